Context: an optimization exercise on an open-source flow, tuned for small area. The choices shown serve that exercise and are no tape-out recipe.
At most, simulation tests tie the RTL to the original design; equivalence was not proved.
Runs are listed by start time; runs that overlapped did not see each other's results, and the first one shown may already differ from the original design.
The series may have gaps, and a smaller design here may also do less where the tests do not look.
No functional check of the RTL was part of run 1.

`design.v`:
```
`timescale 1ns/100ps
module rst_synch(clk, erst, rst, ena);
    parameter RSTSIZE = 4;
    parameter ENASIZE = 2;
    input clk;
    input erst;
    output rst;
    output ena;
    reg [RSTSIZE+ENASIZE-1:0] buff;
    assign rst = buff[RSTSIZE-1];
    assign ena = ~buff[RSTSIZE+ENASIZE-1];
    always @ (posedge clk or negedge erst) begin
        if (!erst)
            buff <= {(RSTSIZE+ENASIZE){1'd0}};
        else begin
            buff[RSTSIZE+ENASIZE-1:1] <= buff[RSTSIZE+ENASIZE-2:0];
            buff[0] <= 1'd1;
        end
    end
endmodule
`timescale 1ns/100ps
module counter(clk, rst, ena, dout);
    parameter NDATA = 128;
    localparam NDATA_LOG = $clog2(NDATA);
    input clk;
    input rst;
    input ena;
    output reg [NDATA_LOG-1:0] dout;
    wire [NDATA_LOG-1:0] dout_next;
    assign dout_next = dout + {{(NDATA_LOG-1){1'd0}}, 1'd1};
    always @ (posedge clk or negedge rst) begin
        if (!rst)
            dout <= {NDATA_LOG{1'd0}};
        else
            if (!ena)
                dout <= dout_next;
    end
endmodule
`timescale 1ns/100ps
module shift_reg(din, clk, rst, ena, dout);
    parameter NDATA = 128;
    localparam NDATA_LOG = $clog2(NDATA);
    input din;
    input clk;
    input rst;
    input ena;
    output [NDATA-1:0] dout;
    reg [NDATA-1:0] dout;
    always @ (posedge clk or negedge rst) begin
        if (!rst)
            dout <= {NDATA{1'd0}};
        else begin
            if (!ena) begin
                dout[NDATA-1:1] <= dout[NDATA-2:0];
                dout[0] <= din;
            end
        end
    end
endmodule
`timescale 1ns/100ps
module serial_buff(din, cntin, clk, rst, ena, dout);
    parameter MOVIN = 1'd0;
    parameter NDATA = 128;
    localparam NDATA_LOG = $clog2(NDATA);
    input din;
    input [NDATA_LOG-1:0] cntin;
    input clk;
    input rst;
    input ena;
    output reg [NDATA-1:0] dout;
    wire [NDATA-1:0] buffer;
    shift_reg #(NDATA) shiftRegInst (
        .din (din),
        .clk (clk),
        .rst (rst),
        .ena (ena),
        .dout (buffer)
    );
    always @ (posedge clk or negedge rst) begin
        if (!rst)
            dout <= {NDATA{1'd0}};
        else begin
            if (!ena) begin
                if (cntin == {(NDATA_LOG){1'd0}})
                    dout <= buffer;
                else if (!MOVIN && cntin[1:0] == 2'd0) begin
                    dout[NDATA-1:4] <= dout[NDATA-5:0];
                    dout[3:0] <= dout[NDATA-1:NDATA-4];
                end
                else
                    dout <= dout;
            end
        end
    end
endmodule
`timescale 1ns/100ps
module input_buff(  din, cntin, clk, rst, ena,
                    doutRef, doutSigA, doutSigB, doutSigC);
    parameter NDATA = 128;
    localparam NDATA_LOG = $clog2(NDATA);
    input [3:0] din;
    input [NDATA_LOG-1:0] cntin;
    input clk;
    input rst;
    input ena;
    output [NDATA-1:0] doutRef;
    output [NDATA-1:0] doutSigA;
    output [NDATA-1:0] doutSigB;
    output [NDATA-1:0] doutSigC;
    reg [7:0] dinBuff;
    serial_buff #(1'd1, NDATA) serialBuffInstA (
        .din (dinBuff[4]),
        .cntin (cntin),
        .clk (clk),
        .rst (rst),
        .ena (ena),
        .dout (doutRef)
    );
    serial_buff #(1'd0, NDATA) serialBuffInstB (
        .din (dinBuff[5]),
        .cntin (cntin),
        .clk (clk),
        .rst (rst),
        .ena (ena),
        .dout (doutSigA)
    );
    serial_buff #(1'd0, NDATA) serialBuffInstC (
        .din (dinBuff[6]),
        .cntin (cntin),
        .clk (clk),
        .rst (rst),
        .ena (ena),
        .dout (doutSigB)
    );
    serial_buff #(1'd0, NDATA) serialBuffInstD (
        .din (dinBuff[7]),
        .cntin (cntin),
        .clk (clk),
        .rst (rst),
        .ena (ena),
        .dout (doutSigC)
    );
    always @ (posedge clk or negedge rst) begin
        if (!rst) begin
            dinBuff <= 8'd0;
        end
        else
            if (!ena) begin
                dinBuff[7:4] <= dinBuff[3:0];
                dinBuff[3:0] <= din;
            end
    end
endmodule
`timescale 1ns/100ps
module bintree(din, dout);
    parameter NDATA = 128;
    localparam NDATA_LOG = $clog2(NDATA);
    input [NDATA-1:0] din;
    output [NDATA_LOG:0] dout;
    genvar i,x;
    generate
        for(i=1; i<NDATA_LOG;i = i+1) begin: bAdd
            localparam j = (NDATA >> i);
            wire [i:0] data [0:j-1];
            for(x=0; x<j; x = x + 1) begin: bAdder
                localparam nx = x*2;
                if (i == 1)
                    assign bAdd[i].data[x] = din[nx:nx] + din[nx+1:nx+1];
                else
                    assign bAdd[i].data[x] = bAdd[i-1].data[nx] + bAdd[i-1].data[nx+1];
            end
        end
        assign dout = bAdd[NDATA_LOG-1].data[0] + bAdd[NDATA_LOG-1].data[1];
    endgenerate
endmodule
`timescale 1ns/100ps
module xcorr_proc(dinA, dinB, dout);
    parameter NDATA = 128;
    localparam NDATA_LOG = $clog2(NDATA);
    input [NDATA-1:0]           dinA;
    input [NDATA-1:0]           dinB;
    output [NDATA_LOG:0]        dout;
    wire [NDATA-1:0]            dproc;
    assign dproc = ~(dinA ^ dinB);
    bintree #(NDATA) bintreeInst (
        .din                    (dproc),
        .dout                   (dout)
    );
endmodule
`timescale 1ns/100ps
module proc_comp(dinA, dinB, dinC, dinD, dout, doutVal);
    parameter NDATA = 128;
    parameter NDATA_LOG = $clog2(NDATA);
    input [NDATA_LOG:0] dinA;
    input [NDATA_LOG:0] dinB;
    input [NDATA_LOG:0] dinC;
    input [NDATA_LOG:0] dinD;
    output [1:0] dout;
    output reg [NDATA_LOG:0] doutVal;
    wire dgtA, dgtB, dgtAll;
    assign dgtA = (dinB > dinA);
    assign dgtB = (dinD > dinC);
    assign dgtAll = ((dgtB ? dinD : dinC) > (dgtA ? dinB : dinA));
    assign dout = {dgtAll, (dgtAll ? dgtB : dgtA)};
    always @ (*) begin
        case (dout)
            2'd0: doutVal = dinA;
            2'd1: doutVal = dinB;
            2'd2: doutVal = dinC;
            2'd3: doutVal = dinD;
        endcase
    end
endmodule
`timescale 1ns/100ps
module proc_array(dinRef, dinSig, clk, rst, ena, cntin, dout);
    parameter NDATA = 128;
    parameter NDATA_LOG = $clog2(NDATA);
    input [NDATA-1:0] dinRef;
    input [NDATA-1:0] dinSig;
    input clk;
    input rst;
    input ena;
    input [NDATA_LOG-1:0] cntin;
    output reg [NDATA_LOG-1:0] dout;
    reg [NDATA_LOG-1:0] doutId;
    reg [NDATA_LOG:0] doutVal;
    reg [NDATA_LOG-1:0] cntstore;
    wire [1:0] doutLocal;
    wire [NDATA_LOG:0] doutLocalVal;
    wire isReplace;
    wire [NDATA_LOG:0] doutA;
    wire [NDATA_LOG:0] doutB;
    wire [NDATA_LOG:0] doutC;
    wire [NDATA_LOG:0] doutD;
    wire [NDATA-1:0] dinSigA;
    wire [NDATA-1:0] dinSigB;
    wire [NDATA-1:0] dinSigC;
    wire [NDATA-1:0] dinSigD;
    assign dinSigA = dinSig;
    assign dinSigB = {dinSig[NDATA-2:0], dinSig[NDATA-1]};
    assign dinSigC = {dinSig[NDATA-3:0], dinSig[NDATA-1:NDATA-2]};
    assign dinSigD = {dinSig[NDATA-4:0], dinSig[NDATA-1:NDATA-3]};
    xcorr_proc #(NDATA) xcorrProcInstA (
        .dinA (dinRef),
        .dinB (dinSigA),
        .dout (doutA)
    );
    xcorr_proc #(NDATA) xcorrProcInstB (
        .dinA (dinRef),
        .dinB (dinSigB),
        .dout (doutB)
    );
    xcorr_proc #(NDATA) xcorrProcInstC (
        .dinA (dinRef),
        .dinB (dinSigC),
        .dout (doutC)
    );
    xcorr_proc #(NDATA) xcorrProcInstD (
        .dinA (dinRef),
        .dinB (dinSigD),
        .dout (doutD)
    );
    proc_comp #(NDATA) procCompInst (
        .dinA (doutA),
        .dinB (doutB),
        .dinC (doutC),
        .dinD (doutD),
        .dout (doutLocal),
        .doutVal (doutLocalVal)
    );
    assign isReplace = (doutLocalVal > doutVal);
    always @ (posedge clk or negedge rst) begin
        if (!rst) begin
            dout <= {NDATA_LOG{1'd0}};
            doutId <= {NDATA_LOG{1'd0}};
            doutVal <= {(NDATA_LOG+1){1'd0}};
        end
        else begin
            if (!ena) begin
                if (cntin == {(NDATA_LOG){1'd0}}) begin
                    cntstore <= {(NDATA_LOG-2){1'd0}};
                    dout <= doutId;
                    doutId <= {NDATA_LOG{1'd0}};
                    doutVal <= {(NDATA_LOG+1){1'd0}};
                end
                else if (cntin[1:0] == 2'd0) begin
                    if (isReplace) begin
                        doutId <= {cntstore[NDATA_LOG-1:2], doutLocal};
                        doutVal <= doutLocalVal;
                    end
                    cntstore <= cntin;
                end
            end
        end
    end
endmodule
module output_lut(din, clk, rst, ena, dout);
    parameter NDATA = 128;
    parameter NDATA_LOG = $clog2(NDATA);
    input [NDATA_LOG-1:0] din;
    input clk;
    input rst;
    input ena;
    output reg [8:0] dout;
    always @ (posedge clk or negedge rst) begin
        if (!rst)
            dout <= 9'd0;
        else
            if (!ena)
                case (din)
                    0: dout <= 9'd90;
                    1: dout <= 9'd89;
                    2: dout <= 9'd88;
                    3: dout <= 9'd87;
                    4: dout <= 9'd86;
                    5: dout <= 9'd85;
                    6: dout <= 9'd85;
                    7: dout <= 9'd84;
                    8: dout <= 9'd83;
                    9: dout <= 9'd82;
                    10: dout <= 9'd81;
                    11: dout <= 9'd80;
                    12: dout <= 9'd79;
                    13: dout <= 9'd78;
                    14: dout <= 9'd77;
                    15: dout <= 9'd76;
                    16: dout <= 9'd75;
                    17: dout <= 9'd74;
                    18: dout <= 9'd73;
                    19: dout <= 9'd72;
                    20: dout <= 9'd71;
                    21: dout <= 9'd71;
                    22: dout <= 9'd70;
                    23: dout <= 9'd69;
                    24: dout <= 9'd68;
                    25: dout <= 9'd67;
                    26: dout <= 9'd66;
                    27: dout <= 9'd65;
                    28: dout <= 9'd64;
                    29: dout <= 9'd63;
                    30: dout <= 9'd62;
                    31: dout <= 9'd61;
                    32: dout <= 9'd59;
                    33: dout <= 9'd58;
                    34: dout <= 9'd57;
                    35: dout <= 9'd56;
                    36: dout <= 9'd55;
                    37: dout <= 9'd54;
                    38: dout <= 9'd53;
                    39: dout <= 9'd52;
                    40: dout <= 9'd51;
                    41: dout <= 9'd49;
                    42: dout <= 9'd48;
                    43: dout <= 9'd47;
                    44: dout <= 9'd46;
                    45: dout <= 9'd44;
                    46: dout <= 9'd43;
                    47: dout <= 9'd42;
                    48: dout <= 9'd40;
                    49: dout <= 9'd39;
                    50: dout <= 9'd37;
                    51: dout <= 9'd36;
                    52: dout <= 9'd34;
                    53: dout <= 9'd33;
                    54: dout <= 9'd31;
                    55: dout <= 9'd29;
                    56: dout <= 9'd27;
                    57: dout <= 9'd25;
                    58: dout <= 9'd23;
                    59: dout <= 9'd21;
                    60: dout <= 9'd18;
                    61: dout <= 9'd14;
                    62: dout <= 9'd10;
                    63: dout <= 9'd0;
                    64: dout <= 9'd0;
                    65: dout <= 9'd180;
                    66: dout <= 9'd170;
                    67: dout <= 9'd166;
                    68: dout <= 9'd162;
                    69: dout <= 9'd159;
                    70: dout <= 9'd157;
                    71: dout <= 9'd155;
                    72: dout <= 9'd153;
                    73: dout <= 9'd151;
                    74: dout <= 9'd149;
                    75: dout <= 9'd147;
                    76: dout <= 9'd146;
                    77: dout <= 9'd144;
                    78: dout <= 9'd143;
                    79: dout <= 9'd141;
                    80: dout <= 9'd140;
                    81: dout <= 9'd138;
                    82: dout <= 9'd137;
                    83: dout <= 9'd136;
                    84: dout <= 9'd134;
                    85: dout <= 9'd133;
                    86: dout <= 9'd132;
                    87: dout <= 9'd131;
                    88: dout <= 9'd129;
                    89: dout <= 9'd128;
                    90: dout <= 9'd127;
                    91: dout <= 9'd126;
                    92: dout <= 9'd125;
                    93: dout <= 9'd124;
                    94: dout <= 9'd123;
                    95: dout <= 9'd122;
                    96: dout <= 9'd121;
                    97: dout <= 9'd119;
                    98: dout <= 9'd118;
                    99: dout <= 9'd117;
                    100: dout <= 9'd116;
                    101: dout <= 9'd115;
                    102: dout <= 9'd114;
                    103: dout <= 9'd113;
                    104: dout <= 9'd112;
                    105: dout <= 9'd111;
                    106: dout <= 9'd110;
                    107: dout <= 9'd109;
                    108: dout <= 9'd109;
                    109: dout <= 9'd108;
                    110: dout <= 9'd107;
                    111: dout <= 9'd106;
                    112: dout <= 9'd105;
                    113: dout <= 9'd104;
                    114: dout <= 9'd103;
                    115: dout <= 9'd102;
                    116: dout <= 9'd101;
                    117: dout <= 9'd100;
                    118: dout <= 9'd99;
                    119: dout <= 9'd98;
                    120: dout <= 9'd97;
                    121: dout <= 9'd96;
                    122: dout <= 9'd95;
                    123: dout <= 9'd95;
                    124: dout <= 9'd94;
                    125: dout <= 9'd93;
                    126: dout <= 9'd92;
                    127: dout <= 9'd91;
                endcase
    end
endmodule
`timescale 1ns/100ps
module addthree(din, dout);
    input [3:0] din;
    output reg [3:0] dout;
    always @ (*) begin
        case (din)
            4'd0: dout = 4'd0;
            4'd1: dout = 4'd1;
            4'd2: dout = 4'd2;
            4'd3: dout = 4'd3;
            4'd4: dout = 4'd4;
            4'd5: dout = 4'd8;
            4'd6: dout = 4'd9;
            4'd7: dout = 4'd10;
            4'd8: dout = 4'd11;
            4'd9: dout = 4'd12;
            default: dout = 4'd0;
        endcase
    end
endmodule
`timescale 1ns/100ps
module bcd(din, dout);
    input [8:0] din;
    output [11:0] dout;
    wire [3:0] dat [0:8];
    addthree at0 ({1'd0, din[8:6]}, dat[0]);
    addthree at1 ({dat[0][2:0], din[5]}, dat[1]);
    addthree at2 ({dat[1][2:0], din[4]}, dat[2]);
    addthree at3 ({dat[2][2:0], din[3]}, dat[3]);
    addthree at4 ({dat[3][2:0], din[2]}, dat[4]);
    addthree at5 ({dat[4][2:0], din[1]}, dat[5]);
    addthree at6 ({1'd0, dat[0][3], dat[1][3], dat[2][3]}, dat[6]);
    addthree at7 ({dat[6][2:0], dat[3][3]}, dat[7]);
    addthree at8 ({dat[7][2:0], dat[4][3]}, dat[8]);
    assign dout = {1'd0, dat[6][3], dat[7][3], dat[8], dat[5], din[0]};
endmodule
`timescale 1ns/100ps
module sevenseg(din, dout);
    input [3:0] din;
    output reg [6:0] dout;
    always @ (*) begin
        case (din)
            0: dout = 7'b1000000;
            1: dout = 7'b1111001;
            2: dout = 7'b0100100;
            3: dout = 7'b0110000;
            4: dout = 7'b0011001;
            5: dout = 7'b0010010;
            6: dout = 7'b0000010;
            7: dout = 7'b1111000;
            8: dout = 7'b0000000;
            9: dout = 7'b0010000;
            default: dout = 7'b1111111;
        endcase
    end
endmodule
`timescale 1ns/100ps
module output_proc(din, clk, rst, ena, cntin, dout);
    parameter NDATA = 128;
    parameter NDATA_LOG = $clog2(NDATA);
    input [NDATA_LOG-1:0] din;
    input clk;
    input rst;
    input ena;
    input [NDATA_LOG-1:0] cntin;
    output reg [20:0] dout;
    wire [8:0] lutout;
    wire [11:0] bcdout;
    wire [20:0] dout_next;
    output_lut #(NDATA) outputLutInst(din, clk, rst, ena, lutout);
    bcd bcdInst(lutout, bcdout);
    sevenseg sevensegInstA(bcdout[3:0], dout_next[6:0]);
    sevenseg sevensegInstB(bcdout[7:4], dout_next[13:7]);
    sevenseg sevensegInstC(bcdout[11:8], dout_next[20:14]);
    always @ (posedge clk or negedge rst) begin
        if (!rst)
            dout <= 21'd1;
        else
            if (!ena)
                if (cntin == {{(NDATA_LOG-3){1'd0}}, 3'd4})
                    dout <= dout_next;
    end
endmodule
`timescale 1ns/100ps
module ssl(clk, erst, din, dIdA, dIdB, dIdC, dSsA);
    parameter RSTSIZE = 4;
    parameter ENASIZE = 2;
    parameter NDATA = 128;
    parameter NDATA_LOG = $clog2(NDATA);
    input clk;
    input erst;
    input [3:0] din;
    output [NDATA_LOG-1:0] dIdA;
    output [NDATA_LOG-1:0] dIdB;
    output [NDATA_LOG-1:0] dIdC;
    output [20:0] dSsA;
    wire rst;
    wire ena;
    wire [NDATA_LOG-1:0] cntin;
    wire [NDATA-1:0] dinRef;
    wire [NDATA-1:0] dinSigA;
    wire [NDATA-1:0] dinSigB;
    wire [NDATA-1:0] dinSigC;
    rst_synch #(RSTSIZE, ENASIZE) rstSynchInst (
        .clk (clk),
        .erst (erst),
        .rst (rst),
        .ena (ena)
    );
    counter #(NDATA) counterInst (
        .clk (clk),
        .rst (rst),
        .ena (ena),
        .dout (cntin)
    );
    input_buff #(NDATA) inputBuffInst (
        .din (din),
        .cntin (cntin),
        .clk (clk),
        .rst (rst),
        .ena (ena),
        .doutRef (dinRef),
        .doutSigA (dinSigA),
        .doutSigB (dinSigB),
        .doutSigC (dinSigC)
    );
    proc_array #(NDATA) procArrayA (
        .dinRef (dinRef),
        .dinSig (dinSigA),
        .clk (clk),
        .rst (rst),
        .ena (ena),
        .cntin (cntin),
        .dout (dIdA)
    );
    proc_array #(NDATA) procArrayB (
        .dinRef (dinRef),
        .dinSig (dinSigB),
        .clk (clk),
        .rst (rst),
        .ena (ena),
        .cntin (cntin),
        .dout (dIdB)
    );
    proc_array #(NDATA) procArrayC (
        .dinRef (dinRef),
        .dinSig (dinSigC),
        .clk (clk),
        .rst (rst),
        .ena (ena),
        .cntin (cntin),
        .dout (dIdC)
    );
    output_proc #(NDATA) outputProcA (
        .din (dIdA),
        .clk (clk),
        .rst (rst),
        .ena (ena),
        .cntin (cntin),
        .dout (dSsA)
    );
endmodule
```
`run.sh`:
```
#!/bin/bash
# synth_recipe.tcl (not shown) runs the flow's synth.tcl, then flattens the netlist and writes it again
# the make line also repeats each setting of config.mk as NAME=value (left out here)
make -C /OpenROAD-flow-scripts/flow DESIGN_CONFIG=/design/flow/config.mk WORK_HOME=/design/flow/orfs CLKGATE_MAP_FILE= SYNTH_SCRIPT=/design/flow/synth_recipe.tcl finish
```
`config.mk`:
```
export PLATFORM = sky130hd
export DESIGN_NAME = ssl
export DESIGN_NICKNAME = ssl
export VERILOG_FILES = /design/flow/design.v
export SDC_FILE = /design/flow/constraint.sdc
export NUM_CORES = 4
export LEC_CHECK = 0
export CAP_MARGIN = 20
export CORE_MARGIN = 2
export CORE_UTILIZATION = 40
export SLEW_MARGIN = 20
```
`constraint.sdc`:
```
create_clock -name core_clock -period 15.0 [get_ports {clk}]
set_input_delay 3.0000 -clock core_clock [delete_from_list [all_inputs] [get_ports {clk}]]
set_output_delay 3.0000 -clock core_clock [all_outputs]
set_load 0.01 [all_outputs]
```
==> flow_metrics.env, run 1 <==
export IMPL_max_cap_violations=0
export IMPL_nets=11193
export IMPL_yosys_warnings=14
export IMPL_syn_inst=9799
export IMPL_synthSimpleGateAreaFrac_pct=6.029
export IMPL_antenna_found_initial=3
export IMPL_dp_cells=12637
export IMPL_grt_max_degree=162
export IMPL_worst_endpoint_required_ns=15.69
export IMPL_period_share_pct=94.44
export IMPL_rsz0062_at_grt="no"
export IMPL_core_region_area_sq_um=257200
export IMPL_netlist_area_sq_um=103600
export IMPL_worstSetupStartpointType="flop"
export IMPL_cts_hold_fix_buffers=0
export IMPL_cp_top_family="adder cells"
export IMPL_crit_slowest_cell="dfrtp_1"
export IMPL_synth_xor_area_share_pct=13.50
export IMPL_cpPeakStageDelay_ns=0.79
export IMPL_synth_compound_area_share_pct=5.891
export IMPL_synth_edff_count=5
export IMPL_outcome="timing/DRC/antenna clean"
export IMPL_critPathCaptureType="flop"
export IMPL_gr_total_overflow=0
export IMPL_wl_per_cell_um=26.49
export IMPL_nFillCells=24118
export IMPL_drc=0
export IMPL_grt_usage_pct=26.11
export IMPL_cts_buffer_depth=3
export IMPL_path_buf_inv=9
export IMPL_clk_pin_slew_ns=0.07
export IMPL_drt_initial_drc_count=5865
export IMPL_cp_max_fo=16
export IMPL_fin_skew_ns=0.05817
export IMPL_place_area_sq_um=107100
export IMPL_clk_latency_ns=0.85
export IMPL_tightest_slew_ns=1.069
export IMPL_finalWeightedCongestion=0.9786
export IMPL_dieArea_sq_um=263200
export IMPL_fp_row_count=186
export IMPL_die_width_um=513
export IMPL_slew_violations=0
export IMPL_numCtsBuffers=136
export IMPL_h_tree_depth=4
export IMPL_synth_top_family_by_area="adder cells"
export IMPL_cts_sinks=1143
export IMPL_synth_area_per_cell_sq_um=10.58
export IMPL_grt_pass1_wl_um=498600
export IMPL_synth_async_reset_ratio_pct=99.56
export IMPL_grt_pass1_vias=70253
export IMPL_ys_flop_type="dfrtp_1"
export IMPL_yosysSeqAreaShare_pct=27.63
export IMPL_die_h_um=513
export IMPL_num_vias=67559
export IMPL_slew_headroom_pct=28.72
export IMPL_critical_path_class="reg2reg"
export IMPL_synth_fa_ha_area_share_pct=31.68
export IMPL_synth_mux_area_share_pct=7.664
export IMPL_fin_util_pct=43.45
export IMPL_ios=48
export IMPL_final_cell_area_sq_um=111700
export IMPL_cts_root_buffer="clkbuf_16"
export IMPL_ys_seq_elements=1143
export IMPL_area_growth_pct=7.818
export IMPL_fin_tns_setup_ns=0
export IMPL_antenna_left=0
export IMPL_hold_path_class="reg2async"
export IMPL_cts_resized_gates=0
export IMPL_cts_setup_buffers=0
export IMPL_dp_hpwl_um=278300
export IMPL_worstReg2RegStart="inputBuffInst.serialBuffInstA.dout[61]$_DFFE_PN0P_"
export IMPL_setup_viol=0
export IMPL_instances_no_fill=12882
export IMPL_fin_crit_ns=14.17
export IMPL_cts_tree="done"
export IMPL_max_freq_mhz=70.59
export IMPL_finalHoldViolations=0
export IMPL_arrival_ns=14.86
export IMPL_drive_above_1_share_pct=12.45
export IMPL_drt_first_pass_iters=6
export IMPL_startpoint="inputBuffInst.serialBuffInstA.dout[61]$_DFFE_PN0P_"
export IMPL_viasPerCell=5.244
export IMPL_portBuffers=46
export IMPL_totalWireLength_um=341200
export IMPL_yosysUniqueCellTypes=95
export IMPL_start_util_pct=40.30
export IMPL_path_common_cell="fa_1"
[worst reg2reg max path: cells and delay by family, from the launching register on]
kind	cells	cell delay, ns
adder cells (fa/ha/maj)	15	6.74
AO/OA/AOI/OAI	16	3.62
buffers and inverters	9	1.08
AND/OR/NAND/NOR	6	0.90
flip-flops	1	0.79
XOR/XNOR	2	0.46
multiplexers	1	0.40
[cells in the final DEF (no fill, tap or decap), types with 28 or more instances in the layout]
| cell type | netlist | final |
|---|---|---|
| a21oi_1 | 99 | 99 |
| o21a_1 | 37 | 37 |
| o21ai_0 | 122 | 122 |
| buf_4 | 2 | 224 |
| xor2_1 | 733 | 733 |
| clkbuf_1 | 483 | 30 |
| nand2_1 | 895 | 894 |
| dfrtp_1 | 1137 | 1131 |
| mux2_2 | 678 | 678 |
| a21o_1 | 52 | 52 |
| nor2b_1 | 28 | 28 |
| clkdlybuf4s50_1 | 0 | 46 |
| xnor2_1 | 863 | 863 |
| a31oi_1 | 395 | 395 |
| inv_1 | 1270 | 1270 |
| nor2_1 | 478 | 478 |
| fa_1 | 1380 | 1380 |
| clkbuf_16 | 0 | 136 |
| a211oi_1 | 32 | 32 |
| ha_1 | 416 | 416 |
[synth_stat cells, drive strengths merged, types with 17 or more instances]
| cell | instances | area, sq um |
|---|---|---|
| fa | 1380 | 27630 |
| inv | 1270 | 4767 |
| dfrtp | 1137 | 28450 |
| nand2 | 895 | 3359 |
| xnor2 | 864 | 7575 |
| xor2 | 733 | 6420 |
| mux2 | 678 | 7635 |
| clkbuf | 483 | 1813 |
| nor2 | 480 | 1807 |
| ha | 416 | 5205 |
| a31oi | 395 | 2471 |
| buf | 340 | 1291 |
| o21ai | 129 | 660.6 |
| a21oi | 102 | 521.8 |
| a21o | 55 | 416.7 |
| o21a | 37 | 277.8 |
| a211oi | 35 | 277.8 |
| nor2b | 28 | 175.2 |
| mux2i | 24 | 240.2 |
| nor3 | 23 | 120.1 |
| o211ai | 23 | 182.7 |
| nand3 | 22 | 110.1 |
| nand2b | 17 | 106.4 |
| o31ai | 17 | 127.6 |
[layer usage]
layer / track usage [%] / wire length, um
met2: 41.12 / 155800
met5: 0 / 0
met4: 8.333 / 11550
met3: 3.341 / 19250
met1: 37.30 / 154700
[kinds of logic (layout without fill, tap and decap cells)]
logic type / after synthesis / count (layout)
buffers and inverters: 2094 / 1791
adders and majority gates: 1796 / 1796
xor gates and xnor gates: 1597 / 1597
and+or+nand+nor: 1545 / 1545
DFF: 1143 / 1143
AOI/OAI and AO/OA: 917 / 917
muxes: 705 / 705
other: 2 / 4
[sequential cells by signal (all words and copies together), names as in the netlist]
name,count
counterInst.dout,7
inputBuffInst.dinBuff,8
outputProcA.dout,19
inputBuffInst.serialBuffInstC.dout,128
procArrayB.doutId,7
procArrayB.dout,7
procArrayA.dout,7
inputBuffInst.serialBuffInstC.shiftRegInst.dout,128
procArrayC.cntstore,5
procArrayA.doutVal,8
procArrayA.doutId,7
procArrayC.doutId,7
outputProcA.outputLutInst.dout,8
inputBuffInst.serialBuffInstA.shiftRegInst.dout,128
inputBuffInst.serialBuffInstD.shiftRegInst.dout,128
procArrayC.doutVal,8
procArrayC.dout,7
procArrayB.doutVal,8
inputBuffInst.serialBuffInstB.dout,128
inputBuffInst.serialBuffInstA.dout,128
rstSynchInst.buff,6
inputBuffInst.serialBuffInstD.dout,128
inputBuffInst.serialBuffInstB.shiftRegInst.dout,128
[metrics by stage]
stage,setup WS [ns],hold WS (ns)
after detailed placement,0.9228,0.3355
after floorplan,2.473,0.3312
after global placement,1.136,0.3316
after CTS,0.8266,0.3484
final,0.8346,0.3175
after global routing,0.1318,0.3522
[final timing paths]
kind | end | slack, ns | depth (start not counted)
hold / removal | inputBuffInst.dinBuff[7]$_DFFE_PN0P_ | 0.32 | 0
max in group asynchronous | inputBuffInst.serialBuffInstA.dout[80]$_DFFE_PN0P_ | 10.81 | 4
setup reg to reg | procArrayC.doutVal[4]$_DFFE_PN0P_ | 0.83 | 49
min in group core_clock | rstSynchInst.buff[1]$_DFF_PN0_ | 0.35 | 0
hold reg to reg | inputBuffInst.dinBuff[7]$_DFFE_PN0P_ | 0.32 | 0
setup / recovery | procArrayC.doutVal[4]$_DFFE_PN0P_ | 0.83 | 49
[layout make-up]
type	count	area (sq um)	share of cell area [%]
Antenna cell	2	5.005	0.004479
Clock buffer	190	3846	3.442
Clock inverter	53	804.5	0.7200
Inverter	1271	4771	4.270
Multi-Input combinational cell	6562	67150	60.10
Sequential cell	1143	28640	25.63
Tap cell	3384	4234	3.789
Timing Repair Buffer	277	2282	2.043
Power of run 1 is not shown: default switching activity piles up to over one toggle a cycle in this logic, so the estimate is an artifact.
==> inputs of run 2 (changes only) <==
==> design.v (replaced) <==
`timescale 1ns/100ps
module rst_synch(clk, erst, rst, ena);
    parameter RSTSIZE = 4;
    parameter ENASIZE = 2;
    input clk;
    input erst;
    output rst;
    output ena;
    reg [RSTSIZE+ENASIZE-1:0] buff;
    assign rst = buff[RSTSIZE-1];
    assign ena = ~buff[RSTSIZE+ENASIZE-1];
    always @ (posedge clk or negedge erst) begin
        if (!erst)
            buff <= {(RSTSIZE+ENASIZE){1'd0}};
        else begin
            buff[RSTSIZE+ENASIZE-1:1] <= buff[RSTSIZE+ENASIZE-2:0];
            buff[0] <= 1'd1;
        end
    end
endmodule
`timescale 1ns/100ps
module counter(clk, rst, ena, dout);
    parameter NDATA = 128;
    localparam NDATA_LOG = $clog2(NDATA);
    input clk;
    input rst;
    input ena;
    output reg [NDATA_LOG-1:0] dout;
    wire [NDATA_LOG-1:0] dout_next;
    assign dout_next = dout + {{(NDATA_LOG-1){1'd0}}, 1'd1};
    always @ (posedge clk or negedge rst) begin
        if (!rst)
            dout <= {NDATA_LOG{1'd0}};
        else
            if (!ena)
                dout <= dout_next;
    end
endmodule
`timescale 1ns/100ps
module shift_reg(din, clk, load, dout);
    input din;
    input clk;
    input load;
    output reg [127:0] dout;
    reg [127:0] hist;
    always @ (posedge clk) begin
        hist <= {hist[126:0], din};
        if (load)
            dout <= {hist[126:0], hist[127]};
    end
endmodule
`timescale 1ns/100ps
module serial_buff(din, clk, ph, doutA, doutB);
    input din;
    input clk;
    input ph;
    output reg [127:0] doutA;
    output reg [127:0] doutB;
    always @ (posedge clk) begin
        doutA <= {doutA[126:0], ph ? doutA[127] : din};
        doutB <= {doutB[126:0], ph ? din : doutB[127]};
    end
endmodule
`timescale 1ns/100ps
module input_buff(din, clk, rst, ena, dout);
    input [3:0] din;
    input clk;
    input rst;
    input ena;
    output [3:0] dout;
    reg [7:0] dinBuff;
    assign dout = dinBuff[7:4];
    always @ (posedge clk or negedge rst) begin
        if (!rst)
            dinBuff <= 8'd0;
        else if (!ena) begin
            dinBuff[7:4] <= dinBuff[3:0];
            dinBuff[3:0] <= din;
        end
    end
endmodule
`timescale 1ns/100ps
module bintree(din, dout);
    input [127:0] din;
    output [7:0] dout;
    wire n0;
    wire n1;
    wire n2;
    wire n3;
    wire n4;
    wire n5;
    wire n6;
    wire n7;
    wire n8;
    wire n9;
    wire n10;
    wire n11;
    wire n12;
    wire n13;
    wire n14;
    wire n15;
    wire n16;
    wire n17;
    wire n18;
    wire n19;
    wire n20;
    wire n21;
    wire n22;
    wire n23;
    wire n24;
    wire n25;
    wire n26;
    wire n27;
    wire n28;
    wire n29;
    wire n30;
    wire n31;
    wire n32;
    wire n33;
    wire n34;
    wire n35;
    wire n36;
    wire n37;
    wire n38;
    wire n39;
    wire n40;
    wire n41;
    wire n42;
    wire n43;
    wire n44;
    wire n45;
    wire n46;
    wire n47;
    wire n48;
    wire n49;
    wire n50;
    wire n51;
    wire n52;
    wire n53;
    wire n54;
    wire n55;
    wire n56;
    wire n57;
    wire n58;
    wire n59;
    wire n60;
    wire n61;
    wire n62;
    wire n63;
    wire n64;
    wire n65;
    wire n66;
    wire n67;
    wire n68;
    wire n69;
    wire n70;
    wire n71;
    wire n72;
    wire n73;
    wire n74;
    wire n75;
    wire n76;
    wire n77;
    wire n78;
    wire n79;
    wire n80;
    wire n81;
    wire n82;
    wire n83;
    wire n84;
    wire n85;
    wire n86;
    wire n87;
    wire n88;
    wire n89;
    wire n90;
    wire n91;
    wire n92;
    wire n93;
    wire n94;
    wire n95;
    wire n96;
    wire n97;
    wire n98;
    wire n99;
    wire n100;
    wire n101;
    wire n102;
    wire n103;
    wire n104;
    wire n105;
    wire n106;
    wire n107;
    wire n108;
    wire n109;
    wire n110;
    wire n111;
    wire n112;
    wire n113;
    wire n114;
    wire n115;
    wire n116;
    wire n117;
    wire n118;
    wire n119;
    wire n120;
    wire n121;
    wire n122;
    wire n123;
    wire n124;
    wire n125;
    wire n126;
    wire n127;
    wire n128;
    wire n129;
    wire n130;
    wire n131;
    wire n132;
    wire n133;
    wire n134;
    wire n135;
    wire n136;
    wire n137;
    wire n138;
    wire n139;
    wire n140;
    wire n141;
    wire n142;
    wire n143;
    wire n144;
    wire n145;
    wire n146;
    wire n147;
    wire n148;
    wire n149;
    wire n150;
    wire n151;
    wire n152;
    wire n153;
    wire n154;
    wire n155;
    wire n156;
    wire n157;
    wire n158;
    wire n159;
    wire n160;
    wire n161;
    wire n162;
    wire n163;
    wire n164;
    wire n165;
    wire n166;
    wire n167;
    wire n168;
    wire n169;
    wire n170;
    wire n171;
    wire n172;
    wire n173;
    wire n174;
    wire n175;
    wire n176;
    wire n177;
    wire n178;
    wire n179;
    wire n180;
    wire n181;
    wire n182;
    wire n183;
    wire n184;
    wire n185;
    wire n186;
    wire n187;
    wire n188;
    wire n189;
    wire n190;
    wire n191;
    wire n192;
    wire n193;
    wire n194;
    wire n195;
    wire n196;
    wire n197;
    wire n198;
    wire n199;
    wire n200;
    wire n201;
    wire n202;
    wire n203;
    wire n204;
    wire n205;
    wire n206;
    wire n207;
    wire n208;
    wire n209;
    wire n210;
    wire n211;
    wire n212;
    wire n213;
    wire n214;
    wire n215;
    wire n216;
    wire n217;
    wire n218;
    wire n219;
    wire n220;
    wire n221;
    wire n222;
    wire n223;
    wire n224;
    wire n225;
    wire n226;
    wire n227;
    wire n228;
    wire n229;
    wire n230;
    wire n231;
    wire n232;
    wire n233;
    wire n234;
    wire n235;
    wire n236;
    wire n237;
    wire n238;
    wire n239;
    wire n240;
    wire n241;
    wire n242;
    wire n243;
    wire n244;
    wire n245;
    wire n246;
    wire n247;
    wire n248;
    wire n249;
    wire n250;
    wire n251;
    wire n252;
    wire n253;
    fadd fa2 (.a(din[0]), .b(din[1]), .c(din[2]), .s(n0), .co(n1));
    fadd fa4 (.a(din[3]), .b(din[4]), .c(din[5]), .s(n2), .co(n3));
    fadd fa6 (.a(din[6]), .b(din[7]), .c(din[8]), .s(n4), .co(n5));
    fadd fa8 (.a(din[9]), .b(din[10]), .c(din[11]), .s(n6), .co(n7));
    fadd fa10 (.a(din[12]), .b(din[13]), .c(din[14]), .s(n8), .co(n9));
    fadd fa12 (.a(din[15]), .b(din[16]), .c(din[17]), .s(n10), .co(n11));
    fadd fa14 (.a(din[18]), .b(din[19]), .c(din[20]), .s(n12), .co(n13));
    fadd fa16 (.a(din[21]), .b(din[22]), .c(din[23]), .s(n14), .co(n15));
    fadd fa18 (.a(din[24]), .b(din[25]), .c(din[26]), .s(n16), .co(n17));
    fadd fa20 (.a(din[27]), .b(din[28]), .c(din[29]), .s(n18), .co(n19));
    fadd fa22 (.a(din[30]), .b(din[31]), .c(din[32]), .s(n20), .co(n21));
    fadd fa24 (.a(din[33]), .b(din[34]), .c(din[35]), .s(n22), .co(n23));
    fadd fa26 (.a(din[36]), .b(din[37]), .c(din[38]), .s(n24), .co(n25));
    fadd fa28 (.a(din[39]), .b(din[40]), .c(din[41]), .s(n26), .co(n27));
    fadd fa30 (.a(din[42]), .b(din[43]), .c(din[44]), .s(n28), .co(n29));
    fadd fa32 (.a(din[45]), .b(din[46]), .c(din[47]), .s(n30), .co(n31));
    fadd fa34 (.a(din[48]), .b(din[49]), .c(din[50]), .s(n32), .co(n33));
    fadd fa36 (.a(din[51]), .b(din[52]), .c(din[53]), .s(n34), .co(n35));
    fadd fa38 (.a(din[54]), .b(din[55]), .c(din[56]), .s(n36), .co(n37));
    fadd fa40 (.a(din[57]), .b(din[58]), .c(din[59]), .s(n38), .co(n39));
    fadd fa42 (.a(din[60]), .b(din[61]), .c(din[62]), .s(n40), .co(n41));
    fadd fa44 (.a(din[63]), .b(din[64]), .c(din[65]), .s(n42), .co(n43));
    fadd fa46 (.a(din[66]), .b(din[67]), .c(din[68]), .s(n44), .co(n45));
    fadd fa48 (.a(din[69]), .b(din[70]), .c(din[71]), .s(n46), .co(n47));
    fadd fa50 (.a(din[72]), .b(din[73]), .c(din[74]), .s(n48), .co(n49));
    fadd fa52 (.a(din[75]), .b(din[76]), .c(din[77]), .s(n50), .co(n51));
    fadd fa54 (.a(din[78]), .b(din[79]), .c(din[80]), .s(n52), .co(n53));
    fadd fa56 (.a(din[81]), .b(din[82]), .c(din[83]), .s(n54), .co(n55));
    fadd fa58 (.a(din[84]), .b(din[85]), .c(din[86]), .s(n56), .co(n57));
    fadd fa60 (.a(din[87]), .b(din[88]), .c(din[89]), .s(n58), .co(n59));
    fadd fa62 (.a(din[90]), .b(din[91]), .c(din[92]), .s(n60), .co(n61));
    fadd fa64 (.a(din[93]), .b(din[94]), .c(din[95]), .s(n62), .co(n63));
    fadd fa66 (.a(din[96]), .b(din[97]), .c(din[98]), .s(n64), .co(n65));
    fadd fa68 (.a(din[99]), .b(din[100]), .c(din[101]), .s(n66), .co(n67));
    fadd fa70 (.a(din[102]), .b(din[103]), .c(din[104]), .s(n68), .co(n69));
    fadd fa72 (.a(din[105]), .b(din[106]), .c(din[107]), .s(n70), .co(n71));
    fadd fa74 (.a(din[108]), .b(din[109]), .c(din[110]), .s(n72), .co(n73));
    fadd fa76 (.a(din[111]), .b(din[112]), .c(din[113]), .s(n74), .co(n75));
    fadd fa78 (.a(din[114]), .b(din[115]), .c(din[116]), .s(n76), .co(n77));
    fadd fa80 (.a(din[117]), .b(din[118]), .c(din[119]), .s(n78), .co(n79));
    fadd fa82 (.a(din[120]), .b(din[121]), .c(din[122]), .s(n80), .co(n81));
    fadd fa84 (.a(din[123]), .b(din[124]), .c(din[125]), .s(n82), .co(n83));
    fadd fa86 (.a(n0), .b(n2), .c(n4), .s(n84), .co(n85));
    fadd fa88 (.a(n6), .b(n8), .c(n10), .s(n86), .co(n87));
    fadd fa90 (.a(n12), .b(n14), .c(n16), .s(n88), .co(n89));
    fadd fa92 (.a(n18), .b(n20), .c(n22), .s(n90), .co(n91));
    fadd fa94 (.a(n24), .b(n26), .c(n28), .s(n92), .co(n93));
    fadd fa96 (.a(n30), .b(n32), .c(n34), .s(n94), .co(n95));
    fadd fa98 (.a(n36), .b(n38), .c(n40), .s(n96), .co(n97));
    fadd fa100 (.a(n42), .b(n44), .c(n46), .s(n98), .co(n99));
    fadd fa102 (.a(n48), .b(n50), .c(n52), .s(n100), .co(n101));
    fadd fa104 (.a(n54), .b(n56), .c(n58), .s(n102), .co(n103));
    fadd fa106 (.a(n60), .b(n62), .c(n64), .s(n104), .co(n105));
    fadd fa108 (.a(n66), .b(n68), .c(n70), .s(n106), .co(n107));
    fadd fa110 (.a(n72), .b(n74), .c(n76), .s(n108), .co(n109));
    fadd fa112 (.a(n78), .b(n80), .c(n82), .s(n110), .co(n111));
    fadd fa114 (.a(n1), .b(n3), .c(n5), .s(n112), .co(n113));
    fadd fa116 (.a(n7), .b(n9), .c(n11), .s(n114), .co(n115));
    fadd fa118 (.a(n13), .b(n15), .c(n17), .s(n116), .co(n117));
    fadd fa120 (.a(n19), .b(n21), .c(n23), .s(n118), .co(n119));
    fadd fa122 (.a(n25), .b(n27), .c(n29), .s(n120), .co(n121));
    fadd fa124 (.a(n31), .b(n33), .c(n35), .s(n122), .co(n123));
    fadd fa126 (.a(n37), .b(n39), .c(n41), .s(n124), .co(n125));
    fadd fa128 (.a(n43), .b(n45), .c(n47), .s(n126), .co(n127));
    fadd fa130 (.a(n49), .b(n51), .c(n53), .s(n128), .co(n129));
    fadd fa132 (.a(n55), .b(n57), .c(n59), .s(n130), .co(n131));
    fadd fa134 (.a(n61), .b(n63), .c(n65), .s(n132), .co(n133));
    fadd fa136 (.a(n67), .b(n69), .c(n71), .s(n134), .co(n135));
    fadd fa138 (.a(n73), .b(n75), .c(n77), .s(n136), .co(n137));
    fadd fa140 (.a(n79), .b(n81), .c(n83), .s(n138), .co(n139));
    fadd fa142 (.a(n84), .b(n86), .c(n88), .s(n140), .co(n141));
    fadd fa144 (.a(n90), .b(n92), .c(n94), .s(n142), .co(n143));
    fadd fa146 (.a(n96), .b(n98), .c(n100), .s(n144), .co(n145));
    fadd fa148 (.a(n102), .b(n104), .c(n106), .s(n146), .co(n147));
    fadd fa150 (.a(n108), .b(n110), .c(din[126]), .s(n148), .co(n149));
    fadd fa152 (.a(n85), .b(n87), .c(n89), .s(n150), .co(n151));
    fadd fa154 (.a(n91), .b(n93), .c(n95), .s(n152), .co(n153));
    fadd fa156 (.a(n97), .b(n99), .c(n101), .s(n154), .co(n155));
    fadd fa158 (.a(n103), .b(n105), .c(n107), .s(n156), .co(n157));
    fadd fa160 (.a(n109), .b(n111), .c(n112), .s(n158), .co(n159));
    fadd fa162 (.a(n114), .b(n116), .c(n118), .s(n160), .co(n161));
    fadd fa164 (.a(n120), .b(n122), .c(n124), .s(n162), .co(n163));
    fadd fa166 (.a(n126), .b(n128), .c(n130), .s(n164), .co(n165));
    fadd fa168 (.a(n132), .b(n134), .c(n136), .s(n166), .co(n167));
    fadd fa170 (.a(n113), .b(n115), .c(n117), .s(n168), .co(n169));
    fadd fa172 (.a(n119), .b(n121), .c(n123), .s(n170), .co(n171));
    fadd fa174 (.a(n125), .b(n127), .c(n129), .s(n172), .co(n173));
    fadd fa176 (.a(n131), .b(n133), .c(n135), .s(n174), .co(n175));
    fadd fa178 (.a(n140), .b(n142), .c(n144), .s(n176), .co(n177));
    fadd fa180 (.a(n146), .b(n148), .c(din[127]), .s(n178), .co(n179));
    fadd fa182 (.a(n141), .b(n143), .c(n145), .s(n180), .co(n181));
    fadd fa184 (.a(n147), .b(n149), .c(n150), .s(n182), .co(n183));
    fadd fa186 (.a(n152), .b(n154), .c(n156), .s(n184), .co(n185));
    fadd fa188 (.a(n158), .b(n160), .c(n162), .s(n186), .co(n187));
    fadd fa190 (.a(n164), .b(n166), .c(n138), .s(n188), .co(n189));
    fadd fa192 (.a(n151), .b(n153), .c(n155), .s(n190), .co(n191));
    fadd fa194 (.a(n157), .b(n159), .c(n161), .s(n192), .co(n193));
    fadd fa196 (.a(n163), .b(n165), .c(n167), .s(n194), .co(n195));
    fadd fa198 (.a(n168), .b(n170), .c(n172), .s(n196), .co(n197));
    fadd fa200 (.a(n174), .b(n137), .c(n139), .s(n198), .co(n199));
    fadd fa202 (.a(n169), .b(n171), .c(n173), .s(n200), .co(n201));
    fadd fa204 (.a(n177), .b(n179), .c(n180), .s(n202), .co(n203));
    fadd fa206 (.a(n182), .b(n184), .c(n186), .s(n204), .co(n205));
    fadd fa208 (.a(n181), .b(n183), .c(n185), .s(n206), .co(n207));
    fadd fa210 (.a(n187), .b(n189), .c(n190), .s(n208), .co(n209));
    fadd fa212 (.a(n192), .b(n194), .c(n196), .s(n210), .co(n211));
    fadd fa214 (.a(n191), .b(n193), .c(n195), .s(n212), .co(n213));
    fadd fa216 (.a(n197), .b(n199), .c(n200), .s(n214), .co(n215));
    fadd fa218 (.a(n202), .b(n204), .c(n188), .s(n216), .co(n217));
    fadd fa220 (.a(n203), .b(n205), .c(n206), .s(n218), .co(n219));
    fadd fa222 (.a(n208), .b(n210), .c(n198), .s(n220), .co(n221));
    fadd fa224 (.a(n207), .b(n209), .c(n211), .s(n222), .co(n223));
    fadd fa226 (.a(n212), .b(n214), .c(n175), .s(n224), .co(n225));
    fadd fa228 (.a(n213), .b(n215), .c(n201), .s(n226), .co(n227));
    fadd fa230 (.a(n217), .b(n218), .c(n220), .s(n228), .co(n229));
    fadd fa232 (.a(n219), .b(n221), .c(n222), .s(n230), .co(n231));
    fadd fa234 (.a(n223), .b(n225), .c(n226), .s(n232), .co(n233));
    fadd fa236 (.a(n229), .b(n230), .c(n224), .s(n234), .co(n235));
    fadd fa238 (.a(n235), .b(n231), .c(n232), .s(n236), .co(n237));
    fadd fa240 (.a(n237), .b(n233), .c(n227), .s(n238), .co(n239));
    hadd ha242 (.a(n176), .b(n178), .s(n240), .co(n241));
    hadd ha244 (.a(n216), .b(n241), .s(n242), .co(n243));
    hadd ha246 (.a(n228), .b(n243), .s(n244), .co(n245));
    hadd ha248 (.a(n234), .b(n245), .s(n246), .co(n247));
    hadd ha250 (.a(n236), .b(n247), .s(n248), .co(n249));
    hadd ha252 (.a(n238), .b(n249), .s(n250), .co(n251));
    hadd ha254 (.a(n239), .b(n251), .s(n252), .co(n253));
    assign dout = {n253, n252, n250, n248, n246, n244, n242, n240};
endmodule
module fadd(a, b, c, s, co);
    input a, b, c;
    output s, co;
    assign s = a ^ b ^ c;
    assign co = (a & b) | (a & c) | (b & c);
endmodule
module hadd(a, b, s, co);
    input a, b;
    output s, co;
    assign s = a ^ b;
    assign co = a & b;
endmodule
`timescale 1ns/100ps
module xcorr_proc(dinA, dinB0, dinB1, sel, seln, dout);
    input [127:0] dinA;
    input [127:0] dinB0;
    input [127:0] dinB1;
    input sel;
    input seln;
    output [7:0] dout;
    wire [127:0] nprod;
    genvar i;
    generate
        for (i = 0; i < 128; i = i + 1) begin: gbit
            xcorr_bit xcorrBitInst (
                .a (dinA[i]),
                .b0 (dinB0[i]),
                .b1 (dinB1[i]),
                .s (sel),
                .sn (seln),
                .y (nprod[i])
            );
        end
    endgenerate
    bintree bintreeInst (
        .din (nprod),
        .dout (dout)
    );
endmodule
module xcorr_bit(a, b0, b1, s, sn, y);
    input a, b0, b1, s, sn;
    output y;
    assign y = ~(a & (b1 | sn) & (b0 | s));
endmodule
`timescale 1ns/100ps
module proc_comp(clk, cntin, din, dout);
    input clk;
    input [6:0] cntin;
    input [7:0] din;
    output reg [6:0] dout;
    reg [7:0] best;
    wire first = (cntin == 7'd1);
    wire inwin = (cntin != 7'd0) && (cntin < 7'd125);
    wire upd = first | (inwin & (din < best));
    always @ (posedge clk) begin
        if (upd) begin
            best <= din;
            dout <= cntin - 7'd1;
        end
    end
endmodule
`timescale 1ns/100ps
module proc_array(dinRef, din, clk, rst, ph, phn, valid, cntin, dout);
    input [127:0] dinRef;
    input din;
    input clk;
    input rst;
    input ph;
    input phn;
    input valid;
    input [6:0] cntin;
    output reg [6:0] dout;
    wire [127:0] dinSigA;
    wire [127:0] dinSigB;
    wire [7:0] score;
    wire [6:0] bestId;
    serial_buff serialBuffInst (
        .din (din),
        .clk (clk),
        .ph (ph),
        .doutA (dinSigA),
        .doutB (dinSigB)
    );
    xcorr_proc xcorrProcInst (
        .dinA (dinRef),
        .dinB0 (dinSigB),
        .dinB1 (dinSigA),
        .sel (ph),
        .seln (phn),
        .dout (score)
    );
    proc_comp procCompInst (
        .clk (clk),
        .cntin (cntin),
        .din (score),
        .dout (bestId)
    );
    always @ (posedge clk or negedge rst) begin
        if (!rst)
            dout <= 7'd0;
        else if (cntin == 7'd0)
            dout <= valid ? bestId : 7'd0;
    end
endmodule
module output_lut(din, dout);
    input [6:0] din;
    output reg [8:0] dout;
    always @ (*)
                case (din)
                    0: dout = 9'd90;
                    1: dout = 9'd89;
                    2: dout = 9'd88;
                    3: dout = 9'd87;
                    4: dout = 9'd86;
                    5: dout = 9'd85;
                    6: dout = 9'd85;
                    7: dout = 9'd84;
                    8: dout = 9'd83;
                    9: dout = 9'd82;
                    10: dout = 9'd81;
                    11: dout = 9'd80;
                    12: dout = 9'd79;
                    13: dout = 9'd78;
                    14: dout = 9'd77;
                    15: dout = 9'd76;
                    16: dout = 9'd75;
                    17: dout = 9'd74;
                    18: dout = 9'd73;
                    19: dout = 9'd72;
                    20: dout = 9'd71;
                    21: dout = 9'd71;
                    22: dout = 9'd70;
                    23: dout = 9'd69;
                    24: dout = 9'd68;
                    25: dout = 9'd67;
                    26: dout = 9'd66;
                    27: dout = 9'd65;
                    28: dout = 9'd64;
                    29: dout = 9'd63;
                    30: dout = 9'd62;
                    31: dout = 9'd61;
                    32: dout = 9'd59;
                    33: dout = 9'd58;
                    34: dout = 9'd57;
                    35: dout = 9'd56;
                    36: dout = 9'd55;
                    37: dout = 9'd54;
                    38: dout = 9'd53;
                    39: dout = 9'd52;
                    40: dout = 9'd51;
                    41: dout = 9'd49;
                    42: dout = 9'd48;
                    43: dout = 9'd47;
                    44: dout = 9'd46;
                    45: dout = 9'd44;
                    46: dout = 9'd43;
                    47: dout = 9'd42;
                    48: dout = 9'd40;
                    49: dout = 9'd39;
                    50: dout = 9'd37;
                    51: dout = 9'd36;
                    52: dout = 9'd34;
                    53: dout = 9'd33;
                    54: dout = 9'd31;
                    55: dout = 9'd29;
                    56: dout = 9'd27;
                    57: dout = 9'd25;
                    58: dout = 9'd23;
                    59: dout = 9'd21;
                    60: dout = 9'd18;
                    61: dout = 9'd14;
                    62: dout = 9'd10;
                    63: dout = 9'd0;
                    64: dout = 9'd0;
                    65: dout = 9'd180;
                    66: dout = 9'd170;
                    67: dout = 9'd166;
                    68: dout = 9'd162;
                    69: dout = 9'd159;
                    70: dout = 9'd157;
                    71: dout = 9'd155;
                    72: dout = 9'd153;
                    73: dout = 9'd151;
                    74: dout = 9'd149;
                    75: dout = 9'd147;
                    76: dout = 9'd146;
                    77: dout = 9'd144;
                    78: dout = 9'd143;
                    79: dout = 9'd141;
                    80: dout = 9'd140;
                    81: dout = 9'd138;
                    82: dout = 9'd137;
                    83: dout = 9'd136;
                    84: dout = 9'd134;
                    85: dout = 9'd133;
                    86: dout = 9'd132;
                    87: dout = 9'd131;
                    88: dout = 9'd129;
                    89: dout = 9'd128;
                    90: dout = 9'd127;
                    91: dout = 9'd126;
                    92: dout = 9'd125;
                    93: dout = 9'd124;
                    94: dout = 9'd123;
                    95: dout = 9'd122;
                    96: dout = 9'd121;
                    97: dout = 9'd119;
                    98: dout = 9'd118;
                    99: dout = 9'd117;
                    100: dout = 9'd116;
                    101: dout = 9'd115;
                    102: dout = 9'd114;
                    103: dout = 9'd113;
                    104: dout = 9'd112;
                    105: dout = 9'd111;
                    106: dout = 9'd110;
                    107: dout = 9'd109;
                    108: dout = 9'd109;
                    109: dout = 9'd108;
                    110: dout = 9'd107;
                    111: dout = 9'd106;
                    112: dout = 9'd105;
                    113: dout = 9'd104;
                    114: dout = 9'd103;
                    115: dout = 9'd102;
                    116: dout = 9'd101;
                    117: dout = 9'd100;
                    118: dout = 9'd99;
                    119: dout = 9'd98;
                    120: dout = 9'd97;
                    121: dout = 9'd96;
                    122: dout = 9'd95;
                    123: dout = 9'd95;
                    124: dout = 9'd94;
                    125: dout = 9'd93;
                    126: dout = 9'd92;
                    127: dout = 9'd91;
                endcase
endmodule
`timescale 1ns/100ps
module addthree(din, dout);
    input [3:0] din;
    output reg [3:0] dout;
    always @ (*) begin
        case (din)
            4'd0: dout = 4'd0;
            4'd1: dout = 4'd1;
            4'd2: dout = 4'd2;
            4'd3: dout = 4'd3;
            4'd4: dout = 4'd4;
            4'd5: dout = 4'd8;
            4'd6: dout = 4'd9;
            4'd7: dout = 4'd10;
            4'd8: dout = 4'd11;
            4'd9: dout = 4'd12;
            default: dout = 4'd0;
        endcase
    end
endmodule
`timescale 1ns/100ps
module bcd(din, dout);
    input [8:0] din;
    output [11:0] dout;
    wire [3:0] dat [0:8];
    addthree at0 ({1'd0, din[8:6]}, dat[0]);
    addthree at1 ({dat[0][2:0], din[5]}, dat[1]);
    addthree at2 ({dat[1][2:0], din[4]}, dat[2]);
    addthree at3 ({dat[2][2:0], din[3]}, dat[3]);
    addthree at4 ({dat[3][2:0], din[2]}, dat[4]);
    addthree at5 ({dat[4][2:0], din[1]}, dat[5]);
    addthree at6 ({1'd0, dat[0][3], dat[1][3], dat[2][3]}, dat[6]);
    addthree at7 ({dat[6][2:0], dat[3][3]}, dat[7]);
    addthree at8 ({dat[7][2:0], dat[4][3]}, dat[8]);
    assign dout = {1'd0, dat[6][3], dat[7][3], dat[8], dat[5], din[0]};
endmodule
`timescale 1ns/100ps
module sevenseg(din, dout);
    input [3:0] din;
    output reg [6:0] dout;
    always @ (*) begin
        case (din)
            0: dout = 7'b1000000;
            1: dout = 7'b1111001;
            2: dout = 7'b0100100;
            3: dout = 7'b0110000;
            4: dout = 7'b0011001;
            5: dout = 7'b0010010;
            6: dout = 7'b0000010;
            7: dout = 7'b1111000;
            8: dout = 7'b0000000;
            9: dout = 7'b0010000;
            default: dout = 7'b1111111;
        endcase
    end
endmodule
`timescale 1ns/100ps
module output_proc(din, clk, rst, cntin, dout);
    input [6:0] din;
    input clk;
    input rst;
    input [6:0] cntin;
    output reg [20:0] dout;
    wire [8:0] lutout;
    wire [11:0] bcdout;
    wire [20:0] dout_next;
    output_lut outputLutInst(din, lutout);
    bcd bcdInst(lutout, bcdout);
    sevenseg sevensegInstA(bcdout[3:0], dout_next[6:0]);
    sevenseg sevensegInstB(bcdout[7:4], dout_next[13:7]);
    sevenseg sevensegInstC(bcdout[11:8], dout_next[20:14]);
    always @ (posedge clk or negedge rst) begin
        if (!rst)
            dout <= 21'd1;
        else if (cntin == 7'd4)
            dout <= dout_next;
    end
endmodule
`timescale 1ns/100ps
module ssl(clk, erst, din, dIdA, dIdB, dIdC, dSsA);
    input clk;
    input erst;
    input [3:0] din;
    output [6:0] dIdA;
    output [6:0] dIdB;
    output [6:0] dIdC;
    output [20:0] dSsA;
    wire rst;
    wire ena;
    wire [6:0] cntin;
    wire [3:0] dline;
    wire [127:0] dinRef;
    reg ph;
    reg valid0, valid1;
    rst_synch #(4, 2) rstSynchInst (
        .clk (clk),
        .erst (erst),
        .rst (rst),
        .ena (ena)
    );
    counter #(128) counterInst (
        .clk (clk),
        .rst (rst),
        .ena (ena),
        .dout (cntin)
    );
    input_buff inputBuffInst (
        .din (din),
        .clk (clk),
        .rst (rst),
        .ena (ena),
        .dout (dline)
    );
    always @ (posedge clk or negedge rst) begin
        if (!rst) begin
            ph <= 1'b0;
            valid0 <= 1'b0;
            valid1 <= 1'b0;
        end
        else if (cntin == 7'd127) begin
            ph <= ~ph;
            valid0 <= 1'b1;
            valid1 <= valid0;
        end
    end
    shift_reg refInst (
        .din (dline[0]),
        .clk (clk),
        .load (cntin == 7'd0),
        .dout (dinRef)
    );
    proc_array procArrayA (
        .dinRef (dinRef), .din (dline[1]), .clk (clk), .rst (rst),
        .ph (ph), .phn (~ph), .valid (valid1), .cntin (cntin), .dout (dIdA)
    );
    proc_array procArrayB (
        .dinRef (dinRef), .din (dline[2]), .clk (clk), .rst (rst),
        .ph (ph), .phn (~ph), .valid (valid1), .cntin (cntin), .dout (dIdB)
    );
    proc_array procArrayC (
        .dinRef (dinRef), .din (dline[3]), .clk (clk), .rst (rst),
        .ph (ph), .phn (~ph), .valid (valid1), .cntin (cntin), .dout (dIdC)
    );
    output_proc outputProcA (
        .din (dIdA),
        .clk (clk),
        .rst (rst),
        .cntin (cntin),
        .dout (dSsA)
    );
endmodule
--- a/config.mk
+++ b/config.mk
@@ -9,3 +9,5 @@
 export CORE_MARGIN = 2
 export CORE_UTILIZATION = 40
 export SLEW_MARGIN = 20
+export SYNTH_HIERARCHICAL = 1
+export SYNTH_MINIMUM_KEEP_SIZE = 0
==> flow_metrics.env, run 2 <==
export IMPL_dieArea_sq_um=110700
export IMPL_cts_buffer_depth=3
export IMPL_max_freq_mhz=97.19
export IMPL_cts_root_buffer="clkbuf_16"
export IMPL_die_width_um=332.6
export IMPL_viasPerCell=5.134
export IMPL_yosys_top_cells_count="896 x dfxtp_1, 384 x o221ai_2, 360 x fa_1"
export IMPL_clk_pin_slew_ns=0.06
export IMPL_ios=48
export IMPL_area_growth_pct=14.83
export IMPL_synth_area_per_cell_sq_um=16.54
export IMPL_r2r_end="procArrayC.procCompInst.dout[2]$_DFFE_PP_"
export IMPL_synth_area_leaders="dfxtp_1 42%, fa_1 17%, o221ai_2 13%, edfxtp_1 12%, dfrtp_1 3.8%"
export IMPL_cts_tree="done"
export IMPL_die_h_um=332.6
export IMPL_finalWorstSetupSlack_ns=4.711
export IMPL_critical_path_class="reg2reg"
export IMPL_nets=3189
export IMPL_cts_setup_buffers=0
export IMPL_synth_async_reset_ratio_pct=5.815
export IMPL_syn_inst=2612
export IMPL_drive_above_1_share_pct=28.31
export IMPL_fin_skew_ns=0.04953
export IMPL_grt_usage_pct=16.56
export IMPL_cts_sinks=1135
export IMPL_worstSetupStartpointType="flop"
export IMPL_rr_worst_depth=21
export IMPL_antenna_cells=0
export IMPL_cts_hold_fix_buffers=0
export IMPL_num_vias=21782
export IMPL_gr_total_overflow=0
export IMPL_final_common_cell="dfxtp_1"
export IMPL_fin_tns_setup_ns=0
export IMPL_critPathCaptureType="flop"
export IMPL_instances_no_fill=4243
export IMPL_totalWireLength_um=90520
export IMPL_rsz0062_at_grt="no"
export IMPL_dp_hpwl_um=65580
export IMPL_yosysSeqAreaShare_pct=57.37
export IMPL_setup_viol=0
export IMPL_grt_pass1_wl_um=142200
export IMPL_wl_per_cell_um=21.33
export IMPL_rrSetupSlack_ns=4.71
export IMPL_fp_row_count=120
export IMPL_ys_flop_type="dfxtp_1"
export IMPL_synth_edff_count=173
export IMPL_dp_cells=4032
export IMPL_finalWeightedCongestion=0.8517
export IMPL_outcome="timing/DRC/antenna clean"
export IMPL_slew_violations=0
export IMPL_drc=0
export IMPL_antenna_left=0
export IMPL_drt_initial_drc_count=1202
export IMPL_portBuffers=47
export IMPL_startpoint="ph$_DFFE_PN0N_"
export IMPL_max_cap_violations=0
export IMPL_grt_pass1_vias=23967
export IMPL_cp_max_fo=64
export IMPL_fin_util_pct=46.34
export IMPL_synth_top_cell_by_area="dfxtp_1"
export IMPL_numCtsBuffers=112
export IMPL_grt_max_degree=140
export IMPL_pre_cts_slack_ns=4.432
export IMPL_yosys_warnings=19
export IMPL_ys_seq_elements=1135
export IMPL_worstReg2RegStart="ph$_DFFE_PN0N_"
export IMPL_clk_latency_ns=0.69
export IMPL_start_util_pct=40.36
export IMPL_mostFrequentLayoutCells="896 x dfxtp_1, 384 x o221ai_2, 267 x fa_1"
export IMPL_synth_top_area_share_pct=41.52
export IMPL_netlist_area_sq_um=43200
export IMPL_yosysUniqueCellTypes=74
export IMPL_slew_headroom_pct=16.69
export IMPL_period_share_pct=68.60
export IMPL_antenna_found_initial=0
export IMPL_core_region_area_sq_um=107100
export IMPL_synth_most_common_cell="dfxtp_1"
export IMPL_drt_first_pass_iters=5
export IMPL_worst_endpoint_required_ns=15.33
export IMPL_arrival_ns=10.62
export IMPL_tightest_slew_ns=1.250
export IMPL_finalHoldViolations=0
export IMPL_fin_crit_ns=10.29
export IMPL_h_tree_depth=3
export IMPL_hold_path_class="reg2async"
export IMPL_cts_resized_gates=0
## run 2: cell count changes after synthesis, moves of 850 or more
| cell | change |
|---|---|
| fa_1 | -1020 |
| dfrtp_1 | -1072 |
| nand2_1 | -850 |
| xnor2_1 | -854 |
| inv_1 | -1195 |
| dfxtp_1 | +896 |
## run 2: worst max-delay path: stages, from the launching register on
cell and delay [ns]:
dfrtp_4 0.84, buf_4 0.69, buf_6 0.70, buf_4 0.85
o221ai_2 0.25, fa_1 0.52, fa_1 0.54, fa_1 0.58
fa_1 0.49, fa_1 0.55, fa_1 0.45, fa_2 0.42
fa_2 0.40, fa_2 0.35, fa_1 0.57, ha_2 0.23
ha_4 0.21, ha_4 0.21, o21ai_1 0.15, nor2_1 0.07
a211oi_1 0.21, a22o_2 0.42
## run 2: final cells by class
| cell class | instances | area, sq um |
|---|---|---|
| tap | 1403 | 1755 |
| clock buffer | 152 | 3208 |
| fill | 9030 | 57450 |
| clock inverter | 59 | 600.6 |
| sequential | 1135 | 24790 |
| timing repair buffer | 65 | 646.9 |
| multi-input combinational | 1354 | 18320 |
| inverter | 75 | 289.0 |
## run 2: how the worst max path moves through the flow
stage	slack, ns	end	depth (start not counted)
after floorplan	-22.21	procArrayA.procCompInst.best[0]$_DFFE_PP_	20
after global placement	4.59	procArrayC.procCompInst.dout[3]$_DFFE_PP_	21
after detailed placement	4.43	procArrayC.procCompInst.dout[1]$_DFFE_PP_	21
after CTS	4.41	procArrayC.procCompInst.dout[2]$_DFFE_PP_	21
after global routing	4.31	procArrayA.procCompInst.dout[3]$_DFFE_PP_	21
final	4.71	procArrayC.procCompInst.dout[2]$_DFFE_PP_	21
## run 2: metal layers
layer	vias up	GRT usage (%)	wire length [um]
li1	10068	-	-
met1	11205	21.77	40280
met2	370	27.75	44290
met3	139	3.049	3477
met4	0	5.106	2474
met5	-	0	0
## run 2: Yosys stat by module, one instance, submodules excluded, a selection
module       times used  cells inside
output_lut            1           185
output_proc           1            47
proc_comp             3            62
input_buff            1            21
proc_array            3            31
sevenseg              3            33
ssl                   1            12
addthree              9            13
bintree               3             8
bcd                   1             3
xcorr_bit           384             1
## run 2: per-stage QoR
| stage | hold WS (ns) | area [sq um] |
|---|---|---|
| floorplan | 0.3265 | 43910 |
| global route | 0.1295 | 49610 |
| CTS | 0.1208 | 49600 |
| detailed placement | 0.1140 | 45790 |
| finish | 0.1093 | 49610 |
| global placement | 0.1121 | 45790 |
## run 2: cells by family (layout without fill, tap and decap cells)
kind of cell | count (synthesis) | in the layout | share of synthesized area (%)
AOI/OAI and AO/OA | 551 | 551 | 15.93
xor gates and xnor gates | 24 | 24 | 0.4866
adders and majority gates | 440 | 440 | 19.00
buffers and inverters | 137 | 351 | 1.680
DFF | 1135 | 1135 | 57.37
muxes | 62 | 62 | 1.787
other | 3 | 17 | 0.02606
and+or+nand+nor | 260 | 260 | 3.722
Power of run 2 is not shown: the default activity estimate is doubtful for this run.
==> inputs of run 3 (changes only) <==
--- a/design.v
+++ b/design.v
@@ -511,37 +511,25 @@
     assign y = ~(a & (b1 | sn) & (b0 | s));
 endmodule
 `timescale 1ns/100ps
-module proc_comp(clk, cntin, din, dout);
-    input clk;
-    input [6:0] cntin;
-    input [7:0] din;
-    output reg [6:0] dout;
-    reg [7:0] best;
-    wire first = (cntin == 7'd1);
-    wire inwin = (cntin != 7'd0) && (cntin < 7'd125);
-    wire upd = first | (inwin & (din < best));
-    always @ (posedge clk) begin
-        if (upd) begin
-            best <= din;
-            dout <= cntin - 7'd1;
-        end
-    end
-endmodule
-`timescale 1ns/100ps
-module proc_array(dinRef, din, clk, rst, ph, phn, valid, cntin, dout);
+module proc_array(dinRef, din, clk, rst, ph, phn, first, inwin, lag, cnt0,
+                  valid, dout);
     input [127:0] dinRef;
     input din;
     input clk;
     input rst;
     input ph;
     input phn;
-    input valid;
-    input [6:0] cntin;
+    input first;         
+    input inwin;         
+    input [6:0] lag;     
+    input cnt0;          
+    input valid;         
     output reg [6:0] dout;
     wire [127:0] dinSigA;
     wire [127:0] dinSigB;
     wire [7:0] score;
-    wire [6:0] bestId;
+    reg [7:0] best;
+    reg [6:0] bestId;
     serial_buff serialBuffInst (
         .din (din),
         .clk (clk),
@@ -557,230 +545,181 @@
         .seln (phn),
         .dout (score)
     );
-    proc_comp procCompInst (
-        .clk (clk),
-        .cntin (cntin),
-        .din (score),
-        .dout (bestId)
-    );
+    always @ (posedge clk) begin
+        if (first | (inwin & (score < best))) begin
+            best <= score;
+            bestId <= lag;
+        end
+    end
     always @ (posedge clk or negedge rst) begin
         if (!rst)
             dout <= 7'd0;
-        else if (cntin == 7'd0)
+        else if (cnt0)
             dout <= valid ? bestId : 7'd0;
     end
 endmodule
+`timescale 1ns/100ps
 module output_lut(din, dout);
     input [6:0] din;
-    output reg [8:0] dout;
-    always @ (*)
-                case (din)
-                    0: dout = 9'd90;
-                    1: dout = 9'd89;
-                    2: dout = 9'd88;
-                    3: dout = 9'd87;
-                    4: dout = 9'd86;
-                    5: dout = 9'd85;
-                    6: dout = 9'd85;
-                    7: dout = 9'd84;
-                    8: dout = 9'd83;
-                    9: dout = 9'd82;
-                    10: dout = 9'd81;
-                    11: dout = 9'd80;
-                    12: dout = 9'd79;
-                    13: dout = 9'd78;
-                    14: dout = 9'd77;
-                    15: dout = 9'd76;
-                    16: dout = 9'd75;
-                    17: dout = 9'd74;
-                    18: dout = 9'd73;
-                    19: dout = 9'd72;
-                    20: dout = 9'd71;
-                    21: dout = 9'd71;
-                    22: dout = 9'd70;
-                    23: dout = 9'd69;
-                    24: dout = 9'd68;
-                    25: dout = 9'd67;
-                    26: dout = 9'd66;
-                    27: dout = 9'd65;
-                    28: dout = 9'd64;
-                    29: dout = 9'd63;
-                    30: dout = 9'd62;
-                    31: dout = 9'd61;
-                    32: dout = 9'd59;
-                    33: dout = 9'd58;
-                    34: dout = 9'd57;
-                    35: dout = 9'd56;
-                    36: dout = 9'd55;
-                    37: dout = 9'd54;
-                    38: dout = 9'd53;
-                    39: dout = 9'd52;
-                    40: dout = 9'd51;
-                    41: dout = 9'd49;
-                    42: dout = 9'd48;
-                    43: dout = 9'd47;
-                    44: dout = 9'd46;
-                    45: dout = 9'd44;
-                    46: dout = 9'd43;
-                    47: dout = 9'd42;
-                    48: dout = 9'd40;
-                    49: dout = 9'd39;
-                    50: dout = 9'd37;
-                    51: dout = 9'd36;
-                    52: dout = 9'd34;
-                    53: dout = 9'd33;
-                    54: dout = 9'd31;
-                    55: dout = 9'd29;
-                    56: dout = 9'd27;
-                    57: dout = 9'd25;
-                    58: dout = 9'd23;
-                    59: dout = 9'd21;
-                    60: dout = 9'd18;
-                    61: dout = 9'd14;
-                    62: dout = 9'd10;
-                    63: dout = 9'd0;
-                    64: dout = 9'd0;
-                    65: dout = 9'd180;
-                    66: dout = 9'd170;
-                    67: dout = 9'd166;
-                    68: dout = 9'd162;
-                    69: dout = 9'd159;
-                    70: dout = 9'd157;
-                    71: dout = 9'd155;
-                    72: dout = 9'd153;
-                    73: dout = 9'd151;
-                    74: dout = 9'd149;
-                    75: dout = 9'd147;
-                    76: dout = 9'd146;
-                    77: dout = 9'd144;
-                    78: dout = 9'd143;
-                    79: dout = 9'd141;
-                    80: dout = 9'd140;
-                    81: dout = 9'd138;
-                    82: dout = 9'd137;
-                    83: dout = 9'd136;
-                    84: dout = 9'd134;
-                    85: dout = 9'd133;
-                    86: dout = 9'd132;
-                    87: dout = 9'd131;
-                    88: dout = 9'd129;
-                    89: dout = 9'd128;
-                    90: dout = 9'd127;
-                    91: dout = 9'd126;
-                    92: dout = 9'd125;
-                    93: dout = 9'd124;
-                    94: dout = 9'd123;
-                    95: dout = 9'd122;
-                    96: dout = 9'd121;
-                    97: dout = 9'd119;
-                    98: dout = 9'd118;
-                    99: dout = 9'd117;
-                    100: dout = 9'd116;
-                    101: dout = 9'd115;
-                    102: dout = 9'd114;
-                    103: dout = 9'd113;
-                    104: dout = 9'd112;
-                    105: dout = 9'd111;
-                    106: dout = 9'd110;
-                    107: dout = 9'd109;
-                    108: dout = 9'd109;
-                    109: dout = 9'd108;
-                    110: dout = 9'd107;
-                    111: dout = 9'd106;
-                    112: dout = 9'd105;
-                    113: dout = 9'd104;
-                    114: dout = 9'd103;
-                    115: dout = 9'd102;
-                    116: dout = 9'd101;
-                    117: dout = 9'd100;
-                    118: dout = 9'd99;
-                    119: dout = 9'd98;
-                    120: dout = 9'd97;
-                    121: dout = 9'd96;
-                    122: dout = 9'd95;
-                    123: dout = 9'd95;
-                    124: dout = 9'd94;
-                    125: dout = 9'd93;
-                    126: dout = 9'd92;
-                    127: dout = 9'd91;
-                endcase
-endmodule
-`timescale 1ns/100ps
-module addthree(din, dout);
-    input [3:0] din;
-    output reg [3:0] dout;
-    always @ (*) begin
-        case (din)
-            4'd0: dout = 4'd0;
-            4'd1: dout = 4'd1;
-            4'd2: dout = 4'd2;
-            4'd3: dout = 4'd3;
-            4'd4: dout = 4'd4;
-            4'd5: dout = 4'd8;
-            4'd6: dout = 4'd9;
-            4'd7: dout = 4'd10;
-            4'd8: dout = 4'd11;
-            4'd9: dout = 4'd12;
-            default: dout = 4'd0;
-        endcase
-    end
-endmodule
-`timescale 1ns/100ps
-module bcd(din, dout);
-    input [8:0] din;
-    output [11:0] dout;
-    wire [3:0] dat [0:8];
-    addthree at0 ({1'd0, din[8:6]}, dat[0]);
-    addthree at1 ({dat[0][2:0], din[5]}, dat[1]);
-    addthree at2 ({dat[1][2:0], din[4]}, dat[2]);
-    addthree at3 ({dat[2][2:0], din[3]}, dat[3]);
-    addthree at4 ({dat[3][2:0], din[2]}, dat[4]);
-    addthree at5 ({dat[4][2:0], din[1]}, dat[5]);
-    addthree at6 ({1'd0, dat[0][3], dat[1][3], dat[2][3]}, dat[6]);
-    addthree at7 ({dat[6][2:0], dat[3][3]}, dat[7]);
-    addthree at8 ({dat[7][2:0], dat[4][3]}, dat[8]);
-    assign dout = {1'd0, dat[6][3], dat[7][3], dat[8], dat[5], din[0]};
-endmodule
-`timescale 1ns/100ps
-module sevenseg(din, dout);
-    input [3:0] din;
-    output reg [6:0] dout;
+    output reg [20:0] dout;
     always @ (*) begin
         case (din)
-            0: dout = 7'b1000000;
-            1: dout = 7'b1111001;
-            2: dout = 7'b0100100;
-            3: dout = 7'b0110000;
-            4: dout = 7'b0011001;
-            5: dout = 7'b0010010;
-            6: dout = 7'b0000010;
-            7: dout = 7'b1111000;
-            8: dout = 7'b0000000;
-            9: dout = 7'b0010000;
-            default: dout = 7'b1111111;
+            7'd0: dout = 21'b100000000100001000000;
+            7'd1: dout = 21'b100000000000000010000;
+            7'd2: dout = 21'b100000000000000000000;
+            7'd3: dout = 21'b100000000000001111000;
+            7'd4: dout = 21'b100000000000000000010;
+            7'd5: dout = 21'b100000000000000010010;
+            7'd6: dout = 21'b100000000000000010010;
+            7'd7: dout = 21'b100000000000000011001;
+            7'd8: dout = 21'b100000000000000110000;
+            7'd9: dout = 21'b100000000000000100100;
+            7'd10: dout = 21'b100000000000001111001;
+            7'd11: dout = 21'b100000000000001000000;
+            7'd12: dout = 21'b100000011110000010000;
+            7'd13: dout = 21'b100000011110000000000;
+            7'd14: dout = 21'b100000011110001111000;
+            7'd15: dout = 21'b100000011110000000010;
+            7'd16: dout = 21'b100000011110000010010;
+            7'd17: dout = 21'b100000011110000011001;
+            7'd18: dout = 21'b100000011110000110000;
+            7'd19: dout = 21'b100000011110000100100;
+            7'd20: dout = 21'b100000011110001111001;
+            7'd21: dout = 21'b100000011110001111001;
+            7'd22: dout = 21'b100000011110001000000;
+            7'd23: dout = 21'b100000000000100010000;
+            7'd24: dout = 21'b100000000000100000000;
+            7'd25: dout = 21'b100000000000101111000;
+            7'd26: dout = 21'b100000000000100000010;
+            7'd27: dout = 21'b100000000000100010010;
+            7'd28: dout = 21'b100000000000100011001;
+            7'd29: dout = 21'b100000000000100110000;
+            7'd30: dout = 21'b100000000000100100100;
+            7'd31: dout = 21'b100000000000101111001;
+            7'd32: dout = 21'b100000000100100010000;
+            7'd33: dout = 21'b100000000100100000000;
+            7'd34: dout = 21'b100000000100101111000;
+            7'd35: dout = 21'b100000000100100000010;
+            7'd36: dout = 21'b100000000100100010010;
+            7'd37: dout = 21'b100000000100100011001;
+            7'd38: dout = 21'b100000000100100110000;
+            7'd39: dout = 21'b100000000100100100100;
+            7'd40: dout = 21'b100000000100101111001;
+            7'd41: dout = 21'b100000000110010010000;
+            7'd42: dout = 21'b100000000110010000000;
+            7'd43: dout = 21'b100000000110011111000;
+            7'd44: dout = 21'b100000000110010000010;
+            7'd45: dout = 21'b100000000110010011001;
+            7'd46: dout = 21'b100000000110010110000;
+            7'd47: dout = 21'b100000000110010100100;
+            7'd48: dout = 21'b100000000110011000000;
+            7'd49: dout = 21'b100000001100000010000;
+            7'd50: dout = 21'b100000001100001111000;
+            7'd51: dout = 21'b100000001100000000010;
+            7'd52: dout = 21'b100000001100000011001;
+            7'd53: dout = 21'b100000001100000110000;
+            7'd54: dout = 21'b100000001100001111001;
+            7'd55: dout = 21'b100000001001000010000;
+            7'd56: dout = 21'b100000001001001111000;
+            7'd57: dout = 21'b100000001001000010010;
+            7'd58: dout = 21'b100000001001000110000;
+            7'd59: dout = 21'b100000001001001111001;
+            7'd60: dout = 21'b100000011110010000000;
+            7'd61: dout = 21'b100000011110010011001;
+            7'd62: dout = 21'b100000011110011000000;
+            7'd63: dout = 21'b100000010000001000000;
+            7'd64: dout = 21'b100000010000001000000;
+            7'd65: dout = 21'b111100100000001000000;
+            7'd66: dout = 21'b111100111110001000000;
+            7'd67: dout = 21'b111100100000100000010;
+            7'd68: dout = 21'b111100100000100100100;
+            7'd69: dout = 21'b111100100100100010000;
+            7'd70: dout = 21'b111100100100101111000;
+            7'd71: dout = 21'b111100100100100010010;
+            7'd72: dout = 21'b111100100100100110000;
+            7'd73: dout = 21'b111100100100101111001;
+            7'd74: dout = 21'b111100100110010010000;
+            7'd75: dout = 21'b111100100110011111000;
+            7'd76: dout = 21'b111100100110010000010;
+            7'd77: dout = 21'b111100100110010011001;
+            7'd78: dout = 21'b111100100110010110000;
+            7'd79: dout = 21'b111100100110011111001;
+            7'd80: dout = 21'b111100100110011000000;
+            7'd81: dout = 21'b111100101100000000000;
+            7'd82: dout = 21'b111100101100001111000;
+            7'd83: dout = 21'b111100101100000000010;
+            7'd84: dout = 21'b111100101100000011001;
+            7'd85: dout = 21'b111100101100000110000;
+            7'd86: dout = 21'b111100101100000100100;
+            7'd87: dout = 21'b111100101100001111001;
+            7'd88: dout = 21'b111100101001000010000;
+            7'd89: dout = 21'b111100101001000000000;
+            7'd90: dout = 21'b111100101001001111000;
+            7'd91: dout = 21'b111100101001000000010;
+            7'd92: dout = 21'b111100101001000010010;
+            7'd93: dout = 21'b111100101001000011001;
+            7'd94: dout = 21'b111100101001000110000;
+            7'd95: dout = 21'b111100101001000100100;
+            7'd96: dout = 21'b111100101001001111001;
+            7'd97: dout = 21'b111100111110010010000;
+            7'd98: dout = 21'b111100111110010000000;
+            7'd99: dout = 21'b111100111110011111000;
+            7'd100: dout = 21'b111100111110010000010;
+            7'd101: dout = 21'b111100111110010010010;
+            7'd102: dout = 21'b111100111110010011001;
+            7'd103: dout = 21'b111100111110010110000;
+            7'd104: dout = 21'b111100111110010100100;
+            7'd105: dout = 21'b111100111110011111001;
+            7'd106: dout = 21'b111100111110011000000;
+            7'd107: dout = 21'b111100110000000010000;
+            7'd108: dout = 21'b111100110000000010000;
+            7'd109: dout = 21'b111100110000000000000;
+            7'd110: dout = 21'b111100110000001111000;
+            7'd111: dout = 21'b111100110000000000010;
+            7'd112: dout = 21'b111100110000000010010;
+            7'd113: dout = 21'b111100110000000011001;
+            7'd114: dout = 21'b111100110000000110000;
+            7'd115: dout = 21'b111100110000000100100;
+            7'd116: dout = 21'b111100110000001111001;
+            7'd117: dout = 21'b111100110000001000000;
+            7'd118: dout = 21'b100000000100000010000;
+            7'd119: dout = 21'b100000000100000000000;
+            7'd120: dout = 21'b100000000100001111000;
+            7'd121: dout = 21'b100000000100000000010;
+            7'd122: dout = 21'b100000000100000010010;
+            7'd123: dout = 21'b100000000100000010010;
+            7'd124: dout = 21'b100000000100000011001;
+            7'd125: dout = 21'b100000000100000110000;
+            7'd126: dout = 21'b100000000100000100100;
+            7'd127: dout = 21'b100000000100001111001;
+            default: dout = 21'd0;
         endcase
     end
 endmodule
 `timescale 1ns/100ps
-module output_proc(din, clk, rst, cntin, dout);
+module output_proc(din, clk, rst, load, dout);
     input [6:0] din;
     input clk;
     input rst;
-    input [6:0] cntin;
-    output reg [20:0] dout;
-    wire [8:0] lutout;
-    wire [11:0] bcdout;
-    wire [20:0] dout_next;
-    output_lut outputLutInst(din, lutout);
-    bcd bcdInst(lutout, bcdout);
-    sevenseg sevensegInstA(bcdout[3:0], dout_next[6:0]);
-    sevenseg sevensegInstB(bcdout[7:4], dout_next[13:7]);
-    sevenseg sevensegInstC(bcdout[11:8], dout_next[20:14]);
+    input load;
+    output [20:0] dout;
+    reg [6:0] idx;
+    reg loaded;
+    wire [20:0] seg;
+    output_lut outputLutInst (
+        .din (idx),
+        .dout (seg)
+    );
+    assign dout = loaded ? seg : 21'd1;
     always @ (posedge clk or negedge rst) begin
         if (!rst)
-            dout <= 21'd1;
-        else if (cntin == 7'd4)
-            dout <= dout_next;
+            loaded <= 1'b0;
+        else if (load)
+            loaded <= 1'b1;
+    end
+    always @ (posedge clk) begin
+        if (load)
+            idx <= din;
     end
 endmodule
 `timescale 1ns/100ps
@@ -830,29 +769,36 @@
             valid1 <= valid0;
         end
     end
+    wire cnt0 = (cntin == 7'd0);
+    wire first = (cntin == 7'd1);
+    wire inwin = (cntin != 7'd0) && (cntin < 7'd125);
+    wire [6:0] lag = cntin - 7'd1;
     shift_reg refInst (
         .din (dline[0]),
         .clk (clk),
-        .load (cntin == 7'd0),
+        .load (cnt0),
         .dout (dinRef)
     );
     proc_array procArrayA (
         .dinRef (dinRef), .din (dline[1]), .clk (clk), .rst (rst),
-        .ph (ph), .phn (~ph), .valid (valid1), .cntin (cntin), .dout (dIdA)
+        .ph (ph), .phn (~ph), .first (first), .inwin (inwin), .lag (lag),
+        .cnt0 (cnt0), .valid (valid1), .dout (dIdA)
     );
     proc_array procArrayB (
         .dinRef (dinRef), .din (dline[2]), .clk (clk), .rst (rst),
-        .ph (ph), .phn (~ph), .valid (valid1), .cntin (cntin), .dout (dIdB)
+        .ph (ph), .phn (~ph), .first (first), .inwin (inwin), .lag (lag),
+        .cnt0 (cnt0), .valid (valid1), .dout (dIdB)
     );
     proc_array procArrayC (
         .dinRef (dinRef), .din (dline[3]), .clk (clk), .rst (rst),
-        .ph (ph), .phn (~ph), .valid (valid1), .cntin (cntin), .dout (dIdC)
+        .ph (ph), .phn (~ph), .first (first), .inwin (inwin), .lag (lag),
+        .cnt0 (cnt0), .valid (valid1), .dout (dIdC)
     );
     output_proc outputProcA (
         .din (dIdA),
         .clk (clk),
         .rst (rst),
-        .cntin (cntin),
+        .load (cntin == 7'd4),
         .dout (dSsA)
     );
 endmodule
==> flow/run.sh (new file) <==
#!/bin/bash
# Own layout flow: the standard synthesis, then the standard ORFS layout
# with three changes:
#  * combinational cells in the synthesized netlist start at their smallest
#    drive strength (downsize.py); repair_design and repair_timing size up
#    whatever needs it;
#  * floorplan removes synthesis buffers instead of sizing on wire-load
#    estimates (REMOVE_ABC_BUFFERS);
#  * CTS uses small clock buffers and no dummy loads.
set -euo pipefail
R=orfs/results/${FLOW_PLATFORM}/ssl/base

bash standard.sh synth > synth.log 2>&1
cp $R/1_2_yosys.v synth_netlist.v
python3 flow/downsize.py $R/1_2_yosys.v > downsize.log 2>&1

CTS="-sink_clustering_enable -repair_clock_nets -dont_use_dummy_load"
CTS="$CTS -buf_list ${CTS_BUF:-sky130_fd_sc_hd__clkbuf_4}"
bash standard.sh REMOVE_ABC_BUFFERS=1 "CTS_ARGS=$CTS" finish > layout.log 2>&1
==> flow/downsize.py (new file) <==
#!/usr/bin/env python3
"""Rewrite a sky130hd gate-level netlist so that every combinational cell is
the smallest drive strength of its function (same cell family, same pins).
Flip-flops, tie cells and clock cells are left alone."""
import re
import sys

LIB = '/OpenROAD-flow-scripts/flow/platforms/sky130hd/lib/sky130_fd_sc_hd__tt_025C_1v80.lib'
DONT = ('probe', 'lpflow', 'df', 'sdf', 'edf', 'dl', 'conb', 'clk', 'tap',
        'fill', 'decap', 'diode', 'mux4')


def areas():
    t = open(LIB).read()
    res = {}
    for m in re.finditer(r'\n\s*cell\s*\(\s*"?(\w+)"?\s*\)', t):
        a = re.search(r'area\s*:\s*([\d.]+)', t[m.end():m.end() + 5000])
        if a:
            res[m.group(1)] = float(a.group(1))
    return res


def main(path):
    area = areas()
    fam = {}
    for c in area:
        m = re.match(r'(sky130_fd_sc_hd__\w+?)_(\d+)$', c)
        if m:
            fam.setdefault(m.group(1), []).append(c)
    best = {}
    for base, cells in fam.items():
        if any(k in base[len('sky130_fd_sc_hd__'):] for k in DONT):
            continue
        small = min(cells, key=lambda c: (area[c], int(c.rsplit('_', 1)[1])))
        for c in cells:
            if c != small and area[c] > area[small]:
                best[c] = small
    text = open(path).read()
    count = {}

    def sub(m):
        c = m.group(1)
        if c in best:
            count[c] = count.get(c, 0) + 1
            return best[c] + m.group(2)
        return m.group(0)

    text = re.sub(r'\b(sky130_fd_sc_hd__\w+)(\s+\S+\s*\()', sub, text)
    open(path, 'w').write(text)
    for c, n in sorted(count.items()):
        print('%5d %s -> %s' % (n, c, best[c]))


if __name__ == '__main__':
    main(sys.argv[1])
==> standard.sh (new file) <==
#!/bin/bash
# synth_recipe.tcl (not shown) runs the flow's synth.tcl, then flattens the netlist and writes it again
# the make line also repeats each setting of config.mk as NAME=value (left out here)
make -C /OpenROAD-flow-scripts/flow DESIGN_CONFIG=/design/flow/config.mk WORK_HOME=/design/flow/orfs CLKGATE_MAP_FILE= SYNTH_SCRIPT=/design/flow/synth_recipe.tcl "${@:-finish}"
--- a/config.mk
+++ b/config.mk
@@ -7,7 +7,7 @@
 export LEC_CHECK = 0
 export CAP_MARGIN = 20
 export CORE_MARGIN = 2
-export CORE_UTILIZATION = 40
+export CORE_UTILIZATION = 50
 export SLEW_MARGIN = 20
 export SYNTH_HIERARCHICAL = 1
 export SYNTH_MINIMUM_KEEP_SIZE = 0
removed: run.sh
==> flow_metrics.env, run 3 <==
export IMPL_dieArea_sq_um=79610
export IMPL_grt_max_degree=211
export IMPL_totalWireLength_um=83270
export IMPL_fp_row_count=101
export IMPL_hold_path_class="reg2reg"
export IMPL_startpoint="ph$_DFFE_PN0N_"
export IMPL_grt_pass1_wl_um=131800
export IMPL_die_width_um=282.2
export IMPL_worst_endpoint_required_ns=15.73
export IMPL_period_share_pct=71.09
export IMPL_yosys_warnings=15
export IMPL_viasPerCell=5.634
export IMPL_final_common_cell="dfxtp_1"
export IMPL_dp_hpwl_um=58280
export IMPL_ios=48
export IMPL_fin_skew_ns=0.08969
export IMPL_grt_pass1_vias=23425
export IMPL_antenna_found_initial=2
export IMPL_cts_root_buffer="clkbuf_4"
export IMPL_drc=0
export IMPL_rr_worst_depth=20
export IMPL_fin_tns_setup_ns=0
export IMPL_wl_per_cell_um=22.19
export IMPL_finalWeightedCongestion=0.8783
export IMPL_mostFrequentLayoutCells="896 x dfxtp_1, 386 x o221ai_1, 360 x fa_1"
export IMPL_die_h_um=282.2
export IMPL_r2r_end="procArrayB.bestId[0]$_DFFE_PP_"
export IMPL_seq_area_sq_um=24500
export IMPL_h_tree_depth=5
export IMPL_fin_util_pct=55.75
export IMPL_crit_end="procArrayB.bestId[0]$_DFFE_PP_"
export IMPL_gr_total_overflow=0
export IMPL_synth_area_per_cell_sq_um=15.89
export IMPL_syn_inst=2434
export IMPL_cts_tree="done"
export IMPL_rrSetupSlack_ns=4.34
export IMPL_worstSetupStartpointType="flop"
export IMPL_outcome="timing/DRC/antenna clean"
export IMPL_drt_first_pass_iters=5
export IMPL_cts_buffer_depth=4
export IMPL_setup_viol=0
export IMPL_max_cap_violations=0
export IMPL_slew_headroom_pct=28.60
export IMPL_portBuffers=45
export IMPL_max_freq_mhz=93.77
export IMPL_min_from="procArrayC.serialBuffInst.doutA[37]$_DFF_P_"
export IMPL_rsz0062_at_grt="no"
export IMPL_worstReg2RegStart="ph$_DFFE_PN0N_"
export IMPL_tightest_slew_ns=1.071
export IMPL_core_region_area_sq_um=76330
export IMPL_cts_resized_gates=0
export IMPL_start_util_pct=50.68
export IMPL_cp_max_fo=99
export IMPL_drive_above_1_share_pct=12.07
export IMPL_finalHoldViolations=0
export IMPL_numCtsBuffers=296
export IMPL_antenna_left=0
export IMPL_drt_initial_drc_count=1320
export IMPL_nFillCells=6245
export IMPL_arrival_ns=11.40
export IMPL_area_growth_pct=9.994
export IMPL_clk_latency_ns=1.07
export IMPL_num_vias=21143
export IMPL_critical_path_class="reg2reg"
export IMPL_cts_hold_fix_buffers=0
export IMPL_netlist_area_sq_um=38690
export IMPL_clk_pin_slew_ns=0.06
export IMPL_critPathCaptureType="flop"
export IMPL_nets=3145
export IMPL_grt_usage_pct=21.84
export IMPL_cts_sinks=1122
export IMPL_cts_setup_buffers=0
export IMPL_multi_input_area_sq_um=13710
export IMPL_slew_violations=0
export IMPL_fin_crit_ns=10.66
[run 3: layout make-up]
| type | instances | area share [%] |
|---|---|---|
| Sequential cell | 1122 | 57.57 |
| Multi-Input combinational cell | 1183 | 32.22 |
| Clock buffer | 296 | 5.222 |
| Tap cell | 1030 | 3.029 |
| Timing Repair Buffer | 59 | 1.400 |
| Inverter | 58 | 0.5293 |
| Antenna cell | 5 | 0.02940 |
[run 3: worst min-delay path by stage]
stage / endpoint / slack [ns] / cells past startpoint
CTS: procArrayC.serialBuffInst.doutA[38]$_DFF_P_ / 0.25 / 0
finish: procArrayC.serialBuffInst.doutA[38]$_DFF_P_ / 0.27 / 0
floorplan: refInst.hist[100]$_DFF_P_ / 0.33 / 0
detailed placement: refInst.hist[24]$_DFF_P_ / 0.33 / 0
global placement: refInst.hist[78]$_DFF_P_ / 0.33 / 0
global route: procArrayC.serialBuffInst.doutA[38]$_DFF_P_ / 0.27 / 0
[run 3: worst max-delay path, cell delays in order (launching register included)]
cell       delay (ns)
dfrtp_4          1.01
buf_6            0.66
buf_4            0.87
o221ai_1         0.36
fa_1             0.63
fa_1             0.46
fa_1             0.56
fa_1             0.49
fa_1             0.52
fa_1             0.47
fa_1             0.46
fa_1             0.49
fa_1             0.47
fa_1             0.49
ha_1             0.21
ha_1             0.29
ha_1             0.33
a21o_1           0.17
a211oi_1         0.28
a2bb2oi_1        0.71
buf_4            0.33
[run 3: routing by layer]
layer / part of all wire [%] / global-route usage, % / vias up
li1: - / - / 9639
met1: 45 / 28.96 / 10854
met4: 3.0 / 9.795 / 0
met2: 48 / 34.42 / 497
met3: 4.2 / 5.129 / 153
met5: 0 / 0 / -
[run 3: stage by stage]
| step | worst slack, ns | hold WS (ns) | area (sq um) | instances |
|---|---|---|---|---|
| 3_5_place_dp | 3.885 | 0.3327 | 40280 | 3451 |
| 2_1_floorplan | -9.961 | 0.3265 | 38420 | 2363 |
| 4_1_cts | 3.874 | 0.2498 | 42500 | 3747 |
| 5_1_grt | 3.801 | 0.2720 | 42550 | 3753 |
| 3_3_place_gp | 4.074 | 0.3291 | 40280 | 3451 |
| 6_report | 4.336 | 0.2705 | 42550 | 3753 |
Power of run 3 is not shown: the default activity estimate is doubtful for this run.
==> inputs of run 4 (changes only) <==
==> flow/run.sh (replaced) <==
#!/bin/bash
# Own layout flow: the standard synthesis, then the standard ORFS layout
# with these changes (settings in flow/knobs.sh):
#  * combinational cells in the synthesized netlist start at their smallest
#    drive strength (downsize.py); repair_design and repair_timing size up
#    whatever needs it;
#  * floorplan removes synthesis buffers instead of sizing on wire-load
#    estimates (REMOVE_ABC_BUFFERS);
#  * the port buffers are the smallest buffer cell;
#  * CTS uses the clock buffer and clustering in knobs.sh and no dummy loads.
set -euo pipefail
R=orfs/results/${FLOW_PLATFORM}/ssl/base
source flow/knobs.sh

bash standard.sh synth > synth.log 2>&1
cp $R/1_2_yosys.v synth_netlist.v
python3 flow/downsize.py $R/1_2_yosys.v > downsize.log 2>&1

CTS="-sink_clustering_enable -repair_clock_nets -dont_use_dummy_load"
CTS="$CTS -buf_list $CTS_BUF $CTS_EXTRA"
bash standard.sh REMOVE_ABC_BUFFERS=1 "CTS_ARGS=$CTS" \
    "BUFFER_PORTS_ARGS=-buffer_cell sky130_fd_sc_hd__buf_1" \
    $EXTRA_VARS finish > layout.log 2>&1
==> flow/knobs.sh (new file) <==
CTS_BUF=sky130_fd_sc_hd__clkbuf_8
CTS_EXTRA="-sink_clustering_size 18 -sink_clustering_max_diameter 50"
EXTRA_VARS=""
==> flow_metrics.env, run 4 <==
export IMPL_outcome="timing/DRC/antenna clean"
export IMPL_cts_setup_buffers=0
export IMPL_slew_violations=0
export IMPL_synth_area_per_cell_sq_um=15.89
export IMPL_start_util_pct=50.68
export IMPL_hold_slack_ns=0.2843
export IMPL_arrival_ns=10.81
export IMPL_worstSetupStartpointType="flop"
export IMPL_setup_viol=0
export IMPL_mostFrequentLayoutCells="896 x dfxtp_1, 386 x o221ai_1, 360 x fa_1"
export IMPL_critical_path_class="reg2reg"
export IMPL_drt_initial_drc_count=1637
export IMPL_dieArea_sq_um=79610
export IMPL_ios=48
export IMPL_die_width_um=282.2
export IMPL_wl_per_cell_um=23.19
export IMPL_antenna_left=0
export IMPL_rsz0062_at_grt="no"
export IMPL_drive_above_1_share_pct=5.159
export IMPL_viasPerCell=5.724
export IMPL_totalWireLength_um=82350
export IMPL_cts_buffer_depth=3
export IMPL_multi_input_area_sq_um=13710
export IMPL_h_tree_depth=3
export IMPL_numCtsBuffers=96
export IMPL_finalHoldViolations=0
export IMPL_die_h_um=282.2
export IMPL_max_cap_violations=0
export IMPL_syn_inst=2434
export IMPL_max_freq_mhz=95.81
export IMPL_clk_pin_slew_ns=0.10
export IMPL_antenna_found_initial=1
export IMPL_hold_path_class="reg2reg"
export IMPL_finalWeightedCongestion=0.8869
export IMPL_fin_tns_setup_ns=0
export IMPL_grt_pass1_wl_um=128600
export IMPL_slew_headroom_pct=30.10
export IMPL_grt_max_degree=152
export IMPL_final_common_cell="dfxtp_1"
export IMPL_period_share_pct=69.58
export IMPL_grt_usage_pct=21.25
export IMPL_drt_first_pass_iters=7
export IMPL_critPathCaptureType="flop"
export IMPL_seq_area_sq_um=24500
export IMPL_cp_max_fo=103
export IMPL_worst_endpoint_required_ns=15.37
export IMPL_yosys_warnings=15
export IMPL_cts_tree="done"
export IMPL_tightest_slew_ns=1.049
export IMPL_gr_total_overflow=0
export IMPL_fin_crit_ns=10.44
export IMPL_num_vias=20326
export IMPL_grt_pass1_vias=21644
export IMPL_cts_resized_gates=0
export IMPL_dp_hpwl_um=59570
export IMPL_cts_sinks=1122
export IMPL_fin_util_pct=54.16
export IMPL_cts_hold_fix_buffers=0
export IMPL_fin_skew_ns=0.08709
export IMPL_cts_root_buffer="clkbuf_8"
export IMPL_fp_row_count=101
export IMPL_clk_latency_ns=0.72
export IMPL_drc=0
export IMPL_area_growth_pct=6.857
export IMPL_nets=2947
export IMPL_core_region_area_sq_um=76330
export IMPL_nFillCells=6295
export IMPL_netlist_area_sq_um=38690
export IMPL_portBuffers=45
==> run 4: final timing paths <==
kind | start | slack, ns | depth (start not counted) | end
worst min-delay path | refInst.hist[56]$_DFF_P_ | 0.28 | 0 | refInst.hist[57]$_DFF_P_
worst min register to register | refInst.hist[56]$_DFF_P_ | 0.28 | 0 | refInst.hist[57]$_DFF_P_
min in group asynchronous | rstSynchInst.buff[3]$_DFF_PN0_ | 0.40 | 0 | inputBuffInst.dinBuff[4]$_DFFE_PN0N_
worst max-delay path | ph$_DFFE_PN0N_ | 4.56 | 20 | procArrayC.bestId[2]$_DFFE_PP_
worst max register to register | ph$_DFFE_PN0N_ | 4.56 | 20 | procArrayC.bestId[2]$_DFFE_PP_
max in group asynchronous | erst | 12.58 | 1 | rstSynchInst.buff[3]$_DFF_PN0_
==> run 4: metrics by stage <==
stage | area, sq um | setup WS (ns) | instances
floorplan | 38420 | -9.961 | 2363
global placement | 40010 | 4.650 | 3454
detailed placement | 40010 | 4.580 | 3454
CTS | 41330 | 4.488 | 3550
global route | 41340 | 4.009 | 3551
finish | 41340 | 4.563 | 3551
==> run 4: area by class of cell <==
cell class / count / area share, %
Antenna cell: 1 / 0.006053
Inverter: 58 / 0.5448
Timing Repair Buffer: 61 / 0.7083
Multi-Input combinational cell: 1183 / 33.16
Clock buffer: 96 / 3.196
Sequential cell: 1122 / 59.26
Tap cell: 1030 / 3.118
==> run 4: worst max-delay path: stages (launching register included) <==
cell,delay [ns]
dfrtp_4,0.80
buf_4,0.68
buf_4,0.91
o221ai_1,0.32
fa_1,0.56
fa_1,0.57
fa_1,0.54
fa_1,0.51
fa_1,0.51
fa_1,0.46
fa_1,0.46
fa_1,0.46
fa_1,0.46
fa_1,0.61
ha_1,0.25
ha_1,0.29
ha_1,0.33
a21o_1,0.17
a211oi_1,0.23
a2bb2oi_1,0.55
buf_4,0.30
==> run 4: layer usage <==
| layer | global-route usage [%] | part of all wire (%) | routed length (um) | vias up |
|---|---|---|---|---|
| li1 | - | - | - | 9163 |
| met1 | 30.03 | 46 | 37540 | 10652 |
| met2 | 35.12 | 49 | 40090 | 401 |
| met3 | 3.097 | 3.8 | 3122 | 110 |
| met4 | 4.640 | 1.9 | 1602 | 0 |
| met5 | 0 | 0 | 0 | - |
Power of run 4 is not shown: the default activity estimate is doubtful for this run.
==> inputs of run 5 (changes only) <==
==> flow/knobs.sh (replaced) <==
CTS_BUF=sky130_fd_sc_hd__clkbuf_4
CTS_EXTRA="-sink_clustering_size 9 -sink_clustering_max_diameter 40"
EXTRA_VARS=""
==> flow_metrics.env, run 5 <==
export IMPL_setup_viol=0
export IMPL_cts_sinks=1122
export IMPL_cpPeakStageDelay_ns=0.90
export IMPL_outcome="timing/DRC/antenna clean"
export IMPL_cts_resized_gates=0
export IMPL_whs_path_depth=0
export IMPL_start_util_pct=50.68
export IMPL_num_vias=20657
export IMPL_dp_hpwl_um=59570
export IMPL_fp_row_count=101
export IMPL_cts_setup_buffers=0
export IMPL_min_from="procArrayB.serialBuffInst.doutA[89]$_DFF_P_"
export IMPL_cp_cell_sequence="buf_4, buf_4, o221ai_1, fa_1, fa_1, fa_1, fa_1, fa_1, fa_1, fa_1, fa_1, fa_1, fa_1, ha_1, ha_1, ha_1, a21o_1, a211oi_1, a2bb2oi_1, buf_4"
export IMPL_crit_slowest_cell="buf_4"
export IMPL_max_cap_violations=0
export IMPL_drive_above_1_share_pct=7.364
export IMPL_cp_max_fo=103
export IMPL_drt_first_pass_iters=5
export IMPL_rsz0062_at_grt="no"
export IMPL_period_share_pct=69.32
export IMPL_ios=48
export IMPL_clk_latency_ns=1.05
export IMPL_cts_hold_fix_buffers=0
export IMPL_netlist_area_sq_um=38690
export IMPL_antenna_left=0
export IMPL_worst_endpoint_required_ns=15.68
export IMPL_yosys_warnings=15
export IMPL_cts_root_buffer="clkbuf_4"
export IMPL_grt_max_degree=152
export IMPL_totalWireLength_um=82940
export IMPL_antenna_found_initial=3
export IMPL_wl_per_cell_um=22.94
export IMPL_tightest_slew_ns=1.062
export IMPL_r2r_end="procArrayA.bestId[4]$_DFFE_PP_"
export IMPL_rr_worst_depth=20
export IMPL_die_h_um=282.2
export IMPL_gr_total_overflow=0
export IMPL_hold_end="procArrayB.serialBuffInst.doutA[90]$_DFF_P_"
export IMPL_clk_pin_slew_ns=0.09
export IMPL_die_width_um=282.2
export IMPL_finalHoldViolations=0
export IMPL_viasPerCell=5.714
export IMPL_core_region_area_sq_um=76330
export IMPL_fin_tns_setup_ns=0
export IMPL_final_common_cell="dfxtp_1"
export IMPL_h_tree_depth=4
export IMPL_cts_buffer_depth=3
export IMPL_worstSetupStartpointType="flop"
export IMPL_mostFrequentLayoutCells="896 x dfxtp_1, 386 x o221ai_1, 360 x fa_1"
export IMPL_path_common_cell="fa_1"
export IMPL_final_cell_area_sq_um=41200
export IMPL_fin_crit_ns=10.40
export IMPL_arrival_ns=11.08
export IMPL_finalWeightedCongestion=0.8869
export IMPL_nets=3007
export IMPL_slew_headroom_pct=29.22
export IMPL_max_freq_mhz=96.18
export IMPL_area_growth_pct=6.494
export IMPL_place_area_sq_um=40010
export IMPL_drt_initial_drc_count=1637
export IMPL_portBuffers=45
export IMPL_synth_area_per_cell_sq_um=15.89
export IMPL_cts_tree="done"
export IMPL_path_buf_inv=3
export IMPL_cp_top_family="adder cells"
export IMPL_worstReg2RegStart="ph$_DFFE_PN0N_"
export IMPL_grt_pass1_wl_um=129600
export IMPL_critical_path_class="reg2reg"
export IMPL_numCtsBuffers=156
export IMPL_fin_skew_ns=0.1370
export IMPL_dieArea_sq_um=79610
export IMPL_hold_path_class="reg2reg"
export IMPL_slew_violations=0
export IMPL_grt_pass1_vias=22218
export IMPL_drc=0
export IMPL_syn_inst=2434
export IMPL_critPathCaptureType="flop"
export IMPL_grt_usage_pct=21.67
export IMPL_rrSetupSlack_ns=4.60
run 5: worst max path at each step:
stage / slack (ns) / startpoint / depth (start not counted) / to
after detailed placement: 4.58 / ph$_DFFE_PN0N_ / 20 / procArrayB.bestId[4]$_DFFE_PP_
after global placement: 4.65 / ph$_DFFE_PN0N_ / 20 / procArrayB.bestId[0]$_DFFE_PP_
after global routing: 4.07 / ph$_DFFE_PN0N_ / 20 / procArrayB.best[7]$_DFFE_PP_
after floorplan: -9.96 / ph$_DFFE_PN0N_ / 18 / procArrayA.bestId[0]$_DFFE_PP_
final: 4.60 / ph$_DFFE_PN0N_ / 20 / procArrayA.bestId[4]$_DFFE_PP_
after CTS: 4.52 / ph$_DFFE_PN0N_ / 20 / procArrayB.best[7]$_DFFE_PP_
run 5: area by class of cell:
class | instances | area (sq um)
fillers | 6360 | 35130
flip-flops and latches | 1122 | 24500
diodes | 5 | 12.51
clock buffers | 156 | 1171
multi-input cells | 1183 | 13710
repair buffers | 61 | 292.8
inverters | 58 | 225.2
well taps | 1030 | 1289
run 5: per-stage QoR:
stage	setup slack (ns)	util (%)	cells	hold WS, ns
after floorplan	-9.961	-	2363	0.3265
after global placement	4.650	52.42	3454	0.3289
after detailed placement	4.580	52.42	3454	0.3338
after CTS	4.521	53.95	3610	0.2297
after global routing	4.072	53.97	3614	0.2367
final	4.602	53.98	3615	0.2500
run 5: worst reg2reg max path, cell delays in order (launching register included):
cell and delay [ns]:
dfrtp_4 0.80, buf_4 0.73, buf_4 0.90, o221ai_1 0.40, fa_1 0.57, fa_1 0.50
fa_1 0.57, fa_1 0.55, fa_1 0.60, fa_1 0.45, fa_1 0.41, fa_1 0.47
fa_1 0.47, fa_1 0.54, ha_1 0.23, ha_1 0.30, ha_1 0.34, a21o_1 0.17
a211oi_1 0.30, a2bb2oi_1 0.47, buf_4 0.31
run 5: per-layer routing:
layer	vias to the layer above	part of all wire, %	global-route usage, %
li1	9350	-	-
met1	10611	43	28.93
met2	528	48	34.11
met3	166	5.8	5.402
met4	2	3.2	8.845
met5	-	0.011	0
Power of run 5 is not shown: the default activity estimate is doubtful for this run.
==> inputs of run 6 (changes only) <==
==> flow/knobs.sh (replaced) <==
CTS_BUF=sky130_fd_sc_hd__clkbuf_4
CTS_EXTRA="-sink_clustering_size 11 -sink_clustering_max_diameter 40"
EXTRA_VARS=""
==> flow_metrics.env, run 6 <==
export IMPL_rsz0062_at_grt="no"
export IMPL_drive_above_1_share_pct=6.823
export IMPL_dieArea_sq_um=79610
export IMPL_max_cap_violations=0
export IMPL_arrival_ns=11.13
export IMPL_drt_initial_drc_count=1628
export IMPL_finalHoldViolations=0
export IMPL_max_freq_mhz=95.70
export IMPL_cp_cell_sequence="buf_4, buf_4, o221ai_1, fa_1, fa_1, fa_1, fa_1, fa_1, fa_1, fa_1, fa_1, fa_1, fa_1, ha_1, ha_1, ha_1, a21o_1, a211oi_1, a2bb2oi_1, buf_4"
export IMPL_die_h_um=282.2
export IMPL_synth_area_per_cell_sq_um=15.89
export IMPL_hold_path_class="reg2reg"
export IMPL_cts_buffer_depth=3
export IMPL_cpPeakStageDelay_ns=0.91
export IMPL_min_from="procArrayB.serialBuffInst.doutB[10]$_DFF_P_"
export IMPL_worstSetupStartpointType="flop"
export IMPL_viasPerCell=5.722
export IMPL_drt_first_pass_iters=5
export IMPL_totalWireLength_um=82610
export IMPL_ios=48
export IMPL_worstReg2RegStart="ph$_DFFE_PN0N_"
export IMPL_yosys_warnings=15
export IMPL_startpoint="ph$_DFFE_PN0N_"
export IMPL_slew_headroom_pct=29.00
export IMPL_fp_row_count=101
export IMPL_cts_hold_fix_buffers=0
export IMPL_critPathCaptureType="flop"
export IMPL_fin_util_pct=53.83
export IMPL_dr_max_layer_used="met4"
export IMPL_crit_slowest_cell="buf_4"
export IMPL_slew_violations=0
export IMPL_outcome="timing/DRC/antenna clean"
export IMPL_gr_total_overflow=0
export IMPL_hold_slack_ns=0.2529
export IMPL_antenna_found_initial=2
export IMPL_critical_path_class="reg2reg"
export IMPL_start_util_pct=50.68
export IMPL_cp_max_fo=103
export IMPL_h_tree_depth=4
export IMPL_numCtsBuffers=141
export IMPL_cts_resized_gates=0
export IMPL_antenna_left=0
export IMPL_cts_setup_buffers=0
export IMPL_area_growth_pct=6.203
export IMPL_cts_root_buffer="clkbuf_4"
export IMPL_grt_pass1_vias=21910
export IMPL_fin_crit_ns=10.45
export IMPL_tightest_slew_ns=1.065
export IMPL_clk_latency_ns=1.02
export IMPL_finalWorstSetupSlack_ns=4.550
export IMPL_rrSetupSlack_ns=4.55
export IMPL_dp_hpwl_um=59570
export IMPL_mostFrequentLayoutCells="896 x dfxtp_1, 386 x o221ai_1, 360 x fa_1"
export IMPL_dr_wl_met2_um=40060
export IMPL_fin_skew_ns=0.1052
export IMPL_syn_inst=2434
export IMPL_num_vias=20600
export IMPL_cts_tree="done"
export IMPL_worst_endpoint_required_ns=15.68
export IMPL_cts_sinks=1122
export IMPL_drc=0
export IMPL_die_width_um=282.2
export IMPL_core_region_area_sq_um=76330
export IMPL_wl_per_cell_um=22.95
export IMPL_grt_usage_pct=21.62
export IMPL_grt_max_degree=152
export IMPL_wl_met1_um=36860
export IMPL_pre_cts_slack_ns=4.580
export IMPL_final_common_cell="dfxtp_1"
export IMPL_setup_viol=0
export IMPL_finalWeightedCongestion=0.8869
export IMPL_period_share_pct=69.67
export IMPL_clk_pin_slew_ns=0.11
export IMPL_nets=2992
export IMPL_portBuffers=45
export IMPL_grt_pass1_wl_um=129900
export IMPL_netlist_area_sq_um=38690
export IMPL_path_common_cell="fa_1"
export IMPL_wl_met3_um=4111
run 6: changes by cell type in the layout (fill, tap and decap cells not counted):
cell / before / now
clkbuf_4: 156 / 141
run 6: cell type report:
cell class,instances,area (sq um)
fillers,6353,35240
flip-flops and latches,1122,24500
multi-input cells,1183,13710
well taps,1030,1289
clock buffers,141,1059
repair buffers,61,292.8
inverters,58,225.2
diodes,5,12.51
run 6: layer usage:
| metal | track usage, % | up-vias |
|---|---|---|
| li1 | - | 9303 |
| met1 | 29.99 | 10686 |
| met2 | 34.88 | 489 |
| met3 | 3.915 | 122 |
| met4 | 6.621 | 0 |
| met5 | 0 | - |
run 6: worst paths after layout:
| check | cells after the start | endpoint |
|---|---|---|
| setup / recovery | 20 | procArrayB.best[7]$_DFFE_PP_ |
| hold / removal | 0 | procArrayB.serialBuffInst.doutB[11]$_DFF_P_ |
| setup reg to reg | 20 | procArrayB.best[7]$_DFFE_PP_ |
| hold reg to reg | 0 | procArrayB.serialBuffInst.doutB[11]$_DFF_P_ |
| max in group asynchronous | 1 | rstSynchInst.buff[3]$_DFF_PN0_ |
| min in group asynchronous | 0 | procArrayA.dout[3]$_DFFE_PN0P_ |
run 6: worst max-delay path, delay by kind of cell (launching register included):
kind                     cells  cell delay (ns)
adder cells (fa/ha/maj)     13             5.95
buffers and inverters        3             1.89
AO/OA/AOI/OAI                4             1.38
flip-flops                   1             0.80
run 6: stage by stage:
| step | cell area [sq um] | std cells | TNS, ns |
|---|---|---|---|
| floorplan | 38420 | 2363 | -624.09 |
| finish | 41090 | 3600 | 0 |
| global placement | 40010 | 3454 | 0 |
| CTS | 41070 | 3595 | 0 |
| detailed placement | 40010 | 3454 | 0 |
| global route | 41080 | 3598 | 0 |
Power of run 6 is not shown: the default activity estimate is doubtful for this run.
==> inputs of run 7 (changes only) <==
--- a/config.mk
+++ b/config.mk
@@ -7,7 +7,7 @@
 export LEC_CHECK = 0
 export CAP_MARGIN = 20
 export CORE_MARGIN = 2
-export CORE_UTILIZATION = 50
+export CORE_UTILIZATION = 65
 export SLEW_MARGIN = 20
 export SYNTH_HIERARCHICAL = 1
 export SYNTH_MINIMUM_KEEP_SIZE = 0
==> flow_metrics.env, run 7 <==
export IMPL_outcome="timing/DRC/antenna clean"
export IMPL_fp_row_count=89
export IMPL_dp_hpwl_um=56790
export IMPL_core_region_area_sq_um=58910
export IMPL_crit_slowest_cell="inv_8"
export IMPL_finalWeightedCongestion=0.8839
export IMPL_hold_path_class="reg2reg"
export IMPL_clk_pin_slew_ns=0.10
export IMPL_die_width_um=248.0
export IMPL_totalWireLength_um=79140
export IMPL_period_share_pct=71.36
export IMPL_finalWorstSetupSlack_ns=4.296
export IMPL_slew_violations=0
export IMPL_drive_above_1_share_pct=6.497
export IMPL_grt_pass1_vias=21513
export IMPL_critical_path_class="reg2reg"
export IMPL_tightest_slew_ns=1.135
export IMPL_synth_area_per_cell_sq_um=15.89
export IMPL_syn_inst=2434
export IMPL_clk_latency_ns=1.01
export IMPL_dieArea_sq_um=61480
export IMPL_cpPeakStageDelay_ns=0.82
export IMPL_gr_total_overflow=0
export IMPL_path_common_cell="fa_1"
export IMPL_place_area_sq_um=39700
export IMPL_cts_tree="done"
export IMPL_h_tree_depth=4
export IMPL_nFillCells=4106
export IMPL_instances_no_fill=3335
export IMPL_antenna_found_initial=2
export IMPL_mostFrequentLayoutCells="896 x dfxtp_1, 386 x o221ai_1, 360 x fa_1"
export IMPL_cts_hold_fix_buffers=0
export IMPL_max_freq_mhz=93.42
export IMPL_rsz0062_at_grt="no"
export IMPL_nets=2982
export IMPL_wl_per_cell_um=23.73
export IMPL_start_util_pct=65.67
export IMPL_viasPerCell=6.149
export IMPL_netlist_area_sq_um=38690
export IMPL_antenna_left=0
export IMPL_grt_max_degree=209
export IMPL_final_common_cell="dfxtp_1"
export IMPL_die_h_um=248.0
export IMPL_dp_cells=3194
export IMPL_slew_headroom_pct=24.33
export IMPL_cts_root_buffer="clkbuf_4"
export IMPL_worst_endpoint_required_ns=15.70
export IMPL_setup_viol=0
export IMPL_grt_usage_pct=26.96
export IMPL_arrival_ns=11.41
export IMPL_worstSetupStartpointType="flop"
export IMPL_cts_buffer_depth=3
export IMPL_finalHoldViolations=0
export IMPL_fin_skew_ns=0.1186
export IMPL_cts_resized_gates=0
export IMPL_portBuffers=45
export IMPL_drt_first_pass_iters=5
export IMPL_cts_setup_buffers=0
export IMPL_grt_pass1_wl_um=124100
export IMPL_numCtsBuffers=134
export IMPL_cp_cell_sequence="buf_12, inv_8, buf_12, o221ai_1, fa_1, fa_1, fa_1, fa_1, fa_1, fa_1, fa_1, fa_1, fa_1, fa_1, ha_1, ha_1, ha_1, a21o_1, a211oi_1, a2bb2oi_2, buf_4"
export IMPL_drt_initial_drc_count=1294
export IMPL_drc=0
export IMPL_fin_crit_ns=10.70
export IMPL_ios=48
export IMPL_final_cell_area_sq_um=40720
export IMPL_pre_cts_slack_ns=4.512
export IMPL_num_vias=20506
export IMPL_critPathCaptureType="flop"
export IMPL_cp_max_fo=208
export IMPL_area_growth_pct=5.262
export IMPL_yosys_warnings=15
export IMPL_cts_sinks=1122
export IMPL_max_cap_violations=0
[run 7: area by class of cell]
cell class / count / area (sq um) / area share (%)
Clock buffer: 134 / 1006 / 2.470
Tap cell: 773 / 967.2 / 2.375
Antenna cell: 7 / 17.52 / 0.04302
Timing Repair Buffer: 58 / 291.5 / 0.7159
Inverter: 58 / 225.2 / 0.5531
Sequential cell: 1122 / 24500 / 60.16
Multi-Input combinational cell: 1183 / 13720 / 33.68
[run 7: worst max-delay path, delay by kind of cell, from the launching register on]
family | cells | cell delay, ns
compound gates | 4 | 1.45
fa+ha+maj | 13 | 5.88
buf+inv | 4 | 2.03
flops | 1 | 0.49
[run 7: through the flow]
stage                     hold WS [ns]  util, %  setup TNS (ns)
after CTS                       0.2349    69.10               0
after detailed placement        0.3323    67.39               0
after global routing            0.2323    69.11               0
after global placement          0.3273    67.38               0
after floorplan                 0.3265        -         -624.09
final                           0.2510    69.13               0
[run 7: worst paths after layout]
check | startpoint | end | slack (ns) | cells past startpoint
min reg2reg | refInst.hist[119]$_DFF_P_ | refInst.hist[120]$_DFF_P_ | 0.25 | 0
min in group asynchronous | rstSynchInst.buff[3]$_DFF_PN0_ | inputBuffInst.dinBuff[2]$_DFFE_PN0N_ | 0.41 | 0
max in group asynchronous | erst | rstSynchInst.buff[2]$_DFF_PN0_ | 12.92 | 1
min | refInst.hist[119]$_DFF_P_ | refInst.hist[120]$_DFF_P_ | 0.25 | 0
max | ph$_DFFE_PN0N_ | procArrayB.bestId[5]$_DFFE_PP_ | 4.30 | 21
max reg2reg | ph$_DFFE_PN0N_ | procArrayB.bestId[5]$_DFFE_PP_ | 4.30 | 21
[run 7: metal layers]
metal | up-vias | wire length, um | global-route usage, %
met5 | - | 0 | 0
met4 | 0 | 2505 | 10.07
met3 | 150 | 3431 | 4.736
met2 | 468 | 37690 | 42.31
met1 | 10609 | 35510 | 38.16
li1 | 9279 | - | -
Power of run 7 is not shown: the default activity estimate is doubtful for this run.
==> inputs of run 8 (changes only) <==
--- a/design.v
+++ b/design.v
@@ -561,140 +561,553 @@
 `timescale 1ns/100ps
 module output_lut(din, dout);
     input [6:0] din;
-    output reg [20:0] dout;
-    always @ (*) begin
-        case (din)
-            7'd0: dout = 21'b100000000100001000000;
-            7'd1: dout = 21'b100000000000000010000;
-            7'd2: dout = 21'b100000000000000000000;
-            7'd3: dout = 21'b100000000000001111000;
-            7'd4: dout = 21'b100000000000000000010;
-            7'd5: dout = 21'b100000000000000010010;
-            7'd6: dout = 21'b100000000000000010010;
-            7'd7: dout = 21'b100000000000000011001;
-            7'd8: dout = 21'b100000000000000110000;
-            7'd9: dout = 21'b100000000000000100100;
-            7'd10: dout = 21'b100000000000001111001;
-            7'd11: dout = 21'b100000000000001000000;
-            7'd12: dout = 21'b100000011110000010000;
-            7'd13: dout = 21'b100000011110000000000;
-            7'd14: dout = 21'b100000011110001111000;
-            7'd15: dout = 21'b100000011110000000010;
-            7'd16: dout = 21'b100000011110000010010;
-            7'd17: dout = 21'b100000011110000011001;
-            7'd18: dout = 21'b100000011110000110000;
-            7'd19: dout = 21'b100000011110000100100;
-            7'd20: dout = 21'b100000011110001111001;
-            7'd21: dout = 21'b100000011110001111001;
-            7'd22: dout = 21'b100000011110001000000;
-            7'd23: dout = 21'b100000000000100010000;
-            7'd24: dout = 21'b100000000000100000000;
-            7'd25: dout = 21'b100000000000101111000;
-            7'd26: dout = 21'b100000000000100000010;
-            7'd27: dout = 21'b100000000000100010010;
-            7'd28: dout = 21'b100000000000100011001;
-            7'd29: dout = 21'b100000000000100110000;
-            7'd30: dout = 21'b100000000000100100100;
-            7'd31: dout = 21'b100000000000101111001;
-            7'd32: dout = 21'b100000000100100010000;
-            7'd33: dout = 21'b100000000100100000000;
-            7'd34: dout = 21'b100000000100101111000;
-            7'd35: dout = 21'b100000000100100000010;
-            7'd36: dout = 21'b100000000100100010010;
-            7'd37: dout = 21'b100000000100100011001;
-            7'd38: dout = 21'b100000000100100110000;
-            7'd39: dout = 21'b100000000100100100100;
-            7'd40: dout = 21'b100000000100101111001;
-            7'd41: dout = 21'b100000000110010010000;
-            7'd42: dout = 21'b100000000110010000000;
-            7'd43: dout = 21'b100000000110011111000;
-            7'd44: dout = 21'b100000000110010000010;
-            7'd45: dout = 21'b100000000110010011001;
-            7'd46: dout = 21'b100000000110010110000;
-            7'd47: dout = 21'b100000000110010100100;
-            7'd48: dout = 21'b100000000110011000000;
-            7'd49: dout = 21'b100000001100000010000;
-            7'd50: dout = 21'b100000001100001111000;
-            7'd51: dout = 21'b100000001100000000010;
-            7'd52: dout = 21'b100000001100000011001;
-            7'd53: dout = 21'b100000001100000110000;
-            7'd54: dout = 21'b100000001100001111001;
-            7'd55: dout = 21'b100000001001000010000;
-            7'd56: dout = 21'b100000001001001111000;
-            7'd57: dout = 21'b100000001001000010010;
-            7'd58: dout = 21'b100000001001000110000;
-            7'd59: dout = 21'b100000001001001111001;
-            7'd60: dout = 21'b100000011110010000000;
-            7'd61: dout = 21'b100000011110010011001;
-            7'd62: dout = 21'b100000011110011000000;
-            7'd63: dout = 21'b100000010000001000000;
-            7'd64: dout = 21'b100000010000001000000;
-            7'd65: dout = 21'b111100100000001000000;
-            7'd66: dout = 21'b111100111110001000000;
-            7'd67: dout = 21'b111100100000100000010;
-            7'd68: dout = 21'b111100100000100100100;
-            7'd69: dout = 21'b111100100100100010000;
-            7'd70: dout = 21'b111100100100101111000;
-            7'd71: dout = 21'b111100100100100010010;
-            7'd72: dout = 21'b111100100100100110000;
-            7'd73: dout = 21'b111100100100101111001;
-            7'd74: dout = 21'b111100100110010010000;
-            7'd75: dout = 21'b111100100110011111000;
-            7'd76: dout = 21'b111100100110010000010;
-            7'd77: dout = 21'b111100100110010011001;
-            7'd78: dout = 21'b111100100110010110000;
-            7'd79: dout = 21'b111100100110011111001;
-            7'd80: dout = 21'b111100100110011000000;
-            7'd81: dout = 21'b111100101100000000000;
-            7'd82: dout = 21'b111100101100001111000;
-            7'd83: dout = 21'b111100101100000000010;
-            7'd84: dout = 21'b111100101100000011001;
-            7'd85: dout = 21'b111100101100000110000;
-            7'd86: dout = 21'b111100101100000100100;
-            7'd87: dout = 21'b111100101100001111001;
-            7'd88: dout = 21'b111100101001000010000;
-            7'd89: dout = 21'b111100101001000000000;
-            7'd90: dout = 21'b111100101001001111000;
-            7'd91: dout = 21'b111100101001000000010;
-            7'd92: dout = 21'b111100101001000010010;
-            7'd93: dout = 21'b111100101001000011001;
-            7'd94: dout = 21'b111100101001000110000;
-            7'd95: dout = 21'b111100101001000100100;
-            7'd96: dout = 21'b111100101001001111001;
-            7'd97: dout = 21'b111100111110010010000;
-            7'd98: dout = 21'b111100111110010000000;
-            7'd99: dout = 21'b111100111110011111000;
-            7'd100: dout = 21'b111100111110010000010;
-            7'd101: dout = 21'b111100111110010010010;
-            7'd102: dout = 21'b111100111110010011001;
-            7'd103: dout = 21'b111100111110010110000;
-            7'd104: dout = 21'b111100111110010100100;
-            7'd105: dout = 21'b111100111110011111001;
-            7'd106: dout = 21'b111100111110011000000;
-            7'd107: dout = 21'b111100110000000010000;
-            7'd108: dout = 21'b111100110000000010000;
-            7'd109: dout = 21'b111100110000000000000;
-            7'd110: dout = 21'b111100110000001111000;
-            7'd111: dout = 21'b111100110000000000010;
-            7'd112: dout = 21'b111100110000000010010;
-            7'd113: dout = 21'b111100110000000011001;
-            7'd114: dout = 21'b111100110000000110000;
-            7'd115: dout = 21'b111100110000000100100;
-            7'd116: dout = 21'b111100110000001111001;
-            7'd117: dout = 21'b111100110000001000000;
-            7'd118: dout = 21'b100000000100000010000;
-            7'd119: dout = 21'b100000000100000000000;
-            7'd120: dout = 21'b100000000100001111000;
-            7'd121: dout = 21'b100000000100000000010;
-            7'd122: dout = 21'b100000000100000010010;
-            7'd123: dout = 21'b100000000100000010010;
-            7'd124: dout = 21'b100000000100000011001;
-            7'd125: dout = 21'b100000000100000110000;
-            7'd126: dout = 21'b100000000100000100100;
-            7'd127: dout = 21'b100000000100001111001;
-            default: dout = 21'd0;
-        endcase
-    end
+    output [20:0] dout;
+    wire _000_;
+    wire _001_;
+    wire _002_;
+    wire _003_;
+    wire _004_;
+    wire _005_;
+    wire _006_;
+    wire _007_;
+    wire _008_;
+    wire _009_;
+    wire _010_;
+    wire _011_;
+    wire _012_;
+    wire _013_;
+    wire _014_;
+    wire _015_;
+    wire _016_;
+    wire _017_;
+    wire _018_;
+    wire _019_;
+    wire _020_;
+    wire _021_;
+    wire _022_;
+    wire _023_;
+    wire _024_;
+    wire _025_;
+    wire _026_;
+    wire _027_;
+    wire _028_;
+    wire _029_;
+    wire _030_;
+    wire _031_;
+    wire _032_;
+    wire _033_;
+    wire _034_;
+    wire _035_;
+    wire _036_;
+    wire _037_;
+    wire _038_;
+    wire _039_;
+    wire _040_;
+    wire _041_;
+    wire _042_;
+    wire _043_;
+    wire _044_;
+    wire _045_;
+    wire _046_;
+    wire _047_;
+    wire _048_;
+    wire _049_;
+    wire _050_;
+    wire _051_;
+    wire _052_;
+    wire _053_;
+    wire _054_;
+    wire _055_;
+    wire _056_;
+    wire _057_;
+    wire _058_;
+    wire _059_;
+    wire _060_;
+    wire _061_;
+    wire _062_;
+    wire _063_;
+    wire _064_;
+    wire _065_;
+    wire _066_;
+    wire _067_;
+    wire _068_;
+    wire _069_;
+    wire _070_;
+    wire _071_;
+    wire _072_;
+    wire _073_;
+    wire _074_;
+    wire _075_;
+    wire _076_;
+    wire _077_;
+    wire _078_;
+    wire _079_;
+    wire _080_;
+    wire _081_;
+    wire _082_;
+    wire _083_;
+    wire _084_;
+    wire _085_;
+    wire _086_;
+    wire _087_;
+    wire _088_;
+    wire _089_;
+    wire _090_;
+    wire _091_;
+    wire _092_;
+    wire _093_;
+    wire _094_;
+    wire _095_;
+    wire _096_;
+    wire _097_;
+    wire _098_;
+    wire _099_;
+    wire _100_;
+    wire _101_;
+    wire _102_;
+    wire _103_;
+    wire _104_;
+    wire _105_;
+    wire _106_;
+    wire _107_;
+    wire _108_;
+    wire _109_;
+    wire _110_;
+    wire _111_;
+    wire _112_;
+    wire _113_;
+    wire _114_;
+    wire _115_;
+    wire _116_;
+    wire _117_;
+    wire _118_;
+    wire _119_;
+    wire _120_;
+    wire _121_;
+    wire _122_;
+    wire _123_;
+    wire _124_;
+    wire _125_;
+    wire _126_;
+    wire _127_;
+    wire _128_;
+    wire _129_;
+    wire _130_;
+    wire _131_;
+    wire _132_;
+    wire _133_;
+    wire _134_;
+    wire _135_;
+    wire _136_;
+    wire _137_;
+    wire _138_;
+    wire _139_;
+    wire _140_;
+    wire _141_;
+    wire _142_;
+    wire _143_;
+    wire _144_;
+    wire _145_;
+    wire _146_;
+    wire _147_;
+    wire _148_;
+    wire _149_;
+    wire _150_;
+    wire _151_;
+    wire _152_;
+    wire _153_;
+    wire _154_;
+    wire _155_;
+    wire _156_;
+    wire _157_;
+    wire _158_;
+    wire _159_;
+    wire _160_;
+    wire _161_;
+    wire _162_;
+    wire _163_;
+    wire _164_;
+    wire _165_;
+    wire _166_;
+    wire [17:0] _167_;
+    wire [17:0] _168_;
+    wire [17:0] _169_;
+    wire [17:0] _170_;
+    wire [17:0] _171_;
+    wire [17:0] _172_;
+    wire [17:0] _173_;
+    wire [17:0] _174_;
+    wire [17:0] _175_;
+    wire [17:0] _176_;
+    wire [17:0] _177_;
+    wire [17:0] _178_;
+    wire [17:0] _179_;
+    wire [17:0] _180_;
+    wire [17:0] _181_;
+    wire [17:0] _182_;
+    wire [17:0] _183_;
+    wire [17:0] _184_;
+    wire [17:0] _185_;
+    wire [17:0] _186_;
+    wire [17:0] _187_;
+    wire [17:0] _188_;
+    wire [17:0] _189_;
+    wire [17:0] _190_;
+    wire [17:0] _191_;
+    wire [17:0] _192_;
+    wire [17:0] _193_;
+    wire [17:0] _194_;
+    wire [17:0] _195_;
+    wire [17:0] _196_;
+    wire [17:0] _197_;
+    wire [17:0] _198_;
+    wire [17:0] _199_;
+    wire [17:0] _200_;
+    wire [17:0] _201_;
+    wire [17:0] _202_;
+    wire [17:0] _203_;
+    wire [17:0] _204_;
+    assign { _203_[17:5], _203_[3:0] } = { _201_[1], _201_[1], _201_[1], _201_[1], _201_[1], 1'h0, din[1], 4'h0, _201_[1], _196_[11], _196_[11], 2'h0, _196_[11] };
+    assign _200_[17:1] = { 12'hf48, din[1], _197_[1], _200_[0], _196_[3], _196_[11] };
+    assign { _198_[17:7], _198_[5:4], _198_[2:0] } = { 5'h1e, _197_[4], 1'h1, _196_[11], 2'h0, _196_[11], _198_[3], _198_[3], 1'h0, _196_[3], 1'h0 };
+    assign { _199_[17:5], _199_[3:0] } = { 11'h7b0, _196_[3], _197_[4], _196_[6], _198_[3], 1'h0, _196_[6] };
+    assign { _201_[17:2], _201_[0] } = { 12'hff2, _196_[3], _197_[4], _198_[3], 1'h0, _198_[3] };
+    assign { _204_[17:5], _204_[3:0] } = { 11'h010, _196_[11], _196_[11], _196_[11], 1'h0, _197_[4], 1'h0 };
+    assign { _197_[17:5], _197_[3:2], _197_[0] } = { 13'h0000, _196_[3], 1'h0, _196_[3] };
+    assign { _196_[17:12], _196_[10:7], _196_[5:4], _196_[2:0] } = { 10'h000, _196_[3], din[0], 3'h0 };
+    assign { _195_[17:7], _195_[2], _195_[0] } = { 11'h010, _184_[2], _184_[0] };
+    assign { _194_[17:14], _194_[12], _194_[10:6], _194_[3:1] } = { _194_[13], _194_[13], _194_[13], _194_[13], 5'h00, _192_[1], _194_[0], _181_[5], _181_[11] };
+    assign { _193_[17:8], _193_[2:0] } = { 5'h1f, _193_[7], _193_[7], _193_[7], 2'h0, _181_[11], _181_[0], _182_[2] };
+    assign { _192_[17:6], _192_[2] } = { 4'hf, _186_[7], 1'h1, _186_[7], _186_[7], _181_[11], 1'h0, _186_[7], _181_[6], 1'h0 };
+    assign { _202_[17:7], _202_[5:0] } = { 5'h1f, _197_[1], _197_[1], _197_[1], 2'h0, _197_[1], _201_[1], din[0], _200_[0], _196_[11], 1'h0, _200_[0] };
+    assign { _191_[17:7], _191_[5], _191_[2:0] } = { 5'h1e, _186_[7], 1'h1, _181_[11], 2'h0, _181_[11], _189_[11], _184_[2], _181_[5], _184_[0] };
+    assign { _190_[17:9], _190_[3:1] } = { 7'h79, _190_[7], 1'h0, din[0], 1'h0, _186_[1] };
+    assign { _189_[17:14], _189_[12], _189_[10:9], _189_[7:6], _189_[3:0] } = { _186_[7], _186_[7], _186_[7], _186_[7], _182_[0], _182_[0], 2'h0, _182_[5], _184_[2], _186_[1], _181_[3], 1'h0 };
+    assign { _188_[17:10], _188_[8:6], _188_[3:1] } = { 4'h0, din[2], _183_[10], _181_[1], _181_[1], 1'h0, _181_[1], _186_[5], _186_[3], 1'h0, _182_[2] };
+    assign { _187_[17:7], _187_[2:1] } = { 5'h00, _186_[7], _183_[10], _181_[11], _181_[0], 1'h0, _181_[11], 1'h0, _181_[5] };
+    assign { _186_[17:8], _186_[6], _186_[2] } = { 7'h01, _186_[7], 1'h0, _181_[11], _181_[6], _181_[0] };
+    assign { _185_[17:6], _185_[2] } = { 11'h012, _182_[0], _181_[0] };
+    assign _184_[17:7] = 11'h002;
+    assign { _183_[17:11], _183_[9:6], _183_[3:1] } = { 4'h0, _183_[10], _183_[10], _183_[10], 1'h0, _181_[0], 1'h0, _181_[1], _183_[0], _181_[5], _181_[11] };
+    assign { _182_[17:7], _182_[1] } = { 4'h0, din[2], din[2], din[2], din[2], 3'h0, _181_[0] };
+    assign { _181_[17:12], _181_[10:7], _181_[2] } = 11'h000;
+    assign { _180_[17:14], _180_[12], _180_[10:7], _180_[2] } = { _180_[13], _180_[13], _180_[13], _180_[13], 5'h00, _174_[2] };
+    assign { _179_[17:13], _179_[11:8] } = { 4'hf, _177_[14], _179_[7], _179_[7], _178_[7], 1'h0 };
+    assign { _178_[17:12], _178_[10:8] } = { 5'h1e, _177_[14], _178_[7], din[3], 1'h0 };
+    assign { _177_[17:15], _177_[9] } = { _177_[14], _177_[14], _177_[14], 1'h0 };
+    assign { _176_[17:13], _176_[10], _176_[8], _176_[2] } = { 4'h0, _173_[10], _176_[7], 2'h0 };
+    assign _175_[17:9] = { 7'h01, _175_[7], 1'h0 };
+    assign { _174_[17:11], _174_[9], _174_[7] } = { 4'h0, _174_[10], _174_[10], _174_[10], 2'h0 };
+    assign { _173_[17:12], _173_[9:7] } = { 4'h0, _173_[10], _173_[10], 3'h0 };
+    assign { _172_[17:15], _172_[10], _172_[8] } = { _172_[14], _172_[14], _172_[14], _172_[7], 1'h0 };
+    assign _171_[17:15] = { _171_[14], _171_[14], _171_[14] };
+    assign { _170_[17:14], _170_[10] } = { 4'h0, _170_[7] };
+    assign { _169_[17:12], _169_[9], _169_[7] } = { 4'h0, _169_[10], _169_[10], 2'h0 };
+    assign _168_[17:15] = { _168_[14], _168_[14], _168_[14] };
+    assign _167_[17:14] = 4'h0;
+    assign dout[20:15] = { 1'h1, dout[14], dout[14], dout[14], 2'h0 };
+    assign _002_ = din[2];
+    assign _001_ = din[1];
+    assign _000_ = din[0];
+    assign _003_ = din[3];
+    assign _004_ = din[4];
+    assign _005_ = din[5];
+    assign _006_ = din[6];
+    assign dout[13] = _011_;
+    assign dout[12] = _010_;
+    assign dout[11] = _009_;
+    assign dout[10] = _008_;
+    assign dout[9] = _021_;
+    assign dout[8] = _020_;
+    assign dout[7] = _019_;
+    assign dout[6] = _018_;
+    assign dout[5] = _017_;
+    assign dout[4] = _016_;
+    assign dout[3] = _015_;
+    assign dout[2] = _014_;
+    assign dout[1] = _013_;
+    assign dout[0] = _007_;
+    assign dout[14] = _012_;
+    lut_a31oi g0 (.A1(_052_), .A2(_001_), .A3(_004_), .B1(_068_), .Y(_069_));
+    lut_o21ai g1 (.A1(_164_), .A2(_160_), .B1(_102_), .Y(_070_));
+    lut_clkinv g2 (.A(_133_), .Y(_071_));
+    lut_a211oi g3 (.A1(_157_), .A2(_071_), .B1(_067_), .C1(_046_), .Y(_072_));
+    lut_o311ai g4 (.A1(_006_), .A2(_115_), .A3(_061_), .B1(_070_), .C1(_072_), .Y(_073_));
+    lut_nor2 g5 (.A(_073_), .B(_069_), .Y(_074_));
+    lut_clkinv g6 (.A(_074_), .Y(_075_));
+    lut_nor2 g7 (.A(_016_), .B(_075_), .Y(_014_));
+    lut_a311oi g8 (.A1(_094_), .A2(_107_), .A3(_122_), .B1(_067_), .C1(_014_), .Y(_076_));
+    lut_nand3 g9 (.A(_076_), .B(_065_), .C(_066_), .Y(_077_));
+    lut_a22oi g10 (.A1(_095_), .A2(_104_), .B1(_077_), .B2(_060_), .Y(_018_));
+    lut_nand2 g11 (.A(_018_), .B(_016_), .Y(_078_));
+    lut_o211ai g12 (.A1(_125_), .A2(_064_), .B1(_075_), .C1(_078_), .Y(_017_));
+    lut_clkinv g13 (.A(_078_), .Y(_079_));
+    lut_nand2 g14 (.A(_071_), .B(_121_), .Y(_080_));
+    lut_a21oi g15 (.A1(_144_), .A2(_113_), .B1(_155_), .Y(_081_));
+    lut_nand3 g16 (.A(_094_), .B(_004_), .C(_005_), .Y(_082_));
+    lut_nand2 g17 (.A(_104_), .B(_002_), .Y(_083_));
+    lut_a21oi g18 (.A1(_083_), .A2(_082_), .B1(_047_), .Y(_084_));
+    lut_a31oi g19 (.A1(_095_), .A2(_137_), .A3(_111_), .B1(_084_), .Y(_085_));
+    lut_a22oi g20 (.A1(_081_), .A2(_085_), .B1(_142_), .B2(_080_), .Y(_086_));
+    lut_nor2 g21 (.A(_086_), .B(_079_), .Y(_087_));
+    lut_clkinv g22 (.A(_087_), .Y(_015_));
+    lut_a21oi g23 (.A1(_002_), .A2(_001_), .B1(_064_), .Y(_088_));
+    lut_nor4 g24 (.A(_031_), .B(_074_), .C(_088_), .D(_015_), .Y(_013_));
+    lut_nand3 g25 (.A(_122_), .B(_091_), .C(_101_), .Y(_089_));
+    lut_o21ai g26 (.A1(_117_), .A2(_122_), .B1(_089_), .Y(_090_));
+    lut_a2111oi g27 (.A1(_156_), .A2(_079_), .B1(_135_), .C1(_090_), .D1(_087_), .Y(_007_));
+    lut_a22o g28 (.A1(_160_), .A2(_052_), .B1(_077_), .B2(_029_), .X(_012_));
+    lut_clkinv g29 (.A(_002_), .Y(_091_));
+    lut_clkinv g30 (.A(_003_), .Y(_092_));
+    lut_nor2 g31 (.A(_091_), .B(_092_), .Y(_093_));
+    lut_nor2 g32 (.A(_002_), .B(_003_), .Y(_094_));
+    lut_nor2 g33 (.A(_001_), .B(_000_), .Y(_095_));
+    lut_a21oi g34 (.A1(_094_), .A2(_095_), .B1(_093_), .Y(_096_));
+    lut_nor3 g35 (.A(_004_), .B(_005_), .C(_006_), .Y(_097_));
+    lut_clkinv g36 (.A(_005_), .Y(_098_));
+    lut_nor2 g37 (.A(_003_), .B(_004_), .Y(_099_));
+    lut_clkinv g38 (.A(_004_), .Y(_100_));
+    lut_nor2 g39 (.A(_092_), .B(_100_), .Y(_101_));
+    lut_a211oi g40 (.A1(_000_), .A2(_099_), .B1(_091_), .C1(_101_), .Y(_102_));
+    lut_nand3 g41 (.A(_102_), .B(_000_), .C(_005_), .Y(_103_));
+    lut_nor2 g42 (.A(_005_), .B(_092_), .Y(_104_));
+    lut_nor2 g43 (.A(_003_), .B(_098_), .Y(_105_));
+    lut_nor2 g44 (.A(_104_), .B(_105_), .Y(_106_));
+    lut_clkinv g45 (.A(_095_), .Y(_107_));
+    lut_nor2 g46 (.A(_004_), .B(_091_), .Y(_108_));
+    lut_clkinv g47 (.A(_108_), .Y(_109_));
+    lut_nor3 g48 (.A(_107_), .B(_109_), .C(_106_), .Y(_110_));
+    lut_nor2 g49 (.A(_091_), .B(_100_), .Y(_111_));
+    lut_clkinv g50 (.A(_001_), .Y(_112_));
+    lut_nor2 g51 (.A(_000_), .B(_112_), .Y(_113_));
+    lut_a31oi g52 (.A1(_106_), .A2(_111_), .A3(_113_), .B1(_110_), .Y(_114_));
+    lut_nor2 g53 (.A(_001_), .B(_003_), .Y(_115_));
+    lut_nor2 g54 (.A(_002_), .B(_004_), .Y(_116_));
+    lut_clkinv g55 (.A(_116_), .Y(_117_));
+    lut_nor4 g56 (.A(_000_), .B(_098_), .C(_115_), .D(_117_), .Y(_118_));
+    lut_nor2 g57 (.A(_005_), .B(_100_), .Y(_119_));
+    lut_clkinv g58 (.A(_000_), .Y(_120_));
+    lut_nor2 g59 (.A(_112_), .B(_120_), .Y(_121_));
+    lut_clkinv g60 (.A(_121_), .Y(_122_));
+    lut_nor2 g61 (.A(_092_), .B(_122_), .Y(_123_));
+    lut_nor2 g62 (.A(_120_), .B(_100_), .Y(_124_));
+    lut_clkinv g63 (.A(_124_), .Y(_125_));
+    lut_nor4 g64 (.A(_002_), .B(_001_), .C(_092_), .D(_125_), .Y(_126_));
+    lut_clkinv g65 (.A(_094_), .Y(_127_));
+    lut_nor2 g66 (.A(_005_), .B(_127_), .Y(_128_));
+    lut_clkinv g67 (.A(_128_), .Y(_129_));
+    lut_a21oi g68 (.A1(_001_), .A2(_004_), .B1(_129_), .Y(_130_));
+    lut_a2111oi g69 (.A1(_119_), .A2(_123_), .B1(_118_), .C1(_126_), .D1(_130_), .Y(_131_));
+    lut_nand3 g70 (.A(_131_), .B(_103_), .C(_114_), .Y(_132_));
+    lut_nand2 g71 (.A(_099_), .B(_098_), .Y(_133_));
+    lut_nor2 g72 (.A(_133_), .B(_107_), .Y(_134_));
+    lut_nor2 g73 (.A(_112_), .B(_127_), .Y(_135_));
+    lut_nor2 g74 (.A(_001_), .B(_120_), .Y(_136_));
+    lut_clkinv g75 (.A(_104_), .Y(_137_));
+    lut_o21ai g76 (.A1(_119_), .A2(_093_), .B1(_137_), .Y(_138_));
+    lut_o21ai g77 (.A1(_098_), .A2(_109_), .B1(_138_), .Y(_139_));
+    lut_clkinv g78 (.A(_111_), .Y(_140_));
+    lut_a211oi g79 (.A1(_003_), .A2(_005_), .B1(_107_), .C1(_140_), .Y(_141_));
+    lut_a211oi g80 (.A1(_139_), .A2(_136_), .B1(_006_), .C1(_141_), .Y(_142_));
+    lut_nor2 g81 (.A(_004_), .B(_106_), .Y(_143_));
+    lut_nor2 g82 (.A(_098_), .B(_109_), .Y(_144_));
+    lut_o21ai g83 (.A1(_144_), .A2(_143_), .B1(_000_), .Y(_145_));
+    lut_nand2 g84 (.A(_004_), .B(_005_), .Y(_146_));
+    lut_nand3 g85 (.A(_127_), .B(_119_), .C(_120_), .Y(_147_));
+    lut_clkinv g86 (.A(_093_), .Y(_148_));
+    lut_nor3 g87 (.A(_001_), .B(_098_), .C(_148_), .Y(_149_));
+    lut_a31oi g88 (.A1(_106_), .A2(_116_), .A3(_113_), .B1(_149_), .Y(_150_));
+    lut_o2111ai g89 (.A1(_096_), .A2(_146_), .B1(_147_), .C1(_145_), .D1(_150_), .Y(_151_));
+    lut_a221oi g90 (.A1(_124_), .A2(_135_), .B1(_151_), .B2(_142_), .C1(_134_), .Y(_152_));
+    lut_clkinv g91 (.A(_152_), .Y(_153_));
+    lut_a21oi g92 (.A1(_006_), .A2(_132_), .B1(_153_), .Y(_016_));
+    lut_a2111oi g93 (.A1(_002_), .A2(_006_), .B1(_000_), .C1(_098_), .D1(_016_), .Y(_154_));
+    lut_clkinv g94 (.A(_006_), .Y(_155_));
+    lut_nor2 g95 (.A(_000_), .B(_109_), .Y(_156_));
+    lut_clkinv g96 (.A(_156_), .Y(_157_));
+    lut_a21oi g97 (.A1(_157_), .A2(_129_), .B1(_155_), .Y(_158_));
+    lut_clkinv g98 (.A(_158_), .Y(_159_));
+    lut_nor2 g99 (.A(_098_), .B(_155_), .Y(_160_));
+    lut_clkinv g100 (.A(_160_), .Y(_161_));
+    lut_nor2 g101 (.A(_002_), .B(_001_), .Y(_162_));
+    lut_a31oi g102 (.A1(_162_), .A2(_100_), .A3(_006_), .B1(_099_), .Y(_163_));
+    lut_nor2 g103 (.A(_005_), .B(_006_), .Y(_164_));
+    lut_nor2 g104 (.A(_164_), .B(_160_), .Y(_165_));
+    lut_nand2 g105 (.A(_165_), .B(_163_), .Y(_166_));
+    lut_nor2 g106 (.A(_100_), .B(_149_), .Y(_022_));
+    lut_o22ai g107 (.A1(_161_), .A2(_163_), .B1(_166_), .B2(_022_), .Y(_023_));
+    lut_a21oi g108 (.A1(_004_), .A2(_095_), .B1(_023_), .Y(_024_));
+    lut_a21oi g109 (.A1(_095_), .A2(_159_), .B1(_024_), .Y(_025_));
+    lut_nor2 g110 (.A(_025_), .B(_154_), .Y(_026_));
+    lut_clkinv g111 (.A(_026_), .Y(_019_));
+    lut_nor2 g112 (.A(_101_), .B(_160_), .Y(_027_));
+    lut_nor2 g113 (.A(_098_), .B(_108_), .Y(_028_));
+    lut_nor2 g114 (.A(_005_), .B(_155_), .Y(_029_));
+    lut_a22oi g115 (.A1(_148_), .A2(_029_), .B1(_027_), .B2(_028_), .Y(_030_));
+    lut_o22ai g116 (.A1(_104_), .A2(_140_), .B1(_121_), .B2(_030_), .Y(_031_));
+    lut_a21oi g117 (.A1(_092_), .A2(_113_), .B1(_123_), .Y(_032_));
+    lut_o21ai g118 (.A1(_100_), .A2(_005_), .B1(_032_), .Y(_033_));
+    lut_nor3 g119 (.A(_003_), .B(_091_), .C(_112_), .Y(_034_));
+    lut_nor3 g120 (.A(_092_), .B(_100_), .C(_161_), .Y(_035_));
+    lut_o32ai g121 (.A1(_027_), .A2(_034_), .A3(_035_), .B1(_033_), .B2(_159_), .Y(_036_));
+    lut_a31oi g122 (.A1(_155_), .A2(_121_), .A3(_031_), .B1(_036_), .Y(_037_));
+    lut_nor2 g123 (.A(_037_), .B(_019_), .Y(_038_));
+    lut_a21oi g124 (.A1(_096_), .A2(_097_), .B1(_038_), .Y(_009_));
+    lut_nor2 g125 (.A(_004_), .B(_127_), .Y(_039_));
+    lut_nor2 g126 (.A(_164_), .B(_039_), .Y(_040_));
+    lut_a21oi g127 (.A1(_155_), .A2(_039_), .B1(_040_), .Y(_041_));
+    lut_o21ai g128 (.A1(_019_), .A2(_041_), .B1(_009_), .Y(_042_));
+    lut_nand2 g129 (.A(_111_), .B(_120_), .Y(_043_));
+    lut_o211ai g130 (.A1(_034_), .A2(_125_), .B1(_029_), .C1(_043_), .Y(_044_));
+    lut_nand2 g131 (.A(_112_), .B(_100_), .Y(_045_));
+    lut_nor3 g132 (.A(_003_), .B(_098_), .C(_045_), .Y(_046_));
+    lut_clkinv g133 (.A(_136_), .Y(_047_));
+    lut_nand3 g134 (.A(_028_), .B(_047_), .C(_155_), .Y(_048_));
+    lut_o21ai g135 (.A1(_046_), .A2(_048_), .B1(_044_), .Y(_049_));
+    lut_o21a g136 (.A1(_162_), .A2(_033_), .B1(_049_), .X(_050_));
+    lut_nor2 g137 (.A(_005_), .B(_050_), .Y(_051_));
+    lut_o21ai g138 (.A1(_009_), .A2(_051_), .B1(_042_), .Y(_052_));
+    lut_a31oi g139 (.A1(_002_), .A2(_155_), .A3(_101_), .B1(_166_), .Y(_053_));
+    lut_clkinv g140 (.A(_053_), .Y(_054_));
+    lut_nor2 g141 (.A(_005_), .B(_153_), .Y(_055_));
+    lut_o21bai g142 (.A1(_023_), .A2(_055_), .B1_N(_009_), .Y(_056_));
+    lut_nand3 g143 (.A(_052_), .B(_054_), .C(_056_), .Y(_057_));
+    lut_clkinv g144 (.A(_057_), .Y(_011_));
+    lut_clkinv g145 (.A(_042_), .Y(_008_));
+    lut_nor2 g146 (.A(_023_), .B(_008_), .Y(_058_));
+    lut_xor2 g147 (.A(_054_), .B(_058_), .X(_010_));
+    lut_lpflow_inputiso0p g148 (.A(_010_), .SLEEP(_009_), .X(_021_));
+    lut_nor2 g149 (.A(_100_), .B(_164_), .Y(_059_));
+    lut_nor3 g150 (.A(_097_), .B(_059_), .C(_052_), .Y(_020_));
+    lut_clkinv g151 (.A(_050_), .Y(_060_));
+    lut_clkinv g152 (.A(_031_), .Y(_061_));
+    lut_o211ai g153 (.A1(_120_), .A2(_098_), .B1(_112_), .C1(_003_), .Y(_062_));
+    lut_a31oi g154 (.A1(_148_), .A2(_062_), .A3(_117_), .B1(_165_), .Y(_063_));
+    lut_clkinv g155 (.A(_063_), .Y(_064_));
+    lut_o21ai g156 (.A1(_061_), .A2(_057_), .B1(_064_), .Y(_065_));
+    lut_nand3 g157 (.A(_011_), .B(_033_), .C(_063_), .Y(_066_));
+    lut_nor2 g158 (.A(_001_), .B(_148_), .Y(_067_));
+    lut_o21ai g159 (.A1(_091_), .A2(_095_), .B1(_045_), .Y(_068_));
+endmodule
+module lut_a2111oi(A1, A2, B1, C1, D1, Y);
+    input A1, A2, B1, C1, D1;
+    output Y;
+    assign Y = (~(A1)&~(B1)&~(C1)&~(D1)) | (~(A2)&~(B1)&~(C1)&~(D1));
+endmodule
+module lut_a211oi(A1, A2, B1, C1, Y);
+    input A1, A2, B1, C1;
+    output Y;
+    assign Y = (~(A1)&~(B1)&~(C1)) | (~(A2)&~(B1)&~(C1));
+endmodule
+module lut_a21oi(A1, A2, B1, Y);
+    input A1, A2, B1;
+    output Y;
+    assign Y = (~(A1)&~(B1)) | (~(A2)&~(B1));
+endmodule
+module lut_a221oi(A1, A2, B1, B2, C1, Y);
+    input A1, A2, B1, B2, C1;
+    output Y;
+    assign Y = (~(A1)&~(B1)&~(C1)) | (~(A1)&~(B2)&~(C1)) | (~(A2)&~(B1)&~(C1)) | (~(A2)&~(B2)&~(C1));
+endmodule
+module lut_a22o(A1, A2, B1, B2, X);
+    input A1, A2, B1, B2;
+    output X;
+    assign X = ((B1)&(B2)) | ((A1)&(A2));
+endmodule
+module lut_a22oi(A1, A2, B1, B2, Y);
+    input A1, A2, B1, B2;
+    output Y;
+    assign Y = (~(A1)&~(B1)) | (~(A1)&~(B2)) | (~(A2)&~(B1)) | (~(A2)&~(B2));
+endmodule
+module lut_a311oi(A1, A2, A3, B1, C1, Y);
+    input A1, A2, A3, B1, C1;
+    output Y;
+    assign Y = (~(A1)&~(B1)&~(C1)) | (~(A2)&~(B1)&~(C1)) | (~(A3)&~(B1)&~(C1));
+endmodule
+module lut_a31oi(A1, A2, A3, B1, Y);
+    input A1, A2, A3, B1;
+    output Y;
+    assign Y = (~(A1)&~(B1)) | (~(A2)&~(B1)) | (~(A3)&~(B1));
+endmodule
+module lut_clkinv(A, Y);
+    input A;
+    output Y;
+    assign Y = (~(A));
+endmodule
+module lut_lpflow_inputiso0p(A, SLEEP, X);
+    input A, SLEEP;
+    output X;
+    assign X = (~(SLEEP)&(A));
+endmodule
+module lut_nand2(A, B, Y);
+    input A, B;
+    output Y;
+    assign Y = (~(A)) | (~(B));
+endmodule
+module lut_nand3(A, B, C, Y);
+    input A, B, C;
+    output Y;
+    assign Y = (~(A)) | (~(B)) | (~(C));
+endmodule
+module lut_nor2(A, B, Y);
+    input A, B;
+    output Y;
+    assign Y = (~(A)&~(B));
+endmodule
+module lut_nor3(A, B, C, Y);
+    input A, B, C;
+    output Y;
+    assign Y = (~(A)&~(B)&~(C));
+endmodule
+module lut_nor4(A, B, C, D, Y);
+    input A, B, C, D;
+    output Y;
+    assign Y = (~(A)&~(B)&~(C)&~(D));
+endmodule
+module lut_o2111ai(A1, A2, B1, C1, D1, Y);
+    input A1, A2, B1, C1, D1;
+    output Y;
+    assign Y = (~(A1)&~(A2)) | (~(B1)) | (~(C1)) | (~(D1));
+endmodule
+module lut_o211ai(A1, A2, B1, C1, Y);
+    input A1, A2, B1, C1;
+    output Y;
+    assign Y = (~(A1)&~(A2)) | (~(B1)) | (~(C1));
+endmodule
+module lut_o21a(A1, A2, B1, X);
+    input A1, A2, B1;
+    output X;
+    assign X = ((A1)&(B1)) | ((A2)&(B1));
+endmodule
+module lut_o21ai(A1, A2, B1, Y);
+    input A1, A2, B1;
+    output Y;
+    assign Y = (~(A1)&~(A2)) | (~(B1));
+endmodule
+module lut_o21bai(A1, A2, B1_N, Y);
+    input A1, A2, B1_N;
+    output Y;
+    assign Y = (~(A1)&~(A2)) | ((B1_N));
+endmodule
+module lut_o22ai(A1, A2, B1, B2, Y);
+    input A1, A2, B1, B2;
+    output Y;
+    assign Y = (~(B1)&~(B2)) | (~(A1)&~(A2));
+endmodule
+module lut_o311ai(A1, A2, A3, B1, C1, Y);
+    input A1, A2, A3, B1, C1;
+    output Y;
+    assign Y = (~(A1)&~(A2)&~(A3)) | (~(B1)) | (~(C1));
+endmodule
+module lut_o32ai(A1, A2, A3, B1, B2, Y);
+    input A1, A2, A3, B1, B2;
+    output Y;
+    assign Y = (~(A1)&~(A2)&~(A3)) | (~(B1)&~(B2));
+endmodule
+module lut_xor2(A, B, X);
+    input A, B;
+    output X;
+    assign X = ((A)&~(B)) | (~(A)&(B));
 endmodule
 `timescale 1ns/100ps
 module output_proc(din, clk, rst, load, dout);
==> flow/knobs.sh (replaced) <==
CTS_BUF=sky130_fd_sc_hd__clkbuf_4
CTS_EXTRA="-sink_clustering_size 10 -sink_clustering_max_diameter 40"
EXTRA_VARS=""
==> flow_metrics.env, run 8 <==
export IMPL_grt_pass1_wl_um=121700
export IMPL_hold_path_class="reg2reg"
export IMPL_fin_crit_ns=10.47
export IMPL_h_tree_depth=4
export IMPL_cts_sinks=1122
export IMPL_crit_end="procArrayC.best[6]$_DFFE_PP_"
export IMPL_die_h_um=245.2
export IMPL_drive_above_1_share_pct=6.556
export IMPL_cp_cell_sequence="buf_4, buf_4, o221ai_1, fa_1, fa_1, fa_1, fa_1, fa_1, fa_1, fa_1, fa_1, fa_1, fa_1, ha_1, ha_1, ha_1, a21o_1, a211oi_1, a2bb2oi_1, buf_4"
export IMPL_clk_pin_slew_ns=0.10
export IMPL_finalWeightedCongestion=0.9093
export IMPL_antenna_found_initial=2
export IMPL_tightest_slew_ns=1.143
export IMPL_whs_path_depth=0
export IMPL_max_freq_mhz=95.54
export IMPL_grt_pass1_vias=21048
export IMPL_outcome="timing/DRC/antenna clean"
export IMPL_cts_resized_gates=0
export IMPL_cts_tree="done"
export IMPL_cpPeakStageDelay_ns=0.91
export IMPL_dp_hpwl_um=56750
export IMPL_fin_skew_ns=0.1144
export IMPL_wl_per_cell_um=23.92
export IMPL_crit_slowest_cell="dfrtp_4"
export IMPL_rsz0062_at_grt="no"
export IMPL_netlist_area_sq_um=37830
export IMPL_critPathCaptureType="flop"
export IMPL_cts_buffer_depth=3
export IMPL_viasPerCell=6.106
export IMPL_final_cell_area_sq_um=39900
export IMPL_dp_cells=3097
export IMPL_dieArea_sq_um=60140
export IMPL_hold_slack_ns=0.2884
export IMPL_max_cap_violations=0
export IMPL_cts_root_buffer="clkbuf_4"
export IMPL_slew_violations=0
export IMPL_finalHoldViolations=0
export IMPL_slew_headroom_pct=23.78
export IMPL_rr_worst_depth=20
export IMPL_antenna_left=0
export IMPL_numCtsBuffers=139
export IMPL_clk_latency_ns=1.00
export IMPL_place_area_sq_um=38850
export IMPL_nets=2886
export IMPL_startpoint="ph$_DFFE_PN0N_"
export IMPL_start_util_pct=65.69
export IMPL_die_width_um=245.2
export IMPL_setup_viol=0
export IMPL_area_growth_pct=5.484
export IMPL_final_common_cell="dfxtp_1"
export IMPL_fp_row_count=88
export IMPL_worstReg2RegStart="ph$_DFFE_PN0N_"
export IMPL_period_share_pct=69.78
export IMPL_num_vias=19771
export IMPL_drt_first_pass_iters=5
export IMPL_drt_initial_drc_count=1353
export IMPL_worstSetupStartpointType="flop"
export IMPL_rrSetupSlack_ns=4.53
export IMPL_r2r_end="procArrayC.best[6]$_DFFE_PP_"
export IMPL_ios=48
export IMPL_cts_setup_buffers=0
export IMPL_drc=0
export IMPL_synth_area_per_cell_sq_um=16.23
export IMPL_gr_total_overflow=0
export IMPL_fin_tns_setup_ns=0
export IMPL_cp_max_fo=98
export IMPL_arrival_ns=11.09
export IMPL_grt_usage_pct=27.02
export IMPL_portBuffers=45
export IMPL_syn_inst=2331
export IMPL_worst_endpoint_required_ns=15.63
export IMPL_yosys_warnings=14
export IMPL_critical_path_class="reg2reg"
export IMPL_grt_max_degree=226
export IMPL_cts_hold_fix_buffers=0
export IMPL_mostFrequentLayoutCells="896 x dfxtp_1, 384 x o221ai_1, 360 x fa_1"
export IMPL_core_region_area_sq_um=57590
export IMPL_path_common_cell="fa_1"
export IMPL_totalWireLength_um=77470
export IMPL_instances_no_fill=3238
==> run 8: changes by cell type in the layout (fill, tap and decap cells not counted), moves of 11 or more <==
cell	change
a21oi_1	-15
nor2_1	+26
nand2_1	-17
o21ai_0	-21
inv_1	+24
o21ai_1	+11
ha_1	-12
==> run 8: cell type report <==
class,count,area [sq um]
flip-flops and latches,1122,24500
multi-input cells,1075,12830
fillers,4014,17680
inverters,80,307.8
clock buffers,139,1044
repair buffers,55,256.5
diodes,2,5.005
well taps,765,957.2
==> run 8: metrics by stage <==
stage,worst slack (ns),util (%)
3_5_place_dp,4.643,67.47
3_3_place_gp,4.804,67.47
2_1_floorplan,-9.961,-
4_1_cts,4.603,69.28
6_report,4.533,69.29
5_1_grt,4.072,69.29
==> run 8: how the worst min path moves through the flow <==
stage,startpoint,endpoint
after global placement,refInst.hist[72]$_DFF_P_,refInst.hist[73]$_DFF_P_
after CTS,procArrayA.serialBuffInst.doutB[74]$_DFF_P_,procArrayA.serialBuffInst.doutB[75]$_DFF_P_
final,procArrayA.serialBuffInst.doutB[74]$_DFF_P_,procArrayA.serialBuffInst.doutB[75]$_DFF_P_
after detailed placement,refInst.hist[50]$_DFF_P_,refInst.hist[51]$_DFF_P_
after global routing,procArrayA.serialBuffInst.doutB[74]$_DFF_P_,procArrayA.serialBuffInst.doutB[75]$_DFF_P_
after floorplan,refInst.hist[99]$_DFF_P_,refInst.hist[100]$_DFF_P_
==> run 8: routing by layer <==
| layer | track usage, % | share of wire [%] | wire [um] |
|---|---|---|---|
| met4 | 9.469 | 2.7 | 2102 |
| met2 | 41.48 | 47 | 36230 |
| met3 | 5.784 | 5.5 | 4291 |
| met5 | 0 | 0 | 0 |
| met1 | 38.71 | 45 | 34840 |
==> run 8: critical path: cells and delay by family (launching register included) <==
family | cells | cell delay (ns)
fa+ha+maj | 13 | 5.77
buf+inv | 3 | 2.02
compound gates | 4 | 1.28
flops | 1 | 0.91
Power of run 8 is not shown: the default activity estimate is doubtful for this run.
==> inputs of run 9 (changes only) <==
--- a/design.v
+++ b/design.v
@@ -20,20 +20,15 @@
 endmodule
 `timescale 1ns/100ps
 module counter(clk, rst, ena, dout);
-    parameter NDATA = 128;
-    localparam NDATA_LOG = $clog2(NDATA);
     input clk;
     input rst;
     input ena;
-    output reg [NDATA_LOG-1:0] dout;
-    wire [NDATA_LOG-1:0] dout_next;
-    assign dout_next = dout + {{(NDATA_LOG-1){1'd0}}, 1'd1};
+    output reg [6:0] dout;
     always @ (posedge clk or negedge rst) begin
         if (!rst)
-            dout <= {NDATA_LOG{1'd0}};
-        else
-            if (!ena)
-                dout <= dout_next;
+            dout <= 7'd127;
+        else if (!ena)
+            dout <= dout + 7'd1;
     end
 endmodule
 `timescale 1ns/100ps
@@ -1157,7 +1152,7 @@
         .rst (rst),
         .ena (ena)
     );
-    counter #(128) counterInst (
+    counter counterInst (
         .clk (clk),
         .rst (rst),
         .ena (ena),
@@ -1176,16 +1171,16 @@
             valid0 <= 1'b0;
             valid1 <= 1'b0;
         end
-        else if (cntin == 7'd127) begin
+        else if (cntin == 7'd126) begin
             ph <= ~ph;
             valid0 <= 1'b1;
             valid1 <= valid0;
         end
     end
-    wire cnt0 = (cntin == 7'd0);
-    wire first = (cntin == 7'd1);
-    wire inwin = (cntin != 7'd0) && (cntin < 7'd125);
-    wire [6:0] lag = cntin - 7'd1;
+    wire cnt0 = (cntin == 7'd127);
+    wire first = (cntin == 7'd0);
+    wire inwin = (cntin < 7'd124);
+    wire [6:0] lag = cntin;
     shift_reg refInst (
         .din (dline[0]),
         .clk (clk),
@@ -1211,7 +1206,7 @@
         .din (dIdA),
         .clk (clk),
         .rst (rst),
-        .load (cntin == 7'd4),
+        .load (cntin == 7'd3),
         .dout (dSsA)
     );
 endmodule
==> flow_metrics.env, run 9 <==
export IMPL_fp_row_count=88
export IMPL_drt_initial_drc_count=1522
export IMPL_cts_resized_gates=0
export IMPL_h_tree_depth=4
export IMPL_crit_slowest_cell="dfrtp_4"
export IMPL_cts_root_buffer="clkbuf_4"
export IMPL_finalWorstSetupSlack_ns=4.557
export IMPL_period_share_pct=69.62
export IMPL_nFillCells=3963
export IMPL_cp_top_family="adder cells"
export IMPL_portBuffers=45
export IMPL_syn_inst=2311
export IMPL_place_area_sq_um=38750
export IMPL_fin_util_pct=69.26
export IMPL_rrSetupSlack_ns=4.56
export IMPL_grt_pass1_vias=20979
export IMPL_numCtsBuffers=140
export IMPL_arrival_ns=11.06
export IMPL_slew_headroom_pct=25.21
export IMPL_mostFrequentLayoutCells="896 x dfxtp_1, 384 x o221ai_1, 360 x fa_1"
export IMPL_clk_pin_slew_ns=0.10
export IMPL_yosys_warnings=14
export IMPL_dieArea_sq_um=59940
export IMPL_finalHoldViolations=0
export IMPL_pre_cts_slack_ns=4.749
export IMPL_cts_hold_fix_buffers=0
export IMPL_final_common_cell="dfxtp_1"
export IMPL_fin_crit_ns=10.44
export IMPL_nets=2863
export IMPL_tightest_slew_ns=1.122
export IMPL_worstReg2RegStart="ph$_DFFE_PN0N_"
export IMPL_min_from="procArrayB.serialBuffInst.doutA[48]$_DFF_P_"
export IMPL_antenna_left=0
export IMPL_rr_worst_depth=20
export IMPL_max_cap_violations=0
export IMPL_drt_first_pass_iters=5
export IMPL_grt_pass1_wl_um=121000
export IMPL_cts_setup_buffers=0
export IMPL_cp_max_fo=216
export IMPL_synth_area_per_cell_sq_um=16.31
export IMPL_core_region_area_sq_um=57480
export IMPL_cts_buffer_depth=3
export IMPL_fin_tns_setup_ns=0
export IMPL_path_buf_inv=3
export IMPL_totalWireLength_um=76900
export IMPL_wl_per_cell_um=23.88
export IMPL_worstSetupStartpointType="flop"
export IMPL_path_common_cell="fa_1"
export IMPL_critical_path_class="reg2reg"
export IMPL_final_cell_area_sq_um=39810
export IMPL_netlist_area_sq_um=37700
export IMPL_start_util_pct=65.59
export IMPL_grt_usage_pct=26.87
export IMPL_hold_path_class="reg2reg"
export IMPL_antenna_found_initial=2
export IMPL_outcome="timing/DRC/antenna clean"
export IMPL_area_growth_pct=5.599
export IMPL_rsz0062_at_grt="no"
export IMPL_r2r_end="procArrayA.bestId[5]$_DFFE_PP_"
export IMPL_cts_tree="done"
export IMPL_die_width_um=244.8
export IMPL_drc=0
export IMPL_whs_path_depth=0
export IMPL_cts_sinks=1122
export IMPL_dp_hpwl_um=56160
export IMPL_setup_viol=0
export IMPL_fin_skew_ns=0.09032
export IMPL_hold_end="procArrayB.serialBuffInst.doutA[49]$_DFF_P_"
export IMPL_max_freq_mhz=95.76
export IMPL_drive_above_1_share_pct=6.974
export IMPL_cpPeakStageDelay_ns=0.69
export IMPL_grt_max_degree=217
export IMPL_worst_endpoint_required_ns=15.62
export IMPL_die_h_um=244.8
export IMPL_viasPerCell=6.104
export IMPL_slew_violations=0
export IMPL_critPathCaptureType="flop"
export IMPL_cp_cell_sequence="inv_8, buf_12, o221ai_1, fa_1, fa_1, fa_1, fa_1, fa_1, fa_1, fa_1, fa_1, fa_1, fa_1, ha_1, ha_1, ha_1, a21o_1, a211oi_1, a2bb2oi_1, buf_4"
export IMPL_num_vias=19656
export IMPL_finalWeightedCongestion=0.8665
export IMPL_ios=48
export IMPL_clk_latency_ns=0.96
export IMPL_gr_total_overflow=0
run 9: layer usage:
metal | global-route usage (%) | vias to the layer above | part of all wire [%]
met5 | 0 | - | 0
met4 | 9.828 | 0 | 2.9
met3 | 5.292 | 144 | 5.4
met2 | 41.85 | 535 | 47
met1 | 38.13 | 10169 | 44
li1 | - | 8808 | -
run 9: worst max-delay path by stage:
stage                         from                             end  slack (ns)  depth (start not counted)
global route        ph$_DFFE_PN0N_  procArrayA.bestId[5]$_DFFE_PP_        4.18                         20
detailed placement  ph$_DFFE_PN0N_  procArrayA.bestId[6]$_DFFE_PP_        4.75                         20
global placement    ph$_DFFE_PN0N_  procArrayA.bestId[2]$_DFFE_PP_        4.94                         20
finish              ph$_DFFE_PN0N_  procArrayA.bestId[5]$_DFFE_PP_        4.56                         20
floorplan           ph$_DFFE_PN0N_  procArrayA.bestId[0]$_DFFE_PP_       -9.96                         18
CTS                 ph$_DFFE_PN0N_  procArrayA.bestId[5]$_DFFE_PP_        4.65                         20
run 9: final cells by class:
class	count	area [sq um]	area share, %
Tap cell	765	957.2	2.405
Sequential cell	1122	24510	61.57
Timing Repair Buffer	55	269.0	0.6758
Clock buffer	140	1051	2.640
Inverter	77	296.5	0.7449
Antenna cell	3	7.507	0.01886
Multi-Input combinational cell	1058	12720	31.95
run 9: per-stage QoR:
stage / std cells / hold slack, ns
detailed placement: 3077 / 0.3323
finish: 3220 / 0.2961
floorplan: 2257 / 0.3265
global route: 3220 / 0.2835
CTS: 3217 / 0.2920
global placement: 3077 / 0.3273
Power of run 9 is not shown: the default activity estimate is doubtful for this run.
==> inputs of run 10 (changes only) <==
--- a/design.v
+++ b/design.v
@@ -506,8 +506,152 @@
     assign y = ~(a & (b1 | sn) & (b0 | s));
 endmodule
 `timescale 1ns/100ps
-module proc_array(dinRef, din, clk, rst, ph, phn, first, inwin, lag, cnt0,
-                  valid, dout);
+module proc_comp(score, best, first, inwin, upd);
+    input [7:0] score;
+    input [7:0] best;
+    input first;
+    input inwin;
+    output upd;
+    wire _00_;
+    wire _01_;
+    wire _02_;
+    wire _03_;
+    wire _04_;
+    wire _05_;
+    wire _06_;
+    wire _07_;
+    wire _08_;
+    wire _09_;
+    wire _10_;
+    wire _11_;
+    wire _12_;
+    wire _13_;
+    wire _14_;
+    wire _15_;
+    wire _16_;
+    wire _17_;
+    wire _18_;
+    wire _19_;
+    wire _20_;
+    wire _21_;
+    wire _22_;
+    wire _23_;
+    wire _24_;
+    wire _25_;
+    wire _26_;
+    wire _27_;
+    wire _28_;
+    wire _29_;
+    wire _30_;
+    wire _31_;
+    wire _32_;
+    wire _33_;
+    wire _34_;
+    wire _35_;
+    wire _36_;
+    wire _37_;
+    wire [7:0] _38_;
+    wire [7:0] _39_;
+    wire [7:0] _40_;
+    wire [7:0] _41_;
+    wire _42_;
+    wire _43_;
+    wire _44_;
+    wire _45_;
+    wire _46_;
+    wire _47_;
+    wire _48_;
+    wire _49_;
+    wire _50_;
+    wire _51_;
+    wire _52_;
+    wire _53_;
+    wire _54_;
+    wire _55_;
+    wire _56_;
+    wire _57_;
+    assign _06_ = best[6];
+    assign _05_ = best[5];
+    assign _04_ = best[4];
+    assign _03_ = best[3];
+    assign _02_ = best[2];
+    assign _01_ = best[1];
+    assign _00_ = best[0];
+    assign _33_ = score[5];
+    assign _35_ = score[7];
+    assign _31_ = score[3];
+    assign _28_ = score[0];
+    assign _29_ = score[1];
+    assign _32_ = score[4];
+    assign _30_ = score[2];
+    assign _34_ = score[6];
+    assign _07_ = best[7];
+    assign _08_ = first;
+    assign upd = _36_;
+    assign _09_ = inwin;
+    cg_clkinv g0 (.A(_35_), .Y(_10_));
+    cg_clkinv g1 (.A(_34_), .Y(_11_));
+    cg_clkinv g2 (.A(_32_), .Y(_12_));
+    cg_clkinv g3 (.A(_03_), .Y(_13_));
+    cg_clkinv g4 (.A(_01_), .Y(_14_));
+    cg_a21oi g5 (.A1(_14_), .A2(_29_), .B1(_28_), .Y(_15_));
+    cg_clkinv g6 (.A(_02_), .Y(_16_));
+    cg_o22ai g7 (.A1(_29_), .A2(_14_), .B1(_16_), .B2(_30_), .Y(_17_));
+    cg_a21oi g8 (.A1(_15_), .A2(_00_), .B1(_17_), .Y(_18_));
+    cg_a22o g9 (.A1(_13_), .A2(_31_), .B1(_16_), .B2(_30_), .X(_19_));
+    cg_o22ai g10 (.A1(_13_), .A2(_31_), .B1(_19_), .B2(_18_), .Y(_20_));
+    cg_o21ai g11 (.A1(_04_), .A2(_12_), .B1(_20_), .Y(_21_));
+    cg_clkinv g12 (.A(_33_), .Y(_22_));
+    cg_a22oi g13 (.A1(_22_), .A2(_05_), .B1(_04_), .B2(_12_), .Y(_23_));
+    cg_o22ai g14 (.A1(_06_), .A2(_11_), .B1(_05_), .B2(_22_), .Y(_24_));
+    cg_a21oi g15 (.A1(_21_), .A2(_23_), .B1(_24_), .Y(_25_));
+    cg_a221oi g16 (.A1(_06_), .A2(_11_), .B1(_10_), .B2(_07_), .C1(_25_), .Y(_26_));
+    cg_o21ai g17 (.A1(_07_), .A2(_10_), .B1(_09_), .Y(_27_));
+    cg_o21bai g18 (.A1(_27_), .A2(_26_), .B1_N(_08_), .Y(_36_));
+endmodule
+module cg_a21oi(A1, A2, B1, Y);
+    input A1, A2, B1;
+    output Y;
+    assign Y = (~(A1)&~(B1)) | (~(A2)&~(B1));
+endmodule
+module cg_a221oi(A1, A2, B1, B2, C1, Y);
+    input A1, A2, B1, B2, C1;
+    output Y;
+    assign Y = (~(A1)&~(B1)&~(C1)) | (~(A1)&~(B2)&~(C1)) | (~(A2)&~(B1)&~(C1)) | (~(A2)&~(B2)&~(C1));
+endmodule
+module cg_a22o(A1, A2, B1, B2, X);
+    input A1, A2, B1, B2;
+    output X;
+    assign X = ((B1)&(B2)) | ((A1)&(A2));
+endmodule
+module cg_a22oi(A1, A2, B1, B2, Y);
+    input A1, A2, B1, B2;
+    output Y;
+    assign Y = (~(A1)&~(B1)) | (~(A1)&~(B2)) | (~(A2)&~(B1)) | (~(A2)&~(B2));
+endmodule
+module cg_clkinv(A, Y);
+    input A;
+    output Y;
+    assign Y = (~(A));
+endmodule
+module cg_o21ai(A1, A2, B1, Y);
+    input A1, A2, B1;
+    output Y;
+    assign Y = (~(A1)&~(A2)) | (~(B1));
+endmodule
+module cg_o21bai(A1, A2, B1_N, Y);
+    input A1, A2, B1_N;
+    output Y;
+    assign Y = (~(A1)&~(A2)) | ((B1_N));
+endmodule
+module cg_o22ai(A1, A2, B1, B2, Y);
+    input A1, A2, B1, B2;
+    output Y;
+    assign Y = (~(B1)&~(B2)) | (~(A1)&~(A2));
+endmodule
+`timescale 1ns/100ps
+module proc_array(dinRef, din, clk, rst, ph, phn, first, inwin, lag, pub,
+                  hold, dout);
     input [127:0] dinRef;
     input din;
     input clk;
@@ -517,14 +661,15 @@
     input first;         
     input inwin;         
     input [6:0] lag;     
-    input cnt0;          
-    input valid;         
+    input pub;           
+    input hold;          
     output reg [6:0] dout;
     wire [127:0] dinSigA;
     wire [127:0] dinSigB;
     wire [7:0] score;
     reg [7:0] best;
     reg [6:0] bestId;
+    wire upd;
     serial_buff serialBuffInst (
         .din (din),
         .clk (clk),
@@ -540,8 +685,15 @@
         .seln (phn),
         .dout (score)
     );
+    proc_comp procCompInst (
+        .score (score),
+        .best (best),
+        .first (first),
+        .inwin (inwin),
+        .upd (upd)
+    );
     always @ (posedge clk) begin
-        if (first | (inwin & (score < best))) begin
+        if (upd) begin
             best <= score;
             bestId <= lag;
         end
@@ -549,8 +701,8 @@
     always @ (posedge clk or negedge rst) begin
         if (!rst)
             dout <= 7'd0;
-        else if (cnt0)
-            dout <= valid ? bestId : 7'd0;
+        else
+            dout <= ({7{pub}} & bestId) | ({7{hold}} & dout);
     end
 endmodule
 `timescale 1ns/100ps
@@ -1190,17 +1342,17 @@
     proc_array procArrayA (
         .dinRef (dinRef), .din (dline[1]), .clk (clk), .rst (rst),
         .ph (ph), .phn (~ph), .first (first), .inwin (inwin), .lag (lag),
-        .cnt0 (cnt0), .valid (valid1), .dout (dIdA)
+        .pub (cnt0 & valid1), .hold (~cnt0), .dout (dIdA)
     );
     proc_array procArrayB (
         .dinRef (dinRef), .din (dline[2]), .clk (clk), .rst (rst),
         .ph (ph), .phn (~ph), .first (first), .inwin (inwin), .lag (lag),
-        .cnt0 (cnt0), .valid (valid1), .dout (dIdB)
+        .pub (cnt0 & valid1), .hold (~cnt0), .dout (dIdB)
     );
     proc_array procArrayC (
         .dinRef (dinRef), .din (dline[3]), .clk (clk), .rst (rst),
         .ph (ph), .phn (~ph), .first (first), .inwin (inwin), .lag (lag),
-        .cnt0 (cnt0), .valid (valid1), .dout (dIdC)
+        .pub (cnt0 & valid1), .hold (~cnt0), .dout (dIdC)
     );
     output_proc outputProcA (
         .din (dIdA),
==> flow_metrics.env, run 10 <==
export IMPL_outcome="timing/DRC/antenna clean"
export IMPL_core_region_area_sq_um=56600
export IMPL_cts_sinks=1122
export IMPL_rrSetupSlack_ns=4.89
export IMPL_nets=2787
export IMPL_worst_endpoint_required_ns=15.65
export IMPL_portBuffers=45
export IMPL_grt_max_degree=170
export IMPL_cts_buffer_depth=3
export IMPL_antenna_left=0
export IMPL_die_width_um=243.6
export IMPL_path_common_cell="fa_1"
export IMPL_drc=0
export IMPL_totalWireLength_um=77040
export IMPL_finalWeightedCongestion=0.9283
export IMPL_period_share_pct=67.42
export IMPL_cts_resized_gates=0
export IMPL_final_common_cell="dfxtp_1"
export IMPL_gr_total_overflow=0
export IMPL_ios=48
export IMPL_antenna_found_initial=2
export IMPL_syn_inst=2248
export IMPL_arrival_ns=10.76
export IMPL_critPathCaptureType="flop"
export IMPL_fp_row_count=87
export IMPL_worstSetupStartpointType="flop"
export IMPL_mostFrequentLayoutCells="896 x dfxtp_1, 384 x o221ai_1, 360 x fa_1"
export IMPL_drt_initial_drc_count=1225
export IMPL_whs_path_depth=0
export IMPL_fin_skew_ns=0.1100
export IMPL_dieArea_sq_um=59350
export IMPL_clk_latency_ns=1.01
export IMPL_grt_pass1_wl_um=121200
export IMPL_start_util_pct=65.94
export IMPL_clk_pin_slew_ns=0.10
export IMPL_multi_input_area_sq_um=12420
export IMPL_min_from="procArrayB.serialBuffInst.doutB[63]$_DFF_P_"
export IMPL_area_growth_pct=5.769
export IMPL_viasPerCell=6.131
export IMPL_hold_end="procArrayB.serialBuffInst.doutB[64]$_DFF_P_"
export IMPL_crit_slowest_cell="dfrtp_4"
export IMPL_hold_path_class="reg2reg"
export IMPL_max_cap_violations=0
export IMPL_r2r_end="procArrayB.bestId[3]$_DFFE_PP_"
export IMPL_setup_viol=0
export IMPL_fin_util_pct=69.74
export IMPL_drt_first_pass_iters=5
export IMPL_slew_violations=0
export IMPL_grt_pass1_vias=20939
export IMPL_worstReg2RegStart="ph$_DFFE_PN0N_"
export IMPL_h_tree_depth=4
export IMPL_rsz0062_at_grt="no"
export IMPL_tightest_slew_ns=1.120
export IMPL_slew_headroom_pct=25.32
export IMPL_dp_hpwl_um=55540
export IMPL_yosys_warnings=14
export IMPL_finalHoldViolations=0
export IMPL_cp_cell_sequence="buf_4, buf_4, o221ai_1, fa_1, fa_1, fa_1, fa_1, fa_1, fa_1, fa_1, fa_1, fa_1, fa_1, ha_1, ha_1, inv_1, o22ai_1, a21oi_1, a221oi_1, o21bai_1, buf_4"
export IMPL_cts_hold_fix_buffers=0
export IMPL_die_h_um=243.6
export IMPL_grt_usage_pct=27.13
export IMPL_synth_area_per_cell_sq_um=16.60
export IMPL_cts_tree="done"
export IMPL_wl_per_cell_um=24.39
export IMPL_cpPeakStageDelay_ns=0.92
export IMPL_cts_setup_buffers=0
export IMPL_numCtsBuffers=141
export IMPL_fin_crit_ns=10.11
export IMPL_rr_worst_depth=21
export IMPL_nFillCells=3848
export IMPL_drive_above_1_share_pct=7.384
export IMPL_num_vias=19361
export IMPL_netlist_area_sq_um=37320
export IMPL_seq_area_sq_um=24510
export IMPL_critical_path_class="reg2reg"
export IMPL_cts_root_buffer="clkbuf_4"
export IMPL_cp_max_fo=79
export IMPL_max_freq_mhz=98.88
## run 10: cell type report
| cell class | count | share of cell area (%) |
|---|---|---|
| well taps | 756 | 2.396 |
| repair buffers | 59 | 0.7765 |
| flip-flops and latches | 1122 | 62.08 |
| diodes | 5 | 0.03169 |
| multi-input cells | 1017 | 31.46 |
| inverters | 58 | 0.5705 |
| clock buffers | 141 | 2.681 |
## run 10: metrics by stage
| stage | hold WS [ns] | worst slack [ns] | setup TNS (ns) | instance area (sq um) | cells |
|---|---|---|---|---|---|
| finish | 0.2433 | 4.886 | 0 | 39480 | 3158 |
| global route | 0.2232 | 4.506 | 0 | 39470 | 3156 |
| global placement | 0.3285 | 5.159 | 0 | 38370 | 3011 |
| CTS | 0.2151 | 4.863 | 0 | 39440 | 3152 |
| detailed placement | 0.3323 | 4.950 | 0 | 38380 | 3011 |
| floorplan | 0.3265 | -9.460 | -601.56 | 37130 | 2197 |
## run 10: worst max path at each step
| stage | from | to | depth (start not counted) |
|---|---|---|---|
| global placement | ph$_DFFE_PN0N_ | procArrayB.bestId[1]$_DFFE_PP_ | 21 |
| global route | ph$_DFFE_PN0N_ | procArrayB.bestId[3]$_DFFE_PP_ | 21 |
| floorplan | ph$_DFFE_PN0N_ | procArrayA.bestId[0]$_DFFE_PP_ | 19 |
| detailed placement | ph$_DFFE_PN0N_ | procArrayB.bestId[3]$_DFFE_PP_ | 21 |
| finish | ph$_DFFE_PN0N_ | procArrayB.bestId[3]$_DFFE_PP_ | 21 |
| CTS | ph$_DFFE_PN0N_ | procArrayB.bestId[3]$_DFFE_PP_ | 21 |
## run 10: per-layer routing
metal  GRT usage, %  routed length [um]  part of all wire (%)
met4          9.720                2053                   2.7
met3          4.406                3302                   4.3
met1          38.44               34270                    44
met5              0                   0                     0
met2          43.25               37410                    49
## run 10: worst max-delay path, delay by kind of cell (launching register included)
kind / cells / cell delay (ns)
flops: 1 / 0.92
compound gates: 5 / 1.30
fa+ha+maj: 12 / 5.47
buf+inv: 4 / 1.95
Power of run 10 is not shown: the default activity estimate is doubtful for this run.
==> inputs of run 11 (changes only) <==
==> flow/knobs.sh (replaced) <==
CTS_BUF=sky130_fd_sc_hd__clkbuf_4
CTS_EXTRA="-sink_clustering_size 10 -sink_clustering_max_diameter 60"
EXTRA_VARS=""
==> flow_metrics.env, run 11 <==
export IMPL_hold_end="procArrayB.serialBuffInst.doutB[60]$_DFF_P_"
export IMPL_worst_endpoint_required_ns=15.65
export IMPL_period_share_pct=66.95
export IMPL_core_region_area_sq_um=56600
export IMPL_drive_above_1_share_pct=6.957
export IMPL_wl_per_cell_um=24.44
export IMPL_use_met3_pct=4.902
export IMPL_grt_max_degree=170
export IMPL_busiest_layer="met2"
export IMPL_tightest_slew_ns=1.111
export IMPL_cts_buffer_depth=3
export IMPL_crit_slowest_cell="dfrtp_4"
export IMPL_min_from="procArrayB.serialBuffInst.doutB[59]$_DFF_P_"
export IMPL_drt_first_pass_iters=5
export IMPL_drt_initial_drc_count=1299
export IMPL_multi_input_area_sq_um=12420
export IMPL_cts_tree="done"
export IMPL_rr_worst_depth=21
export IMPL_critical_path_class="reg2reg"
export IMPL_netlist_area_sq_um=37320
export IMPL_slew_headroom_pct=25.94
export IMPL_area_growth_pct=5.561
export IMPL_die_h_um=243.6
export IMPL_max_freq_mhz=99.57
export IMPL_whs_path_depth=0
export IMPL_finalHoldViolations=0
export IMPL_arrival_ns=10.69
export IMPL_ios=48
export IMPL_yosys_warnings=14
export IMPL_outcome="timing/DRC/antenna clean"
export IMPL_cts_root_buffer="clkbuf_4"
export IMPL_finalWeightedCongestion=0.9283
export IMPL_antenna_left=0
export IMPL_die_width_um=243.6
export IMPL_nFillCells=3875
export IMPL_worstReg2RegStart="ph$_DFFE_PN0N_"
export IMPL_fp_row_count=87
export IMPL_grt_pass1_vias=20840
export IMPL_fin_crit_ns=10.04
export IMPL_grt_usage_pct=27.10
export IMPL_gr_total_overflow=0
export IMPL_totalWireLength_um=76970
export IMPL_synth_area_per_cell_sq_um=16.60
export IMPL_nets=2776
export IMPL_met1_usage_pct=38.42
export IMPL_max_cap_violations=0
export IMPL_hold_path_class="reg2reg"
export IMPL_h_tree_depth=4
export IMPL_rsz0062_at_grt="no"
export IMPL_cts_setup_buffers=0
export IMPL_viasPerCell=6.117
export IMPL_cp_cell_sequence="buf_4, buf_4, o221ai_1, fa_1, fa_1, fa_1, fa_1, fa_1, fa_1, fa_1, fa_1, fa_1, fa_1, ha_1, ha_1, inv_1, o22ai_1, a21oi_1, a221oi_1, o21bai_1, buf_4"
export IMPL_grt_pass1_wl_um=121100
export IMPL_cts_resized_gates=0
export IMPL_seq_area_sq_um=24510
export IMPL_numCtsBuffers=130
export IMPL_path_common_cell="fa_1"
export IMPL_clk_latency_ns=1.01
export IMPL_hold_slack_ns=0.3005
export IMPL_critPathCaptureType="flop"
export IMPL_slew_violations=0
export IMPL_fin_skew_ns=0.07538
export IMPL_worstSetupStartpointType="flop"
export IMPL_r2r_end="procArrayB.bestId[3]$_DFFE_PP_"
export IMPL_met2_usage_pct=43.17
export IMPL_clk_pin_slew_ns=0.10
export IMPL_drc=0
export IMPL_dieArea_sq_um=59350
export IMPL_cts_hold_fix_buffers=0
export IMPL_dp_hpwl_um=55540
export IMPL_antenna_found_initial=2
export IMPL_syn_inst=2248
export IMPL_cpPeakStageDelay_ns=0.92
export IMPL_setup_viol=0
export IMPL_final_common_cell="dfxtp_1"
export IMPL_rrSetupSlack_ns=4.96
export IMPL_mostFrequentLayoutCells="896 x dfxtp_1, 384 x o221ai_1, 360 x fa_1"
export IMPL_num_vias=19264
export IMPL_start_util_pct=65.94
export IMPL_fin_util_pct=69.60
export IMPL_portBuffers=45
export IMPL_cp_max_fo=79
export IMPL_cts_sinks=1122
==> run 11: cell types whose count changed in the layout (fill, tap and decap cells not counted), sizes merged <==
cell / change
diode: +2
clkbuf: -11
==> run 11: layer usage <==
metal	up-vias	share of wire, %
met2	464	49
li1	8608	-
met5	-	0
met3	129	4.3
met1	10063	44
met4	0	2.7
==> run 11: worst max-delay path by stage <==
stage,start,endpoint,slack [ns],depth (start not counted)
floorplan,ph$_DFFE_PN0N_,procArrayA.bestId[0]$_DFFE_PP_,-9.46,19
global placement,ph$_DFFE_PN0N_,procArrayB.bestId[1]$_DFFE_PP_,5.16,21
detailed placement,ph$_DFFE_PN0N_,procArrayB.bestId[3]$_DFFE_PP_,4.95,21
CTS,ph$_DFFE_PN0N_,procArrayB.bestId[4]$_DFFE_PP_,4.89,21
global route,ph$_DFFE_PN0N_,procArrayB.bestId[1]$_DFFE_PP_,4.53,21
finish,ph$_DFFE_PN0N_,procArrayB.bestId[3]$_DFFE_PP_,4.96,21
==> run 11: stage by stage <==
| step | std cells | worst slack (ns) | TNS (ns) | area (sq um) |
|---|---|---|---|---|
| floorplan | 2197 | -9.460 | -601.56 | 37130 |
| global placement | 3011 | 5.159 | 0 | 38370 |
| detailed placement | 3011 | 4.950 | 0 | 38380 |
| CTS | 3141 | 4.885 | 0 | 39350 |
| global route | 3149 | 4.535 | 0 | 39400 |
| finish | 3149 | 4.957 | 0 | 39400 |
==> run 11: critical path, delay by kind of cell, from the launching register on <==
| kind | cells | cell delay (ns) |
|---|---|---|
| fa+ha+maj | 12 | 5.47 |
| compound gates | 5 | 1.28 |
| buf+inv | 4 | 1.96 |
| flops | 1 | 0.92 |
==> run 11: final cells by class <==
class | count | area share [%]
multi-input combinational | 1017 | 31.53
sequential | 1122 | 62.20
inverter | 58 | 0.5716
antenna | 7 | 0.04446
clock buffer | 130 | 2.477
timing repair buffer | 59 | 0.7781
tap | 756 | 2.401
Power of run 11 is not shown: the default activity estimate is doubtful for this run.
==> inputs of run 12 (changes only) <==
==> flow/knobs.sh (replaced) <==
CTS_BUF=sky130_fd_sc_hd__clkbuf_4
CTS_EXTRA="-sink_clustering_size 10 -sink_clustering_max_diameter 90"
EXTRA_VARS=""
==> flow_metrics.env, run 12 <==
export IMPL_outcome="timing/DRC/antenna clean"
export IMPL_arrival_ns=10.73
export IMPL_die_width_um=243.6
export IMPL_hold_path_class="reg2reg"
export IMPL_fp_row_count=87
export IMPL_cp_top_family="adder cells"
export IMPL_critPathCaptureType="flop"
export IMPL_cts_sinks=1122
export IMPL_cp_max_fo=79
export IMPL_area_growth_pct=5.561
export IMPL_fin_util_pct=69.60
export IMPL_viasPerCell=6.139
export IMPL_worstSetupStartpointType="flop"
export IMPL_totalWireLength_um=76930
export IMPL_grt_pass1_vias=20855
export IMPL_path_common_cell="fa_1"
export IMPL_grt_usage_pct=27.02
export IMPL_rsz0062_at_grt="no"
export IMPL_cts_resized_gates=0
export IMPL_nets=2776
export IMPL_dp_hpwl_um=55540
export IMPL_finalHoldViolations=0
export IMPL_die_h_um=243.6
export IMPL_start_util_pct=65.94
export IMPL_slew_headroom_pct=26.93
export IMPL_core_region_area_sq_um=56600
export IMPL_syn_inst=2248
export IMPL_drt_initial_drc_count=1272
export IMPL_cts_buffer_depth=3
export IMPL_grt_max_degree=170
export IMPL_final_common_cell="dfxtp_1"
export IMPL_worst_endpoint_required_ns=15.63
export IMPL_cpPeakStageDelay_ns=0.92
export IMPL_max_freq_mhz=99.09
export IMPL_fin_tns_setup_ns=0
export IMPL_antenna_left=0
export IMPL_num_vias=19331
export IMPL_h_tree_depth=4
export IMPL_grt_pass1_wl_um=120800
export IMPL_cp_cell_sequence="buf_4, buf_4, o221ai_1, fa_1, fa_1, fa_1, fa_1, fa_1, fa_1, fa_1, fa_1, fa_1, fa_1, ha_1, ha_1, inv_1, o22ai_1, a21oi_1, a221oi_1, o21bai_1, buf_4"
export IMPL_crit_slowest_cell="dfrtp_4"
export IMPL_cts_hold_fix_buffers=0
export IMPL_yosys_warnings=14
export IMPL_drt_first_pass_iters=6
export IMPL_finalWeightedCongestion=0.9283
export IMPL_gr_total_overflow=0
export IMPL_instances_no_fill=3149
export IMPL_max_cap_violations=0
export IMPL_dieArea_sq_um=59350
export IMPL_critical_path_class="reg2reg"
export IMPL_cts_tree="done"
export IMPL_dp_cells=3011
export IMPL_wl_per_cell_um=24.43
export IMPL_setup_viol=0
export IMPL_numCtsBuffers=130
export IMPL_tightest_slew_ns=1.096
export IMPL_clk_pin_slew_ns=0.10
export IMPL_path_buf_inv=4
export IMPL_antenna_found_initial=3
export IMPL_portBuffers=45
export IMPL_mostFrequentLayoutCells="896 x dfxtp_1, 384 x o221ai_1, 360 x fa_1"
export IMPL_slew_violations=0
export IMPL_ios=48
export IMPL_netlist_area_sq_um=37320
export IMPL_clk_latency_ns=1.02
export IMPL_cts_root_buffer="clkbuf_4"
export IMPL_drc=0
export IMPL_drive_above_1_share_pct=6.957
export IMPL_fin_skew_ns=0.09768
export IMPL_period_share_pct=67.28
export IMPL_fin_crit_ns=10.09
export IMPL_cts_setup_buffers=0
export IMPL_synth_area_per_cell_sq_um=16.60
-- run 12: final timing paths --
path,cells after the start,slack [ns],from,end
worst max-delay path,21,4.91,ph$_DFFE_PN0N_,procArrayB.bestId[3]$_DFFE_PP_
worst max register to register,21,4.91,ph$_DFFE_PN0N_,procArrayB.bestId[3]$_DFFE_PP_
worst min-delay path,0,0.30,procArrayB.serialBuffInst.doutA[74]$_DFF_P_,procArrayB.serialBuffInst.doutA[75]$_DFF_P_
max in group asynchronous,1,12.89,erst,rstSynchInst.buff[3]$_DFF_PN0_
min in group asynchronous,0,0.38,rstSynchInst.buff[3]$_DFF_PN0_,inputBuffInst.dinBuff[0]$_DFFE_PN0N_
worst min register to register,0,0.30,procArrayB.serialBuffInst.doutA[74]$_DFF_P_,procArrayB.serialBuffInst.doutA[75]$_DFF_P_
-- run 12: stage by stage --
step	setup slack [ns]	instance area, sq um	hold slack, ns
floorplan	-9.460	37130	0.3265
global placement	5.159	38370	0.3285
detailed placement	4.950	38380	0.3323
CTS	4.849	39350	0.2898
global route	4.499	39400	0.2854
finish	4.908	39400	0.2982
-- run 12: area by class of cell --
type                    instances  area [sq um]
diodes                          7         17.52
clock buffers                 130         975.9
fillers                      3865         17210
inverters                      58         225.2
multi-input cells            1017         12420
flip-flops and latches       1122         24510
well taps                     756         945.9
repair buffers                 59         306.5
-- run 12: metal layers --
| metal | share of wire (%) | vias up | GRT usage [%] |
|---|---|---|---|
| li1 | - | 8620 | - |
| met1 | 45 | 10124 | 38.42 |
| met2 | 49 | 462 | 43.46 |
| met3 | 4.0 | 123 | 4.406 |
| met4 | 2.3 | 2 | 8.501 |
| met5 | 0.025 | - | 0 |
Power of run 12 is not shown: the default activity estimate is doubtful for this run.
==> inputs of run 13 (changes only) <==
--- a/design.v
+++ b/design.v
@@ -57,21 +57,16 @@
     end
 endmodule
 `timescale 1ns/100ps
-module input_buff(din, clk, rst, ena, dout);
+module input_buff(din, clk, zero, dout);
     input [3:0] din;
     input clk;
-    input rst;
-    input ena;
+    input zero;
     output [3:0] dout;
     reg [7:0] dinBuff;
-    assign dout = dinBuff[7:4];
-    always @ (posedge clk or negedge rst) begin
-        if (!rst)
-            dinBuff <= 8'd0;
-        else if (!ena) begin
-            dinBuff[7:4] <= dinBuff[3:0];
-            dinBuff[3:0] <= din;
-        end
+    assign dout = zero ? 4'd0 : dinBuff[7:4];
+    always @ (posedge clk) begin
+        dinBuff[7:4] <= dinBuff[3:0];
+        dinBuff[3:0] <= din;
     end
 endmodule
 `timescale 1ns/100ps
@@ -1313,8 +1308,7 @@
     input_buff inputBuffInst (
         .din (din),
         .clk (clk),
-        .rst (rst),
-        .ena (ena),
+        .zero (~valid0 & ((cntin == 7'd127) | (cntin == 7'd0))),
         .dout (dline)
     );
     always @ (posedge clk or negedge rst) begin
==> flow/knobs.sh (replaced) <==
CTS_BUF=sky130_fd_sc_hd__clkbuf_4
CTS_EXTRA="-sink_clustering_size 10 -sink_clustering_max_diameter 60"
EXTRA_VARS=""
==> flow_metrics.env, run 13 <==
export IMPL_r2r_end="procArrayB.bestId[5]$_DFFE_PP_"
export IMPL_tightest_slew_ns=1.299
export IMPL_mostFrequentLayoutCells="904 x dfxtp_1, 384 x o221ai_1, 360 x fa_1"
export IMPL_fin_crit_ns=10.47
export IMPL_antenna_left=0
export IMPL_max_freq_mhz=95.52
export IMPL_nets=2775
export IMPL_max_cap_violations=0
export IMPL_critPathCaptureType="flop"
export IMPL_yosys_warnings=14
export IMPL_setup_viol=0
export IMPL_startpoint="ph$_DFFE_PN0N_"
export IMPL_totalWireLength_um=77110
export IMPL_worstReg2RegStart="ph$_DFFE_PN0N_"
export IMPL_area_growth_pct=5.534
export IMPL_cp_max_fo=222
export IMPL_critical_path_class="reg2reg"
export IMPL_met1_usage_pct=38.98
export IMPL_synth_area_per_cell_sq_um=16.60
export IMPL_rsz0062_at_grt="no"
export IMPL_slew_violations=0
export IMPL_finalWeightedCongestion=0.8888
export IMPL_num_vias=19343
export IMPL_cts_buffer_depth=3
export IMPL_dieArea_sq_um=59180
export IMPL_core_region_area_sq_um=56500
export IMPL_rr_worst_depth=21
export IMPL_grt_max_degree=223
export IMPL_cts_resized_gates=0
export IMPL_ios=48
export IMPL_die_h_um=243.3
export IMPL_fin_skew_ns=0.08994
export IMPL_final_cell_area_sq_um=39270
export IMPL_viasPerCell=6.150
export IMPL_worst_endpoint_required_ns=15.63
export IMPL_drt_first_pass_iters=5
export IMPL_finalWorstSetupSlack_ns=4.531
export IMPL_cts_root_buffer="clkbuf_4"
export IMPL_final_common_cell="dfxtp_1"
export IMPL_hold_path_class="reg2async"
export IMPL_busiest_layer="met2"
export IMPL_drc=0
export IMPL_cts_hold_fix_buffers=0
export IMPL_clk_latency_ns=0.99
export IMPL_arrival_ns=11.10
export IMPL_cts_sinks=1122
export IMPL_gr_total_overflow=0
export IMPL_worstSetupStartpointType="flop"
export IMPL_fp_row_count=87
export IMPL_cts_tree="done"
export IMPL_portBuffers=45
export IMPL_dp_hpwl_um=56160
export IMPL_rrSetupSlack_ns=4.53
export IMPL_nFillCells=3824
export IMPL_start_util_pct=65.87
export IMPL_use_met3_pct=5.354
export IMPL_h_tree_depth=4
export IMPL_netlist_area_sq_um=37210
export IMPL_wl_per_cell_um=24.52
export IMPL_die_width_um=243.3
export IMPL_pre_cts_slack_ns=4.757
export IMPL_drive_above_1_share_pct=6.876
export IMPL_grt_usage_pct=27.21
export IMPL_met2_usage_pct=42.43
export IMPL_clk_pin_slew_ns=0.10
export IMPL_outcome="timing/DRC/antenna clean"
export IMPL_grt_pass1_wl_um=121300
export IMPL_syn_inst=2242
export IMPL_seq_area_sq_um=24470
export IMPL_period_share_pct=69.80
export IMPL_antenna_found_initial=2
export IMPL_place_area_sq_um=38280
export IMPL_finalHoldViolations=0
export IMPL_grt_pass1_vias=20641
export IMPL_cts_setup_buffers=0
export IMPL_multi_input_area_sq_um=12360
export IMPL_numCtsBuffers=131
export IMPL_slew_headroom_pct=13.37
export IMPL_drt_initial_drc_count=1381
## run 13: cell type report
class	instances	share of cell area [%]
sequential	1122	62.30
clock buffer	131	2.504
multi-input combinational	1015	31.47
timing repair buffer	58	0.7105
antenna	4	0.02549
tap	756	2.409
inverter	59	0.5830
## run 13: worst max path at each step
stage | cells past startpoint | slack (ns) | endpoint
final | 21 | 4.53 | procArrayB.bestId[5]$_DFFE_PP_
after global routing | 21 | 4.19 | procArrayC.bestId[4]$_DFFE_PP_
after CTS | 21 | 4.71 | procArrayB.bestId[5]$_DFFE_PP_
after detailed placement | 21 | 4.76 | procArrayB.bestId[0]$_DFFE_PP_
after global placement | 21 | 4.96 | procArrayB.bestId[4]$_DFFE_PP_
after floorplan | 19 | -9.46 | procArrayA.bestId[0]$_DFFE_PP_
## run 13: layer usage
layer	wire length, um	vias up	share of wire (%)
li1	-	8627	-
met1	34480	10058	45
met2	36480	537	47
met3	4170	121	5.4
met4	1985	0	2.6
met5	0	-	0
## run 13: through the flow
| step | utilization [%] | setup TNS (ns) | instances | hold slack [ns] |
|---|---|---|---|---|
| 2_1_floorplan | - | -601.56 | 2196 | 0.3096 |
| 3_3_place_gp | 67.76 | 0 | 3010 | 0.2725 |
| 3_5_place_dp | 67.76 | 0 | 3010 | 0.2734 |
| 4_1_cts | 69.50 | 0 | 3141 | 0.2832 |
| 5_1_grt | 69.51 | 0 | 3145 | 0.2916 |
| 6_report | 69.51 | 0 | 3145 | 0.2695 |
## run 13: critical path, cell delays in order (launching register included)
cell      delay, ns
dfrtp_4        0.79
inv_8          0.70
buf_12         0.54
o221ai_1       0.33
fa_1           0.56
fa_1           0.65
fa_1           0.54
fa_1           0.55
fa_1           0.52
fa_1           0.47
fa_1           0.47
fa_1           0.47
fa_1           0.48
fa_1           0.51
ha_1           0.22
ha_1           0.30
inv_1          0.09
o22ai_1        0.08
a21oi_1        0.13
a221oi_1       0.06
o21bai_1       0.67
buf_4          0.31
Power of run 13 is not shown: the default activity estimate is doubtful for this run.
==> inputs of run 14 (changes only) <==
--- a/config.mk
+++ b/config.mk
@@ -7,7 +7,8 @@
 export LEC_CHECK = 0
 export CAP_MARGIN = 20
 export CORE_MARGIN = 2
-export CORE_UTILIZATION = 65
+export CORE_UTILIZATION = 80
+export PLACE_DENSITY = 0.85
 export SLEW_MARGIN = 20
 export SYNTH_HIERARCHICAL = 1
 export SYNTH_MINIMUM_KEEP_SIZE = 0
==> flow_metrics.env, run 14 <==
export IMPL_fin_crit_ns=10.07
export IMPL_crit_end="procArrayC.bestId[3]$_DFFE_PP_"
export IMPL_antenna_left=0
export IMPL_cts_tree="done"
export IMPL_synth_area_per_cell_sq_um=16.60
export IMPL_drt_initial_drc_count=2208
export IMPL_slew_violations=0
export IMPL_grt_max_degree=203
export IMPL_area_growth_pct=5.114
export IMPL_drt_first_pass_iters=7
export IMPL_max_cap_violations=0
export IMPL_grt_usage_pct=38.35
export IMPL_numCtsBuffers=130
export IMPL_path_buf_inv=4
export IMPL_cts_setup_buffers=0
export IMPL_totalWireLength_um=88240
export IMPL_crit_slowest_cell="buf_4"
export IMPL_nFillCells=2045
export IMPL_worstReg2RegStart="ph$_DFFE_PN0N_"
export IMPL_startpoint="ph$_DFFE_PN0N_"
export IMPL_cp_max_fo=189
export IMPL_syn_inst=2242
export IMPL_cpPeakStageDelay_ns=0.95
export IMPL_cp_depth=21
export IMPL_final_common_cell="dfxtp_1"
export IMPL_cts_hold_fix_buffers=0
export IMPL_h_tree_depth=4
export IMPL_rrSetupSlack_ns=4.93
export IMPL_yosys_warnings=14
export IMPL_dp_hpwl_um=58240
export IMPL_cp_top_family="adder cells"
export IMPL_fin_skew_ns=0.06069
export IMPL_rsz0062_at_grt="no"
export IMPL_grt_pass1_wl_um=133200
export IMPL_grt_pass1_vias=22141
export IMPL_path_common_cell="fa_1"
export IMPL_ios=48
export IMPL_viasPerCell=6.958
export IMPL_antenna_found_initial=1
export IMPL_period_share_pct=67.16
export IMPL_fp_row_count=79
export IMPL_die_h_um=219.7
export IMPL_mostFrequentLayoutCells="904 x dfxtp_1, 384 x o221ai_1, 360 x fa_1"
export IMPL_finalWorstSetupSlack_ns=4.927
export IMPL_gr_total_overflow=0
export IMPL_critical_path_class="reg2reg"
export IMPL_max_freq_mhz=99.27
export IMPL_finalWeightedCongestion=0.9290
export IMPL_dieArea_sq_um=48260
export IMPL_arrival_ns=10.77
export IMPL_cts_root_buffer="clkbuf_4"
export IMPL_core_region_area_sq_um=46260
export IMPL_nets=2773
export IMPL_setup_viol=0
export IMPL_cts_sinks=1122
export IMPL_r2r_end="procArrayC.bestId[3]$_DFFE_PP_"
export IMPL_clk_latency_ns=1.00
export IMPL_wl_per_cell_um=29.50
export IMPL_cp_cell_sequence="buf_12, buf_4, o221ai_1, fa_1, fa_1, fa_1, fa_1, fa_1, fa_1, fa_1, fa_1, fa_1, fa_1, ha_1, ha_1, inv_1, o22ai_1, a21oi_1, a221oi_1, o21bai_1, buf_4"
export IMPL_portBuffers=45
export IMPL_tightest_slew_ns=1.139
export IMPL_drc=0
export IMPL_rr_worst_depth=21
export IMPL_die_width_um=219.7
export IMPL_outcome="timing/DRC/antenna clean"
export IMPL_critPathCaptureType="flop"
export IMPL_hold_path_class="reg2async"
export IMPL_worstSetupStartpointType="flop"
export IMPL_slew_headroom_pct=24.07
export IMPL_num_vias=20811
export IMPL_pre_cts_slack_ns=4.545
export IMPL_cts_resized_gates=0
export IMPL_finalHoldViolations=0
export IMPL_cts_buffer_depth=3
export IMPL_instances_no_fill=2991
export IMPL_clk_pin_slew_ns=0.11
export IMPL_drive_above_1_share_pct=6.798
export IMPL_netlist_area_sq_um=37210
export IMPL_start_util_pct=80.44
export IMPL_worst_endpoint_required_ns=15.70
export IMPL_dp_cells=2858
## run 14: cell count changes in the layout (fill, tap and decap cells not counted)
cell	previous run	this run
buf_4	12	8
diode_2	4	1
buf_16	0	2
buf_12	1	2
clkbuf_4	131	130
## run 14: per-stage QoR
step                hold WS, ns  TNS [ns]  util [%]  instance area, sq um
detailed placement       0.3053         0     82.32                 38080
finish                   0.2068         0     84.56                 39120
CTS                      0.2372         0     84.43                 39060
global route             0.2730         0     84.56                 39120
global placement         0.2753         0     82.32                 38080
floorplan                0.3096   -601.56         -                 37040
## run 14: layer usage
metal / vias to the layer above / wire [um] / global-route usage [%]
li1: 8605 / - / -
met1: 10724 / 32700 / 48.60
met2: 1184 / 43090 / 61.16
met3: 298 / 7301 / 9.800
met4: 0 / 5149 / 21.77
met5: - / 0 / 0
## run 14: final cells by class
type	instances	area [sq um]	share of cell area, %
diodes	1	2.502	0.006397
clock buffers	130	975.9	2.495
inverters	59	229.0	0.5854
multi-input cells	1015	12360	31.60
flip-flops and latches	1122	24470	62.55
well taps	607	759.5	1.942
repair buffers	57	324.1	0.8285
## run 14: worst register-to-register path, delay by kind of cell, from the launching register on
family | cells | cell delay (ns)
adders and majority gates | 12 | 5.64
buffers and inverters | 4 | 1.95
AOI/OAI and AO/OA | 5 | 1.50
DFF | 1 | 0.66
## run 14: how the worst min path moves through the flow
| stage | end | depth (start not counted) | slack [ns] |
|---|---|---|---|
| 6_report | procArrayC.dout[5]$_DFF_PN0_ | 1 | 0.21 |
| 5_1_grt | procArrayC.dout[5]$_DFF_PN0_ | 1 | 0.27 |
| 4_1_cts | ph$_DFFE_PN0N_ | 1 | 0.24 |
| 3_5_place_dp | outputProcA.loaded$_DFFE_PN0P_ | 1 | 0.31 |
| 3_3_place_gp | outputProcA.loaded$_DFFE_PN0P_ | 1 | 0.28 |
| 2_1_floorplan | inputBuffInst.dinBuff[4]$_DFF_P_ | 0 | 0.31 |
Power of run 14 is not shown: the default activity estimate is doubtful for this run.
==> inputs of run 15 (changes only) <==
==> config.mk (replaced) <==
export PLATFORM = sky130hd
export DESIGN_NAME = ssl
export DESIGN_NICKNAME = ssl
export VERILOG_FILES = /design/flow/design.v
export SDC_FILE = /design/flow/constraint.sdc
export NUM_CORES = 4
export LEC_CHECK = 0
export CAP_MARGIN = 0
export CORE_MARGIN = 2
export CORE_UTILIZATION = 65
export SLEW_MARGIN = 0
export SYNTH_HIERARCHICAL = 1
export SYNTH_MINIMUM_KEEP_SIZE = 0
==> flow_metrics.env, run 15 <==
export IMPL_outcome="timing/DRC/antenna clean"
export IMPL_yosys_warnings=14
export IMPL_synth_area_per_cell_sq_um=16.60
export IMPL_cts_resized_gates=0
export IMPL_cp_cell_sequence="inv_8, buf_12, o221ai_1, fa_1, fa_1, fa_1, fa_1, fa_1, fa_1, fa_1, fa_1, fa_1, fa_1, ha_1, ha_1, inv_1, o22ai_1, a21oi_1, a221oi_1, o21bai_1, buf_4"
export IMPL_arrival_ns=11.10
export IMPL_ios=48
export IMPL_cp_max_fo=222
export IMPL_rsz0062_at_grt="no"
export IMPL_mostFrequentLayoutCells="904 x dfxtp_1, 384 x o221ai_1, 360 x fa_1"
export IMPL_area_growth_pct=5.534
export IMPL_cts_root_buffer="clkbuf_4"
export IMPL_dieArea_sq_um=59180
export IMPL_portBuffers=45
export IMPL_worstSetupStartpointType="flop"
export IMPL_critPathCaptureType="flop"
export IMPL_grt_max_degree=223
export IMPL_setup_viol=0
export IMPL_clk_latency_ns=0.99
export IMPL_start_util_pct=65.87
export IMPL_antenna_left=0
export IMPL_gr_total_overflow=0
export IMPL_fin_skew_ns=0.08994
export IMPL_cts_buffer_depth=3
export IMPL_cts_tree="done"
export IMPL_drt_first_pass_iters=5
export IMPL_crit_slowest_cell="dfrtp_4"
export IMPL_critical_path_class="reg2reg"
export IMPL_viasPerCell=6.150
export IMPL_netlist_area_sq_um=37210
export IMPL_wl_met3_um=4170
export IMPL_dr_max_layer_used="met4"
export IMPL_wl_per_cell_um=24.52
export IMPL_max_cap_violations=0
export IMPL_drt_initial_drc_count=1381
export IMPL_cts_sinks=1122
export IMPL_slew_violations=0
export IMPL_fin_crit_ns=10.47
export IMPL_cts_setup_buffers=0
export IMPL_cpPeakStageDelay_ns=0.79
export IMPL_grt_pass1_wl_um=121300
export IMPL_finalWeightedCongestion=0.8888
export IMPL_tightest_slew_ns=1.299
export IMPL_final_common_cell="dfxtp_1"
export IMPL_core_region_area_sq_um=56500
export IMPL_nets=2775
export IMPL_dp_cells=3010
export IMPL_instances_no_fill=3145
export IMPL_die_h_um=243.3
export IMPL_worst_endpoint_required_ns=15.63
export IMPL_num_vias=19343
export IMPL_drive_above_1_share_pct=6.876
export IMPL_numCtsBuffers=131
export IMPL_wl_met1_um=34480
export IMPL_antenna_found_initial=2
export IMPL_drc=0
export IMPL_path_common_cell="fa_1"
export IMPL_hold_path_class="reg2async"
export IMPL_clk_pin_slew_ns=0.10
export IMPL_totalWireLength_um=77110
export IMPL_finalHoldViolations=0
export IMPL_period_share_pct=69.80
export IMPL_die_width_um=243.3
export IMPL_dr_wl_met2_um=36480
export IMPL_h_tree_depth=4
export IMPL_syn_inst=2242
export IMPL_fp_row_count=87
export IMPL_grt_pass1_vias=20641
export IMPL_max_freq_mhz=95.52
export IMPL_dp_hpwl_um=56160
export IMPL_grt_usage_pct=27.21
export IMPL_cts_hold_fix_buffers=0
export IMPL_slew_headroom_pct=13.37
run 15: cell type report:
class | count | area [sq um]
well taps | 756 | 945.9
repair buffers | 58 | 279.0
multi-input cells | 1015 | 12360
diodes | 4 | 10.01
fillers | 3824 | 17220
flip-flops and latches | 1122 | 24470
clock buffers | 131 | 983.4
inverters | 59 | 229.0
run 15: per-layer routing:
layer | up-vias | track usage [%]
met3 | 121 | 5.354
met5 | - | 0
li1 | 8627 | -
met2 | 537 | 42.43
met4 | 0 | 9.094
met1 | 10058 | 38.98
run 15: path summary, 6_finish.rpt:
check	startpoint	end	slack, ns	cells after the start
worst max register to register	ph$_DFFE_PN0N_	procArrayB.bestId[5]$_DFFE_PP_	4.53	21
min in group core_clock	inputBuffInst.dinBuff[0]$_DFF_P_	inputBuffInst.dinBuff[4]$_DFF_P_	0.30	0
worst min register to register	rstSynchInst.buff[3]$_DFF_PN0_	valid1$_DFFE_PN0N_	0.27	1
max in group asynchronous	erst	rstSynchInst.buff[2]$_DFF_PN0_	12.75	1
worst max-delay path	ph$_DFFE_PN0N_	procArrayB.bestId[5]$_DFFE_PP_	4.53	21
worst min-delay path	rstSynchInst.buff[3]$_DFF_PN0_	valid1$_DFFE_PN0N_	0.27	1
run 15: per-stage QoR:
stage          TNS [ns]  hold slack [ns]  instance area [sq um]  worst slack, ns  utilization [%]
6_report              0           0.2695                  39270            4.531            69.51
5_1_grt               0           0.2916                  39270            4.195            69.51
4_1_cts               0           0.2832                  39260            4.705            69.50
2_1_floorplan   -601.56           0.3096                  37040           -9.460                -
3_3_place_gp          0           0.2725                  38280            4.965            67.76
3_5_place_dp          0           0.2734                  38280            4.757            67.76
run 15: worst max-delay path: cells and delay by family, from the launching register on:
family                     cells  cell delay, ns
buffers and inverters          4            1.64
AOI/OAI and AO/OA              5            1.27
adders and majority gates     12            5.74
DFF                            1            0.79
Power of run 15 is not shown: the default activity estimate is doubtful for this run.
==> inputs of run 16 (changes only) <==
==> flow/knobs.sh (replaced) <==
CTS_BUF=sky130_fd_sc_hd__clkbuf_4
CTS_EXTRA="-sink_clustering_size 11 -sink_clustering_max_diameter 60"
EXTRA_VARS=""
--- a/config.mk
+++ b/config.mk
@@ -5,9 +5,9 @@
 export SDC_FILE = /design/flow/constraint.sdc
 export NUM_CORES = 4
 export LEC_CHECK = 0
-export CAP_MARGIN = 0
+export CAP_MARGIN = 20
 export CORE_MARGIN = 2
 export CORE_UTILIZATION = 65
-export SLEW_MARGIN = 0
+export SLEW_MARGIN = 20
 export SYNTH_HIERARCHICAL = 1
 export SYNTH_MINIMUM_KEEP_SIZE = 0
==> flow_metrics.env, run 16 <==
export IMPL_grt_pass1_wl_um=120000
export IMPL_rsz0062_at_grt="no"
export IMPL_synth_area_per_cell_sq_um=16.60
export IMPL_clk_latency_ns=0.93
export IMPL_cts_buffer_depth=3
export IMPL_grt_max_degree=223
export IMPL_wl_per_cell_um=24.46
export IMPL_viasPerCell=6.136
export IMPL_nets=2757
export IMPL_dp_hpwl_um=56160
export IMPL_cts_hold_fix_buffers=0
export IMPL_cts_tree="done"
export IMPL_crit_slowest_cell="dfrtp_4"
export IMPL_core_region_area_sq_um=56500
export IMPL_cp_cell_sequence="buf_4, buf_4, o221ai_1, fa_1, fa_1, fa_1, fa_1, fa_1, fa_1, fa_1, fa_1, fa_1, fa_1, ha_1, ha_1, inv_1, o22ai_1, a21oi_1, a221oi_1, o21bai_1, buf_4"
export IMPL_final_common_cell="dfxtp_1"
export IMPL_cp_top_family="adder cells"
export IMPL_totalWireLength_um=76510
export IMPL_cts_resized_gates=0
export IMPL_drt_initial_drc_count=1422
export IMPL_critical_path_class="reg2reg"
export IMPL_place_area_sq_um=38280
export IMPL_outcome="timing/DRC/antenna clean"
export IMPL_drt_first_pass_iters=5
export IMPL_syn_inst=2242
export IMPL_antenna_found_initial=2
export IMPL_fin_tns_setup_ns=0
export IMPL_fp_row_count=87
export IMPL_fin_skew_ns=0.1066
export IMPL_die_width_um=243.3
export IMPL_portBuffers=45
export IMPL_netlist_area_sq_um=37210
export IMPL_antenna_left=0
export IMPL_max_freq_mhz=95.99
export IMPL_cpPeakStageDelay_ns=0.99
export IMPL_cts_setup_buffers=0
export IMPL_period_share_pct=69.45
export IMPL_die_h_um=243.3
export IMPL_slew_headroom_pct=22.56
export IMPL_hold_path_class="reg2async"
export IMPL_grt_pass1_vias=20467
export IMPL_arrival_ns=11.00
export IMPL_h_tree_depth=3
export IMPL_cts_root_buffer="clkbuf_4"
export IMPL_critPathCaptureType="flop"
export IMPL_num_vias=19194
export IMPL_cp_max_fo=96
export IMPL_clk_pin_slew_ns=0.11
export IMPL_area_growth_pct=5.178
export IMPL_numCtsBuffers=113
export IMPL_start_util_pct=65.87
export IMPL_grt_usage_pct=26.80
export IMPL_finalWeightedCongestion=0.8888
export IMPL_fin_util_pct=69.28
export IMPL_path_common_cell="fa_1"
export IMPL_gr_total_overflow=0
export IMPL_yosys_warnings=14
export IMPL_worstSetupStartpointType="flop"
export IMPL_dieArea_sq_um=59180
export IMPL_setup_viol=0
export IMPL_slew_violations=0
export IMPL_final_cell_area_sq_um=39140
export IMPL_cts_sinks=1122
export IMPL_max_cap_violations=0
export IMPL_ios=48
export IMPL_worst_endpoint_required_ns=15.59
export IMPL_path_buf_inv=4
export IMPL_drive_above_1_share_pct=6.168
export IMPL_drc=0
export IMPL_mostFrequentLayoutCells="904 x dfxtp_1, 384 x o221ai_1, 360 x fa_1"
export IMPL_fin_crit_ns=10.42
export IMPL_tightest_slew_ns=1.162
export IMPL_finalHoldViolations=0
export IMPL_rrSetupSlack_ns=4.58
-- run 16: final timing paths --
kind                       depth (start not counted)                                           to                                   startpoint
setup / recovery                                  21               procArrayB.bestId[1]$_DFFE_PP_                               ph$_DFFE_PN0N_
hold / removal                                     1                 procArrayA.dout[0]$_DFF_PN0_               rstSynchInst.buff[3]$_DFF_PN0_
setup reg to reg                                  21               procArrayB.bestId[1]$_DFFE_PP_                               ph$_DFFE_PN0N_
hold reg to reg                                    1                 procArrayA.dout[0]$_DFF_PN0_               rstSynchInst.buff[3]$_DFF_PN0_
max in group asynchronous                          1               rstSynchInst.buff[2]$_DFF_PN0_                                         erst
min in group core_clock                            0  procArrayA.serialBuffInst.doutB[36]$_DFF_P_  procArrayA.serialBuffInst.doutB[35]$_DFF_P_
-- run 16: cell type report --
cell class | count | area [sq um]
Sequential cell | 1122 | 24470
Fill cell | 3858 | 17360
Multi-Input combinational cell | 1015 | 12360
Tap cell | 756 | 945.9
Clock buffer | 113 | 848.3
Timing Repair Buffer | 58 | 279.0
Inverter | 59 | 229.0
Antenna cell | 5 | 12.51
-- run 16: layer usage --
metal / global-route usage [%] / vias to the layer above / share of wire [%] / wire length [um]
met5: 0 / - / 0 / 0
met4: 9.040 / 0 / 3.2 / 2482
met3: 5.838 / 133 / 6.0 / 4596
met2: 41.52 / 544 / 47 / 35740
met1: 38.22 / 9945 / 44 / 33690
li1: - / 8572 / - / -
-- run 16: worst reg2reg max path, delay by kind of cell, from the launching register on --
family | cells | cell delay [ns]
adders and majority gates | 12 | 5.63
buffers and inverters | 4 | 2.21
AOI/OAI and AO/OA | 5 | 1.31
DFF | 1 | 0.99
-- run 16: per-stage QoR --
| stage | hold WS (ns) | std cells | worst slack, ns |
|---|---|---|---|
| floorplan | 0.3096 | 2196 | -9.460 |
| global placement | 0.2725 | 3010 | 4.965 |
| detailed placement | 0.2734 | 3010 | 4.757 |
| CTS | 0.2609 | 3123 | 4.710 |
| global route | 0.2532 | 3128 | 4.227 |
| finish | 0.2643 | 3128 | 4.582 |
Power of run 16 is not shown: the default activity estimate is doubtful for this run.
==> inputs of run 17 (changes only) <==
--- a/design.v
+++ b/design.v
@@ -860,17 +860,17 @@
     wire _153_;
     wire _154_;
     wire _155_;
-    wire _156_;
-    wire _157_;
-    wire _158_;
-    wire _159_;
-    wire _160_;
-    wire _161_;
-    wire _162_;
-    wire _163_;
-    wire _164_;
-    wire _165_;
-    wire _166_;
+    wire [17:0] _156_;
+    wire [17:0] _157_;
+    wire [17:0] _158_;
+    wire [17:0] _159_;
+    wire [17:0] _160_;
+    wire [17:0] _161_;
+    wire [17:0] _162_;
+    wire [17:0] _163_;
+    wire [17:0] _164_;
+    wire [17:0] _165_;
+    wire [17:0] _166_;
     wire [17:0] _167_;
     wire [17:0] _168_;
     wire [17:0] _169_;
@@ -898,55 +898,44 @@
     wire [17:0] _191_;
     wire [17:0] _192_;
     wire [17:0] _193_;
-    wire [17:0] _194_;
-    wire [17:0] _195_;
-    wire [17:0] _196_;
-    wire [17:0] _197_;
-    wire [17:0] _198_;
-    wire [17:0] _199_;
-    wire [17:0] _200_;
-    wire [17:0] _201_;
-    wire [17:0] _202_;
-    wire [17:0] _203_;
-    wire [17:0] _204_;
-    assign { _203_[17:5], _203_[3:0] } = { _201_[1], _201_[1], _201_[1], _201_[1], _201_[1], 1'h0, din[1], 4'h0, _201_[1], _196_[11], _196_[11], 2'h0, _196_[11] };
-    assign _200_[17:1] = { 12'hf48, din[1], _197_[1], _200_[0], _196_[3], _196_[11] };
-    assign { _198_[17:7], _198_[5:4], _198_[2:0] } = { 5'h1e, _197_[4], 1'h1, _196_[11], 2'h0, _196_[11], _198_[3], _198_[3], 1'h0, _196_[3], 1'h0 };
-    assign { _199_[17:5], _199_[3:0] } = { 11'h7b0, _196_[3], _197_[4], _196_[6], _198_[3], 1'h0, _196_[6] };
-    assign { _201_[17:2], _201_[0] } = { 12'hff2, _196_[3], _197_[4], _198_[3], 1'h0, _198_[3] };
-    assign { _204_[17:5], _204_[3:0] } = { 11'h010, _196_[11], _196_[11], _196_[11], 1'h0, _197_[4], 1'h0 };
-    assign { _197_[17:5], _197_[3:2], _197_[0] } = { 13'h0000, _196_[3], 1'h0, _196_[3] };
-    assign { _196_[17:12], _196_[10:7], _196_[5:4], _196_[2:0] } = { 10'h000, _196_[3], din[0], 3'h0 };
-    assign { _195_[17:7], _195_[2], _195_[0] } = { 11'h010, _184_[2], _184_[0] };
-    assign { _194_[17:14], _194_[12], _194_[10:6], _194_[3:1] } = { _194_[13], _194_[13], _194_[13], _194_[13], 5'h00, _192_[1], _194_[0], _181_[5], _181_[11] };
-    assign { _193_[17:8], _193_[2:0] } = { 5'h1f, _193_[7], _193_[7], _193_[7], 2'h0, _181_[11], _181_[0], _182_[2] };
-    assign { _192_[17:6], _192_[2] } = { 4'hf, _186_[7], 1'h1, _186_[7], _186_[7], _181_[11], 1'h0, _186_[7], _181_[6], 1'h0 };
-    assign { _202_[17:7], _202_[5:0] } = { 5'h1f, _197_[1], _197_[1], _197_[1], 2'h0, _197_[1], _201_[1], din[0], _200_[0], _196_[11], 1'h0, _200_[0] };
-    assign { _191_[17:7], _191_[5], _191_[2:0] } = { 5'h1e, _186_[7], 1'h1, _181_[11], 2'h0, _181_[11], _189_[11], _184_[2], _181_[5], _184_[0] };
-    assign { _190_[17:9], _190_[3:1] } = { 7'h79, _190_[7], 1'h0, din[0], 1'h0, _186_[1] };
-    assign { _189_[17:14], _189_[12], _189_[10:9], _189_[7:6], _189_[3:0] } = { _186_[7], _186_[7], _186_[7], _186_[7], _182_[0], _182_[0], 2'h0, _182_[5], _184_[2], _186_[1], _181_[3], 1'h0 };
-    assign { _188_[17:10], _188_[8:6], _188_[3:1] } = { 4'h0, din[2], _183_[10], _181_[1], _181_[1], 1'h0, _181_[1], _186_[5], _186_[3], 1'h0, _182_[2] };
-    assign { _187_[17:7], _187_[2:1] } = { 5'h00, _186_[7], _183_[10], _181_[11], _181_[0], 1'h0, _181_[11], 1'h0, _181_[5] };
-    assign { _186_[17:8], _186_[6], _186_[2] } = { 7'h01, _186_[7], 1'h0, _181_[11], _181_[6], _181_[0] };
-    assign { _185_[17:6], _185_[2] } = { 11'h012, _182_[0], _181_[0] };
-    assign _184_[17:7] = 11'h002;
-    assign { _183_[17:11], _183_[9:6], _183_[3:1] } = { 4'h0, _183_[10], _183_[10], _183_[10], 1'h0, _181_[0], 1'h0, _181_[1], _183_[0], _181_[5], _181_[11] };
-    assign { _182_[17:7], _182_[1] } = { 4'h0, din[2], din[2], din[2], din[2], 3'h0, _181_[0] };
-    assign { _181_[17:12], _181_[10:7], _181_[2] } = 11'h000;
-    assign { _180_[17:14], _180_[12], _180_[10:7], _180_[2] } = { _180_[13], _180_[13], _180_[13], _180_[13], 5'h00, _174_[2] };
-    assign { _179_[17:13], _179_[11:8] } = { 4'hf, _177_[14], _179_[7], _179_[7], _178_[7], 1'h0 };
-    assign { _178_[17:12], _178_[10:8] } = { 5'h1e, _177_[14], _178_[7], din[3], 1'h0 };
-    assign { _177_[17:15], _177_[9] } = { _177_[14], _177_[14], _177_[14], 1'h0 };
-    assign { _176_[17:13], _176_[10], _176_[8], _176_[2] } = { 4'h0, _173_[10], _176_[7], 2'h0 };
-    assign _175_[17:9] = { 7'h01, _175_[7], 1'h0 };
-    assign { _174_[17:11], _174_[9], _174_[7] } = { 4'h0, _174_[10], _174_[10], _174_[10], 2'h0 };
-    assign { _173_[17:12], _173_[9:7] } = { 4'h0, _173_[10], _173_[10], 3'h0 };
-    assign { _172_[17:15], _172_[10], _172_[8] } = { _172_[14], _172_[14], _172_[14], _172_[7], 1'h0 };
-    assign _171_[17:15] = { _171_[14], _171_[14], _171_[14] };
-    assign { _170_[17:14], _170_[10] } = { 4'h0, _170_[7] };
-    assign { _169_[17:12], _169_[9], _169_[7] } = { 4'h0, _169_[10], _169_[10], 2'h0 };
-    assign _168_[17:15] = { _168_[14], _168_[14], _168_[14] };
-    assign _167_[17:14] = 4'h0;
+    assign { _192_[17:5], _192_[3:0] } = { _190_[1], _190_[1], _190_[1], _190_[1], _190_[1], 1'h0, din[1], 4'h0, _190_[1], _185_[11], _185_[11], 2'h0, _185_[11] };
+    assign _189_[17:1] = { 12'hf48, din[1], _186_[1], _189_[0], _185_[3], _185_[11] };
+    assign { _187_[17:7], _187_[5:4], _187_[2:0] } = { 5'h1e, _186_[4], 1'h1, _185_[11], 2'h0, _185_[11], _187_[3], _187_[3], 1'h0, _185_[3], 1'h0 };
+    assign { _188_[17:5], _188_[3:0] } = { 11'h7b0, _185_[3], _186_[4], _185_[6], _187_[3], 1'h0, _185_[6] };
+    assign { _190_[17:2], _190_[0] } = { 12'hff2, _185_[3], _186_[4], _187_[3], 1'h0, _187_[3] };
+    assign { _193_[17:5], _193_[3:0] } = { 11'h010, _185_[11], _185_[11], _185_[11], 1'h0, _186_[4], 1'h0 };
+    assign { _186_[17:5], _186_[3:2], _186_[0] } = { 13'h0000, _185_[3], 1'h0, _185_[3] };
+    assign { _185_[17:12], _185_[10:7], _185_[5:4], _185_[2:0] } = { 10'h000, _185_[3], din[0], 3'h0 };
+    assign { _184_[17:7], _184_[2], _184_[0] } = { 11'h010, _173_[2], _173_[0] };
+    assign { _183_[17:14], _183_[12], _183_[10:6], _183_[3:1] } = { _183_[13], _183_[13], _183_[13], _183_[13], 5'h00, _181_[1], _183_[0], _170_[5], _170_[11] };
+    assign { _182_[17:8], _182_[2:0] } = { 5'h1f, _182_[7], _182_[7], _182_[7], 2'h0, _170_[11], _170_[0], _171_[2] };
+    assign { _181_[17:6], _181_[2] } = { 4'hf, _175_[7], 1'h1, _175_[7], _175_[7], _170_[11], 1'h0, _175_[7], _170_[6], 1'h0 };
+    assign { _191_[17:7], _191_[5:0] } = { 5'h1f, _186_[1], _186_[1], _186_[1], 2'h0, _186_[1], _190_[1], din[0], _189_[0], _185_[11], 1'h0, _189_[0] };
+    assign { _180_[17:7], _180_[5], _180_[2:0] } = { 5'h1e, _175_[7], 1'h1, _170_[11], 2'h0, _170_[11], _178_[11], _173_[2], _170_[5], _173_[0] };
+    assign { _179_[17:9], _179_[3:1] } = { 7'h79, _179_[7], 1'h0, din[0], 1'h0, _175_[1] };
+    assign { _178_[17:14], _178_[12], _178_[10:9], _178_[7:6], _178_[3:0] } = { _175_[7], _175_[7], _175_[7], _175_[7], _171_[0], _171_[0], 2'h0, _171_[5], _173_[2], _175_[1], _170_[3], 1'h0 };
+    assign { _177_[17:10], _177_[8:6], _177_[3:1] } = { 4'h0, din[2], _172_[10], _170_[1], _170_[1], 1'h0, _170_[1], _175_[5], _175_[3], 1'h0, _171_[2] };
+    assign { _176_[17:7], _176_[2:1] } = { 5'h00, _175_[7], _172_[10], _170_[11], _170_[0], 1'h0, _170_[11], 1'h0, _170_[5] };
+    assign { _175_[17:8], _175_[6], _175_[2] } = { 7'h01, _175_[7], 1'h0, _170_[11], _170_[6], _170_[0] };
+    assign { _174_[17:6], _174_[2] } = { 11'h012, _171_[0], _170_[0] };
+    assign _173_[17:7] = 11'h002;
+    assign { _172_[17:11], _172_[9:6], _172_[3:1] } = { 4'h0, _172_[10], _172_[10], _172_[10], 1'h0, _170_[0], 1'h0, _170_[1], _172_[0], _170_[5], _170_[11] };
+    assign { _171_[17:7], _171_[1] } = { 4'h0, din[2], din[2], din[2], din[2], 3'h0, _170_[0] };
+    assign { _170_[17:12], _170_[10:7], _170_[2] } = 11'h000;
+    assign { _169_[17:14], _169_[12], _169_[10:7], _169_[2] } = { _169_[13], _169_[13], _169_[13], _169_[13], 5'h00, _163_[2] };
+    assign { _168_[17:13], _168_[11:8] } = { 4'hf, _166_[14], _168_[7], _168_[7], _167_[7], 1'h0 };
+    assign { _167_[17:12], _167_[10:8] } = { 5'h1e, _166_[14], _167_[7], din[3], 1'h0 };
+    assign { _166_[17:15], _166_[9] } = { _166_[14], _166_[14], _166_[14], 1'h0 };
+    assign { _165_[17:13], _165_[10], _165_[8], _165_[2] } = { 4'h0, _162_[10], _165_[7], 2'h0 };
+    assign _164_[17:9] = { 7'h01, _164_[7], 1'h0 };
+    assign { _163_[17:11], _163_[9], _163_[7] } = { 4'h0, _163_[10], _163_[10], _163_[10], 2'h0 };
+    assign { _162_[17:12], _162_[9:7] } = { 4'h0, _162_[10], _162_[10], 3'h0 };
+    assign { _161_[17:15], _161_[10], _161_[8] } = { _161_[14], _161_[14], _161_[14], _161_[7], 1'h0 };
+    assign _160_[17:15] = { _160_[14], _160_[14], _160_[14] };
+    assign { _159_[17:14], _159_[10] } = { 4'h0, _159_[7] };
+    assign { _158_[17:12], _158_[9], _158_[7] } = { 4'h0, _158_[10], _158_[10], 2'h0 };
+    assign _157_[17:15] = { _157_[14], _157_[14], _157_[14] };
+    assign _156_[17:14] = 4'h0;
     assign dout[20:15] = { 1'h1, dout[14], dout[14], dout[14], 2'h0 };
     assign _002_ = din[2];
     assign _001_ = din[1];
@@ -970,176 +959,160 @@
     assign dout[1] = _013_;
     assign dout[0] = _007_;
     assign dout[14] = _012_;
-    lut_a31oi g0 (.A1(_052_), .A2(_001_), .A3(_004_), .B1(_068_), .Y(_069_));
-    lut_o21ai g1 (.A1(_164_), .A2(_160_), .B1(_102_), .Y(_070_));
-    lut_clkinv g2 (.A(_133_), .Y(_071_));
-    lut_a211oi g3 (.A1(_157_), .A2(_071_), .B1(_067_), .C1(_046_), .Y(_072_));
-    lut_o311ai g4 (.A1(_006_), .A2(_115_), .A3(_061_), .B1(_070_), .C1(_072_), .Y(_073_));
-    lut_nor2 g5 (.A(_073_), .B(_069_), .Y(_074_));
-    lut_clkinv g6 (.A(_074_), .Y(_075_));
-    lut_nor2 g7 (.A(_016_), .B(_075_), .Y(_014_));
-    lut_a311oi g8 (.A1(_094_), .A2(_107_), .A3(_122_), .B1(_067_), .C1(_014_), .Y(_076_));
-    lut_nand3 g9 (.A(_076_), .B(_065_), .C(_066_), .Y(_077_));
-    lut_a22oi g10 (.A1(_095_), .A2(_104_), .B1(_077_), .B2(_060_), .Y(_018_));
-    lut_nand2 g11 (.A(_018_), .B(_016_), .Y(_078_));
-    lut_o211ai g12 (.A1(_125_), .A2(_064_), .B1(_075_), .C1(_078_), .Y(_017_));
-    lut_clkinv g13 (.A(_078_), .Y(_079_));
-    lut_nand2 g14 (.A(_071_), .B(_121_), .Y(_080_));
-    lut_a21oi g15 (.A1(_144_), .A2(_113_), .B1(_155_), .Y(_081_));
-    lut_nand3 g16 (.A(_094_), .B(_004_), .C(_005_), .Y(_082_));
-    lut_nand2 g17 (.A(_104_), .B(_002_), .Y(_083_));
-    lut_a21oi g18 (.A1(_083_), .A2(_082_), .B1(_047_), .Y(_084_));
-    lut_a31oi g19 (.A1(_095_), .A2(_137_), .A3(_111_), .B1(_084_), .Y(_085_));
-    lut_a22oi g20 (.A1(_081_), .A2(_085_), .B1(_142_), .B2(_080_), .Y(_086_));
-    lut_nor2 g21 (.A(_086_), .B(_079_), .Y(_087_));
-    lut_clkinv g22 (.A(_087_), .Y(_015_));
-    lut_a21oi g23 (.A1(_002_), .A2(_001_), .B1(_064_), .Y(_088_));
-    lut_nor4 g24 (.A(_031_), .B(_074_), .C(_088_), .D(_015_), .Y(_013_));
-    lut_nand3 g25 (.A(_122_), .B(_091_), .C(_101_), .Y(_089_));
-    lut_o21ai g26 (.A1(_117_), .A2(_122_), .B1(_089_), .Y(_090_));
-    lut_a2111oi g27 (.A1(_156_), .A2(_079_), .B1(_135_), .C1(_090_), .D1(_087_), .Y(_007_));
-    lut_a22o g28 (.A1(_160_), .A2(_052_), .B1(_077_), .B2(_029_), .X(_012_));
-    lut_clkinv g29 (.A(_002_), .Y(_091_));
-    lut_clkinv g30 (.A(_003_), .Y(_092_));
-    lut_nor2 g31 (.A(_091_), .B(_092_), .Y(_093_));
-    lut_nor2 g32 (.A(_002_), .B(_003_), .Y(_094_));
-    lut_nor2 g33 (.A(_001_), .B(_000_), .Y(_095_));
-    lut_a21oi g34 (.A1(_094_), .A2(_095_), .B1(_093_), .Y(_096_));
-    lut_nor3 g35 (.A(_004_), .B(_005_), .C(_006_), .Y(_097_));
-    lut_clkinv g36 (.A(_005_), .Y(_098_));
-    lut_nor2 g37 (.A(_003_), .B(_004_), .Y(_099_));
-    lut_clkinv g38 (.A(_004_), .Y(_100_));
-    lut_nor2 g39 (.A(_092_), .B(_100_), .Y(_101_));
-    lut_a211oi g40 (.A1(_000_), .A2(_099_), .B1(_091_), .C1(_101_), .Y(_102_));
-    lut_nand3 g41 (.A(_102_), .B(_000_), .C(_005_), .Y(_103_));
-    lut_nor2 g42 (.A(_005_), .B(_092_), .Y(_104_));
-    lut_nor2 g43 (.A(_003_), .B(_098_), .Y(_105_));
-    lut_nor2 g44 (.A(_104_), .B(_105_), .Y(_106_));
-    lut_clkinv g45 (.A(_095_), .Y(_107_));
-    lut_nor2 g46 (.A(_004_), .B(_091_), .Y(_108_));
-    lut_clkinv g47 (.A(_108_), .Y(_109_));
-    lut_nor3 g48 (.A(_107_), .B(_109_), .C(_106_), .Y(_110_));
-    lut_nor2 g49 (.A(_091_), .B(_100_), .Y(_111_));
-    lut_clkinv g50 (.A(_001_), .Y(_112_));
-    lut_nor2 g51 (.A(_000_), .B(_112_), .Y(_113_));
-    lut_a31oi g52 (.A1(_106_), .A2(_111_), .A3(_113_), .B1(_110_), .Y(_114_));
-    lut_nor2 g53 (.A(_001_), .B(_003_), .Y(_115_));
-    lut_nor2 g54 (.A(_002_), .B(_004_), .Y(_116_));
-    lut_clkinv g55 (.A(_116_), .Y(_117_));
-    lut_nor4 g56 (.A(_000_), .B(_098_), .C(_115_), .D(_117_), .Y(_118_));
-    lut_nor2 g57 (.A(_005_), .B(_100_), .Y(_119_));
-    lut_clkinv g58 (.A(_000_), .Y(_120_));
-    lut_nor2 g59 (.A(_112_), .B(_120_), .Y(_121_));
-    lut_clkinv g60 (.A(_121_), .Y(_122_));
-    lut_nor2 g61 (.A(_092_), .B(_122_), .Y(_123_));
-    lut_nor2 g62 (.A(_120_), .B(_100_), .Y(_124_));
-    lut_clkinv g63 (.A(_124_), .Y(_125_));
-    lut_nor4 g64 (.A(_002_), .B(_001_), .C(_092_), .D(_125_), .Y(_126_));
-    lut_clkinv g65 (.A(_094_), .Y(_127_));
-    lut_nor2 g66 (.A(_005_), .B(_127_), .Y(_128_));
-    lut_clkinv g67 (.A(_128_), .Y(_129_));
-    lut_a21oi g68 (.A1(_001_), .A2(_004_), .B1(_129_), .Y(_130_));
-    lut_a2111oi g69 (.A1(_119_), .A2(_123_), .B1(_118_), .C1(_126_), .D1(_130_), .Y(_131_));
-    lut_nand3 g70 (.A(_131_), .B(_103_), .C(_114_), .Y(_132_));
-    lut_nand2 g71 (.A(_099_), .B(_098_), .Y(_133_));
-    lut_nor2 g72 (.A(_133_), .B(_107_), .Y(_134_));
-    lut_nor2 g73 (.A(_112_), .B(_127_), .Y(_135_));
-    lut_nor2 g74 (.A(_001_), .B(_120_), .Y(_136_));
-    lut_clkinv g75 (.A(_104_), .Y(_137_));
-    lut_o21ai g76 (.A1(_119_), .A2(_093_), .B1(_137_), .Y(_138_));
-    lut_o21ai g77 (.A1(_098_), .A2(_109_), .B1(_138_), .Y(_139_));
-    lut_clkinv g78 (.A(_111_), .Y(_140_));
-    lut_a211oi g79 (.A1(_003_), .A2(_005_), .B1(_107_), .C1(_140_), .Y(_141_));
-    lut_a211oi g80 (.A1(_139_), .A2(_136_), .B1(_006_), .C1(_141_), .Y(_142_));
-    lut_nor2 g81 (.A(_004_), .B(_106_), .Y(_143_));
-    lut_nor2 g82 (.A(_098_), .B(_109_), .Y(_144_));
-    lut_o21ai g83 (.A1(_144_), .A2(_143_), .B1(_000_), .Y(_145_));
-    lut_nand2 g84 (.A(_004_), .B(_005_), .Y(_146_));
-    lut_nand3 g85 (.A(_127_), .B(_119_), .C(_120_), .Y(_147_));
-    lut_clkinv g86 (.A(_093_), .Y(_148_));
-    lut_nor3 g87 (.A(_001_), .B(_098_), .C(_148_), .Y(_149_));
-    lut_a31oi g88 (.A1(_106_), .A2(_116_), .A3(_113_), .B1(_149_), .Y(_150_));
-    lut_o2111ai g89 (.A1(_096_), .A2(_146_), .B1(_147_), .C1(_145_), .D1(_150_), .Y(_151_));
-    lut_a221oi g90 (.A1(_124_), .A2(_135_), .B1(_151_), .B2(_142_), .C1(_134_), .Y(_152_));
-    lut_clkinv g91 (.A(_152_), .Y(_153_));
-    lut_a21oi g92 (.A1(_006_), .A2(_132_), .B1(_153_), .Y(_016_));
-    lut_a2111oi g93 (.A1(_002_), .A2(_006_), .B1(_000_), .C1(_098_), .D1(_016_), .Y(_154_));
-    lut_clkinv g94 (.A(_006_), .Y(_155_));
-    lut_nor2 g95 (.A(_000_), .B(_109_), .Y(_156_));
-    lut_clkinv g96 (.A(_156_), .Y(_157_));
-    lut_a21oi g97 (.A1(_157_), .A2(_129_), .B1(_155_), .Y(_158_));
-    lut_clkinv g98 (.A(_158_), .Y(_159_));
-    lut_nor2 g99 (.A(_098_), .B(_155_), .Y(_160_));
-    lut_clkinv g100 (.A(_160_), .Y(_161_));
-    lut_nor2 g101 (.A(_002_), .B(_001_), .Y(_162_));
-    lut_a31oi g102 (.A1(_162_), .A2(_100_), .A3(_006_), .B1(_099_), .Y(_163_));
-    lut_nor2 g103 (.A(_005_), .B(_006_), .Y(_164_));
-    lut_nor2 g104 (.A(_164_), .B(_160_), .Y(_165_));
-    lut_nand2 g105 (.A(_165_), .B(_163_), .Y(_166_));
-    lut_nor2 g106 (.A(_100_), .B(_149_), .Y(_022_));
-    lut_o22ai g107 (.A1(_161_), .A2(_163_), .B1(_166_), .B2(_022_), .Y(_023_));
-    lut_a21oi g108 (.A1(_004_), .A2(_095_), .B1(_023_), .Y(_024_));
-    lut_a21oi g109 (.A1(_095_), .A2(_159_), .B1(_024_), .Y(_025_));
-    lut_nor2 g110 (.A(_025_), .B(_154_), .Y(_026_));
-    lut_clkinv g111 (.A(_026_), .Y(_019_));
-    lut_nor2 g112 (.A(_101_), .B(_160_), .Y(_027_));
-    lut_nor2 g113 (.A(_098_), .B(_108_), .Y(_028_));
-    lut_nor2 g114 (.A(_005_), .B(_155_), .Y(_029_));
-    lut_a22oi g115 (.A1(_148_), .A2(_029_), .B1(_027_), .B2(_028_), .Y(_030_));
-    lut_o22ai g116 (.A1(_104_), .A2(_140_), .B1(_121_), .B2(_030_), .Y(_031_));
-    lut_a21oi g117 (.A1(_092_), .A2(_113_), .B1(_123_), .Y(_032_));
-    lut_o21ai g118 (.A1(_100_), .A2(_005_), .B1(_032_), .Y(_033_));
-    lut_nor3 g119 (.A(_003_), .B(_091_), .C(_112_), .Y(_034_));
-    lut_nor3 g120 (.A(_092_), .B(_100_), .C(_161_), .Y(_035_));
-    lut_o32ai g121 (.A1(_027_), .A2(_034_), .A3(_035_), .B1(_033_), .B2(_159_), .Y(_036_));
-    lut_a31oi g122 (.A1(_155_), .A2(_121_), .A3(_031_), .B1(_036_), .Y(_037_));
-    lut_nor2 g123 (.A(_037_), .B(_019_), .Y(_038_));
-    lut_a21oi g124 (.A1(_096_), .A2(_097_), .B1(_038_), .Y(_009_));
-    lut_nor2 g125 (.A(_004_), .B(_127_), .Y(_039_));
-    lut_nor2 g126 (.A(_164_), .B(_039_), .Y(_040_));
-    lut_a21oi g127 (.A1(_155_), .A2(_039_), .B1(_040_), .Y(_041_));
-    lut_o21ai g128 (.A1(_019_), .A2(_041_), .B1(_009_), .Y(_042_));
-    lut_nand2 g129 (.A(_111_), .B(_120_), .Y(_043_));
-    lut_o211ai g130 (.A1(_034_), .A2(_125_), .B1(_029_), .C1(_043_), .Y(_044_));
-    lut_nand2 g131 (.A(_112_), .B(_100_), .Y(_045_));
-    lut_nor3 g132 (.A(_003_), .B(_098_), .C(_045_), .Y(_046_));
-    lut_clkinv g133 (.A(_136_), .Y(_047_));
-    lut_nand3 g134 (.A(_028_), .B(_047_), .C(_155_), .Y(_048_));
-    lut_o21ai g135 (.A1(_046_), .A2(_048_), .B1(_044_), .Y(_049_));
-    lut_o21a g136 (.A1(_162_), .A2(_033_), .B1(_049_), .X(_050_));
-    lut_nor2 g137 (.A(_005_), .B(_050_), .Y(_051_));
-    lut_o21ai g138 (.A1(_009_), .A2(_051_), .B1(_042_), .Y(_052_));
-    lut_a31oi g139 (.A1(_002_), .A2(_155_), .A3(_101_), .B1(_166_), .Y(_053_));
-    lut_clkinv g140 (.A(_053_), .Y(_054_));
-    lut_nor2 g141 (.A(_005_), .B(_153_), .Y(_055_));
-    lut_o21bai g142 (.A1(_023_), .A2(_055_), .B1_N(_009_), .Y(_056_));
-    lut_nand3 g143 (.A(_052_), .B(_054_), .C(_056_), .Y(_057_));
-    lut_clkinv g144 (.A(_057_), .Y(_011_));
-    lut_clkinv g145 (.A(_042_), .Y(_008_));
-    lut_nor2 g146 (.A(_023_), .B(_008_), .Y(_058_));
-    lut_xor2 g147 (.A(_054_), .B(_058_), .X(_010_));
-    lut_lpflow_inputiso0p g148 (.A(_010_), .SLEEP(_009_), .X(_021_));
-    lut_nor2 g149 (.A(_100_), .B(_164_), .Y(_059_));
-    lut_nor3 g150 (.A(_097_), .B(_059_), .C(_052_), .Y(_020_));
-    lut_clkinv g151 (.A(_050_), .Y(_060_));
-    lut_clkinv g152 (.A(_031_), .Y(_061_));
-    lut_o211ai g153 (.A1(_120_), .A2(_098_), .B1(_112_), .C1(_003_), .Y(_062_));
-    lut_a31oi g154 (.A1(_148_), .A2(_062_), .A3(_117_), .B1(_165_), .Y(_063_));
-    lut_clkinv g155 (.A(_063_), .Y(_064_));
-    lut_o21ai g156 (.A1(_061_), .A2(_057_), .B1(_064_), .Y(_065_));
-    lut_nand3 g157 (.A(_011_), .B(_033_), .C(_063_), .Y(_066_));
-    lut_nor2 g158 (.A(_001_), .B(_148_), .Y(_067_));
-    lut_o21ai g159 (.A1(_091_), .A2(_095_), .B1(_045_), .Y(_068_));
+    lut_a221oi g0 (.A1(_146_), .A2(_071_), .B1(_064_), .B2(_070_), .C1(_018_), .Y(_072_));
+    lut_nor2 g1 (.A(_105_), .B(_147_), .Y(_073_));
+    lut_o21ai g2 (.A1(_001_), .A2(_005_), .B1(_045_), .Y(_074_));
+    lut_a21oi g3 (.A1(_001_), .A2(_085_), .B1(_137_), .Y(_075_));
+    lut_o21ai g4 (.A1(_100_), .A2(_138_), .B1(_002_), .Y(_076_));
+    lut_o22ai g5 (.A1(_076_), .A2(_075_), .B1(_073_), .B2(_074_), .Y(_077_));
+    lut_clkinv g6 (.A(_068_), .Y(_078_));
+    lut_nor2 g7 (.A(_043_), .B(_078_), .Y(_079_));
+    lut_a31oi g8 (.A1(_123_), .A2(_101_), .A3(_077_), .B1(_079_), .Y(_080_));
+    lut_o21bai g9 (.A1(_018_), .A2(_080_), .B1_N(_054_), .Y(_081_));
+    lut_nor2 g10 (.A(_081_), .B(_072_), .Y(_017_));
+    lut_clkinv g11 (.A(_064_), .Y(_015_));
+    lut_nor3 g12 (.A(_016_), .B(_081_), .C(_072_), .Y(_014_));
+    lut_nor2 g13 (.A(_080_), .B(_015_), .Y(_013_));
+    lut_o21ai g14 (.A1(_087_), .A2(_078_), .B1(_109_), .Y(_082_));
+    lut_a21oi g15 (.A1(_082_), .A2(_065_), .B1(_103_), .Y(_083_));
+    lut_a21oi g16 (.A1(_050_), .A2(_083_), .B1(_064_), .Y(_007_));
+    lut_a21oi g17 (.A1(_135_), .A2(_124_), .B1(_116_), .Y(_012_));
+    lut_clkinv g18 (.A(_002_), .Y(_084_));
+    lut_clkinv g19 (.A(_004_), .Y(_085_));
+    lut_clkinv g20 (.A(_001_), .Y(_086_));
+    lut_clkinv g21 (.A(_000_), .Y(_087_));
+    lut_nor2 g22 (.A(_086_), .B(_087_), .Y(_088_));
+    lut_nor2 g23 (.A(_085_), .B(_088_), .Y(_089_));
+    lut_nor3 g24 (.A(_084_), .B(_003_), .C(_089_), .Y(_090_));
+    lut_nor2 g25 (.A(_003_), .B(_085_), .Y(_091_));
+    lut_a21oi g26 (.A1(_087_), .A2(_006_), .B1(_091_), .Y(_092_));
+    lut_a21oi g27 (.A1(_084_), .A2(_092_), .B1(_090_), .Y(_093_));
+    lut_nor2 g28 (.A(_005_), .B(_006_), .Y(_094_));
+    lut_nor2 g29 (.A(_085_), .B(_094_), .Y(_095_));
+    lut_clkinv g30 (.A(_095_), .Y(_096_));
+    lut_clkinv g31 (.A(_003_), .Y(_097_));
+    lut_nor2 g32 (.A(_097_), .B(_085_), .Y(_098_));
+    lut_clkinv g33 (.A(_098_), .Y(_099_));
+    lut_nor2 g34 (.A(_003_), .B(_005_), .Y(_100_));
+    lut_o2111ai g35 (.A1(_094_), .A2(_100_), .B1(_096_), .C1(_099_), .D1(_093_), .Y(_101_));
+    lut_clkinv g36 (.A(_005_), .Y(_102_));
+    lut_nor2 g37 (.A(_084_), .B(_085_), .Y(_103_));
+    lut_nand2 g38 (.A(_103_), .B(_001_), .Y(_104_));
+    lut_nor2 g39 (.A(_003_), .B(_087_), .Y(_105_));
+    lut_nor3 g40 (.A(_084_), .B(_006_), .C(_105_), .Y(_106_));
+    lut_a21oi g41 (.A1(_099_), .A2(_104_), .B1(_106_), .Y(_107_));
+    lut_nor2 g42 (.A(_002_), .B(_001_), .Y(_108_));
+    lut_clkinv g43 (.A(_108_), .Y(_109_));
+    lut_nor3 g44 (.A(_000_), .B(_003_), .C(_109_), .Y(_110_));
+    lut_a21oi g45 (.A1(_085_), .A2(_110_), .B1(_107_), .Y(_111_));
+    lut_nor2 g46 (.A(_006_), .B(_087_), .Y(_112_));
+    lut_nor2 g47 (.A(_112_), .B(_109_), .Y(_113_));
+    lut_nor2 g48 (.A(_097_), .B(_113_), .Y(_114_));
+    lut_nor2 g49 (.A(_006_), .B(_102_), .Y(_115_));
+    lut_clkinv g50 (.A(_006_), .Y(_116_));
+    lut_nor2 g51 (.A(_005_), .B(_116_), .Y(_117_));
+    lut_nor2 g52 (.A(_115_), .B(_117_), .Y(_118_));
+    lut_nor2 g53 (.A(_118_), .B(_110_), .Y(_119_));
+    lut_clkinv g54 (.A(_119_), .Y(_120_));
+    lut_o21ai g55 (.A1(_114_), .A2(_120_), .B1(_111_), .Y(_121_));
+    lut_nor2 g56 (.A(_102_), .B(_121_), .Y(_122_));
+    lut_o21ai g57 (.A1(_006_), .A2(_098_), .B1(_122_), .Y(_123_));
+    lut_nand2 g58 (.A(_123_), .B(_101_), .Y(_011_));
+    lut_clkinv g59 (.A(_111_), .Y(_124_));
+    lut_nor3 g60 (.A(_002_), .B(_097_), .C(_102_), .Y(_125_));
+    lut_clkinv g61 (.A(_125_), .Y(_126_));
+    lut_clkinv g62 (.A(_118_), .Y(_127_));
+    lut_nor2 g63 (.A(_004_), .B(_127_), .Y(_128_));
+    lut_a21oi g64 (.A1(_116_), .A2(_103_), .B1(_128_), .Y(_129_));
+    lut_o21ai g65 (.A1(_003_), .A2(_129_), .B1(_126_), .Y(_130_));
+    lut_nand2 g66 (.A(_130_), .B(_006_), .Y(_131_));
+    lut_a22oi g67 (.A1(_004_), .A2(_120_), .B1(_131_), .B2(_096_), .Y(_132_));
+    lut_nand2 g68 (.A(_088_), .B(_003_), .Y(_133_));
+    lut_o21ai g69 (.A1(_107_), .A2(_133_), .B1(_132_), .Y(_134_));
+    lut_o21ai g70 (.A1(_101_), .A2(_124_), .B1(_134_), .Y(_010_));
+    lut_clkinv g71 (.A(_132_), .Y(_135_));
+    lut_nor3 g72 (.A(_100_), .B(_111_), .C(_135_), .Y(_021_));
+    lut_clkinv g73 (.A(_110_), .Y(_136_));
+    lut_clkinv g74 (.A(_100_), .Y(_137_));
+    lut_nor2 g75 (.A(_001_), .B(_000_), .Y(_138_));
+    lut_nor2 g76 (.A(_084_), .B(_138_), .Y(_139_));
+    lut_o22ai g77 (.A1(_005_), .A2(_006_), .B1(_137_), .B2(_139_), .Y(_140_));
+    lut_a21oi g78 (.A1(_136_), .A2(_140_), .B1(_011_), .Y(_141_));
+    lut_nor2 g79 (.A(_141_), .B(_010_), .Y(_142_));
+    lut_nor2 g80 (.A(_021_), .B(_142_), .Y(_009_));
+    lut_o22ai g81 (.A1(_086_), .A2(_101_), .B1(_121_), .B2(_142_), .Y(_008_));
+    lut_nor2 g82 (.A(_000_), .B(_004_), .Y(_143_));
+    lut_a21oi g83 (.A1(_084_), .A2(_003_), .B1(_139_), .Y(_144_));
+    lut_clkinv g84 (.A(_117_), .Y(_145_));
+    lut_a21oi g85 (.A1(_145_), .A2(_097_), .B1(_115_), .Y(_146_));
+    lut_nor2 g86 (.A(_087_), .B(_085_), .Y(_147_));
+    lut_nand2 g87 (.A(_146_), .B(_147_), .Y(_148_));
+    lut_clkinv g88 (.A(_091_), .Y(_149_));
+    lut_nand2 g89 (.A(_149_), .B(_117_), .Y(_150_));
+    lut_a21oi g90 (.A1(_148_), .A2(_150_), .B1(_144_), .Y(_151_));
+    lut_a221oi g91 (.A1(_139_), .A2(_143_), .B1(_130_), .B2(_000_), .C1(_151_), .Y(_152_));
+    lut_nor2 g92 (.A(_121_), .B(_142_), .Y(_153_));
+    lut_nand2 g93 (.A(_153_), .B(_101_), .Y(_154_));
+    lut_nand2 g94 (.A(_144_), .B(_089_), .Y(_155_));
+    lut_o311ai g95 (.A1(_000_), .A2(_098_), .A3(_100_), .B1(_126_), .C1(_155_), .Y(_022_));
+    lut_nand2 g96 (.A(_154_), .B(_022_), .Y(_023_));
+    lut_nand2 g97 (.A(_023_), .B(_152_), .Y(_024_));
+    lut_clkinv g98 (.A(_024_), .Y(_025_));
+    lut_a21oi g99 (.A1(_105_), .A2(_001_), .B1(_147_), .Y(_026_));
+    lut_nor3 g100 (.A(_138_), .B(_143_), .C(_103_), .Y(_027_));
+    lut_o22ai g101 (.A1(_103_), .A2(_026_), .B1(_097_), .B2(_027_), .Y(_028_));
+    lut_nor3 g102 (.A(_087_), .B(_102_), .C(_109_), .Y(_029_));
+    lut_a21oi g103 (.A1(_003_), .A2(_005_), .B1(_118_), .Y(_030_));
+    lut_o21ai g104 (.A1(_029_), .A2(_030_), .B1(_028_), .Y(_031_));
+    lut_nor2 g105 (.A(_148_), .B(_031_), .Y(_032_));
+    lut_nor2 g106 (.A(_032_), .B(_025_), .Y(_033_));
+    lut_nor2 g107 (.A(_001_), .B(_118_), .Y(_034_));
+    lut_a21oi g108 (.A1(_139_), .A2(_034_), .B1(_033_), .Y(_035_));
+    lut_clkinv g109 (.A(_035_), .Y(_016_));
+    lut_nor2 g110 (.A(_086_), .B(_097_), .Y(_036_));
+    lut_clkinv g111 (.A(_036_), .Y(_037_));
+    lut_a21oi g112 (.A1(_001_), .A2(_004_), .B1(_087_), .Y(_038_));
+    lut_o22ai g113 (.A1(_112_), .A2(_037_), .B1(_038_), .B2(_141_), .Y(_039_));
+    lut_a31oi g114 (.A1(_112_), .A2(_026_), .A3(_037_), .B1(_039_), .Y(_040_));
+    lut_a21oi g115 (.A1(_025_), .A2(_040_), .B1(_086_), .Y(_041_));
+    lut_nor2 g116 (.A(_001_), .B(_003_), .Y(_042_));
+    lut_o21ai g117 (.A1(_036_), .A2(_042_), .B1(_118_), .Y(_043_));
+    lut_nor3 g118 (.A(_000_), .B(_004_), .C(_043_), .Y(_044_));
+    lut_nor2 g119 (.A(_002_), .B(_042_), .Y(_045_));
+    lut_nand2 g120 (.A(_040_), .B(_045_), .Y(_046_));
+    lut_clkinv g121 (.A(_115_), .Y(_047_));
+    lut_a21boi g122 (.A1(_152_), .A2(_047_), .B1_N(_093_), .Y(_048_));
+    lut_o21ai g123 (.A1(_047_), .A2(_152_), .B1(_048_), .Y(_049_));
+    lut_nand3 g124 (.A(_046_), .B(_145_), .C(_049_), .Y(_050_));
+    lut_o221ai g125 (.A1(_044_), .A2(_050_), .B1(_084_), .B2(_041_), .C1(_031_), .Y(_051_));
+    lut_nand3 g126 (.A(_011_), .B(_002_), .C(_091_), .Y(_052_));
+    lut_nand2 g127 (.A(_051_), .B(_052_), .Y(_018_));
+    lut_clkinv g128 (.A(_018_), .Y(_053_));
+    lut_nor2 g129 (.A(_016_), .B(_053_), .Y(_054_));
+    lut_nor4 g130 (.A(_095_), .B(_128_), .C(_008_), .D(_054_), .Y(_020_));
+    lut_clkinv g131 (.A(_154_), .Y(_019_));
+    lut_clkinv g132 (.A(_034_), .Y(_055_));
+    lut_nor2 g133 (.A(_100_), .B(_091_), .Y(_056_));
+    lut_clkinv g134 (.A(_139_), .Y(_057_));
+    lut_o21ai g135 (.A1(_088_), .A2(_057_), .B1(_137_), .Y(_058_));
+    lut_o32ai g136 (.A1(_088_), .A2(_138_), .A3(_056_), .B1(_091_), .B2(_058_), .Y(_059_));
+    lut_nor2 g137 (.A(_001_), .B(_085_), .Y(_060_));
+    lut_nor3 g138 (.A(_086_), .B(_004_), .C(_059_), .Y(_061_));
+    lut_a21oi g139 (.A1(_059_), .A2(_060_), .B1(_061_), .Y(_062_));
+    lut_o221ai g140 (.A1(_127_), .A2(_062_), .B1(_055_), .B2(_059_), .C1(_053_), .Y(_063_));
+    lut_nand2 g141 (.A(_063_), .B(_016_), .Y(_064_));
+    lut_clkinv g142 (.A(_060_), .Y(_065_));
+    lut_o21ai g143 (.A1(_000_), .A2(_003_), .B1(_086_), .Y(_066_));
+    lut_nor2 g144 (.A(_002_), .B(_004_), .Y(_067_));
+    lut_nor2 g145 (.A(_067_), .B(_103_), .Y(_068_));
+    lut_nand2 g146 (.A(_068_), .B(_066_), .Y(_069_));
+    lut_o21ai g147 (.A1(_057_), .A2(_065_), .B1(_069_), .Y(_070_));
+    lut_a21oi g148 (.A1(_109_), .A2(_085_), .B1(_060_), .Y(_071_));
 endmodule
-module lut_a2111oi(A1, A2, B1, C1, D1, Y);
-    input A1, A2, B1, C1, D1;
-    output Y;
-    assign Y = (~(A1)&~(B1)&~(C1)&~(D1)) | (~(A2)&~(B1)&~(C1)&~(D1));
-endmodule
-module lut_a211oi(A1, A2, B1, C1, Y);
-    input A1, A2, B1, C1;
+module lut_a21boi(A1, A2, B1_N, Y);
+    input A1, A2, B1_N;
     output Y;
-    assign Y = (~(A1)&~(B1)&~(C1)) | (~(A2)&~(B1)&~(C1));
+    assign Y = (~(A1)&(B1_N)) | (~(A2)&(B1_N));
 endmodule
 module lut_a21oi(A1, A2, B1, Y);
     input A1, A2, B1;
@@ -1151,21 +1124,11 @@
     output Y;
     assign Y = (~(A1)&~(B1)&~(C1)) | (~(A1)&~(B2)&~(C1)) | (~(A2)&~(B1)&~(C1)) | (~(A2)&~(B2)&~(C1));
 endmodule
-module lut_a22o(A1, A2, B1, B2, X);
-    input A1, A2, B1, B2;
-    output X;
-    assign X = ((B1)&(B2)) | ((A1)&(A2));
-endmodule
 module lut_a22oi(A1, A2, B1, B2, Y);
     input A1, A2, B1, B2;
     output Y;
     assign Y = (~(A1)&~(B1)) | (~(A1)&~(B2)) | (~(A2)&~(B1)) | (~(A2)&~(B2));
 endmodule
-module lut_a311oi(A1, A2, A3, B1, C1, Y);
-    input A1, A2, A3, B1, C1;
-    output Y;
-    assign Y = (~(A1)&~(B1)&~(C1)) | (~(A2)&~(B1)&~(C1)) | (~(A3)&~(B1)&~(C1));
-endmodule
 module lut_a31oi(A1, A2, A3, B1, Y);
     input A1, A2, A3, B1;
     output Y;
@@ -1176,11 +1139,6 @@
     output Y;
     assign Y = (~(A));
 endmodule
-module lut_lpflow_inputiso0p(A, SLEEP, X);
-    input A, SLEEP;
-    output X;
-    assign X = (~(SLEEP)&(A));
-endmodule
 module lut_nand2(A, B, Y);
     input A, B;
     output Y;
@@ -1211,16 +1169,6 @@
     output Y;
     assign Y = (~(A1)&~(A2)) | (~(B1)) | (~(C1)) | (~(D1));
 endmodule
-module lut_o211ai(A1, A2, B1, C1, Y);
-    input A1, A2, B1, C1;
-    output Y;
-    assign Y = (~(A1)&~(A2)) | (~(B1)) | (~(C1));
-endmodule
-module lut_o21a(A1, A2, B1, X);
-    input A1, A2, B1;
-    output X;
-    assign X = ((A1)&(B1)) | ((A2)&(B1));
-endmodule
 module lut_o21ai(A1, A2, B1, Y);
     input A1, A2, B1;
     output Y;
@@ -1231,6 +1179,11 @@
     output Y;
     assign Y = (~(A1)&~(A2)) | ((B1_N));
 endmodule
+module lut_o221ai(A1, A2, B1, B2, C1, Y);
+    input A1, A2, B1, B2, C1;
+    output Y;
+    assign Y = (~(B1)&~(B2)) | (~(A1)&~(A2)) | (~(C1));
+endmodule
 module lut_o22ai(A1, A2, B1, B2, Y);
     input A1, A2, B1, B2;
     output Y;
@@ -1246,11 +1199,6 @@
     output Y;
     assign Y = (~(A1)&~(A2)&~(A3)) | (~(B1)&~(B2));
 endmodule
-module lut_xor2(A, B, X);
-    input A, B;
-    output X;
-    assign X = ((A)&~(B)) | (~(A)&(B));
-endmodule
 `timescale 1ns/100ps
 module output_proc(din, clk, rst, load, dout);
     input [6:0] din;
==> flow/knobs.sh (replaced) <==
CTS_BUF=sky130_fd_sc_hd__clkbuf_4
CTS_EXTRA="-sink_clustering_size 10 -sink_clustering_max_diameter 60"
EXTRA_VARS=""
==> flow_metrics.env, run 17 <==
export IMPL_outcome="timing/DRC/antenna clean"
export IMPL_syn_inst=2231
export IMPL_busiest_layer="met2"
export IMPL_netlist_area_sq_um=37120
export IMPL_worst_endpoint_required_ns=15.63
export IMPL_core_region_area_sq_um=56390
export IMPL_finalHoldViolations=0
export IMPL_antenna_left=0
export IMPL_final_common_cell="dfxtp_1"
export IMPL_nFillCells=3855
export IMPL_fp_row_count=87
export IMPL_dieArea_sq_um=59030
export IMPL_die_width_um=243.0
export IMPL_clk_pin_slew_ns=0.10
export IMPL_use_met3_pct=7.430
export IMPL_viasPerCell=6.146
export IMPL_mostFrequentLayoutCells="904 x dfxtp_1, 386 x o221ai_1, 360 x fa_1"
export IMPL_cts_setup_buffers=0
export IMPL_met2_usage_pct=41.58
export IMPL_ios=48
export IMPL_critical_path_class="reg2reg"
export IMPL_dp_cells=2997
export IMPL_drt_initial_drc_count=1409
export IMPL_synth_area_per_cell_sq_um=16.64
export IMPL_grt_pass1_vias=20520
export IMPL_slew_violations=0
export IMPL_portBuffers=45
export IMPL_hold_slack_ns=0.2701
export IMPL_nets=2761
export IMPL_h_tree_depth=4
export IMPL_grt_usage_pct=27.18
export IMPL_drc=0
export IMPL_fin_skew_ns=0.06647
export IMPL_grt_pass1_wl_um=120200
export IMPL_cts_resized_gates=0
export IMPL_cts_tree="done"
export IMPL_met1_usage_pct=38.44
export IMPL_totalWireLength_um=76780
export IMPL_period_share_pct=68.59
export IMPL_cp_max_fo=172
export IMPL_slew_headroom_pct=10.29
export IMPL_cts_buffer_depth=3
export IMPL_cts_hold_fix_buffers=0
export IMPL_max_cap_violations=0
export IMPL_tightest_slew_ns=1.346
export IMPL_grt_max_degree=229
export IMPL_worstSetupStartpointType="flop"
export IMPL_instances_no_fill=3131
export IMPL_num_vias=19244
export IMPL_rsz0062_at_grt="no"
export IMPL_cts_sinks=1122
export IMPL_clk_latency_ns=0.97
export IMPL_critPathCaptureType="flop"
export IMPL_start_util_pct=65.83
export IMPL_max_freq_mhz=97.19
export IMPL_area_growth_pct=5.522
export IMPL_arrival_ns=10.92
export IMPL_gr_total_overflow=0
export IMPL_drt_first_pass_iters=5
export IMPL_drive_above_1_share_pct=6.790
export IMPL_fin_crit_ns=10.29
export IMPL_die_h_um=243.0
export IMPL_wl_per_cell_um=24.52
export IMPL_dp_hpwl_um=55390
export IMPL_finalWeightedCongestion=0.9099
export IMPL_antenna_found_initial=2
export IMPL_hold_path_class="reg2async"
export IMPL_yosys_warnings=14
export IMPL_cts_root_buffer="clkbuf_4"
export IMPL_numCtsBuffers=130
export IMPL_setup_viol=0
-- run 17: cell types whose count changed in the layout (fill, tap and decap cells not counted), moves of 4 or more --
cell / change
clkbuf_4: +17
a21oi_1: +8
nand3_1: -7
a31oi_1: -6
nand2_1: +6
a211oi_1: -4
-- run 17: worst max-delay path, stage by stage (launching register included) --
cell	delay [ns]
dfrtp_4	0.77
inv_8	0.75
buf_4	0.78
o221ai_1	0.28
fa_1	0.59
fa_1	0.59
fa_1	0.57
fa_1	0.58
fa_1	0.44
fa_1	0.43
fa_1	0.48
fa_1	0.48
fa_1	0.48
fa_1	0.53
ha_1	0.22
ha_1	0.29
inv_1	0.10
o22ai_1	0.09
a21oi_1	0.13
a221oi_1	0.06
o21bai_1	0.71
buf_4	0.31
-- run 17: path summary, 6_finish.rpt --
check                                                             from                                     endpoint  slack, ns  depth (start not counted)
setup / recovery                                        ph$_DFFE_PN0N_               procArrayB.bestId[4]$_DFFE_PP_       4.71                         21
hold / removal                          rstSynchInst.buff[3]$_DFF_PN0_               outputProcA.loaded$_DFFE_PN0P_       0.27                          1
setup reg to reg                                        ph$_DFFE_PN0N_               procArrayB.bestId[4]$_DFFE_PP_       4.71                         21
hold reg to reg                         rstSynchInst.buff[3]$_DFF_PN0_               outputProcA.loaded$_DFFE_PN0P_       0.27                          1
max in group asynchronous                                         erst               rstSynchInst.buff[5]$_DFF_PN0_      12.85                          1
min in group core_clock    procArrayB.serialBuffInst.doutA[48]$_DFF_P_  procArrayB.serialBuffInst.doutA[49]$_DFF_P_       0.29                          0
-- run 17: metal layers --
layer,vias to the layer above,wire length (um)
li1,8559,-
met1,9954,33680
met2,594,35960
met3,137,5130
met4,0,2008
met5,-,0
-- run 17: area by class of cell --
class / count / area, sq um / area share [%]
diodes: 4 / 10.01 / 0.02556
clock buffers: 130 / 975.9 / 2.492
inverters: 56 / 217.7 / 0.5559
multi-input cells: 1007 / 12270 / 31.34
flip-flops and latches: 1122 / 24470 / 62.47
well taps: 756 / 945.9 / 2.415
repair buffers: 56 / 276.5 / 0.7060
-- run 17: per-stage QoR --
| step | instance area, sq um | utilization, % | setup WS (ns) | setup TNS [ns] |
|---|---|---|---|---|
| after floorplan | 36940 | - | -9.460 | -601.56 |
| after global placement | 38180 | 67.71 | 5.063 | 0 |
| after detailed placement | 38180 | 67.71 | 4.878 | 0 |
| after CTS | 39160 | 69.44 | 4.837 | 0 |
| after global routing | 39170 | 69.46 | 4.293 | 0 |
| final | 39170 | 69.46 | 4.711 | 0 |
Power of run 17 is not shown: the default activity estimate is doubtful for this run.

separate check: timing with driven ports:
Ports are ideal in the flow. The routed layouts listed here were re-timed in OpenROAD. Step 1 assumes that a clkbuf_16 drives the clock port and a buf_2 every other input. Step 2 adds t to the input delays and takes it off the output delays; t is the mean of the earliest and latest rising clock arrival at the registers after step 1. Input paths then give back, and output paths get back, about the clock's delay inside the block. a / b / c = no drivers / after step 1 / after step 2; a / b = the first two.
run	t, ns	slack for setup (ns)	worst data-port slew with drivers (ns)
run 1	0.914	0.835 / 0.835 / 0.835	0.08
run 2	0.732	4.711 / 4.711 / 4.711	0.04
run 3	1.090	4.336 / 4.336 / 4.336	0.05
run 4	0.734	4.563 / 4.563 / 4.563	0.05
run 5	1.038	4.602 / 4.602 / 4.602	0.05
run 6	1.024	4.550 / 4.550 / 4.550	0.05
run 7	1.016	4.296 / 4.296 / 4.296	0.03
run 8	1.004	4.533 / 4.533 / 4.533	0.03
run 9	0.971	4.557 / 4.557 / 4.557	0.03
run 10	1.014	4.886 / 4.886 / 4.886	0.04
run 11	1.026	4.957 / 4.957 / 4.957	0.04
run 12	1.015	4.908 / 4.908 / 4.908	0.04
run 13	1.002	4.531 / 4.531 / 4.531	0.03
run 14	1.042	4.927 / 4.927 / 4.927	0.06
run 15	1.002	4.531 / 4.531 / 4.531	0.03
run 16	0.931	4.582 / 4.582 / 4.582	0.04
run 17	1.000	4.711 / 4.711 / 4.711	0.04
After both steps every run listed still meets setup and hold.
